This design comes from an exercise in tuning for small area, a short achievable clock period and few clock cycles per item on the open sky130 flow, not from production work. In this exercise RTL edits were held to simulation tests only and were not proved equivalent to the original. Order is by start time. A run may have started before the one above it ended, and the first run may already hold edits. Some runs may be left out. An edit can pass the tests and still lose a function that they never use. Power and IR drop assume default switching activity.

<file path="design.v">
`timescale 1ns / 1 ps
module SRAM (ReadAddress, ReadBus);
input  [3:0] ReadAddress;  
output [31:0] ReadBus;
reg [31:0]   ReadBus;
always@(*)
  begin
    case(ReadAddress)
      4'd0:  ReadBus = 32'h0000616e ;
      4'd1:  ReadBus = 32'h66726564 ;
      4'd2:  ReadBus = 32'h00616e64 ;
      4'd3:  ReadBus = 32'h66726f64 ;
      4'd4:  ReadBus = 32'h00626174 ;
      4'd5:  ReadBus = 32'h62617474 ;
      4'd6:  ReadBus = 32'h616e6469 ;
      4'd7:  ReadBus = 32'h616e6465 ;
      4'd8:  ReadBus = 32'h66726565 ;
      4'd9:  ReadBus = 32'h00626168 ;
      4'd10: ReadBus = 32'h00000061 ;
      4'd11: ReadBus = 32'h66726f67 ;
      4'd12: ReadBus = 32'h66656564 ;
      4'd13: ReadBus = 32'h00666565 ;
      4'd14: ReadBus = 32'h00666564 ;
      default: ReadBus = 32'h00616e74 ;
    endcase
  end
endmodule
`timescale 1ns / 1 ps
module Match (clock, reset, DataIn, Go_flag, Data, Address, Found, Ready) ;
input clock ;
input reset ;
input [7:0] DataIn ;
input Go_flag ;
output reg [3:0] Address ;
input [31:0] Data ;
output reg [31:0] Found ;
output Ready ;
wire [31:0] Word1, Word2, Word3, Word4 ;
wire [31:0] ex1, ex2, ex3 ;
reg [31:0] theMatch ;  
reg [7:0] Data1, Data2, Data3 ;
reg [31:0] Data_buffer ;
reg [7:0] DataIn_buffer ;
reg [1:0] state ;
reg [3:0] isMatch ;
reg [2:0] isMatchEx ;
reg C_out ;
parameter S0 = 0, S1 = 1, S2 = 2, S3 = 3 ;
assign Ready = (state == S0) ;
assign Word1 = {{24'd0},{DataIn_buffer}} ;
assign Word2 = {{16'd0},{Data1},{DataIn_buffer}} ;
assign Word3 = {{8'd0},{Data2},{Data1},{DataIn_buffer}} ;
assign Word4 = {{Data3},{Data2},{Data1},{DataIn_buffer}} ;
assign ex1 = {{24'd0},{Data1}} ;
assign ex2 = {{16'd0},{Data2},{Data1}} ;
assign ex3 = {{8'd0},{Data3},{Data2},{Data1}} ;
always@(isMatch or isMatchEx or ex1 or ex2 or ex3 or Word4)
	if(isMatch[3]) theMatch = Word4 ;
	else if (~isMatch[3] && isMatchEx[2]) theMatch = ex3 ;
	else if (~isMatch[2] && isMatchEx[1]) theMatch = ex2 ;
	else if (~isMatch[1] && isMatchEx[0]) theMatch = ex1 ;
	else theMatch = 0 ;
always@(posedge clock)
if(reset) begin
	state = S0 ;
	Found = 0 ;
	isMatch = 4'b0000 ;
	isMatchEx = 3'b000 ;
	Address = 0 ;
	C_out = 0 ;
	DataIn_buffer <= 0 ;
	Data1 <= 0 ;
	Data2 <= 0 ;
	Data3 <= 0 ;
end
else
case(state)
S0: begin
	Found = 0 ;
	isMatch = 4'b0000 ;
	Address = 0 ;
	C_out = 0 ;
	if(Go_flag) begin
		state = S3 ;
		DataIn_buffer <= DataIn ;
		Data1 <= DataIn_buffer ;
		Data2 <= Data1 ;
		Data3 <= Data2 ;
	end
	else state = S0 ;
end
S1: begin
	if(Data_buffer == Word1) isMatch[0] = 1 ;
	if(Data_buffer == Word2) isMatch[1] = 1 ;
	if(Data_buffer == Word3) isMatch[2] = 1 ;
	if(Data_buffer == Word4) begin isMatch[3] = 1 ; state = S2 ;  end
	else begin		
		if(~C_out) state = S3 ;
		else if(C_out)begin
			if(|theMatch) state = S2 ;
			else begin
				isMatchEx = isMatch[2:0] ;
				state = S0 ;
			end
		end
	end
end
S2: begin
	Found = theMatch ;
	state = S0 ;
	isMatchEx = isMatch[2:0] ;
end
S3: begin
	Data_buffer = Data ;
	{{C_out},{Address}} = Address + 1 ;
	state = S1 ;
end
default: state = S0 ;
endcase
endmodule
`timescale 1ns / 1 ps
module top(clock, reset, DataIn, Go_flag, Found, Ready) ;
 input clock ;
 input reset ;
 input [7:0] DataIn ;
 input Go_flag ;
 output [31:0] Found ; 
 output Ready ;
 wire [3:0] Address ;
 wire [31:0] Data ;
Match Match_DUT(.clock(clock), .reset(reset), .DataIn(DataIn), .Go_flag(Go_flag), .Data(Data), .Address(Address), .Found(Found), .Ready(Ready));
SRAM MatchMemory(.ReadAddress(Address), .ReadBus(Data)) ;
endmodule
</file>
<file path="run.sh">
#!/bin/bash
# synth_recipe.tcl (not shown) runs the flow's synth.tcl, then flattens the netlist and writes it again
# the make line also repeats each setting of config.mk as NAME=value (left out here)
make -C /OpenROAD-flow-scripts/flow DESIGN_CONFIG=/design/flow/config.mk WORK_HOME=/design/flow/orfs CLKGATE_MAP_FILE= SYNTH_SCRIPT=/design/flow/synth_recipe.tcl finish
</file>
<file path="config.mk">
export PLATFORM = sky130hd
export DESIGN_NAME = top
export DESIGN_NICKNAME = top
export VERILOG_FILES = /design/flow/design.v
export SDC_FILE = /design/flow/constraint.sdc
export NUM_CORES = 4
export LEC_CHECK = 0
export CAP_MARGIN = 20
export CORE_MARGIN = 2
export CORE_UTILIZATION = 30
export SLEW_MARGIN = 20
</file>
<file path="constraint.sdc">
create_clock -name core_clock -period 3.5 [get_ports {clock}]
set_input_delay 0.7000 -clock core_clock [delete_from_list [all_inputs] [get_ports {clock}]]
set_output_delay 0.7000 -clock core_clock [all_outputs]
set_load 0.01 [all_outputs]
</file>
==> results of run 1 <==
## layer usage
| metal | up-vias | share of wire |
|---|---|---|
| met3 | 19 | 0.052 |
| met2 | 119 | 0.47 |
| li1 | 1905 | - |
| met5 | - | 0 |
| met1 | 1855 | 0.46 |
| met4 | 0 | 0.025 |
## final cells by class
class | count | area (sq um) | share of cell area
clock buffers | 12 | 268 | 0.0499
clock inverters | 4 | 30.0 | 0.00559
inverters | 14 | 52.6 | 0.00979
multi-input cells | 375 | 2170 | 0.404
flip-flops and latches | 97 | 2130 | 0.397
well taps | 184 | 230 | 0.0429
repair buffers | 51 | 485 | 0.0904
## worst max-delay path, stage by stage, from the launching register on
cell             delay [ns]
dfxtp_1                0.34
inv_1                  0.08
ha_1                   0.27
clkdlybuf4s50_1        0.59
## registers in the layout (all words and copies together), names as in the netlist
| signal | cells |
|---|---|
| Match_DUT.Found | 32 |
| Match_DUT.Data_buffer | 19 |
| Match_DUT.Data1 | 8 |
| Match_DUT.Data2 | 8 |
| Match_DUT.Data3 | 8 |
| Match_DUT.DataIn_buffer | 8 |
| Match_DUT.Address | 4 |
| Match_DUT.isMatch | 4 |
| Match_DUT.isMatchEx | 3 |
| Match_DUT.state | 2 |
| Match_DUT.C_out | 1 |
## stage by stage
stage	area [sq um]	setup WS, ns	util
final	5370	1.17	0.368
after global routing	5370	1.06	0.368
after CTS	5370	1.14	0.368
after detailed placement	5070	1.32	0.348
after global placement	5070	1.39	0.348
after floorplan	4490	1.16	-
## path summary, 6_finish.rpt
| kind | from | endpoint | slack, ns | cells past startpoint |
|---|---|---|---|---|
| worst max register to register | Match_DUT.isMatch[3] | Match_DUT.isMatchEx[1] | 1.24 | 7 |
| worst min register to register | Match_DUT.DataIn_buffer[5] | Match_DUT.Data1[5] | 0.51 | 2 |
| worst min-delay path | Match_DUT.DataIn_buffer[5] | Match_DUT.Data1[5] | 0.51 | 2 |
| worst max-delay path | Match_DUT.state[1] | Ready | 1.17 | 3 |
## synthesized netlist by cell type, drive strengths merged (2+ instances only)
| library cell | n |
|---|---|
| inv | 13 |
| edfxtp | 19 |
| or3 | 5 |
| nand3 | 9 |
| and4 | 2 |
| o21a | 2 |
| a31oi | 4 |
| nand2b | 6 |
| buf | 2 |
| nand4 | 3 |
| a22oi | 33 |
| o21ai | 10 |
| and3 | 3 |
| ha | 14 |
| o31a | 2 |
| nor2b | 3 |
| clkbuf | 33 |
| dfxtp | 78 |
| and2 | 2 |
| nor2 | 60 |
| a211oi | 3 |
| xnor2 | 5 |
| o211ai | 2 |
| a22o | 22 |
| nor3 | 11 |
| nand2 | 86 |
| xor2 | 11 |
| a311oi | 4 |
| nand3b | 2 |
| a21o | 3 |
| a21oi | 47 |
| o31ai | 2 |
| nor4 | 8 |
| or4 | 3 |
## power breakdown
| part | switching, mW | internal (mW) |
|---|---|---|
| Combinational | 0.203 | 0.0878 |
| Sequential | 0.0347 | 1.16 |
| Clock | 0.437 | 0.549 |
| Total | 0.675 | 1.80 |
## cell families after synthesis
logic type	share of synthesized area
adders and majority gates	0.0390
buffers and inverters	0.0413
AOI/OAI and AO/OA	0.211
and+or+nand+nor	0.202
xor gates and xnor gates	0.0312
DFF	0.475
==> results.tsv, run 1 <==
stage	metric	value	unit
run_status	status	finished clean	
final_layout	fill_cells	1448	
final_layout	layout.cells.most_common	nand2_1	
routing	viasPerCell	5.29	
final_layout	final_cells	737	
global_route	grt_pass1_wl	19.4	mm
clocking	cts_resized	0	
routing	drtPass1Iterations	5	
floorplan	num_rows	44	
timing	finalHoldViolations	0	
critical_path	cp_data_arrival_time	1.63	ns
synthesis	ys_ff_latch	97	
power_and_ir_drop	power_density	461	nW/um^2
synthesis	synth.area.top_cells	dfxtp_1 35%, edfxtp_1 13%, nand2_1 7.2%, a22oi_1 5.5%, a21oi_1 5.2%	
clocking	cts.sinks	97	
clocking	cts_root_buf	clkbuf_16	
clocking	cts_hold_buf	0	
routing	wl_per_cell	16.1	microns
power_and_ir_drop	vdd_drop_max	0.000237	V
timing	slew_headroom	0.412	
floorplan	die_y	126	microns
timing	fin_crit_sh	0.666	
routing	drc	0	
placed_design	dp_hpwl	8.43	mm
floorplan	fp.dieW	126	microns
timing	fin_hold_ws	0.507	ns
routing	drt-initial-drc-count	412	
timing	setup_tns	0	ns
floorplan	core	14600	sq um
final_layout	nets	573	
timing	drv_slew	0	
routing	dr_total_vias	3898	
synthesis	syn_inst	521	
global_route	antenna_found_initial	0	
final_layout	final_cell_mix	86 x nand2_1, 78 x dfxtp_1, 60 x nor2_1	
global_route	grt_pass1_vias	3648	
placed_design	place_inst	721	
timing	clock.fmax	429	MHz
global_route	grt.busiest_layer	met2	
synthesis	async_reset_ff_frac	0	
synthesis	yosysSeqAreaShare	0.475	
critical_path	worstSetupPathType	reg -> out	
clocking	cts_tree	done	
timing	rsz0062_at_grt	no	
global_route	use_met3	0.0405	
synthesis	synthDistinctLibCells	46	
synthesis	ys_warn_count	2	
clocking	worstSkewPairLatency	0.36	ns
synthesis	synth_top_area_frac	0.348	
routing	finalWirelength	11.8	mm
critical_path	crit_path_end_kind	output port	
clocking	cts_buffer_depth	2	
placed_design	place_congestion	0.904	
final_layout	area_delta_synth_final	19.6	%
global_route	met1_usage	0.201	
power_and_ir_drop	p_total	2.48	mW
final_layout	antenna_cells	0	
final_layout	drive_above_1_share	0.0506	
synthesis	ys.flop_type	dfxtp_1	
synthesis	postSynthAreaPerCell	8.61	sq um
worst_hold_path	min-delay-path-class	reg -> reg	
global_route	grt_max_degree	36	
placed_design	io_buffer_count	43	
critical_path	crit_path_max_fanout	6	
routing	postRouteAntennaNets	0	
floorplan	die_area	16000	sq um
global_route	use_met2	0.241	
timing	fin_crit	2.33	ns
timing	setup_viol	0	
synthesis	synth.largest_area_cell	dfxtp_1	
clocking	ctsHtreeMaxLevel	3	
global_route	grt_usage	0.153	
critical_path	worst_setup_path_start_kind	flop	
run	drv_cap	0	
synthesis	netlist_area	4490	sq um
floorplan	ioPinCount	44	
clocking	cts_setup_buffers	0	
timing	tightest_slew	0.878	ns
synthesis	synth_edf_count	19	
power_and_ir_drop	p_leak	1.88	nW
floorplan	initial_core_util	0.308	
global_route	grt_overflow	0	
timing	finClkSkew	0.0124	ns
critical_path	cp.required	2.80	ns
clocking	numCtsBuffers	9	
clocking	path_clk_slew	0.07	ns
Testbench counts, summed over its fixed seeds: cycles 100,608, chars 3,200.
==> run 2, diff against run 1 <==
==> design.v (replaced) <==
`timescale 1ns / 1 ps
module WordRom ( 
    f0, f1, f2, f3, f4,
    w0, w1, w2, w3, w4, w5, w6, w7, w8, w9, w10, w11, w12, w13, w14, w15,
    w16, w17, w18, w19, w20, w21, w22, w23, w24, w25, w26, w27, w28, w29,
    w30, w31  );
  input  f0, f1, f2, f3, f4;
  output w0, w1, w2, w3, w4, w5, w6, w7, w8, w9, w10, w11, w12, w13, w14, w15,
    w16, w17, w18, w19, w20, w21, w22, w23, w24, w25, w26, w27, w28, w29,
    w30, w31;
  wire new_n39, new_n40, new_n41, new_n42, new_n43, new_n44, new_n45,
    new_n46, new_n47, new_n48, new_n50, new_n51, new_n52, new_n53, new_n54,
    new_n56, new_n57, new_n58, new_n59, new_n60, new_n61, new_n62, new_n63,
    new_n64, new_n66, new_n67, new_n68, new_n69, new_n70, new_n72, new_n73,
    new_n74, new_n77, new_n78, new_n79, new_n81, new_n82, new_n83, new_n84,
    new_n86, new_n87, new_n88, new_n89, new_n90, new_n91, new_n92, new_n93,
    new_n94, new_n96, new_n97, new_n98, new_n99, new_n100, new_n101,
    new_n103, new_n104, new_n106, new_n108, new_n109, new_n111, new_n112,
    new_n113, new_n115, new_n117, new_n118, new_n120, new_n122, new_n125;
  assign new_n39 = f0 & f1;
  assign new_n40 = f3 & ~f4;
  assign new_n41 = ~f0 & ~f1;
  assign new_n42 = ~f3 & new_n41;
  assign new_n43 = f4 & new_n42;
  assign new_n44 = ~new_n40 & ~new_n43;
  assign new_n45 = f0 & ~f4;
  assign new_n46 = new_n44 & ~new_n45;
  assign new_n47 = ~f1 & f2;
  assign new_n48 = ~new_n39 & ~new_n47;
  assign w0 = ~new_n46 & new_n48;
  assign new_n50 = f1 & ~f4;
  assign new_n51 = ~f1 & f4;
  assign new_n52 = ~new_n50 & ~new_n51;
  assign new_n53 = ~f2 & ~f3;
  assign new_n54 = ~f0 & new_n53;
  assign w1 = ~new_n52 & new_n54;
  assign new_n56 = ~f1 & ~f3;
  assign new_n57 = f1 & f3;
  assign new_n58 = ~f0 & new_n57;
  assign new_n59 = ~f4 & ~new_n56;
  assign new_n60 = ~new_n58 & new_n59;
  assign new_n61 = ~f0 & f2;
  assign new_n62 = ~f4 & new_n61;
  assign new_n63 = ~f2 & new_n43;
  assign new_n64 = ~new_n60 & ~new_n62;
  assign w2 = new_n63 | ~new_n64;
  assign new_n66 = f2 & ~f3;
  assign new_n67 = f0 & ~new_n66;
  assign new_n68 = ~f4 & ~new_n41;
  assign new_n69 = f1 & f2;
  assign new_n70 = ~new_n67 & ~new_n69;
  assign w3 = new_n68 & new_n70;
  assign new_n72 = ~f3 & new_n62;
  assign new_n73 = ~f2 & f3;
  assign new_n74 = f1 & new_n45;
  assign w12 = new_n73 & new_n74;
  assign w4 = new_n72 | w12;
  assign new_n77 = ~f2 & new_n41;
  assign new_n78 = ~f3 & new_n77;
  assign new_n79 = ~f4 & ~new_n78;
  assign w5 = new_n63 | new_n79;
  assign new_n81 = ~f0 & ~new_n57;
  assign new_n82 = ~f2 & ~new_n81;
  assign new_n83 = ~f4 & ~new_n42;
  assign new_n84 = ~new_n82 & new_n83;
  assign w8 = new_n63 | new_n84;
  assign new_n86 = f0 & f3;
  assign new_n87 = new_n69 & new_n86;
  assign new_n88 = f2 & ~new_n41;
  assign new_n89 = ~f2 & ~new_n39;
  assign new_n90 = ~f3 & ~new_n88;
  assign new_n91 = ~new_n89 & new_n90;
  assign new_n92 = ~new_n87 & ~new_n91;
  assign new_n93 = f4 & ~new_n92;
  assign new_n94 = ~new_n43 & new_n92;
  assign w9 = ~new_n93 & ~new_n94;
  assign new_n96 = ~f3 & ~new_n39;
  assign new_n97 = ~f4 & ~new_n96;
  assign new_n98 = f4 & new_n53;
  assign new_n99 = f2 & ~f4;
  assign new_n100 = ~new_n98 & ~new_n99;
  assign new_n101 = new_n41 & ~new_n100;
  assign w10 = new_n97 | new_n101;
  assign new_n103 = ~f2 & new_n56;
  assign new_n104 = ~f4 & ~new_n103;
  assign w13 = new_n63 | new_n104;
  assign new_n106 = ~f4 & ~new_n89;
  assign w16 = ~new_n88 & new_n106;
  assign new_n108 = ~new_n44 & new_n89;
  assign new_n109 = f2 & new_n68;
  assign w17 = new_n108 | new_n109;
  assign new_n111 = ~new_n39 & new_n88;
  assign new_n112 = new_n39 & ~new_n66;
  assign new_n113 = new_n97 & ~new_n112;
  assign w18 = ~new_n111 & new_n113;
  assign new_n115 = ~new_n39 & new_n73;
  assign w19 = new_n68 & new_n115;
  assign new_n117 = f2 & new_n40;
  assign new_n118 = ~new_n41 & new_n117;
  assign w20 = new_n63 | new_n118;
  assign new_n120 = ~new_n97 & ~new_n99;
  assign w21 = new_n63 | ~new_n120;
  assign new_n122 = f3 & new_n106;
  assign w25 = new_n63 | new_n122;
  assign w26 = new_n63 | new_n117;
  assign new_n125 = new_n40 & ~new_n77;
  assign w29 = new_n63 | new_n125;
  assign w7 = 1'b0;
  assign w15 = 1'b0;
  assign w23 = 1'b0;
  assign w27 = 1'b0;
  assign w28 = 1'b0;
  assign w31 = 1'b0;
  assign w6 = w5;
  assign w11 = w9;
  assign w14 = w13;
  assign w22 = w21;
  assign w24 = w19;
  assign w30 = w29;
endmodule
`timescale 1ns / 1 ps
module Match (clock, reset, DataIn, Go_flag, Found, Ready);
input clock;
input reset;
input [7:0] DataIn;
input Go_flag;
output [31:0] Found;
output Ready;
reg [4:0] state;
reg [4:0] fcode;
wire [4:0] nstate;
wire [4:0] nfcode;
assign Ready = 1'b1;
NextState ns (.s0(state[0]), .s1(state[1]), .s2(state[2]), .s3(state[3]), .s4(state[4]), .d0(DataIn[0]), .d1(DataIn[1]), .d2(DataIn[2]), .d3(DataIn[3]), .d4(DataIn[4]), .d5(DataIn[5]), .d6(DataIn[6]), .d7(DataIn[7]), .ns0(nstate[0]), .ns1(nstate[1]), .ns2(nstate[2]), .ns3(nstate[3]), .ns4(nstate[4]), .nf0(nfcode[0]), .nf1(nfcode[1]), .nf2(nfcode[2]), .nf3(nfcode[3]), .nf4(nfcode[4]));
always @(posedge clock) begin
  if (reset) state <= 5'd0;
  else if (Go_flag) state <= nstate;
  fcode <= nfcode;
end
WordRom rom (.f0(fcode[0]), .f1(fcode[1]), .f2(fcode[2]), .f3(fcode[3]), .f4(fcode[4]), .w0(Found[0]), .w1(Found[1]), .w2(Found[2]), .w3(Found[3]), .w4(Found[4]), .w5(Found[5]), .w6(Found[6]), .w7(Found[7]), .w8(Found[8]), .w9(Found[9]), .w10(Found[10]), .w11(Found[11]), .w12(Found[12]), .w13(Found[13]), .w14(Found[14]), .w15(Found[15]), .w16(Found[16]), .w17(Found[17]), .w18(Found[18]), .w19(Found[19]), .w20(Found[20]), .w21(Found[21]), .w22(Found[22]), .w23(Found[23]), .w24(Found[24]), .w25(Found[25]), .w26(Found[26]), .w27(Found[27]), .w28(Found[28]), .w29(Found[29]), .w30(Found[30]), .w31(Found[31]));
endmodule
`timescale 1ns / 1 ps
module NextState ( 
    s0, s1, s2, s3, s4, d0, d1, d2, d3, d4, d5, d6, d7,
    ns0, ns1, ns2, ns3, ns4, nf0, nf1, nf2, nf3, nf4  );
  input  s0, s1, s2, s3, s4, d0, d1, d2, d3, d4, d5, d6, d7;
  output ns0, ns1, ns2, ns3, ns4, nf0, nf1, nf2, nf3, nf4;
  wire new_n24, new_n25, new_n26, new_n27, new_n28, new_n29, new_n30,
    new_n31, new_n32, new_n33, new_n34, new_n35, new_n36, new_n37, new_n38,
    new_n39, new_n40, new_n41, new_n42, new_n43, new_n44, new_n45, new_n46,
    new_n47, new_n48, new_n49, new_n50, new_n51, new_n52, new_n53, new_n54,
    new_n55, new_n56, new_n57, new_n58, new_n59, new_n60, new_n61, new_n62,
    new_n63, new_n64, new_n65, new_n66, new_n67, new_n68, new_n69, new_n70,
    new_n71, new_n72, new_n73, new_n74, new_n75, new_n76, new_n77, new_n78,
    new_n79, new_n80, new_n81, new_n82, new_n83, new_n84, new_n85, new_n86,
    new_n87, new_n88, new_n89, new_n90, new_n91, new_n92, new_n93, new_n94,
    new_n95, new_n96, new_n97, new_n98, new_n99, new_n100, new_n102,
    new_n103, new_n104, new_n105, new_n106, new_n107, new_n108, new_n109,
    new_n110, new_n111, new_n112, new_n113, new_n114, new_n115, new_n116,
    new_n117, new_n118, new_n119, new_n120, new_n121, new_n122, new_n123,
    new_n124, new_n125, new_n126, new_n127, new_n128, new_n129, new_n130,
    new_n131, new_n132, new_n133, new_n134, new_n136, new_n137, new_n138,
    new_n139, new_n140, new_n141, new_n142, new_n143, new_n144, new_n145,
    new_n146, new_n147, new_n148, new_n149, new_n150, new_n151, new_n152,
    new_n153, new_n154, new_n155, new_n156, new_n157, new_n158, new_n159,
    new_n160, new_n161, new_n162, new_n163, new_n164, new_n165, new_n166,
    new_n167, new_n169, new_n170, new_n171, new_n172, new_n173, new_n174,
    new_n175, new_n176, new_n177, new_n178, new_n179, new_n180, new_n181,
    new_n182, new_n183, new_n184, new_n185, new_n186, new_n187, new_n188,
    new_n189, new_n190, new_n191, new_n192, new_n193, new_n195, new_n196,
    new_n197, new_n198, new_n199, new_n200, new_n202, new_n203, new_n204,
    new_n205, new_n206, new_n207, new_n208, new_n209, new_n210, new_n211,
    new_n212, new_n213, new_n214, new_n215, new_n216, new_n217, new_n218,
    new_n219, new_n220, new_n221, new_n222, new_n224, new_n225, new_n226,
    new_n227, new_n228, new_n229, new_n230, new_n231, new_n232, new_n233,
    new_n234, new_n235, new_n236, new_n237, new_n238, new_n239, new_n240,
    new_n241, new_n242, new_n243, new_n244, new_n245, new_n247, new_n248,
    new_n249, new_n250, new_n251, new_n252, new_n253, new_n254, new_n255,
    new_n256, new_n257, new_n258, new_n259, new_n260, new_n261, new_n262,
    new_n263, new_n264, new_n266, new_n267, new_n268, new_n269, new_n270,
    new_n271, new_n272, new_n273, new_n274, new_n275, new_n277, new_n278;
  assign new_n24 = s1 & s3;
  assign new_n25 = s3 & ~s4;
  assign new_n26 = ~s1 & ~s3;
  assign new_n27 = s4 & new_n26;
  assign new_n28 = ~new_n25 & ~new_n27;
  assign new_n29 = ~s2 & ~new_n28;
  assign new_n30 = ~new_n24 & ~new_n29;
  assign new_n31 = d5 & d6;
  assign new_n32 = ~d7 & new_n31;
  assign new_n33 = ~d3 & new_n32;
  assign new_n34 = ~d0 & d2;
  assign new_n35 = s0 & new_n34;
  assign new_n36 = new_n33 & new_n35;
  assign new_n37 = ~new_n30 & new_n36;
  assign new_n38 = ~s1 & s2;
  assign new_n39 = s3 & new_n38;
  assign new_n40 = ~s0 & d0;
  assign new_n41 = ~d1 & new_n40;
  assign new_n42 = new_n39 & new_n41;
  assign new_n43 = new_n33 & new_n42;
  assign new_n44 = ~new_n37 & ~new_n43;
  assign new_n45 = ~d4 & ~new_n44;
  assign new_n46 = ~d0 & d1;
  assign new_n47 = ~s2 & ~s3;
  assign new_n48 = s2 & s3;
  assign new_n49 = ~new_n47 & ~new_n48;
  assign new_n50 = ~s0 & ~s1;
  assign new_n51 = ~s4 & new_n50;
  assign new_n52 = ~d2 & new_n46;
  assign new_n53 = new_n49 & new_n52;
  assign new_n54 = new_n51 & new_n53;
  assign new_n55 = new_n33 & new_n54;
  assign new_n56 = ~s1 & ~s2;
  assign new_n57 = s3 & s4;
  assign new_n58 = ~new_n56 & new_n57;
  assign new_n59 = ~d4 & new_n46;
  assign new_n60 = d2 & new_n33;
  assign new_n61 = new_n59 & new_n60;
  assign new_n62 = ~new_n58 & ~new_n61;
  assign new_n63 = ~new_n55 & ~new_n62;
  assign new_n64 = d4 & new_n55;
  assign new_n65 = ~new_n63 & ~new_n64;
  assign new_n66 = new_n33 & new_n59;
  assign new_n67 = ~s2 & s3;
  assign new_n68 = ~s1 & ~s4;
  assign new_n69 = ~s0 & ~s2;
  assign new_n70 = s0 & s2;
  assign new_n71 = ~new_n69 & ~new_n70;
  assign new_n72 = ~new_n67 & new_n68;
  assign new_n73 = ~new_n71 & new_n72;
  assign new_n74 = new_n66 & new_n73;
  assign new_n75 = d3 & new_n32;
  assign new_n76 = ~d1 & ~d4;
  assign new_n77 = ~d0 & ~d2;
  assign new_n78 = new_n76 & new_n77;
  assign new_n79 = new_n75 & new_n78;
  assign new_n80 = ~new_n24 & ~new_n27;
  assign new_n81 = new_n69 & ~new_n80;
  assign new_n82 = new_n79 & new_n81;
  assign new_n83 = d0 & new_n76;
  assign new_n84 = ~d2 & new_n83;
  assign new_n85 = new_n33 & new_n84;
  assign new_n86 = s0 & new_n39;
  assign new_n87 = new_n47 & new_n51;
  assign new_n88 = ~new_n86 & ~new_n87;
  assign new_n89 = ~new_n85 & new_n88;
  assign new_n90 = ~d3 & ~d5;
  assign new_n91 = ~d6 & ~d7;
  assign new_n92 = new_n90 & new_n91;
  assign new_n93 = new_n78 & new_n92;
  assign new_n94 = ~new_n85 & ~new_n93;
  assign new_n95 = new_n85 & ~new_n88;
  assign new_n96 = ~new_n89 & ~new_n94;
  assign new_n97 = ~new_n95 & new_n96;
  assign new_n98 = ~new_n74 & ~new_n82;
  assign new_n99 = ~new_n97 & new_n98;
  assign new_n100 = ~new_n45 & new_n99;
  assign ns0 = new_n65 & new_n100;
  assign new_n102 = s1 & s2;
  assign new_n103 = s0 & ~s4;
  assign new_n104 = ~s3 & new_n103;
  assign new_n105 = new_n102 & new_n104;
  assign new_n106 = new_n85 & new_n105;
  assign new_n107 = new_n60 & new_n83;
  assign new_n108 = s3 & new_n51;
  assign new_n109 = new_n107 & new_n108;
  assign new_n110 = ~new_n106 & ~new_n109;
  assign new_n111 = d1 & ~d4;
  assign new_n112 = d0 & d2;
  assign new_n113 = new_n111 & new_n112;
  assign new_n114 = new_n39 & new_n113;
  assign new_n115 = new_n75 & new_n114;
  assign new_n116 = new_n34 & new_n111;
  assign new_n117 = new_n32 & new_n116;
  assign new_n118 = s3 & new_n102;
  assign new_n119 = new_n117 & new_n118;
  assign new_n120 = ~new_n115 & ~new_n119;
  assign new_n121 = ~s0 & ~new_n120;
  assign new_n122 = new_n56 & new_n104;
  assign new_n123 = new_n117 & new_n122;
  assign new_n124 = ~d1 & new_n34;
  assign new_n125 = new_n33 & new_n124;
  assign new_n126 = d4 & new_n125;
  assign new_n127 = ~new_n79 & ~new_n126;
  assign new_n128 = new_n69 & ~new_n127;
  assign new_n129 = ~new_n80 & new_n128;
  assign new_n130 = ~new_n93 & ~new_n123;
  assign new_n131 = ~new_n95 & new_n130;
  assign new_n132 = ~new_n121 & new_n131;
  assign new_n133 = new_n110 & new_n132;
  assign new_n134 = new_n65 & new_n133;
  assign ns1 = ~new_n129 & new_n134;
  assign new_n136 = ~s0 & ~s4;
  assign new_n137 = s1 & new_n136;
  assign new_n138 = new_n49 & new_n137;
  assign new_n139 = new_n75 & new_n138;
  assign new_n140 = ~new_n74 & ~new_n139;
  assign new_n141 = new_n116 & ~new_n140;
  assign new_n142 = ~new_n87 & new_n93;
  assign new_n143 = new_n47 & new_n136;
  assign new_n144 = ~new_n105 & ~new_n143;
  assign new_n145 = new_n85 & new_n144;
  assign new_n146 = ~new_n142 & ~new_n145;
  assign new_n147 = ~new_n58 & ~new_n86;
  assign new_n148 = ~new_n146 & new_n147;
  assign new_n149 = new_n56 & new_n117;
  assign new_n150 = ~s0 & ~s3;
  assign new_n151 = s4 & new_n150;
  assign new_n152 = d3 & new_n151;
  assign new_n153 = new_n149 & new_n152;
  assign new_n154 = ~new_n58 & ~new_n73;
  assign new_n155 = ~d2 & new_n66;
  assign new_n156 = new_n154 & new_n155;
  assign new_n157 = s0 & ~s2;
  assign new_n158 = new_n60 & new_n76;
  assign new_n159 = new_n157 & new_n158;
  assign new_n160 = ~new_n128 & ~new_n159;
  assign new_n161 = s1 & new_n25;
  assign new_n162 = ~new_n27 & ~new_n161;
  assign new_n163 = ~new_n160 & ~new_n162;
  assign new_n164 = ~new_n55 & ~new_n153;
  assign new_n165 = ~new_n156 & new_n164;
  assign new_n166 = ~new_n141 & new_n165;
  assign new_n167 = ~new_n148 & new_n166;
  assign ns2 = new_n163 | ~new_n167;
  assign new_n169 = s4 & ~new_n56;
  assign new_n170 = new_n75 & new_n116;
  assign new_n171 = ~new_n38 & ~new_n170;
  assign new_n172 = ~new_n169 & ~new_n171;
  assign new_n173 = s0 & ~s3;
  assign new_n174 = ~new_n94 & new_n173;
  assign new_n175 = ~s0 & new_n107;
  assign new_n176 = ~new_n174 & ~new_n175;
  assign new_n177 = new_n172 & ~new_n176;
  assign new_n178 = ~d3 & new_n154;
  assign new_n179 = s4 & ~new_n47;
  assign new_n180 = s1 & new_n47;
  assign new_n181 = ~s0 & ~new_n68;
  assign new_n182 = ~new_n179 & new_n181;
  assign new_n183 = ~new_n180 & new_n182;
  assign new_n184 = ~new_n122 & ~new_n183;
  assign new_n185 = ~new_n178 & new_n184;
  assign new_n186 = new_n117 & ~new_n185;
  assign new_n187 = new_n115 & new_n136;
  assign new_n188 = ~d4 & new_n47;
  assign new_n189 = new_n137 & new_n188;
  assign new_n190 = new_n85 & new_n189;
  assign new_n191 = ~new_n187 & ~new_n190;
  assign new_n192 = ~new_n64 & new_n191;
  assign new_n193 = ~new_n186 & new_n192;
  assign ns3 = new_n177 | ~new_n193;
  assign new_n195 = ~new_n56 & ~new_n102;
  assign new_n196 = s3 & new_n103;
  assign new_n197 = ~new_n195 & new_n196;
  assign new_n198 = new_n125 & new_n197;
  assign new_n199 = ~new_n187 & ~new_n198;
  assign new_n200 = new_n110 & new_n199;
  assign ns4 = new_n163 | ~new_n200;
  assign new_n202 = ~d4 & new_n125;
  assign new_n203 = s1 & ~new_n202;
  assign new_n204 = s2 & ~new_n126;
  assign new_n205 = ~new_n203 & ~new_n204;
  assign new_n206 = s0 & ~new_n205;
  assign new_n207 = ~s1 & ~new_n125;
  assign new_n208 = ~s2 & new_n126;
  assign new_n209 = ~new_n207 & ~new_n208;
  assign new_n210 = s3 & ~new_n209;
  assign new_n211 = new_n75 & new_n84;
  assign new_n212 = s4 & ~new_n211;
  assign new_n213 = new_n180 & ~new_n212;
  assign new_n214 = s3 & ~d4;
  assign new_n215 = s4 & new_n157;
  assign new_n216 = ~new_n214 & new_n215;
  assign new_n217 = new_n51 & ~new_n85;
  assign new_n218 = ~new_n58 & ~new_n216;
  assign new_n219 = ~new_n217 & new_n218;
  assign new_n220 = ~new_n172 & new_n219;
  assign new_n221 = ~new_n213 & new_n220;
  assign new_n222 = ~new_n206 & new_n221;
  assign nf0 = ~new_n210 & new_n222;
  assign new_n224 = new_n67 & new_n137;
  assign new_n225 = d4 & new_n224;
  assign new_n226 = s1 & s4;
  assign new_n227 = new_n157 & new_n214;
  assign new_n228 = ~new_n226 & new_n227;
  assign new_n229 = ~new_n225 & ~new_n228;
  assign new_n230 = new_n125 & ~new_n229;
  assign new_n231 = new_n56 & new_n57;
  assign new_n232 = new_n175 & new_n231;
  assign new_n233 = s2 & s4;
  assign new_n234 = new_n173 & new_n233;
  assign new_n235 = ~s1 & new_n234;
  assign new_n236 = ~new_n125 & new_n197;
  assign new_n237 = d3 & new_n103;
  assign new_n238 = new_n149 & new_n237;
  assign new_n239 = ~s2 & new_n107;
  assign new_n240 = s1 & new_n151;
  assign new_n241 = ~new_n239 & new_n240;
  assign new_n242 = ~new_n235 & ~new_n236;
  assign new_n243 = ~new_n238 & new_n242;
  assign new_n244 = ~new_n230 & new_n243;
  assign new_n245 = ~new_n232 & ~new_n241;
  assign nf1 = ~new_n244 | ~new_n245;
  assign new_n247 = ~new_n71 & ~new_n207;
  assign new_n248 = ~s3 & new_n169;
  assign new_n249 = ~new_n247 & new_n248;
  assign new_n250 = ~new_n127 & new_n224;
  assign new_n251 = ~s3 & ~d4;
  assign new_n252 = new_n233 & new_n251;
  assign new_n253 = s1 & ~d4;
  assign new_n254 = ~s1 & d4;
  assign new_n255 = ~new_n253 & ~new_n254;
  assign new_n256 = new_n67 & new_n103;
  assign new_n257 = ~new_n255 & new_n256;
  assign new_n258 = ~new_n252 & ~new_n257;
  assign new_n259 = new_n125 & ~new_n258;
  assign new_n260 = s0 & d0;
  assign new_n261 = new_n231 & ~new_n260;
  assign new_n262 = new_n158 & new_n261;
  assign new_n263 = ~new_n259 & ~new_n262;
  assign new_n264 = ~new_n249 & new_n263;
  assign nf2 = new_n250 | ~new_n264;
  assign new_n266 = new_n151 & new_n211;
  assign new_n267 = ~new_n107 & ~new_n266;
  assign new_n268 = ~new_n25 & ~new_n150;
  assign new_n269 = s1 & ~s2;
  assign new_n270 = ~new_n136 & new_n269;
  assign new_n271 = ~new_n268 & new_n270;
  assign new_n272 = ~new_n267 & new_n271;
  assign new_n273 = ~s1 & ~new_n126;
  assign new_n274 = new_n234 & ~new_n273;
  assign new_n275 = ~new_n262 & ~new_n272;
  assign nf3 = new_n274 | ~new_n275;
  assign new_n277 = new_n111 & new_n260;
  assign new_n278 = new_n231 & new_n277;
  assign nf4 = new_n60 & new_n278;
endmodule
`timescale 1ns / 1 ps
module top(clock, reset, DataIn, Go_flag, Found, Ready);
input clock;
input reset;
input [7:0] DataIn;
input Go_flag;
output [31:0] Found;
output Ready;
Match Match_DUT(.clock(clock), .reset(reset), .DataIn(DataIn), .Go_flag(Go_flag), .Found(Found), .Ready(Ready));
endmodule
==> run 2 against run 1 <==
  * Clock skew down 0.0067 ns
  * First-iteration DRC count down 41%
  * Worst hold slack better by 0.15 ns
  * Sequential share of layout area down 31 points
  * Combinational power down 32%
  * Critical path depth up 1
  * Synthesized area down 55%
  * Sequential power down 88%
  * Clock-buffer cell count down 9
==> results.tsv, run 2 <==
stage	metric	value	unit	change
global_route	met1_usage	0.203		+0.00144
critical_path	r2r_start	Match_DUT.state[2]		
final_layout	drive_above_1_share	0.0478		-0.00285
synthesis	synth_edf_count	0		-19
critical_path	worstPathBufferInverterCount	1		-1
critical_path	cp_data_arrival_time	2.26	ns	+0.63 ns
floorplan	fp.dieW	85.8	microns	-32%
global_route	antenna_found_initial	0		unchanged
synthesis	synthTopCellsByCount	33 x buf_4, 31 x nor2_1, 27 x nand2_1		
clocking	cts_hold_buf	0		unchanged
run	drv_cap	0		unchanged
routing	postRouteAntennaNets	0		unchanged
synthesis	synth.largest_area_cell	buf_4		
final_layout	final_cells	370		-50%
clocking	cts_buffer_depth	2		unchanged
timing	finalHoldViolations	0		unchanged
synthesis	synth_top_area_frac	0.124		-0.224
routing	finalWirelength	5.55	mm	-53%
final_layout	nets	315		-45%
clocking	cts_setup_buffers	0		unchanged
worst_hold_path	hp-start	Match_DUT.state[3]		
placed_design	place_inst	367		-49%
global_route	grt_usage	0.148		-0.00456
critical_path	slowest_stage	clkdlybuf4s50_1		
routing	viasPerCell	5.88		+11%
synthesis	synthMostInstantiatedCell	buf_4		
final_layout	antenna_cells	0		unchanged
routing	drt-initial-drc-count	242		-41%
critical_path	cp.required	2.80	ns	about the same
clocking	cts.sinks	10		-90%
synthesis	ys_warn_count	1		-1
critical_path	r2r_cells	6		-1
placed_design	io_buffer_count	36		-16%
final_layout	layout.cells.most_common	clkdlybuf4s50_1		
clocking	cts_root_buf	clkbuf_8		
timing	tightest_slew	0.660	ns	-0.217 ns
timing	fin_crit	2.96	ns	+0.626 ns
global_route	grt_pass1_vias	1865		-49%
critical_path	worst_setup_path_start_kind	flop		
timing	finClkSkew	0.00571	ns	-0.00670 ns
timing	setup_ws	0.542	ns	-0.626 ns
synthesis	ys_ff_latch	10		-90%
final_layout	final_cell_mix	36 x clkdlybuf4s50_1, 31 x nor2_1, 27 x nand2_1		
critical_path	crit_path_max_fanout	22		+16
global_route	grt.busiest_layer	met2		
timing	setup_tns	0	ns	unchanged
global_route	grt_max_degree	23		-36%
worst_hold_path	min-delay-path-class	reg -> reg		
clocking	numCtsBuffers	3		-6
placed_design	dp_hpwl	4.19	mm	-50%
critical_path	path_cells	nor3b_1 -> nand2_1 -> o21ai_0 -> clkdlybuf4s50_1		
synthesis	syn_inst	298		-43%
critical_path	crit_path_end_kind	output port		
timing	clock.fmax	338	MHz	-21%
global_route	use_met2	0.241		+0.000807
floorplan	core	6420	sq um	-56%
global_route	grt_pass1_wl	9.18	mm	-53%
routing	drc	0		unchanged
routing	wl_per_cell	15.0	microns	-6.7%
timing	fin_crit_sh	0.845		+0.179
global_route	grt_overflow	0		unchanged
synthesis	yosysSeqAreaShare	0.0998		-0.375
timing	drv_slew	0		unchanged
critical_path	r2r_slack	0.99	ns	-0.25 ns
synthesis	synthDistinctLibCells	62		+35%
floorplan	ioPinCount	44		unchanged
floorplan	initial_core_util	0.312		+0.00466
clocking	cts_resized	0		unchanged
clocking	cts_tree	done		
worst_hold_path	hold_end	Match_DUT.state[3]		
run_status	status	finished clean		
floorplan	die_y	85.8	microns	-32%
timing	setup_viol	0		unchanged
clocking	worstSkewPairLatency	0.24	ns	-0.12 ns
power_and_ir_drop	power_density	206	nW/um^2	-55%
timing	rsz0062_at_grt	no		
worst_hold_path	hold_depth	2		unchanged
placed_design	pre_cts_slack	0.655	ns	-0.669 ns
clocking	ctsHtreeMaxLevel	1		-2
power_and_ir_drop	vdd_drop_max	0.000102	V	-57%
global_route	use_met3	0.0298		-0.0107
floorplan	die_area	7360	sq um	-54%
placed_design	place_congestion	1.01		+12%
timing	slew_headroom	0.559		+0.147
synthesis	postSynthAreaPerCell	6.73	sq um	-22%
critical_path	worstSetupPathType	reg -> out		
critical_path	crit_family	simple AND/OR/NAND/NOR gates		
synthesis	netlist_area	2010	sq um	-55%
floorplan	num_rows	29		-34%
routing	dr_total_vias	2176		-44%
synthesis	ys.flop_type	dfxtp_1		
critical_path	r2r_end	Match_DUT.state[2]		
final_layout	area_delta_synth_final	10.5	%	
clocking	path_clk_slew	0.05	ns	-0.02 ns
power_and_ir_drop	p_leak	0.798	nW	-58%
synthesis	synth.area.top_cells	buf_4 12%, dfxtp_1 10%, nor2_1 5.8%, o21ai_0 5.7%, ha_1 5.6%		
routing	drtPass1Iterations	25		+20
synthesis	async_reset_ff_frac	0		unchanged
critical_path	slowest_delay	0.59	ns	about the same
run 2: how the worst max path moves through the flow:
stage	slack, ns	to	cells past startpoint	from
after floorplan	1.35	Match_DUT.state[0]	8	Match_DUT.state[0]
after global placement	0.61	Match_DUT.state[1]	6	DataIn[3]
after detailed placement	0.65	Match_DUT.state[1]	6	DataIn[3]
after CTS	0.53	Found[9]	4	Match_DUT.fcode[2]
after global routing	0.30	Found[21]	4	Match_DUT.fcode[2]
final	0.54	Found[9]	4	Match_DUT.fcode[2]
run 2: cell type report:
cell class	count	area [sq um]
inverter	9	33.8
timing repair buffer	42	405
tap	77	96.3
fill	662	4210
clock buffer	3	41.3
sequential	10	200
multi-input combinational	229	1440
run 2: routing by layer:
metal	share of wire	vias up
met5	0	-
met4	0.025	0
met3	0.096	19
met2	0.45	137
met1	0.43	981
li1	-	1039
run 2: tightest hold or removal path, stage by stage (launching register included):
cell and delay [ns]:
dfxtp_1 0.42, nor2_1 0.13, a311oi_1 0.06
run 2: logic make-up after synthesis:
| group | after synthesis | synth area share |
|---|---|---|
| multiplexers | 2 | 0.00998 |
| buffers and inverters | 64 | 0.192 |
| other | 2 | 0.00374 |
| adder cells (fa/ha/maj) | 9 | 0.0561 |
| XOR/XNOR | 4 | 0.0175 |
| AO/OA/AOI/OAI | 84 | 0.288 |
| AND/OR/NAND/NOR | 123 | 0.333 |
| flip-flops | 10 | 0.0998 |
run 2: metrics by stage:
stage	total power [mW]	hold WS (ns)	instance area (sq um)	util
5_1_grt	0.485	0.674	2220	0.345
3_3_place_gp	0.341	0.635	2180	0.339
3_5_place_dp	0.336	0.636	2180	0.339
4_1_cts	0.455	0.645	2220	0.345
2_1_floorplan	0.288	0.541	2020	-
6_report	0.458	0.658	2220	0.345
run 2: report_power, final:
group          total (mW)  switching [mW]  internal [mW]
logic               0.199           0.111         0.0881
clock network       0.119          0.0440         0.0752
registers           0.139          0.0185          0.121
Testbench counts for the RTL of run 2, summed over its fixed seeds: cycles 3,208, chars 3,200.
==> run 3, diff against run 2 <==
--- a/config.mk
+++ b/config.mk
@@ -5,7 +5,9 @@
 export SDC_FILE = /design/flow/constraint.sdc
 export NUM_CORES = 4
 export LEC_CHECK = 0
+export ABC_CLOCK_PERIOD_IN_PS = 2000
 export CAP_MARGIN = 20
 export CORE_MARGIN = 2
 export CORE_UTILIZATION = 30
+export SETUP_SLACK_MARGIN = 1.2
 export SLEW_MARGIN = 20
==> run 3 against run 2 <==
  * Largest cell class unchanged
  * Still clean on timing, DRC and antenna
  * Combinational power increased by 11%
  * Maximum frequency increased by 29%
  * Total power increased by 3.8%
  * Synthesized cell count unchanged
  * Highest routed layer unchanged
  * Final cell count increased by 5.7%
  * Clock power about the same
  * Global-route usage increased by 0.50 points
==> results.tsv, run 3 <==
stage	metric	value	unit	change
synthesis	synth_edf_count	0		unchanged
floorplan	ioPinCount	44		unchanged
worst_hold_path	min-delay-path-class	reg -> reg		
synthesis	ys_warn_count	1		unchanged
placed_design	io_buffer_count	36		unchanged
critical_path	crit_path_end_kind	flop		
synthesis	yosysSeqAreaShare	0.0998		unchanged
timing	tightest_slew	0.745	ns	+0.0846 ns
placed_design	dp_hpwl	4.19	mm	unchanged
final_layout	fill_cells	656		-0.91%
timing	clock.fmax	435	MHz	+29%
power_and_ir_drop	power_density	193	nW/um^2	-6.3%
run	drv_cap	0		unchanged
routing	drc	0		unchanged
timing	setup_viol	0		unchanged
clocking	worstSkewPairLatency	0.24	ns	about the same
critical_path	cp.required	3.64	ns	+0.84 ns
timing	rsz0062_at_grt	yes		
floorplan	initial_core_util	0.312		unchanged
global_route	grt_pass1_wl	9.47	mm	+3.1%
clocking	ctsHtreeMaxLevel	1		unchanged
clocking	cts_tree	done		
critical_path	worst_setup_path_start_kind	input pin		
critical_path	crit_path_max_fanout	10		-55%
final_layout	register_area	220	sq um	+10%
clocking	cts_root_buf	clkbuf_8		
placed_design	pre_cts_slack	0.655	ns	unchanged
routing	drt-initial-drc-count	242		unchanged
timing	setup_tns	0	ns	unchanged
floorplan	core	6420	sq um	unchanged
synthesis	postSynthAreaPerCell	6.73	sq um	unchanged
synthesis	netlist_area	2010	sq um	unchanged
placed_design	place_congestion	1.01		unchanged
critical_path	path_cells	dlygate4sd2_1 -> nor4b_4 -> nand2_1 -> o31ai_2 -> a311oi_1 -> a311oi_1		
routing	drtPass1Iterations	20		-20%
global_route	grt_usage	0.153		+0.00502
synthesis	synth_top_area_frac	0.124		unchanged
global_route	grt_overflow	0		unchanged
synthesis	synthDistinctLibCells	62		unchanged
timing	finClkSkew	0.00376	ns	-0.00194 ns
timing	slew_headroom	0.503		-0.0565
synthesis	ys_ff_latch	10		unchanged
global_route	antenna_found_initial	0		unchanged
power_and_ir_drop	vdd_drop_max	0.000104	V	+2.4%
synthesis	synth.area.top_cells	buf_4 12%, dfxtp_1 10%, nor2_1 5.8%, o21ai_0 5.7%, ha_1 5.6%		
clocking	numCtsBuffers	3		unchanged
run_status	status	finished clean		
synthesis	syn_inst	298		unchanged
timing	setup_ws	1.20	ns	+0.659 ns
final_layout	area_delta_synth_final	22.5	%	
floorplan	fp.dieW	85.8	microns	unchanged
final_layout	nets	336		+6.7%
timing	drv_slew	0		unchanged
critical_path	slowest_stage	dlygate4sd2_1		
timing	finalHoldViolations	0		unchanged
global_route	grt_pass1_vias	1955		+4.8%
routing	viasPerCell	5.97		+1.6%
synthesis	synth.largest_area_cell	buf_4		
power_and_ir_drop	p_leak	1.06	nW	+32%
synthesis	synthMostInstantiatedCell	buf_4		
global_route	grt_max_degree	22		-4.3%
clocking	cts.sinks	10		unchanged
floorplan	die_area	7360	sq um	unchanged
routing	wl_per_cell	15.9	microns	+5.8%
critical_path	slowest_delay	0.48	ns	-0.11 ns
final_layout	multi_input_area	1540	sq um	+7.2%
routing	postRouteAntennaNets	0		unchanged
clocking	cts_buffer_depth	2		unchanged
final_layout	drive_above_1_share	0.201		+0.153
critical_path	worstSetupPathType	in -> reg		
critical_path	cp_data_arrival_time	2.44	ns	+0.18 ns
floorplan	num_rows	29		unchanged
clocking	cts_hold_buf	0		unchanged
routing	finalWirelength	6.20	mm	+12%
floorplan	die_y	85.8	microns	unchanged
clocking	path_clk_slew	0.05	ns	about the same
synthesis	synthTopCellsByCount	33 x buf_4, 31 x nor2_1, 27 x nand2_1		
final_layout	antenna_cells	0		unchanged
synthesis	ys.flop_type	dfxtp_1		
routing	dr_total_vias	2336		+7.4%
synthesis	async_reset_ff_frac	0		unchanged
critical_path	cp_common_cell	a311oi_1		
timing	fin_crit_sh	0.657		-0.188
timing	fin_crit	2.30	ns	-0.659 ns
final_layout	final_cell_mix	27 x nand2_1, 27 x nor2_1, 25 x buf_4		
==> run 3: cell count changes in the layout (fill, tap and decap cells not counted), sizes merged <==
cell,delta
clkdlybuf4s50,-31
nand2,+1
dlymetal6s2s,+2
clkinvlp,+1
clkbuf,+3
dlygate4sd2,+24
buf,+19
clkdlybuf4s15,+3
inv,-1
==> run 3: final cells by class <==
| class | instances | share of cell area |
|---|---|---|
| multi-input combinational | 230 | 0.628 |
| timing repair buffer | 62 | 0.211 |
| sequential | 10 | 0.0896 |
| tap | 77 | 0.0392 |
| clock buffer | 3 | 0.0168 |
| inverter | 9 | 0.0153 |
==> run 3: worst paths after layout <==
path / start / end / slack [ns] / cells after the start
worst min-delay path: Match_DUT.state[3] / Match_DUT.state[3] / 0.58 / 2
worst max register to register: Match_DUT.state[2] / Match_DUT.state[0] / 1.27 / 7
worst min register to register: Match_DUT.state[3] / Match_DUT.state[3] / 0.58 / 2
worst max-delay path: DataIn[0] / Match_DUT.state[2] / 1.20 / 6
==> run 3: report_power, final <==
group	total, mW	switching, mW	internal (mW)
Sequential	0.136	0.0161	0.120
Combinational	0.220	0.127	0.0928
Clock	0.119	0.0441	0.0752
Total	0.475	0.188	0.288
==> run 3: critical path: cells and delay by family <==
| kind | cells | cell delay, ns |
|---|---|---|
| AOI/OAI and AO/OA | 3 | 0.67 |
| buffers and inverters | 1 | 0.48 |
| and+or+nand+nor | 2 | 0.59 |
==> run 3: cell families after synthesis <==
group	after synthesis	synth area share
AOI/OAI and AO/OA	84	0.288
buffers and inverters	64	0.192
adders and majority gates	9	0.0561
and+or+nand+nor	123	0.333
DFF	10	0.0998
muxes	2	0.00998
xor gates and xnor gates	4	0.0175
other	2	0.00374
==> run 3: per-layer routing <==
layer	up-vias	GRT usage	share of wire	wire length, microns
li1	1090	-	-	-
met1	1046	0.203	0.40	2450
met2	174	0.255	0.47	2910
met3	26	0.0289	0.11	666
met4	0	0.0418	0.027	170
met5	-	0	0	0
==> run 3: per-stage QoR <==
stage	util	area, sq um	power, mW	std cells	hold WS [ns]
floorplan	-	2020	0.288	303	0.541
global placement	0.339	2180	0.341	367	0.635
detailed placement	0.339	2180	0.336	367	0.636
CTS	0.358	2300	0.449	378	0.573
global route	0.383	2460	0.503	391	0.603
finish	0.383	2460	0.475	391	0.577
==> run 3: timing repair <==
action / in CTS / in global routing
resized for setup: 52 / 26
gates cloned: 1 / 0
buffers inserted: 7 / 13
pin swaps: 2 / 2
endpoints found under the setup margin: 35 / 23
==> run 4, diff against run 3 <==
--- a/config.mk
+++ b/config.mk
@@ -5,7 +5,6 @@
 export SDC_FILE = /design/flow/constraint.sdc
 export NUM_CORES = 4
 export LEC_CHECK = 0
-export ABC_CLOCK_PERIOD_IN_PS = 2000
 export CAP_MARGIN = 20
 export CORE_MARGIN = 2
 export CORE_UTILIZATION = 30
==> run 4 against run 3 <==
  * Critical path depth stayed put
  * Combinational power hardly changed
  * Maximum frequency stayed put
  * Highest routed layer unchanged
  * First-iteration DRC count stayed put
  * Register-to-register slack hardly changed
  * Non-clock buffer count stayed put
==> results.tsv, run 4 <==
stage	metric	value	unit	change
run_status	status	finished clean		
floorplan	core	6420	sq um	unchanged
clocking	numCtsBuffers	3		unchanged
global_route	grt_max_degree	22		unchanged
critical_path	path_cells	dlygate4sd2_1 -> nor4b_4 -> nand2_1 -> o31ai_2 -> a311oi_1 -> a311oi_1		
critical_path	crit_family	compound AO/OA/AOI/OAI gates		
routing	wl_per_cell	15.9	microns	unchanged
placed_design	place_area	2180	sq um	unchanged
placed_design	io_buffer_count	36		unchanged
placed_design	dp_hpwl	4.19	mm	unchanged
placed_design	place_congestion	1.01		unchanged
clocking	cts.sinks	10		unchanged
clocking	cts_root_buf	clkbuf_8		
floorplan	fp.dieW	85.8	microns	unchanged
timing	finClkSkew	0.00376	ns	unchanged
synthesis	synth.area.top_cells	buf_4 12%, dfxtp_1 10%, nor2_1 5.8%, o21ai_0 5.7%, ha_1 5.6%		
floorplan	ioPinCount	44		unchanged
power_and_ir_drop	p_leak	1.06	nW	unchanged
timing	clock.fmax	435	MHz	unchanged
critical_path	cp_common_cell	a311oi_1		
global_route	grt_overflow	0		unchanged
final_layout	drive_above_1_share	0.201		unchanged
final_layout	antenna_cells	0		unchanged
final_layout	area_delta_synth_final	22.5	%	unchanged
timing	finalHoldViolations	0		unchanged
routing	drt-initial-drc-count	242		unchanged
power_and_ir_drop	power_density	193	nW/um^2	unchanged
final_layout	stdcell_area	2460	sq um	unchanged
timing	drv_slew	0		unchanged
synthesis	synth_edf_count	0		unchanged
clocking	path_clk_slew	0.05	ns	about the same
routing	postRouteAntennaNets	0		unchanged
timing	fin_crit_sh	0.657		unchanged
critical_path	worstPathBufferInverterCount	1		unchanged
timing	fin_hold_ws	0.577	ns	unchanged
critical_path	cp_data_arrival_time	2.44	ns	about the same
timing	fin_crit	2.30	ns	unchanged
routing	dr_total_vias	2336		unchanged
synthesis	syn_inst	298		unchanged
routing	viasPerCell	5.97		unchanged
routing	drc	0		unchanged
global_route	grt_usage	0.153		unchanged
clocking	cts_tree	done		
synthesis	synthTopCellsByCount	33 x buf_4, 31 x nor2_1, 27 x nand2_1		
final_layout	final_cells	391		unchanged
synthesis	synthMostInstantiatedCell	buf_4		
power_and_ir_drop	vdd_drop_max	0.000104	V	unchanged
final_layout	final_cell_mix	27 x nand2_1, 27 x nor2_1, 25 x buf_4		
critical_path	worst_setup_path_start_kind	input pin		
clocking	cts_buffer_depth	2		unchanged
critical_path	cp.depth	6		unchanged
critical_path	r2r_cells	7		unchanged
synthesis	yosysSeqAreaShare	0.0998		unchanged
global_route	grt_pass1_wl	9.47	mm	unchanged
worst_hold_path	min-delay-path-class	reg -> reg		
synthesis	ys_ff_latch	10		unchanged
synthesis	async_reset_ff_frac	0		unchanged
synthesis	ys_warn_count	1		unchanged
floorplan	num_rows	29		unchanged
clocking	worstSkewPairLatency	0.24	ns	about the same
worst_hold_path	hold_depth	2		unchanged
timing	rsz0062_at_grt	yes		
synthesis	postSynthAreaPerCell	6.73	sq um	unchanged
final_layout	nets	336		unchanged
critical_path	crit_path_max_fanout	10		unchanged
critical_path	crit_path_end_kind	flop		
routing	finalWirelength	6.20	mm	unchanged
critical_path	cp.required	3.64	ns	about the same
global_route	grt_pass1_vias	1955		unchanged
synthesis	synthDistinctLibCells	62		unchanged
synthesis	synth.largest_area_cell	buf_4		
clocking	ctsHtreeMaxLevel	1		unchanged
timing	setup_viol	0		unchanged
global_route	antenna_found_initial	0		unchanged
critical_path	worstSetupPathType	in -> reg		
timing	slew_headroom	0.503		unchanged
critical_path	slowest_stage	dlygate4sd2_1		
synthesis	synth_top_area_frac	0.124		unchanged
placed_design	place_inst	367		unchanged
floorplan	initial_core_util	0.312		unchanged
floorplan	die_y	85.8	microns	unchanged
synthesis	ys.flop_type	dfxtp_1		
run	drv_cap	0		unchanged
critical_path	slowest_delay	0.48	ns	about the same
routing	drtPass1Iterations	20		unchanged
timing	tightest_slew	0.745	ns	unchanged
timing	setup_tns	0	ns	unchanged
floorplan	die_area	7360	sq um	unchanged
synthesis	netlist_area	2010	sq um	unchanged
run 4: cell counts after synthesis:
Identical to the previous run, type by type.
run 4: cells by family (layout without fill, tap and decap cells):
| family | after synthesis | count (layout) | synth area share |
|---|---|---|---|
| compound gates | 84 | 84 | 0.288 |
| xor+xnor | 4 | 4 | 0.0175 |
| fa+ha+maj | 9 | 9 | 0.0561 |
| buf+inv | 64 | 74 | 0.192 |
| flops | 10 | 10 | 0.0998 |
| mux | 2 | 2 | 0.00998 |
| other cells | 2 | 7 | 0.00374 |
| simple gates | 123 | 124 | 0.333 |
run 4: timing repair:
| action | 4_1_cts | 5_1_grt |
|---|---|---|
| pin swaps | 2 | 2 |
| endpoints found under the hold margin | 0 | 0 |
| cloned | 1 | 0 |
| hold buffers | 0 | 0 |
| setup endpoints to repair | 35 | 23 |
| buffers inserted | 7 | 13 |
| gates resized for setup | 52 | 26 |
run 4: layout make-up:
class                           count  area (sq um)
Fill cell                         656          3970
Timing Repair Buffer               62           518
Tap cell                           77          96.3
Inverter                            9          37.5
Sequential cell                    10           220
Multi-Input combinational cell    230          1540
Clock buffer                        3          41.3
run 4: worst reg2reg max path: cells and delay by family (launching register included):
family | cells | cell delay [ns]
simple gates | 2 | 0.62
fa+ha+maj | 1 | 0.29
buf+inv | 1 | 0.18
flops | 1 | 0.42
compound gates | 3 | 0.60
run 4: worst paths after layout:
check                startpoint            endpoint  slack (ns)
min reg2reg  Match_DUT.state[3]  Match_DUT.state[3]        0.58
min          Match_DUT.state[3]  Match_DUT.state[3]        0.58
max reg2reg  Match_DUT.state[2]  Match_DUT.state[0]        1.27
max                   DataIn[0]  Match_DUT.state[2]        1.20
run 4: per-layer routing:
layer | share of wire | wire length [microns] | track usage
met2 | 0.47 | 2910 | 0.255
met1 | 0.40 | 2450 | 0.203
met4 | 0.027 | 170 | 0.0418
met5 | 0 | 0 | 0
met3 | 0.11 | 666 | 0.0289
run 4: where the power goes:
group | switching, mW | internal (mW) | leakage [nW] | total [mW]
Sequential | 0.0161 | 0.120 | 0.0861 | 0.136
Clock | 0.0441 | 0.0752 | 0.0216 | 0.119
Combinational | 0.127 | 0.0928 | 0.949 | 0.220
run 4: stage by stage:
stage	worst slack (ns)	util	total power [mW]
after floorplan	1.35	-	0.288
final	1.20	0.383	0.475
after global placement	0.612	0.339	0.341
after detailed placement	0.655	0.339	0.336
after CTS	1.16	0.358	0.449
after global routing	1.17	0.383	0.503
==> run 5, diff against run 4 <==
==> flow/run.sh (new file) <==
#!/bin/bash
# Standard ORFS layout, but with port buffers of a plain buffer cell and
# resizing free to change a cell's footprint.
set -euo pipefail
cd "$(dirname "$0")/.."
bash standard.sh MATCH_CELL_FOOTPRINT=0 "BUFFER_PORTS_ARGS=-buffer_cell sky130_fd_sc_hd__buf_2" finish > standard_flow.log 2>&1
==> standard.sh (new file) <==
#!/bin/bash
# synth_recipe.tcl (not shown) runs the flow's synth.tcl, then flattens the netlist and writes it again
# the make line also repeats each setting of config.mk as NAME=value (left out here)
make -C /OpenROAD-flow-scripts/flow DESIGN_CONFIG=/design/flow/config.mk WORK_HOME=/design/flow/orfs CLKGATE_MAP_FILE= SYNTH_SCRIPT=/design/flow/synth_recipe.tcl "${@:-finish}"
--- a/config.mk
+++ b/config.mk
@@ -8,5 +8,5 @@
 export CAP_MARGIN = 20
 export CORE_MARGIN = 2
 export CORE_UTILIZATION = 30
-export SETUP_SLACK_MARGIN = 1.2
+export SETUP_SLACK_MARGIN = 1.8
 export SLEW_MARGIN = 20
removed: run.sh
==> run 5 against run 4 <==
  * Still clean on timing, DRC and antenna
  * Maximum frequency up 13%
  * Clock-buffer cell count did not move
  * Total power is 19% higher
  * Final cell count is 8.2% higher
  * Critical path depth decreased by 1
  * Routed wire length is 23% higher
  * Sequential power is essentially flat
  * Utilization grew 9.7 points
  * Via count rose by 8.9%
  * First-iteration DRC count is 6.6% lower
  * Highest routed layer unchanged
==> results.tsv, run 5 <==
stage	metric	value	unit	change
run_status	status	finished clean		
timing	setup_viol	0		unchanged
clocking	cts_buffer_depth	2		unchanged
power_and_ir_drop	power_density	184	nW/um^2	-4.9%
critical_path	cp.required	2.80	ns	-0.84 ns
routing	drtPass1Iterations	20		unchanged
clocking	ctsHtreeMaxLevel	1		unchanged
timing	setup_tns	0	ns	unchanged
routing	drc	0		unchanged
routing	wl_per_cell	18.0	microns	+14%
synthesis	ys_ff_latch	10		unchanged
final_layout	final_util	0.480		+0.0972
clocking	path_clk_slew	0.05	ns	about the same
global_route	grt_overflow	0		unchanged
synthesis	postSynthAreaPerCell	6.73	sq um	unchanged
final_layout	nets	368		+9.5%
synthesis	synthTopCellsByCount	33 x buf_4, 31 x nor2_1, 27 x nand2_1		
synthesis	synth.area.top_cells	buf_4 12%, dfxtp_1 10%, nor2_1 5.8%, o21ai_0 5.7%, ha_1 5.6%		
power_and_ir_drop	p_leak	1.24	nW	+17%
synthesis	ys.flop_type	dfxtp_1		
critical_path	cp_data_arrival_time	1.34	ns	-1.10 ns
critical_path	path_cells	buf_6 -> nor2b_4 -> mux2i_1 -> o22ai_1 -> buf_2		
final_layout	layout.cells.most_common	buf_4		
synthesis	ys_warn_count	1		unchanged
timing	drv_slew	0		unchanged
global_route	grt_usage	0.187		+0.0339
final_layout	antenna_cells	0		unchanged
critical_path	r2r_cells	6		-1
placed_design	place_area	2060	sq um	-5.5%
floorplan	num_rows	29		unchanged
floorplan	die_y	85.8	microns	unchanged
synthesis	synth.largest_area_cell	buf_4		
routing	drt-initial-drc-count	226		-6.6%
final_layout	final_cell_mix	43 x buf_4, 31 x buf_2, 24 x nor2_1		
synthesis	yosysSeqAreaShare	0.0998		unchanged
floorplan	fp.dieW	85.8	microns	unchanged
floorplan	initial_core_util	0.312		unchanged
final_layout	area_delta_synth_final	53.6	%	
floorplan	core	6420	sq um	unchanged
clocking	worstSkewPairLatency	0.25	ns	about the same
synthesis	synth_edf_count	0		unchanged
synthesis	synthDistinctLibCells	62		unchanged
placed_design	dp_hpwl	4.12	mm	-1.6%
critical_path	crit_path_max_fanout	6		-4
timing	clock.fmax	490	MHz	+13%
global_route	grt_max_degree	22		unchanged
floorplan	die_area	7360	sq um	unchanged
synthesis	synth_top_area_frac	0.124		unchanged
routing	viasPerCell	6.01		+0.67%
worst_hold_path	hold_depth	2		unchanged
timing	finalHoldViolations	0		unchanged
synthesis	netlist_area	2010	sq um	unchanged
run	drv_cap	0		unchanged
global_route	grt_pass1_vias	2227		+14%
routing	dr_total_vias	2544		+8.9%
placed_design	place_congestion	0.925		-8.6%
placed_design	io_buffer_count	36		unchanged
worst_hold_path	min-delay-path-class	in -> reg		
timing	fin_crit	2.04	ns	-0.260 ns
routing	finalWirelength	7.63	mm	+23%
power_and_ir_drop	vdd_drop_max	0.000133	V	+27%
clocking	cts.sinks	10		unchanged
clocking	cts_tree	done		
global_route	antenna_found_initial	0		unchanged
critical_path	worstSetupPathType	reg -> out		
clocking	numCtsBuffers	3		unchanged
critical_path	worst_setup_path_start_kind	flop		
critical_path	slowest_delay	0.40	ns	-0.08 ns
synthesis	async_reset_ff_frac	0		unchanged
clocking	cts_root_buf	clkbuf_8		
critical_path	crit_path_end_kind	output port		
synthesis	synthMostInstantiatedCell	buf_4		
critical_path	slowest_stage	dfxtp_4		
global_route	grt_pass1_wl	11.1	mm	+17%
timing	finClkSkew	0.00762	ns	+0.00386 ns
final_layout	stdcell_area	3080	sq um	+25%
floorplan	ioPinCount	44		unchanged
synthesis	syn_inst	298		unchanged
timing	rsz0062_at_grt	yes		
timing	fin_crit_sh	0.583		-0.0742
routing	postRouteAntennaNets	0		unchanged
final_layout	drive_above_1_share	0.526		+0.325
[run 5: worst paths after layout]
path,endpoint,start,slack [ns]
setup reg to reg,Match_DUT.state[2],Match_DUT.state[2],1.57
hold reg to reg,Match_DUT.fcode[2],Match_DUT.state[3],0.69
setup / recovery,Found[0],Match_DUT.fcode[3],1.46
hold / removal,Match_DUT.state[4],reset,0.67
[run 5: final cells by class]
class | count | area (sq um)
clock buffers | 3 | 41.3
repair buffers | 94 | 773
inverters | 9 | 42.5
well taps | 77 | 96.3
multi-input cells | 230 | 1890
fillers | 604 | 3340
flip-flops and latches | 10 | 235
[run 5: critical path, delay by kind of cell (launching register included)]
family,cells,cell delay [ns]
buffers and inverters,2,0.30
AO/OA/AOI/OAI,1,0.17
AND/OR/NAND/NOR,1,0.15
multiplexers,1,0.08
flip-flops,1,0.40
[run 5: layer usage]
metal,share of wire,global-route usage,vias up
li1,-,-,1153
met1,0.37,0.231,1164
met2,0.49,0.324,188
met3,0.10,0.0366,39
met4,0.041,0.0664,0
met5,0,0,-
[run 5: per-stage QoR]
step / worst slack [ns] / hold slack (ns) / total power [mW] / cells
after CTS: 1.47 / 0.662 / 0.517 / 410
after floorplan: 1.54 / 0.509 / 0.303 / 303
final: 1.46 / 0.666 / 0.567 / 423
after global placement: 1.21 / 0.567 / 0.324 / 363
after detailed placement: 1.17 / 0.574 / 0.324 / 363
after global routing: 1.40 / 0.680 / 0.592 / 423
[run 5: cell families after synthesis]
group | after synthesis | synth area share
other | 2 | 0.00374
xor gates and xnor gates | 4 | 0.0175
buffers and inverters | 64 | 0.192
and+or+nand+nor | 123 | 0.333
adders and majority gates | 9 | 0.0561
AOI/OAI and AO/OA | 84 | 0.288
DFF | 10 | 0.0998
muxes | 2 | 0.00998
[run 5: timing repair]
| action | CTS | global route |
|---|---|---|
| endpoints found under the hold margin | 0 | 0 |
| pin swaps | 36 | 27 |
| setup endpoints to repair | 35 | 35 |
| resized for setup | 98 | 40 |
| setup buffers | 41 | 13 |
| hold buffers | 0 | 0 |
| gates cloned | 3 | 0 |
[run 5: where the power goes]
| group | switching (mW) | internal [mW] |
|---|---|---|
| registers | 0.0158 | 0.118 |
| clock network | 0.0475 | 0.0755 |
| logic | 0.170 | 0.140 |
==> run 6, diff against run 5 <==
--- a/config.mk
+++ b/config.mk
@@ -5,8 +5,9 @@
 export SDC_FILE = /design/flow/constraint.sdc
 export NUM_CORES = 4
 export LEC_CHECK = 0
+export ABC_AREA = 1
 export CAP_MARGIN = 20
 export CORE_MARGIN = 2
 export CORE_UTILIZATION = 30
-export SETUP_SLACK_MARGIN = 1.8
+export SETUP_SLACK_MARGIN = 1.2
 export SLEW_MARGIN = 20
==> run 6 against run 5 <==
  * Combinational power shrank about 40%
  * First-iteration DRC count is 33% higher
  * Largest power group unchanged
  * Total power is 24% lower
  * Register-to-register slack worse by 0.11 ns
  * Clock-buffer cell count stayed put
  * Sequential share of layout area grew 2.6 points
  * Final area is 32% lower
  * Highest routed layer unchanged
  * Worst hold slack lost 0.0073 ns
==> results.tsv, run 6 <==
stage	metric	value	unit	change
placed_design	place_congestion	0.950		+2.7%
power_and_ir_drop	power_density	207	nW/um^2	+13%
synthesis	synth_edf_count	0		unchanged
final_layout	final_cell_mix	80 x nand2_1, 42 x nor2_1, 36 x buf_2		
global_route	grt_usage	0.153		-0.0347
synthesis	synth_simple_gate_area_share	0.443		+0.110
timing	fin_crit_sh	0.645		+0.0620
synthesis	synthAdderAreaFrac	0.0572		+0.00103
routing	wl_per_cell	13.3	microns	-26%
final_layout	final_cells	431		+1.9%
synthesis	ys.flop_type	dfxtp_1		
critical_path	slowest_delay	0.36	ns	-0.04 ns
floorplan	ioPinCount	44		unchanged
worst_hold_path	min-delay-path-class	in -> reg		
clocking	cts_root_buf	clkbuf_8		
power_and_ir_drop	vdd_drop_max	0.000111	V	-17%
critical_path	crit_path_end_kind	output port		
timing	clock.fmax	443	MHz	-9.6%
synthesis	synth.area.top_cells	nand2_1 15%, buf_4 14%, dfxtp_1 10%, nor2_1 8.6%, inv_1 6.5%		
placed_design	io_buffer_count	36		unchanged
routing	viasPerCell	5.15		-14%
floorplan	initial_core_util	0.310		-0.00215
power_and_ir_drop	p_leak	1.08	nW	-13%
timing	rsz0062_at_grt	yes		
final_layout	antenna_cells	0		unchanged
synthesis	synth_compound_area_frac	0.157		-0.131
critical_path	cp_data_arrival_time	1.56	ns	+0.22 ns
synthesis	synth.largest_area_cell	nand2_1		
timing	setup_tns	0	ns	unchanged
critical_path	crit_family	simple AND/OR/NAND/NOR gates		
synthesis	synth_top_area_frac	0.154		+0.0309
clocking	cts_tree	done		
synthesis	synth_top_family_by_area	simple AND/OR/NAND/NOR gates		
global_route	grt_pass1_vias	1936		-13%
run	drv_cap	0		unchanged
synthesis	async_reset_ff_frac	0		unchanged
floorplan	core	6350	sq um	-1.1%
critical_path	worstPathBufferInverterCount	3		+1
placed_design	place_inst	423		+17%
global_route	antenna_found_initial	0		unchanged
timing	fin_crit	2.26	ns	+0.217 ns
routing	finalWirelength	5.72	mm	-25%
clocking	numCtsBuffers	3		unchanged
final_layout	drive_above_1_share	0.234		-0.292
floorplan	die_y	85.0	microns	-0.87%
critical_path	worst_setup_path_start_kind	flop		
synthesis	netlist_area	1970	sq um	-1.8%
synthesis	postSynthAreaPerCell	5.69	sq um	-15%
final_layout	stdcell_area	2090	sq um	-32%
synthesis	syn_inst	346		+16%
clocking	path_clk_slew	0.04	ns	about the same
critical_path	cp_common_cell	nor2_4		
clocking	cts.sinks	10		unchanged
synthesis	yosysSeqAreaShare	0.102		+0.00184
critical_path	cp.required	2.80	ns	about the same
routing	drtPass1Iterations	6		-70%
final_layout	nets	376		+2.2%
placed_design	place_area	1970	sq um	-4.3%
synthesis	synth_xor_area_frac	0		-0.0175
timing	drv_slew	0		unchanged
critical_path	slowest_stage	dfxtp_4		
synthesis	ys_warn_count	1		unchanged
synthesis	synthMuxAreaShare	0		-0.00998
routing	drc	0		unchanged
routing	drt-initial-drc-count	301		+33%
synthesis	ys_ff_latch	10		unchanged
final_layout	layout.cells.most_common	nand2_1		
critical_path	worstSetupPathType	reg -> out		
timing	fin_hold_ws	0.659	ns	-0.00729 ns
final_layout	area_delta_synth_final	6.10	%	
routing	dr_total_vias	2218		-13%
global_route	grt_pass1_wl	9.12	mm	-18%
floorplan	die_area	7230	sq um	-1.7%
clocking	ctsHtreeMaxLevel	1		unchanged
clocking	worstSkewPairLatency	0.23	ns	-0.02 ns
run_status	status	finished clean		
critical_path	crit_path_max_fanout	6		unchanged
global_route	grt_overflow	0		unchanged
timing	finClkSkew	0.000888	ns	-0.00674 ns
clocking	cts_hold_buf	0		unchanged
clocking	cts_buffer_depth	2		unchanged
floorplan	num_rows	29		unchanged
placed_design	dp_hpwl	4.52	mm	+9.6%
critical_path	path_cells	nor2_4 -> inv_2 -> nor2_4 -> nand2_2 -> nor2_4 -> inv_1 -> o311ai_0 -> buf_2		
routing	postRouteAntennaNets	0		unchanged
timing	setup_viol	0		unchanged
synthesis	synthTopCellsByCount	81 x nand2_1, 45 x nor2_1, 36 x buf_4		
synthesis	synthMostInstantiatedCell	nand2_1		
synthesis	synthDistinctLibCells	39		-37%
timing	finalHoldViolations	0		unchanged
floorplan	fp.dieW	85.0	microns	-0.87%
global_route	grt_max_degree	14		-36%
final_layout	fill_cells	699		+16%
run 6: cell count changes in the layout (fill, tap and decap cells not counted), moves of 6 or more:
cell,change
buf_4,-37
nand3_1,+19
nor3_2,-6
o21ai_2,-9
inv_1,+27
dfxtp_4,-6
nor2_1,+18
nand2_1,+58
buf_6,-12
nor2_4,+7
o21ai_0,+6
run 6: timing repair:
action,4_1_cts,5_1_grt
endpoints found under the setup margin,14,21
pin swaps,1,5
setup buffers,1,4
resized for setup,5,13
run 6: area by class of cell:
cell class	count	area [sq um]	share of cell area
Timing Repair Buffer	42	225	0.108
Tap cell	77	96.3	0.0461
Clock buffer	3	41.3	0.0198
Multi-Input combinational cell	257	1350	0.646
Sequential cell	10	214	0.102
Inverter	42	163	0.0778
run 6: layer usage:
layer	vias up	part of all wire	track usage	routed length [microns]
met5	-	0	0	0
met2	125	0.46	0.251	2640
met3	10	0.088	0.0321	501
li1	1105	-	-	-
met1	978	0.43	0.207	2480
met4	0	0.017	0.0317	97
run 6: cells by family after synthesis:
kind of cell / count (synthesis)
simple gates: 191
flops: 10
fa+ha+maj: 9
compound gates: 50
other cells: 2
buf+inv: 84
run 6: per-stage QoR:
step / power (mW) / utilization / worst slack [ns]
global placement: 0.303 / 0.310 / 1.34
detailed placement: 0.303 / 0.310 / 1.30
floorplan: 0.279 / - / 1.48
finish: 0.433 / 0.329 / 1.24
global route: 0.468 / 0.329 / 1.14
CTS: 0.421 / 0.319 / 1.17
run 6: worst reg2reg max path: stages, from the launching register on:
cell and delay, ns:
dfxtp_1 0.47, inv_1 0.25, ha_1 0.36, nor2_1 0.11
nand3_1 0.13, nand3b_1 0.25, o21ai_0 0.11, nand2_1 0.08
nand3_1 0.11, nor2_1 0.06, nor2_2 0.06
run 6: final timing paths:
| check | from | endpoint | slack [ns] | cells past startpoint |
|---|---|---|---|---|
| worst max-delay path | Match_DUT.fcode[0] | Found[2] | 1.24 | 8 |
| worst max register to register | Match_DUT.state[2] | Match_DUT.state[2] | 1.46 | 10 |
| worst min-delay path | reset | Match_DUT.state[1] | 0.66 | 2 |
| worst min register to register | Match_DUT.state[1] | Match_DUT.state[1] | 0.67 | 3 |
run 6: power breakdown:
| group | leakage [nW] | internal (mW) | switching (mW) |
|---|---|---|---|
| Sequential | 0.0853 | 0.120 | 0.0147 |
| Clock | 0.0216 | 0.0746 | 0.0373 |
| Combinational | 0.972 | 0.0673 | 0.119 |
| Total | 1.08 | 0.262 | 0.171 |
==> run 7, diff against run 6 <==
--- a/config.mk
+++ b/config.mk
@@ -5,7 +5,6 @@
 export SDC_FILE = /design/flow/constraint.sdc
 export NUM_CORES = 4
 export LEC_CHECK = 0
-export ABC_AREA = 1
 export CAP_MARGIN = 20
 export CORE_MARGIN = 2
 export CORE_UTILIZATION = 30
==> run 7 against run 6 <==
  * Synthesized cell count fell by 14%
  * Clock-buffer cell count did not move
  * Total power rose by 1.5%
  * Sequential share of layout area rose by 0.26 points
  * Flip-flop and latch count did not move
  * Non-clock buffer count rose by 2
  * Critical path depth fell by 2
  * Synthesized area rose by 1.8%
  * Final area rose by 0.42%
  * Critical endpoint is now Match_DUT.fcode[0]
==> results.tsv, run 7 <==
stage	metric	value	unit	change
run_status	status	finished clean		
synthesis	netlist_area	2010	sq um	+1.8%
synthesis	synthMostInstantiatedCell	buf_4		
global_route	grt_usage	0.145		-0.00779
synthesis	synth.area.top_cells	buf_4 12%, dfxtp_1 10%, nor2_1 5.8%, o21ai_0 5.7%, ha_1 5.6%		
placed_design	io_buffer_count	36		unchanged
critical_path	crit_path_max_fanout	20		+14
power_and_ir_drop	vdd_drop_max	0.000126	V	+14%
routing	postRouteAntennaNets	0		unchanged
synthesis	synthTopCellsByCount	33 x buf_4, 31 x nor2_1, 27 x nand2_1		
clocking	cts.sinks	10		unchanged
placed_design	dp_hpwl	3.98	mm	-12%
final_layout	antenna_cells	0		unchanged
global_route	grt_pass1_wl	8.68	mm	-4.8%
clocking	cts_tree	done		
global_route	grt_pass1_vias	1756		-9.3%
timing	tightest_slew	0.687	ns	
synthesis	synth.largest_area_cell	buf_4		
timing	finClkSkew	0.00459	ns	+0.00370 ns
routing	viasPerCell	5.79		+12%
critical_path	slowest_stage	a2111oi_1		
critical_path	crit_path_end_kind	flop		
synthesis	yosysSeqAreaShare	0.0998		-0.00184
floorplan	ioPinCount	44		unchanged
worst_hold_path	min-delay-path-class	reg -> reg		
global_route	grt_overflow	0		unchanged
floorplan	fp.dieW	85.8	microns	+0.88%
floorplan	num_rows	29		unchanged
final_layout	layout.cells.most_common	buf_2		
synthesis	syn_inst	298		-14%
synthesis	ys.flop_type	dfxtp_1		
synthesis	ys_warn_count	1		unchanged
global_route	antenna_found_initial	0		unchanged
synthesis	synthDistinctLibCells	62		+59%
power_and_ir_drop	p_leak	0.861	nW	-20%
clocking	path_clk_slew	0.05	ns	about the same
routing	dr_total_vias	2153		-2.9%
final_layout	final_cell_mix	36 x buf_2, 30 x nor2_1, 26 x nand2_1		
floorplan	initial_core_util	0.312		+0.00215
timing	rsz0062_at_grt	no		
synthesis	postSynthAreaPerCell	6.73	sq um	+18%
synthesis	synth_edf_count	0		unchanged
timing	setup_tns	0	ns	unchanged
routing	finalWirelength	5.39	mm	-5.7%
run	drv_cap	0		unchanged
floorplan	die_area	7360	sq um	+1.8%
global_route	grt_max_degree	23		+9
clocking	worstSkewPairLatency	0.24	ns	about the same
floorplan	core	6420	sq um	+1.1%
final_layout	area_delta_synth_final	4.62	%	
critical_path	slowest_delay	0.42	ns	+0.06 ns
placed_design	place_congestion	0.932		-1.9%
power_and_ir_drop	power_density	209	nW/um^2	+1.0%
timing	setup_viol	0		unchanged
final_layout	drive_above_1_share	0.217		-0.0175
timing	slew_headroom	0.541		
routing	wl_per_cell	14.5	microns	+9.2%
synthesis	synth_top_area_frac	0.124		-0.0309
clocking	cts_hold_buf	0		unchanged
critical_path	cp.required	3.59	ns	+0.79 ns
floorplan	die_y	85.8	microns	+0.88%
timing	fin_crit_sh	0.630		-0.0152
final_layout	nets	317		-16%
routing	drc	0		unchanged
synthesis	async_reset_ff_frac	0		unchanged
critical_path	worst_setup_path_start_kind	input pin		
clocking	cts_buffer_depth	2		unchanged
clocking	numCtsBuffers	3		unchanged
placed_design	pre_cts_slack	1.13	ns	-0.168 ns
critical_path	cp_data_arrival_time	2.30	ns	+0.74 ns
clocking	cts_root_buf	clkbuf_8		
timing	setup_ws	1.30	ns	+0.0531 ns
timing	drv_slew	0		unchanged
timing	clock.fmax	454	MHz	+2.4%
routing	drtPass1Iterations	20		+14
timing	finalHoldViolations	0		unchanged
critical_path	path_cells	buf_2 -> and4bb_1 -> and3_1 -> o21ai_0 -> nand2_1 -> a2111oi_1		
timing	fin_crit	2.20	ns	-0.0531 ns
routing	drt-initial-drc-count	127		-58%
synthesis	ys_ff_latch	10		unchanged
clocking	ctsHtreeMaxLevel	1		unchanged
critical_path	worstSetupPathType	in -> reg		
==> run 7: cell count changes after synthesis, moves of 6 or more <==
cell / delta
nand2b_1: +6
nor2b_1: +8
clkbuf_1: +9
nand2_1: -54
o21ai_0: +9
nor2_2: -8
nand3_1: -17
buf_2: +6
inv_1: -26
nor2_1: -14
==> run 7: layout make-up <==
type | count | area [sq um]
inverters | 9 | 41.3
well taps | 77 | 96.3
clock buffers | 3 | 41.3
fillers | 664 | 4320
repair buffers | 44 | 240
multi-input cells | 229 | 1460
flip-flops and latches | 10 | 220
==> run 7: repair_timing <==
action                                  4_1_cts  5_1_grt
resized for setup                             9        9
buffers inserted                              0        4
endpoints found under the setup margin       19       14
pin swaps                                     0        1
==> run 7: stage by stage <==
stage / hold slack [ns] / cell area, sq um / cells / util / total power, mW
global route: 0.611 / 2100 / 372 / 0.327 / 0.469
floorplan: 0.541 / 2020 / 303 / - / 0.288
detailed placement: 0.630 / 1980 / 365 / 0.308 / 0.311
finish: 0.577 / 2100 / 372 / 0.327 / 0.440
CTS: 0.570 / 2040 / 368 / 0.318 / 0.436
global placement: 0.621 / 1980 / 365 / 0.308 / 0.314
==> run 7: layer usage <==
layer | share of wire | track usage
met5 | 0 | 0
met4 | 0.031 | 0.0736
met3 | 0.12 | 0.0385
met2 | 0.43 | 0.212
met1 | 0.42 | 0.195
==> run 7: power breakdown <==
group / total (mW) / internal [mW] / switching (mW)
registers: 0.142 / 0.120 / 0.0221
clock network: 0.120 / 0.0753 / 0.0447
logic: 0.178 / 0.0708 / 0.107
==> run 7: worst paths after layout <==
check                          start                  to  slack [ns]  cells after the start
setup / recovery           DataIn[4]  Match_DUT.fcode[0]        1.30                      6
hold / removal    Match_DUT.state[2]  Match_DUT.state[2]        0.58                      2
setup reg to reg  Match_DUT.state[1]  Match_DUT.state[3]        1.32                      7
hold reg to reg   Match_DUT.state[2]  Match_DUT.state[2]        0.58                      2
==> run 7: logic make-up (layout without fill, tap and decap cells) <==
| family | Yosys count | count (layout) | share of synthesized area |
|---|---|---|---|
| simple gates | 123 | 123 | 0.333 |
| compound gates | 84 | 84 | 0.288 |
| buf+inv | 64 | 56 | 0.192 |
| flops | 10 | 10 | 0.0998 |
| fa+ha+maj | 9 | 9 | 0.0561 |
| xor+xnor | 4 | 4 | 0.0175 |
| other cells | 2 | 7 | 0.00374 |
| mux | 2 | 2 | 0.00998 |
==> run 7: worst max-delay path, delay by kind of cell <==
family | cells | cell delay [ns]
compound gates | 2 | 0.64
buf+inv | 1 | 0.33
simple gates | 3 | 0.62
==> run 8, diff against run 7 <==
--- a/config.mk
+++ b/config.mk
@@ -8,5 +8,5 @@
 export CAP_MARGIN = 20
 export CORE_MARGIN = 2
 export CORE_UTILIZATION = 30
-export SETUP_SLACK_MARGIN = 1.2
+export SETUP_SLACK_MARGIN = 1.4
 export SLEW_MARGIN = 20
==> run 8 against run 7 <==
  * Routed wire length increased by 18%
  * Worst hold slack got worse by 0.0090 ns
  * Via count increased by 8.9%
  * First-iteration DRC count increased by 69%
  * Utilization increased by 4.9 points
  * Sequential power increased by 5%
  * Register-to-register slack improved by 0.10 ns
  * Synthesized area unchanged
  * Maximum frequency increased by 5.2%
  * Final area increased by 15%
  * Critical endpoint unchanged
  * Largest cell class unchanged
==> results.tsv, run 8 <==
stage	metric	value	unit	change
run_status	status	finished clean		
run	drv_cap	0		unchanged
floorplan	die_y	85.8	microns	unchanged
critical_path	cp_data_arrival_time	2.20	ns	-0.10 ns
floorplan	core	6420	sq um	unchanged
clocking	cts_root_buf	clkbuf_8		
power_and_ir_drop	combPwrFrac	0.434		+0.029
placed_design	io_buffer_count	36		unchanged
timing	setup_tns	0	ns	unchanged
final_layout	layout.cells.most_common	buf_2		
final_layout	area_delta_synth_final	20.5	%	
clocking	path_clk_slew	0.05	ns	about the same
power_and_ir_drop	switchingPower	0.192	mW	+11%
synthesis	ys_ff_latch	10		unchanged
synthesis	ys.flop_type	dfxtp_1		
critical_path	worstPathBufferInverterCount	1		unchanged
routing	wl_met1	2.68	mm	+18%
power_and_ir_drop	switching_share	0.406		+0.0107
placed_design	place_congestion	0.975		+4.5%
timing	fin_crit_sh	0.598		-0.0312
synthesis	netlist_area	2010	sq um	unchanged
critical_path	path_cells	buf_2 -> and4bb_4 -> and3_1 -> o22ai_1 -> a2111oi_1		
clocking	cts_hold_buf	0		unchanged
timing	drv_slew	0		unchanged
routing	dr_total_vias	2344		+8.9%
floorplan	initial_core_util	0.312		unchanged
global_route	grt_pass1_wl	9.63	mm	+11%
synthesis	async_reset_ff_frac	0		unchanged
placed_design	dp_hpwl	4.15	mm	+4.1%
critical_path	cp.depth	5		-1
floorplan	num_rows	29		unchanged
global_route	grt_pass1_vias	1974		+12%
critical_path	r2r_cells	7		unchanged
routing	finalWirelength	6.38	mm	+18%
floorplan	fp.dieW	85.8	microns	unchanged
power_and_ir_drop	p_leak	0.981	nW	+14%
clocking	cts_tree	done		
synthesis	postSynthAreaPerCell	6.73	sq um	unchanged
final_layout	nets	335		+5.7%
timing	finalHoldViolations	0		unchanged
power_and_ir_drop	clkPwrFrac	0.251		-0.022
critical_path	worstSetupPathType	in -> reg		
timing	clock.fmax	477	MHz	+5.2%
clocking	worstSkewPairLatency	0.24	ns	about the same
synthesis	synth_edf_count	0		unchanged
synthesis	syn_inst	298		unchanged
critical_path	slowest_stage	and3_1		
routing	top_layer	met4		
routing	wl_met3	517	microns	-19%
clocking	numCtsBuffers	3		unchanged
critical_path	slowest_delay	0.40	ns	-0.02 ns
final_layout	drive_above_1_share	0.351		+0.134
synthesis	ys_warn_count	1		unchanged
routing	drt-initial-drc-count	215		+69%
clocking	cts_buffer_depth	2		unchanged
timing	finClkSkew	0.00176	ns	-0.00283 ns
floorplan	ioPinCount	44		unchanged
synthesis	synthTopCellsByCount	33 x buf_4, 31 x nor2_1, 27 x nand2_1		
timing	setup_viol	0		unchanged
critical_path	cp.required	3.61	ns	+0.02 ns
routing	drtPass1Iterations	16		-20%
routing	wl_met2	2.97	mm	+28%
power_and_ir_drop	seqPwrFrac	0.315		-0.008
timing	rsz0062_at_grt	yes		
power_and_ir_drop	vdd_drop_max	0.000188	V	+49%
critical_path	crit_path_end_kind	flop		
global_route	antenna_found_initial	0		unchanged
critical_path	worst_setup_path_start_kind	input pin		
global_route	grt_overflow	0		unchanged
synthesis	synthMostInstantiatedCell	buf_4		
worst_hold_path	hold_depth	2		unchanged
routing	postRouteAntennaNets	0		unchanged
synthesis	yosysSeqAreaShare	0.0998		unchanged
global_route	grt_usage	0.158		+0.0127
final_layout	antenna_cells	0		unchanged
synthesis	synthDistinctLibCells	62		unchanged
routing	viasPerCell	6.01		+3.8%
routing	wl_per_cell	16.4	microns	+13%
critical_path	crit_path_max_fanout	14		-30%
final_layout	final_cell_mix	35 x buf_2, 28 x nor2_1, 25 x nand2_1		
power_and_ir_drop	power_density	196	nW/um^2	-6.3%
critical_path	crit_family	simple AND/OR/NAND/NOR gates		
floorplan	die_area	7360	sq um	unchanged
power_and_ir_drop	power.internal	0.282	mW	+5.9%
power_and_ir_drop	p_total	0.474	mW	+7.8%
clocking	cts.sinks	10		unchanged
synthesis	synth.largest_area_cell	buf_4		
synthesis	synth.area.top_cells	buf_4 12%, dfxtp_1 10%, nor2_1 5.8%, o21ai_0 5.7%, ha_1 5.6%		
global_route	grt_max_degree	24		+4.3%
timing	fin_crit	2.09	ns	-0.109 ns
worst_hold_path	min-delay-path-class	reg -> reg		
clocking	ctsHtreeMaxLevel	1		unchanged
routing	drc	0		unchanged
synthesis	synth_top_area_frac	0.124		unchanged
run 8: final timing paths:
path	from	slack (ns)	end
worst max-delay path	DataIn[3]	1.41	Match_DUT.fcode[0]
worst min-delay path	Match_DUT.state[2]	0.57	Match_DUT.state[2]
worst max register to register	Match_DUT.state[2]	1.42	Match_DUT.state[0]
worst min register to register	Match_DUT.state[2]	0.57	Match_DUT.state[2]
run 8: area by class of cell:
cell class | count | area, sq um
flip-flops and latches | 10 | 231
fillers | 667 | 4010
inverters | 9 | 45.0
multi-input cells | 230 | 1630
clock buffers | 3 | 41.3
well taps | 77 | 96.3
repair buffers | 61 | 374
run 8: per-stage QoR:
stage / hold slack, ns / instance area [sq um] / cells / setup slack (ns) / utilization
6_report: 0.568 / 2420 / 390 / 1.41 / 0.376
5_1_grt: 0.589 / 2420 / 390 / 1.34 / 0.376
4_1_cts: 0.578 / 2170 / 379 / 1.38 / 0.338
3_5_place_dp: 0.639 / 1970 / 363 / 0.801 / 0.307
3_3_place_gp: 0.630 / 1970 / 363 / 0.852 / 0.307
2_1_floorplan: 0.541 / 2030 / 303 / 1.42 / -
run 8: what timing repair did:
action                     CTS  global route
setup endpoints to repair   30            29
setup buffers               12            11
cloned                       1             0
pin swaps                    0            11
resized for setup           29            39
run 8: power by group through the flow:
stage                     sequential [mW]  combinational (mW)  clock (mW)
after global placement              0.151               0.160           0
after global routing                0.152               0.223       0.128
after floorplan                     0.128               0.161           0
after detailed placement            0.151               0.160           0
after CTS                           0.149               0.167       0.123
final                               0.149               0.206       0.119
run 8: cell families after synthesis:
family / Yosys count / share of synthesized area
XOR/XNOR: 4 / 0.0175
other: 2 / 0.00374
AND/OR/NAND/NOR: 123 / 0.333
buffers and inverters: 64 / 0.192
AO/OA/AOI/OAI: 84 / 0.288
flip-flops: 10 / 0.0998
multiplexers: 2 / 0.00998
adder cells (fa/ha/maj): 9 / 0.0561
run 8: per-layer routing:
metal	GRT usage	vias to the layer above
met3	0.0318	22
met4	0.0447	0
met2	0.251	122
met1	0.215	1109
met5	0	-
li1	-	1091
run 8: worst reg2reg max path: cells and delay by family, from the launching register on:
| family | cells | cell delay, ns |
|---|---|---|
| buffers and inverters | 1 | 0.20 |
| AND/OR/NAND/NOR | 2 | 0.57 |
| adder cells (fa/ha/maj) | 1 | 0.23 |
| AO/OA/AOI/OAI | 3 | 0.58 |
| flip-flops | 1 | 0.40 |
==> run 9, diff against run 8 <==
--- a/config.mk
+++ b/config.mk
@@ -8,5 +8,5 @@
 export CAP_MARGIN = 20
 export CORE_MARGIN = 2
 export CORE_UTILIZATION = 30
-export SETUP_SLACK_MARGIN = 1.4
+export SETUP_SLACK_MARGIN = 1.0
 export SLEW_MARGIN = 20
==> run 9 against run 8 <==
  * Critical path depth unchanged
  * Clock-buffer cell count is the same
  * Highest routed layer unchanged
  * Register-to-register slack got worse by 0.19 ns
  * Total power fell by 8.4%
  * Clock power about the same
  * Sequential share of layout area up 0.63 points
  * Largest cell class unchanged
  * Die area unchanged
  * Still clean on timing, DRC and antenna
  * Flip-flop and latch count did not move
  * Final cell count down 5.6%
==> results.tsv, run 9 <==
stage	metric	value	unit	change
clocking	cts_tree	done		
floorplan	num_rows	29		unchanged
synthesis	synth_top_area_frac	0.124		unchanged
critical_path	cp.required	2.80	ns	-0.81 ns
timing	setup_tns	0	ns	unchanged
clocking	ctsHtreeMaxLevel	1		unchanged
placed_design	io_buffer_count	36		unchanged
synthesis	synthDistinctLibCells	62		unchanged
routing	finalWirelength	5.33	mm	-16%
synthesis	postSynthAreaPerCell	6.73	sq um	unchanged
timing	setup_viol	0		unchanged
power_and_ir_drop	power_density	213	nW/um^2	+8.8%
timing	slew_headroom	0.543		
placed_design	dp_hpwl	3.98	mm	-4.0%
critical_path	cp_data_arrival_time	1.59	ns	-0.61 ns
run_status	status	finished clean		
synthesis	synth.largest_area_cell	buf_4		
synthesis	netlist_area	2010	sq um	unchanged
clocking	cts_root_buf	clkbuf_8		
final_layout	final_cells	368		-5.6%
power_and_ir_drop	p_total	0.434	mW	-8.4%
timing	fin_crit_sh	0.656		+0.0572
final_layout	layout.cells.most_common	buf_2		
floorplan	die_y	85.8	microns	unchanged
run	drv_cap	0		unchanged
critical_path	slowest_delay	0.55	ns	+0.15 ns
timing	finalHoldViolations	0		unchanged
clocking	numCtsBuffers	3		unchanged
routing	viasPerCell	5.79		-3.7%
floorplan	initial_core_util	0.312		unchanged
global_route	grt_usage	0.145		-0.0129
clocking	path_clk_slew	0.05	ns	about the same
floorplan	fp.dieW	85.8	microns	unchanged
critical_path	crit_family	flip-flops		
synthesis	syn_inst	298		unchanged
placed_design	pre_cts_slack	1.13	ns	+0.329 ns
timing	tightest_slew	0.684	ns	
routing	wl_per_cell	14.5	microns	-11%
global_route	grt_max_degree	23		-4.2%
final_layout	area_delta_synth_final	1.43	%	
synthesis	yosysSeqAreaShare	0.0998		unchanged
final_layout	drive_above_1_share	0.189		-0.162
critical_path	worst_setup_path_start_kind	flop		
global_route	grt_pass1_wl	8.67	mm	-9.9%
synthesis	ys_warn_count	1		unchanged
synthesis	async_reset_ff_frac	0		unchanged
synthesis	synth.area.top_cells	buf_4 12%, dfxtp_1 10%, nor2_1 5.8%, o21ai_0 5.7%, ha_1 5.6%		
clocking	cts.sinks	10		unchanged
routing	postRouteAntennaNets	0		unchanged
critical_path	worstSetupPathType	reg -> out		
critical_path	crit_path_max_fanout	22		+8
placed_design	place_congestion	0.932		-4.3%
global_route	grt_pass1_vias	1755		-11%
timing	clock.fmax	436	MHz	-8.7%
critical_path	worstPathBufferInverterCount	1		unchanged
clocking	cts_setup_buffers	0		-12
final_layout	fill_cells	675		+1.2%
routing	drtPass1Iterations	21		+5
timing	fin_crit	2.29	ns	+0.200 ns
critical_path	path_cells	nor2b_1 -> nor3_1 -> a21oi_1 -> o21ai_0 -> buf_2		
floorplan	die_area	7360	sq um	unchanged
timing	finClkSkew	0.00423	ns	+0.00247 ns
final_layout	antenna_cells	0		unchanged
synthesis	synthTopCellsByCount	33 x buf_4, 31 x nor2_1, 27 x nand2_1		
synthesis	ys.flop_type	dfxtp_1		
routing	drt-initial-drc-count	153		-29%
timing	rsz0062_at_grt	no		
final_layout	nets	313		-6.6%
timing	setup_ws	1.21	ns	-0.200 ns
routing	drc	0		unchanged
worst_hold_path	min-delay-path-class	reg -> reg		
floorplan	core	6420	sq um	unchanged
clocking	worstSkewPairLatency	0.24	ns	about the same
power_and_ir_drop	vdd_drop_max	0.000125	V	-34%
synthesis	synth_edf_count	0		unchanged
floorplan	ioPinCount	44		unchanged
clocking	cts_buffer_depth	2		unchanged
routing	dr_total_vias	2129		-9.2%
clocking	cts_hold_buf	0		unchanged
synthesis	synthMostInstantiatedCell	buf_4		
critical_path	crit_path_end_kind	output port		
synthesis	ys_ff_latch	10		unchanged
placed_design	place_inst	365		+0.55%
global_route	grt_overflow	0		unchanged
global_route	antenna_found_initial	0		unchanged
final_layout	final_cell_mix	36 x buf_2, 31 x nor2_1, 27 x nand2_1		
power_and_ir_drop	p_leak	0.845	nW	-14%
timing	drv_slew	0		unchanged
critical_path	slowest_stage	dfxtp_2		
==> run 9: final cells by class <==
type                            instances  area [sq um]  area share
Timing Repair Buffer                   40           210       0.103
Multi-Input combinational cell        229          1450       0.710
Sequential cell                        10           208       0.102
Tap cell                               77          96.3      0.0474
Clock buffer                            3          41.3      0.0203
Inverter                                9          33.8      0.0166
==> run 9: where the power goes <==
group | leakage (nW) | total, mW | internal (mW) | switching [mW]
clock network | 0.0216 | 0.120 | 0.0753 | 0.0447
logic | 0.739 | 0.172 | 0.0661 | 0.106
registers | 0.0844 | 0.143 | 0.122 | 0.0209
total | 0.845 | 0.434 | 0.263 | 0.171
==> run 9: final timing paths <==
path,from,end,slack (ns),cells after the start
worst max-delay path,Match_DUT.fcode[2],Found[11],1.21,5
worst min-delay path,Match_DUT.state[2],Match_DUT.state[2],0.57,2
worst max register to register,Match_DUT.state[0],Match_DUT.state[3],1.23,7
worst min register to register,Match_DUT.state[2],Match_DUT.state[2],0.57,2
==> run 9: metrics by stage <==
stage          instance area, sq um   util  hold WS [ns]
6_report                       2030  0.317         0.573
5_1_grt                        2030  0.317         0.612
4_1_cts                        2020  0.315         0.637
3_5_place_dp                   1980  0.308         0.630
3_3_place_gp                   1980  0.308         0.621
2_1_floorplan                  2020      -         0.541
==> run 9: layer usage <==
| metal | GRT usage | wire [microns] | vias up |
|---|---|---|---|
| li1 | - | - | 1035 |
| met1 | 0.195 | 2250 | 936 |
| met2 | 0.211 | 2270 | 139 |
| met3 | 0.0395 | 607 | 19 |
| met4 | 0.0736 | 201 | 0 |
| met5 | 0 | 0 | - |
==> run 9: cell families after synthesis <==
family | Yosys count | share of synthesized area
compound gates | 84 | 0.288
xor+xnor | 4 | 0.0175
fa+ha+maj | 9 | 0.0561
buf+inv | 64 | 0.192
flops | 10 | 0.0998
mux | 2 | 0.00998
other cells | 2 | 0.00374
simple gates | 123 | 0.333
==> run 9: what timing repair did <==
item | 4_1_cts | 5_1_grt
pin swaps | 0 | 0
endpoints found under the setup margin | 2 | 16
resized for setup | 1 | 6
==> run 9: tightest hold or removal path, cell delays in order, from the launching register on <==
cell,delay [ns]
dfxtp_2,0.37
nor2_1,0.10
a311oi_1,0.05
==> run 10, diff against run 9 <==
==> flow/run.sh (replaced) <==
#!/bin/bash
# Standard ORFS layout, but with port buffers of a plain buffer cell and
# resizing free to change a cell's footprint.
set -euo pipefail
cd "$(dirname "$0")/.."
bash standard.sh MATCH_CELL_FOOTPRINT=0 "BUFFER_PORTS_ARGS=-buffer_cell sky130_fd_sc_hd__buf_1" finish > standard_flow.log 2>&1
--- a/config.mk
+++ b/config.mk
@@ -7,6 +7,6 @@
 export LEC_CHECK = 0
 export CAP_MARGIN = 20
 export CORE_MARGIN = 2
-export CORE_UTILIZATION = 30
+export CORE_UTILIZATION = 60
 export SETUP_SLACK_MARGIN = 1.0
 export SLEW_MARGIN = 20
==> run 10 against run 9 <==
  * Still clean
  * Clock-buffer cell count rose by 1
  * Flip-flop and latch count is the same
  * Total power down 3.6%
  * Clock power decreased by 9%
  * Clock skew up 0.012 ns
  * Final area down 4.7%
  * Final cell count fell by 9.2%
  * First-iteration DRC count up 18%
  * Synthesized area stayed put
  * Critical path type is now reg -> reg
  * Highest routed layer unchanged
==> results.tsv, run 10 <==
stage	metric	value	unit	change
run_status	status	finished clean		
final_layout	drive_above_1_share	0.0724		-0.117
clocking	ctsHtreeMaxLevel	1		unchanged
synthesis	synthDistinctLibCells	62		unchanged
timing	rsz0062_at_grt	no		
power_and_ir_drop	p_leak	0.702	nW	-17%
global_route	grt_overflow	0		unchanged
clocking	cts_buffer_depth	2		unchanged
clocking	cts_setup_buffers	0		unchanged
global_route	grt_pass1_wl	8.66	mm	-0.16%
global_route	antenna_found_initial	0		unchanged
worst_hold_path	min-delay-path-class	reg -> reg		
synthesis	synth_top_family_by_area	simple AND/OR/NAND/NOR gates		
synthesis	ys.flop_type	dfxtp_1		
synthesis	synthTopCellsByCount	33 x buf_4, 31 x nor2_1, 27 x nand2_1		
critical_path	worst_setup_path_start_kind	flop		
routing	dr_total_vias	2141		+0.56%
global_route	grt_usage	0.303		+0.158
critical_path	crit_path_max_fanout	21		-4.5%
synthesis	synthMuxAreaShare	0.00998		unchanged
timing	drv_slew	0		unchanged
synthesis	ys_warn_count	1		unchanged
critical_path	slowest_stage	dfxtp_2		
final_layout	fill_cells	328		-51%
clocking	cts_tree	done		
final_layout	layout.cells.most_common	buf_1		
floorplan	die_y	61.8	microns	-28%
routing	wl_per_cell	16.7	microns	+16%
clocking	worstSkewPairLatency	0.28	ns	+0.04 ns
clocking	cts_root_buf	clkbuf_4		
placed_design	dp_hpwl	3.96	mm	-0.62%
clocking	cts.sinks	10		unchanged
clocking	numCtsBuffers	3		unchanged
timing	finClkSkew	0.0164	ns	+0.0121 ns
routing	drc	0		unchanged
critical_path	worstSetupPathType	reg -> reg		
final_layout	nets	311		-0.64%
run	drv_cap	0		unchanged
timing	setup_viol	0		unchanged
floorplan	fp.dieW	61.8	microns	-28%
power_and_ir_drop	p_total	0.418	mW	-3.6%
clocking	cts_hold_buf	0		unchanged
synthesis	synth_simple_gate_area_share	0.333		unchanged
synthesis	yosysSeqAreaShare	0.0998		unchanged
synthesis	async_reset_ff_frac	0		unchanged
critical_path	path_cells	inv_1 -> ha_1 -> nand3b_1 -> nand2_1 -> nor2_1 -> o311ai_1 -> a311oi_1		
placed_design	place_congestion	1.01		+7.8%
synthesis	postSynthAreaPerCell	6.73	sq um	unchanged
synthesis	netlist_area	2010	sq um	unchanged
timing	fin_crit_sh	0.664		+0.00858
timing	tightest_slew	0.690	ns	+0.00552 ns
floorplan	ioPinCount	44		unchanged
synthesis	ys_ff_latch	10		unchanged
synthesis	syn_inst	298		unchanged
final_layout	area_delta_synth_final	-3.37	%	
global_route	grt_max_degree	23		unchanged
timing	slew_headroom	0.528		-0.0149
timing	finalHoldViolations	0		unchanged
power_and_ir_drop	power_density	216	nW/um^2	+1.1%
synthesis	synth_top_area_frac	0.124		unchanged
routing	drtPass1Iterations	5		-76%
floorplan	num_rows	20		-31%
global_route	grt_pass1_vias	1739		-0.91%
final_layout	final_cell_mix	35 x buf_1, 30 x nor2_1, 27 x nand2_1		
timing	clock.fmax	430	MHz	-1.3%
synthesis	synth_xor_area_frac	0.0175		unchanged
synthesis	synthAdderAreaFrac	0.0561		unchanged
synthesis	synth.largest_area_cell	buf_4		
synthesis	synth.area.top_cells	buf_4 12%, dfxtp_1 10%, nor2_1 5.8%, o21ai_0 5.7%, ha_1 5.6%		
critical_path	crit_path_end_kind	flop		
floorplan	core	3130	sq um	-51%
routing	finalWirelength	5.59	mm	+4.9%
synthesis	synth_edf_count	0		unchanged
critical_path	crit_family	flip-flops		
critical_path	worstPathBufferInverterCount	1		unchanged
critical_path	slowest_delay	0.59	ns	+0.04 ns
critical_path	cp.required	3.65	ns	+0.85 ns
routing	drt-initial-drc-count	180		+18%
placed_design	io_buffer_count	36		unchanged
floorplan	die_area	3820	sq um	-48%
power_and_ir_drop	vdd_drop_max	0.000211	V	+69%
routing	viasPerCell	6.41		+11%
synthesis	synthMostInstantiatedCell	buf_4		
critical_path	cp_data_arrival_time	2.48	ns	+0.89 ns
floorplan	initial_core_util	0.641		+0.329
routing	postRouteAntennaNets	0		unchanged
synthesis	synth_compound_area_frac	0.288		unchanged
timing	setup_tns	0	ns	unchanged
timing	fin_crit	2.32	ns	+0.0300 ns
clocking	path_clk_slew	0.08	ns	+0.03 ns
final_layout	antenna_cells	0		unchanged
==> run 10: metal layers <==
metal / GRT usage / part of all wire / wire length, microns / vias up
li1: - / - / - / 1033
met4: 0.0669 / 0.016 / 89 / 0
met2: 0.420 / 0.42 / 2340 / 160
met1: 0.467 / 0.44 / 2470 / 931
met5: 0 / 0 / 0 / -
met3: 0.0745 / 0.12 / 689 / 17
==> run 10: path summary, 6_finish.rpt <==
kind,start,end,slack [ns],cells after the start
setup / recovery,Match_DUT.state[1],Match_DUT.state[3],1.18,7
setup reg to reg,Match_DUT.state[1],Match_DUT.state[3],1.18,7
hold reg to reg,Match_DUT.state[2],Match_DUT.state[2],0.58,2
hold / removal,Match_DUT.state[2],Match_DUT.state[2],0.58,2
==> run 10: tightest hold or removal path, delay by kind of cell (launching register included) <==
family,cells,cell delay [ns]
and+or+nand+nor,1,0.10
AOI/OAI and AO/OA,1,0.05
DFF,1,0.39
==> run 10: cell type report <==
cell class | instances | area, sq um | area share
well taps | 44 | 55.1 | 0.0284
inverters | 9 | 33.8 | 0.0174
multi-input cells | 229 | 1450 | 0.747
repair buffers | 38 | 151 | 0.0781
clock buffers | 4 | 36.3 | 0.0187
flip-flops and latches | 10 | 214 | 0.110
==> run 10: cells by family (layout without fill, tap and decap cells) <==
family | Yosys count | in the layout
multiplexers | 2 | 2
other | 2 | 7
AND/OR/NAND/NOR | 123 | 123
buffers and inverters | 64 | 51
XOR/XNOR | 4 | 4
adder cells (fa/ha/maj) | 9 | 9
flip-flops | 10 | 10
AO/OA/AOI/OAI | 84 | 84
==> run 10: per-stage QoR <==
stage	cells	util	instance area [sq um]	worst slack [ns]	hold WS, ns
after global routing	334	0.620	1940	1.01	0.600
after CTS	334	0.614	1920	1.00	0.613
after detailed placement	330	0.601	1880	0.809	0.609
after floorplan	303	-	2020	1.35	0.541
final	334	0.620	1940	1.18	0.579
after global placement	330	0.601	1880	0.869	0.625
==> run 10: what timing repair did <==
action / 4_1_cts / 5_1_grt
setup endpoints to repair: 16 / 20
gates resized for setup: 3 / 10
gates cloned: 0 / 0
==> run 10: power breakdown <==
| group | total [mW] | internal [mW] | switching, mW |
|---|---|---|---|
| clock network | 0.109 | 0.0633 | 0.0458 |
| logic | 0.165 | 0.0597 | 0.105 |
| registers | 0.145 | 0.120 | 0.0248 |
==> run 11, diff against run 10 <==
==> design.v (replaced) <==
`timescale 1ns / 1 ps
module WordRom ( 
    f0, f1, f2, f3, f4,
    w0, w1, w2, w3, w4, w5, w6, w7, w8, w9, w10, w11, w12, w13, w14, w15,
    w16, w17, w18, w19, w20, w21, w22, w23, w24, w25, w26, w27, w28, w29,
    w30, w31  );
  input  f0, f1, f2, f3, f4;
  output w0, w1, w2, w3, w4, w5, w6, w7, w8, w9, w10, w11, w12, w13, w14, w15,
    w16, w17, w18, w19, w20, w21, w22, w23, w24, w25, w26, w27, w28, w29,
    w30, w31;
  wire new_n39, new_n40, new_n41, new_n42, new_n43, new_n44, new_n45,
    new_n46, new_n47, new_n48, new_n50, new_n51, new_n52, new_n53, new_n54,
    new_n56, new_n57, new_n58, new_n59, new_n60, new_n61, new_n62, new_n63,
    new_n64, new_n66, new_n67, new_n68, new_n69, new_n70, new_n72, new_n73,
    new_n74, new_n77, new_n78, new_n79, new_n81, new_n82, new_n83, new_n84,
    new_n86, new_n87, new_n88, new_n89, new_n90, new_n91, new_n92, new_n93,
    new_n94, new_n96, new_n97, new_n98, new_n99, new_n100, new_n101,
    new_n103, new_n104, new_n106, new_n108, new_n109, new_n111, new_n112,
    new_n113, new_n115, new_n117, new_n118, new_n120, new_n122, new_n125;
  assign new_n39 = f0 & f1;
  assign new_n40 = f3 & ~f4;
  assign new_n41 = ~f0 & ~f1;
  assign new_n42 = ~f3 & new_n41;
  assign new_n43 = f4 & new_n42;
  assign new_n44 = ~new_n40 & ~new_n43;
  assign new_n45 = f0 & ~f4;
  assign new_n46 = new_n44 & ~new_n45;
  assign new_n47 = ~f1 & f2;
  assign new_n48 = ~new_n39 & ~new_n47;
  assign w0 = ~new_n46 & new_n48;
  assign new_n50 = f1 & ~f4;
  assign new_n51 = ~f1 & f4;
  assign new_n52 = ~new_n50 & ~new_n51;
  assign new_n53 = ~f2 & ~f3;
  assign new_n54 = ~f0 & new_n53;
  assign w1 = ~new_n52 & new_n54;
  assign new_n56 = ~f1 & ~f3;
  assign new_n57 = f1 & f3;
  assign new_n58 = ~f0 & new_n57;
  assign new_n59 = ~f4 & ~new_n56;
  assign new_n60 = ~new_n58 & new_n59;
  assign new_n61 = ~f0 & f2;
  assign new_n62 = ~f4 & new_n61;
  assign new_n63 = ~f2 & new_n43;
  assign new_n64 = ~new_n60 & ~new_n62;
  assign w2 = new_n63 | ~new_n64;
  assign new_n66 = f2 & ~f3;
  assign new_n67 = f0 & ~new_n66;
  assign new_n68 = ~f4 & ~new_n41;
  assign new_n69 = f1 & f2;
  assign new_n70 = ~new_n67 & ~new_n69;
  assign w3 = new_n68 & new_n70;
  assign new_n72 = ~f3 & new_n62;
  assign new_n73 = ~f2 & f3;
  assign new_n74 = f1 & new_n45;
  assign w12 = new_n73 & new_n74;
  assign w4 = new_n72 | w12;
  assign new_n77 = ~f2 & new_n41;
  assign new_n78 = ~f3 & new_n77;
  assign new_n79 = ~f4 & ~new_n78;
  assign w5 = new_n63 | new_n79;
  assign new_n81 = ~f0 & ~new_n57;
  assign new_n82 = ~f2 & ~new_n81;
  assign new_n83 = ~f4 & ~new_n42;
  assign new_n84 = ~new_n82 & new_n83;
  assign w8 = new_n63 | new_n84;
  assign new_n86 = f0 & f3;
  assign new_n87 = new_n69 & new_n86;
  assign new_n88 = f2 & ~new_n41;
  assign new_n89 = ~f2 & ~new_n39;
  assign new_n90 = ~f3 & ~new_n88;
  assign new_n91 = ~new_n89 & new_n90;
  assign new_n92 = ~new_n87 & ~new_n91;
  assign new_n93 = f4 & ~new_n92;
  assign new_n94 = ~new_n43 & new_n92;
  assign w9 = ~new_n93 & ~new_n94;
  assign new_n96 = ~f3 & ~new_n39;
  assign new_n97 = ~f4 & ~new_n96;
  assign new_n98 = f4 & new_n53;
  assign new_n99 = f2 & ~f4;
  assign new_n100 = ~new_n98 & ~new_n99;
  assign new_n101 = new_n41 & ~new_n100;
  assign w10 = new_n97 | new_n101;
  assign new_n103 = ~f2 & new_n56;
  assign new_n104 = ~f4 & ~new_n103;
  assign w13 = new_n63 | new_n104;
  assign new_n106 = ~f4 & ~new_n89;
  assign w16 = ~new_n88 & new_n106;
  assign new_n108 = ~new_n44 & new_n89;
  assign new_n109 = f2 & new_n68;
  assign w17 = new_n108 | new_n109;
  assign new_n111 = ~new_n39 & new_n88;
  assign new_n112 = new_n39 & ~new_n66;
  assign new_n113 = new_n97 & ~new_n112;
  assign w18 = ~new_n111 & new_n113;
  assign new_n115 = ~new_n39 & new_n73;
  assign w19 = new_n68 & new_n115;
  assign new_n117 = f2 & new_n40;
  assign new_n118 = ~new_n41 & new_n117;
  assign w20 = new_n63 | new_n118;
  assign new_n120 = ~new_n97 & ~new_n99;
  assign w21 = new_n63 | ~new_n120;
  assign new_n122 = f3 & new_n106;
  assign w25 = new_n63 | new_n122;
  assign w26 = new_n63 | new_n117;
  assign new_n125 = new_n40 & ~new_n77;
  assign w29 = new_n63 | new_n125;
  assign w7 = 1'b0;
  assign w15 = 1'b0;
  assign w23 = 1'b0;
  assign w27 = 1'b0;
  assign w28 = 1'b0;
  assign w31 = 1'b0;
  assign w6 = w5;
  assign w11 = w9;
  assign w14 = w13;
  assign w22 = w21;
  assign w24 = w19;
  assign w30 = w29;
endmodule
`timescale 1ns / 1 ps
module Match (clock, reset, DataIn, Go_flag, Found, Ready);
input clock;
input reset;
input [7:0] DataIn;
input Go_flag;
output [31:0] Found;
output Ready;
reg [4:0] state;
reg [4:0] fcode;
wire [4:0] nstate;
wire [4:0] nfcode;
assign Ready = 1'b1;
NextState ns (.s0(state[0]), .s1(state[1]), .s2(state[2]), .s3(state[3]), .s4(state[4]), .d0(DataIn[0]), .d1(DataIn[1]), .d2(DataIn[2]), .d3(DataIn[3]), .d4(DataIn[4]), .d5(DataIn[5]), .d6(DataIn[6]), .d7(DataIn[7]), .ns0(nstate[0]), .ns1(nstate[1]), .ns2(nstate[2]), .ns3(nstate[3]), .ns4(nstate[4]), .nf0(nfcode[0]), .nf1(nfcode[1]), .nf2(nfcode[2]), .nf3(nfcode[3]), .nf4(nfcode[4]));
always @(posedge clock) begin
  if (reset) state <= 5'd0;
  else if (Go_flag) state <= nstate;
  fcode <= nfcode;
end
WordRom rom (.f0(fcode[0]), .f1(fcode[1]), .f2(fcode[2]), .f3(fcode[3]), .f4(fcode[4]), .w0(Found[0]), .w1(Found[1]), .w2(Found[2]), .w3(Found[3]), .w4(Found[4]), .w5(Found[5]), .w6(Found[6]), .w7(Found[7]), .w8(Found[8]), .w9(Found[9]), .w10(Found[10]), .w11(Found[11]), .w12(Found[12]), .w13(Found[13]), .w14(Found[14]), .w15(Found[15]), .w16(Found[16]), .w17(Found[17]), .w18(Found[18]), .w19(Found[19]), .w20(Found[20]), .w21(Found[21]), .w22(Found[22]), .w23(Found[23]), .w24(Found[24]), .w25(Found[25]), .w26(Found[26]), .w27(Found[27]), .w28(Found[28]), .w29(Found[29]), .w30(Found[30]), .w31(Found[31]));
endmodule
`timescale 1ns / 1 ps
module NextState ( 
    s0, s1, s2, s3, s4, d0, d1, d2, d3, d4, d5, d6, d7,
    ns0, ns1, ns2, ns3, ns4, nf0, nf1, nf2, nf3, nf4  );
  input  s0, s1, s2, s3, s4, d0, d1, d2, d3, d4, d5, d6, d7;
  output ns0, ns1, ns2, ns3, ns4, nf0, nf1, nf2, nf3, nf4;
  wire new_n24, new_n25, new_n26, new_n27, new_n28, new_n29, new_n30,
    new_n31, new_n32, new_n33, new_n34, new_n35, new_n36, new_n37, new_n38,
    new_n39, new_n40, new_n41, new_n42, new_n43, new_n44, new_n45, new_n46,
    new_n47, new_n48, new_n49, new_n50, new_n51, new_n52, new_n53, new_n54,
    new_n55, new_n56, new_n57, new_n58, new_n59, new_n60, new_n61, new_n62,
    new_n63, new_n64, new_n65, new_n66, new_n67, new_n68, new_n69, new_n70,
    new_n71, new_n72, new_n73, new_n74, new_n75, new_n76, new_n77, new_n78,
    new_n79, new_n80, new_n81, new_n82, new_n83, new_n84, new_n85, new_n86,
    new_n87, new_n88, new_n89, new_n90, new_n91, new_n92, new_n93, new_n94,
    new_n96, new_n97, new_n98, new_n99, new_n100, new_n101, new_n102,
    new_n103, new_n104, new_n105, new_n106, new_n107, new_n108, new_n109,
    new_n110, new_n111, new_n112, new_n113, new_n115, new_n116, new_n117,
    new_n118, new_n119, new_n120, new_n121, new_n123, new_n124, new_n125,
    new_n126, new_n127, new_n128, new_n129, new_n130, new_n131, new_n132,
    new_n133, new_n134, new_n135, new_n136, new_n138, new_n139, new_n140,
    new_n141, new_n142, new_n143, new_n144, new_n145, new_n146, new_n147,
    new_n148, new_n149, new_n151, new_n152, new_n153, new_n154, new_n155,
    new_n156, new_n157, new_n158, new_n159, new_n160, new_n161, new_n162,
    new_n163, new_n164, new_n165, new_n166, new_n167, new_n168, new_n169,
    new_n170, new_n171, new_n172, new_n173, new_n174, new_n175, new_n176,
    new_n177, new_n178, new_n179, new_n180, new_n181, new_n183, new_n184,
    new_n185, new_n186, new_n187, new_n188, new_n189, new_n190, new_n191,
    new_n192, new_n193, new_n194, new_n195, new_n196, new_n197, new_n198,
    new_n199, new_n201, new_n202, new_n203, new_n204, new_n205, new_n206,
    new_n207, new_n208, new_n209, new_n210, new_n211, new_n212, new_n214,
    new_n215, new_n216, new_n217, new_n218, new_n219, new_n220, new_n221,
    new_n222, new_n223, new_n224, new_n225, new_n226, new_n228, new_n229;
  assign new_n24 = ~s1 & ~s2;
  assign new_n25 = s3 & ~s4;
  assign new_n26 = ~new_n24 & new_n25;
  assign new_n27 = ~d1 & ~d3;
  assign new_n28 = ~d4 & new_n27;
  assign new_n29 = d5 & d6;
  assign new_n30 = ~d7 & new_n29;
  assign new_n31 = d0 & new_n28;
  assign new_n32 = new_n30 & new_n31;
  assign new_n33 = ~d2 & new_n32;
  assign new_n34 = s0 & ~s4;
  assign new_n35 = s3 & ~new_n34;
  assign new_n36 = s0 & ~s2;
  assign new_n37 = ~s0 & s2;
  assign new_n38 = ~new_n36 & ~new_n37;
  assign new_n39 = ~s1 & ~new_n35;
  assign new_n40 = ~new_n38 & new_n39;
  assign new_n41 = d3 & ~new_n40;
  assign new_n42 = d2 & ~d7;
  assign new_n43 = new_n29 & new_n42;
  assign new_n44 = d1 & ~d4;
  assign new_n45 = ~d0 & new_n44;
  assign new_n46 = new_n43 & new_n45;
  assign new_n47 = ~new_n41 & new_n46;
  assign new_n48 = ~new_n33 & ~new_n47;
  assign new_n49 = ~s0 & ~s3;
  assign new_n50 = s1 & new_n49;
  assign new_n51 = new_n33 & new_n50;
  assign new_n52 = ~new_n26 & ~new_n51;
  assign new_n53 = ~new_n48 & new_n52;
  assign new_n54 = s1 & new_n36;
  assign new_n55 = d1 & ~d3;
  assign new_n56 = new_n30 & new_n55;
  assign new_n57 = ~s3 & ~d0;
  assign new_n58 = ~d2 & d4;
  assign new_n59 = new_n57 & new_n58;
  assign new_n60 = new_n54 & new_n59;
  assign new_n61 = new_n56 & new_n60;
  assign new_n62 = s0 & ~s3;
  assign new_n63 = s1 & s2;
  assign new_n64 = new_n44 & new_n63;
  assign new_n65 = new_n43 & new_n64;
  assign new_n66 = s4 & d0;
  assign new_n67 = d3 & new_n66;
  assign new_n68 = new_n62 & new_n67;
  assign new_n69 = new_n65 & new_n68;
  assign new_n70 = ~d1 & ~d2;
  assign new_n71 = ~d4 & new_n70;
  assign new_n72 = ~d0 & ~d3;
  assign new_n73 = ~d5 & ~d6;
  assign new_n74 = ~d7 & new_n73;
  assign new_n75 = new_n72 & new_n74;
  assign new_n76 = new_n71 & new_n75;
  assign new_n77 = s0 & new_n63;
  assign new_n78 = ~s0 & new_n24;
  assign new_n79 = ~new_n77 & ~new_n78;
  assign new_n80 = ~s4 & ~new_n79;
  assign new_n81 = ~new_n26 & new_n76;
  assign new_n82 = ~new_n80 & new_n81;
  assign new_n83 = ~new_n69 & ~new_n82;
  assign new_n84 = new_n49 & new_n63;
  assign new_n85 = new_n32 & new_n84;
  assign new_n86 = ~d0 & new_n27;
  assign new_n87 = new_n43 & new_n86;
  assign new_n88 = d4 & new_n87;
  assign new_n89 = ~s1 & s2;
  assign new_n90 = ~s3 & new_n89;
  assign new_n91 = new_n88 & new_n90;
  assign new_n92 = ~new_n61 & ~new_n85;
  assign new_n93 = ~new_n91 & new_n92;
  assign new_n94 = new_n83 & new_n93;
  assign ns0 = new_n53 | ~new_n94;
  assign new_n96 = d2 & new_n32;
  assign new_n97 = s2 & ~s4;
  assign new_n98 = s1 & new_n62;
  assign new_n99 = ~new_n97 & new_n98;
  assign new_n100 = new_n96 & new_n99;
  assign new_n101 = ~new_n61 & ~new_n100;
  assign new_n102 = new_n83 & new_n101;
  assign new_n103 = d3 & new_n30;
  assign new_n104 = new_n71 & new_n103;
  assign new_n105 = ~s1 & new_n104;
  assign new_n106 = new_n37 & new_n57;
  assign new_n107 = new_n105 & new_n106;
  assign new_n108 = ~s0 & new_n91;
  assign new_n109 = ~d0 & ~d4;
  assign new_n110 = ~new_n26 & new_n109;
  assign new_n111 = new_n56 & new_n110;
  assign new_n112 = ~new_n107 & ~new_n111;
  assign new_n113 = ~new_n108 & new_n112;
  assign ns1 = ~new_n102 | ~new_n113;
  assign new_n115 = ~s2 & new_n51;
  assign new_n116 = d3 & new_n46;
  assign new_n117 = new_n40 & new_n116;
  assign new_n118 = new_n28 & new_n43;
  assign new_n119 = new_n84 & new_n118;
  assign new_n120 = ~new_n117 & ~new_n119;
  assign new_n121 = ~new_n115 & new_n120;
  assign ns2 = ~new_n102 | ~new_n121;
  assign new_n123 = ~new_n91 & ~new_n107;
  assign new_n124 = new_n62 & new_n89;
  assign new_n125 = new_n87 & new_n124;
  assign new_n126 = ~s4 & new_n78;
  assign new_n127 = new_n33 & new_n126;
  assign new_n128 = ~new_n34 & ~new_n96;
  assign new_n129 = new_n34 & ~new_n76;
  assign new_n130 = ~s3 & new_n63;
  assign new_n131 = ~new_n129 & new_n130;
  assign new_n132 = ~new_n128 & new_n131;
  assign new_n133 = ~new_n69 & ~new_n119;
  assign new_n134 = ~new_n125 & new_n133;
  assign new_n135 = ~new_n127 & new_n134;
  assign new_n136 = new_n123 & new_n135;
  assign ns3 = new_n132 | ~new_n136;
  assign new_n138 = new_n54 & new_n96;
  assign new_n139 = ~s1 & new_n36;
  assign new_n140 = new_n116 & new_n139;
  assign new_n141 = new_n38 & ~new_n89;
  assign new_n142 = new_n33 & new_n141;
  assign new_n143 = new_n56 & new_n109;
  assign new_n144 = ~new_n79 & new_n143;
  assign new_n145 = ~new_n140 & ~new_n144;
  assign new_n146 = ~new_n138 & new_n145;
  assign new_n147 = ~new_n142 & new_n146;
  assign new_n148 = ~s4 & ~new_n147;
  assign new_n149 = ~new_n26 & ~new_n76;
  assign ns4 = ~new_n148 & new_n149;
  assign new_n151 = ~s4 & new_n49;
  assign new_n152 = new_n33 & new_n151;
  assign new_n153 = ~d4 & new_n87;
  assign new_n154 = ~s4 & new_n153;
  assign new_n155 = new_n62 & new_n154;
  assign new_n156 = ~new_n152 & ~new_n155;
  assign new_n157 = ~s1 & ~new_n156;
  assign new_n158 = d0 & new_n105;
  assign new_n159 = s3 & s4;
  assign new_n160 = ~s0 & new_n159;
  assign new_n161 = ~new_n63 & new_n160;
  assign new_n162 = ~new_n158 & new_n161;
  assign new_n163 = new_n139 & ~new_n159;
  assign new_n164 = ~new_n116 & new_n163;
  assign new_n165 = s1 & ~s2;
  assign new_n166 = new_n159 & new_n165;
  assign new_n167 = new_n88 & new_n166;
  assign new_n168 = s1 & new_n159;
  assign new_n169 = ~new_n151 & ~new_n168;
  assign new_n170 = s2 & ~new_n169;
  assign new_n171 = new_n153 & new_n170;
  assign new_n172 = s4 & ~new_n109;
  assign new_n173 = ~s3 & ~new_n88;
  assign new_n174 = ~new_n116 & new_n173;
  assign new_n175 = ~new_n172 & ~new_n174;
  assign new_n176 = ~s0 & new_n89;
  assign new_n177 = ~new_n175 & new_n176;
  assign new_n178 = ~new_n164 & ~new_n167;
  assign new_n179 = ~new_n171 & new_n178;
  assign new_n180 = ~new_n162 & new_n179;
  assign new_n181 = ~new_n157 & new_n180;
  assign nf0 = new_n177 | ~new_n181;
  assign new_n183 = s3 & new_n140;
  assign new_n184 = ~new_n108 & ~new_n183;
  assign new_n185 = ~s4 & ~new_n184;
  assign new_n186 = ~s4 & ~d4;
  assign new_n187 = new_n87 & ~new_n186;
  assign new_n188 = new_n124 & ~new_n187;
  assign new_n189 = new_n84 & new_n154;
  assign new_n190 = s2 & ~new_n153;
  assign new_n191 = s0 & new_n168;
  assign new_n192 = ~new_n190 & new_n191;
  assign new_n193 = ~s2 & new_n96;
  assign new_n194 = s1 & ~new_n96;
  assign new_n195 = new_n160 & ~new_n193;
  assign new_n196 = ~new_n194 & new_n195;
  assign new_n197 = ~new_n188 & ~new_n189;
  assign new_n198 = ~new_n192 & new_n197;
  assign new_n199 = ~new_n185 & new_n198;
  assign nf1 = new_n196 | ~new_n199;
  assign new_n201 = ~s4 & ~new_n123;
  assign new_n202 = new_n63 & ~new_n118;
  assign new_n203 = ~new_n24 & new_n160;
  assign new_n204 = ~new_n202 & new_n203;
  assign new_n205 = s0 & new_n159;
  assign new_n206 = new_n153 & new_n205;
  assign new_n207 = s1 & new_n87;
  assign new_n208 = new_n36 & new_n159;
  assign new_n209 = ~new_n207 & new_n208;
  assign new_n210 = ~new_n204 & ~new_n206;
  assign new_n211 = ~new_n209 & new_n210;
  assign new_n212 = ~new_n189 & new_n211;
  assign nf2 = new_n201 | ~new_n212;
  assign new_n214 = new_n63 & new_n118;
  assign new_n215 = ~new_n104 & ~new_n118;
  assign new_n216 = d0 & new_n24;
  assign new_n217 = ~new_n215 & new_n216;
  assign new_n218 = ~new_n214 & ~new_n217;
  assign new_n219 = new_n160 & ~new_n218;
  assign new_n220 = new_n96 & new_n151;
  assign new_n221 = ~new_n206 & ~new_n220;
  assign new_n222 = new_n63 & ~new_n221;
  assign new_n223 = new_n88 & new_n165;
  assign new_n224 = ~new_n89 & ~new_n223;
  assign new_n225 = new_n205 & ~new_n224;
  assign new_n226 = ~new_n219 & ~new_n225;
  assign nf3 = new_n222 | ~new_n226;
  assign new_n228 = d0 & ~d3;
  assign new_n229 = new_n205 & new_n228;
  assign nf4 = new_n65 & new_n229;
endmodule
`timescale 1ns / 1 ps
module top(clock, reset, DataIn, Go_flag, Found, Ready);
input clock;
input reset;
input [7:0] DataIn;
input Go_flag;
output [31:0] Found;
output Ready;
Match Match_DUT(.clock(clock), .reset(reset), .DataIn(DataIn), .Go_flag(Go_flag), .Found(Found), .Ready(Ready));
endmodule
==> flow/run.sh (replaced) <==
#!/bin/bash
# Standard ORFS layout, but with port buffers of a plain buffer cell and
# resizing free to change a cell's footprint.
set -euo pipefail
cd "$(dirname "$0")/.."
bash standard.sh MATCH_CELL_FOOTPRINT=0 "BUFFER_PORTS_ARGS=-buffer_cell sky130_fd_sc_hd__buf_2" finish > standard_flow.log 2>&1
--- a/config.mk
+++ b/config.mk
@@ -7,6 +7,6 @@
 export LEC_CHECK = 0
 export CAP_MARGIN = 20
 export CORE_MARGIN = 2
-export CORE_UTILIZATION = 60
+export CORE_UTILIZATION = 30
 export SETUP_SLACK_MARGIN = 1.0
 export SLEW_MARGIN = 20
==> run 11 against run 10 <==
  * Maximum frequency is 2.7% lower
  * Utilization is 31 points lower
  * Still clean on timing, DRC and antenna
  * Die area is 76% higher
  * Synthesized area is 8.9% lower
  * Largest cell class unchanged
  * Combinational power is 33% lower
  * Total power is 11% lower
  * Critical path depth is 1 lower
  * Via count is 7.8% lower
  * Synthesized cell count is 8.1% lower
  * Global-route usage is 16 points lower
  * Final cell count is 2.1% higher
  * Non-clock buffer count is 1 lower
==> results.tsv, run 11 <==
stage	metric	value	unit	change
floorplan	core	5920	sq um	+89%
critical_path	slowest_stage	dfxtp_2		
global_route	grt_max_degree	23		unchanged
synthesis	ys_ff_latch	10		unchanged
routing	viasPerCell	5.79		-9.7%
synthesis	netlist_area	1830	sq um	-8.9%
clocking	numCtsBuffers	3		unchanged
synthesis	synthMostInstantiatedCell	buf_4		
clocking	worstSkewPairLatency	0.24	ns	-0.04 ns
power_and_ir_drop	p_total	0.371	mW	-11%
timing	finClkSkew	0.00530	ns	-0.0111 ns
final_layout	nets	281		-9.6%
critical_path	worst_setup_path_start_kind	flop		
critical_path	r2r_cells	6		-1
synthesis	synth_edf_count	0		unchanged
timing	drv_slew	0		unchanged
final_layout	stdcell_area	1840	sq um	-5.1%
clocking	cts.sinks	10		unchanged
final_layout	layout.cells.most_common	buf_2		
global_route	grt_pass1_wl	7.67	mm	-11%
timing	setup_tns	0	ns	unchanged
floorplan	initial_core_util	0.309		-0.332
placed_design	place_inst	338		+2.4%
routing	drtPass1Iterations	5		unchanged
clocking	cts_tree	done		
placed_design	place_area	1790	sq um	-4.7%
placed_design	io_buffer_count	36		unchanged
critical_path	cp.required	3.65	ns	about the same
timing	fin_crit_sh	0.683		+0.0187
critical_path	path_cells	clkinv_1 -> ha_1 -> a211o_1 -> a2111oi_0 -> nor3_1 -> a211oi_1		
global_route	antenna_found_initial	0		unchanged
final_layout	drive_above_1_share	0.188		+0.116
synthesis	synth.area.top_cells	buf_4 14%, dfxtp_1 11%, nor2_1 6.6%, o21ai_0 5.2%, nor3_1 4.4%		
timing	setup_ws	1.11	ns	-0.0654 ns
floorplan	fp.dieW	82.1	microns	+33%
final_layout	antenna_cells	0		unchanged
routing	drc	0		unchanged
synthesis	yosysSeqAreaShare	0.110		+0.00970
clocking	ctsHtreeMaxLevel	1		unchanged
floorplan	num_rows	28		+40%
critical_path	crit_path_max_fanout	17		-19%
synthesis	synth_top_area_frac	0.136		+0.0120
global_route	grt_usage	0.142		-0.161
floorplan	die_y	82.1	microns	+33%
final_layout	area_delta_synth_final	0.616	%	
synthesis	async_reset_ff_frac	0		unchanged
synthesis	synthTopCellsByCount	33 x buf_4, 32 x nor2_1, 19 x o21ai_0		
run_status	status	finished clean		
timing	fin_crit	2.39	ns	+0.0654 ns
synthesis	syn_inst	274		-8.1%
routing	dr_total_vias	1973		-7.8%
synthesis	postSynthAreaPerCell	6.67	sq um	-0.88%
global_route	grt_overflow	0		unchanged
routing	postRouteAntennaNets	0		unchanged
routing	finalWirelength	4.89	mm	-13%
critical_path	worstPathBufferInverterCount	1		unchanged
routing	drt-initial-drc-count	106		-41%
timing	rsz0062_at_grt	no		
floorplan	ioPinCount	44		unchanged
synthesis	ys_warn_count	1		unchanged
routing	wl_per_cell	14.3	microns	-14%
run	drv_cap	0		unchanged
critical_path	cp.depth	6		-1
timing	tightest_slew	0.734	ns	+0.0447 ns
synthesis	synth.largest_area_cell	buf_4		
critical_path	slowest_delay	0.51	ns	-0.08 ns
worst_hold_path	min-delay-path-class	reg -> reg		
timing	finalHoldViolations	0		unchanged
floorplan	die_area	6730	sq um	+76%
placed_design	pre_cts_slack	0.938	ns	+0.129 ns
power_and_ir_drop	p_leak	0.732	nW	+4.2%
timing	setup_viol	0		unchanged
timing	slew_headroom	0.510		-0.0186
final_layout	fill_cells	640		+95%
critical_path	worstSetupPathType	reg -> reg		
clocking	cts_buffer_depth	2		unchanged
placed_design	place_congestion	0.929		-7.6%
synthesis	synthDistinctLibCells	57		-8.1%
global_route	grt_pass1_vias	1603		-7.8%
clocking	cts_root_buf	clkbuf_8		
timing	clock.fmax	418	MHz	-2.7%
critical_path	crit_family	compound AO/OA/AOI/OAI gates		
final_layout	final_cells	341		+2.1%
worst_hold_path	hold_depth	2		unchanged
clocking	path_clk_slew	0.05	ns	-0.03 ns
final_layout	final_cell_mix	36 x buf_2, 32 x nor2_1, 19 x o21ai_0		
power_and_ir_drop	power_density	202	nW/um^2	-6.6%
synthesis	ys.flop_type	dfxtp_1		
power_and_ir_drop	vdd_drop_max	0.000139	V	-34%
placed_design	dp_hpwl	3.57	mm	-9.7%
critical_path	crit_path_end_kind	flop		
critical_path	cp_data_arrival_time	2.54	ns	+0.06 ns
[run 11: cell count changes after synthesis, sizes merged, moves of 4 or more]
cell | previous run | this run
nor2b | 8 | 12
nor3 | 9 | 17
ha | 9 | 2
nand2 | 27 | 18
o21ai | 24 | 20
[run 11: cell families (layout without fill, tap and decap cells)]
family,Yosys count,in the layout,share of synthesized area
adder cells (fa/ha/maj),2,2,0.0137
AND/OR/NAND/NOR,132,132,0.417
XOR/XNOR,4,4,0.0192
AO/OA/AOI/OAI,61,61,0.218
buffers and inverters,59,46,0.197
multiplexers,4,4,0.0219
other,2,7,0.00411
flip-flops,10,10,0.110
[run 11: final cells by class]
| type | instances | area, sq um | area share |
|---|---|---|---|
| multi-input cells | 210 | 1290 | 0.701 |
| flip-flops and latches | 10 | 205 | 0.112 |
| repair buffers | 37 | 188 | 0.102 |
| well taps | 75 | 93.8 | 0.0510 |
| clock buffers | 3 | 41.3 | 0.0224 |
| inverters | 6 | 22.5 | 0.0122 |
[run 11: worst paths after layout]
path | from | end | slack (ns)
max | Match_DUT.state[0] | Match_DUT.state[0] | 1.11
min | Match_DUT.state[0] | Match_DUT.state[0] | 0.64
max reg2reg | Match_DUT.state[0] | Match_DUT.state[0] | 1.11
min reg2reg | Match_DUT.state[0] | Match_DUT.state[0] | 0.64
[run 11: where the power goes]
group / total [mW] / internal, mW / switching (mW)
clock: 0.116 / 0.0750 / 0.0414
sequential: 0.143 / 0.120 / 0.0230
combinational: 0.111 / 0.0431 / 0.0683
total: 0.371 / 0.238 / 0.133
[run 11: routing by layer]
layer / vias to the layer above / share of wire / global-route usage
li1: 943 / - / -
met1: 896 / 0.43 / 0.188
met2: 115 / 0.45 / 0.227
met3: 19 / 0.093 / 0.0264
met4: 0 / 0.032 / 0.0500
met5: - / 0 / 0
[run 11: per-stage QoR]
step,util,hold WS (ns)
3_3_place_gp,0.302,0.693
3_5_place_dp,0.302,0.704
5_1_grt,0.311,0.699
6_report,0.311,0.636
2_1_floorplan,-,0.605
4_1_cts,0.310,0.629
[run 11: what timing repair did]
item / in CTS / in global routing
hold buffers: 0 / 0
pin swaps: 0 / 0
gates resized for setup: 1 / 4
buffers inserted: 0 / 0
endpoints found under the setup margin: 1 / 15
[run 11: worst register-to-register path: stages, from the launching register on]
cell and delay [ns]:
dfxtp_2 0.51, clkinv_1 0.33, ha_1 0.43, a211o_1 0.30, a2111oi_0 0.44, nor3_1 0.09
a211oi_1 0.20
Testbench counts for the RTL of run 11, summed over its fixed seeds: cycles 3,208, chars 3,200.
==> run 12, diff against run 11 <==
--- a/config.mk
+++ b/config.mk
@@ -8,5 +8,5 @@
 export CAP_MARGIN = 20
 export CORE_MARGIN = 2
 export CORE_UTILIZATION = 30
-export SETUP_SLACK_MARGIN = 1.0
+export SETUP_SLACK_MARGIN = 1.4
 export SLEW_MARGIN = 20
==> run 12 against run 11 <==
  * Maximum frequency grew 16%
  * Final area is 12% higher
  * Still clean
  * Largest power group unchanged
  * Critical path depth is 1 lower
  * Flip-flop and latch count unchanged
  * Via count rose by 3.6%
  * Clock-buffer cell count stayed put
  * Routed wire length grew 6.4%
  * Largest cell class unchanged
  * Die area unchanged
==> results.tsv, run 12 <==
stage	metric	value	unit	change
run_status	status	finished clean		
timing	fin_crit_sh	0.591		-0.0922
critical_path	worstSetupPathType	reg -> out		
synthesis	synthAdderAreaFrac	0.0137		unchanged
global_route	grt_usage	0.145		+0.00384
run	drv_cap	0		unchanged
synthesis	synth_simple_gate_area_share	0.417		unchanged
synthesis	synth_compound_area_frac	0.218		unchanged
synthesis	synth.area.top_cells	buf_4 14%, dfxtp_1 11%, nor2_1 6.6%, o21ai_0 5.2%, nor3_1 4.4%		
floorplan	initial_core_util	0.309		unchanged
synthesis	netlist_area	1830	sq um	unchanged
synthesis	synthTopCellsByCount	33 x buf_4, 32 x nor2_1, 19 x o21ai_0		
final_layout	nets	301		+7.1%
power_and_ir_drop	vdd_drop_max	0.000155	V	+11%
floorplan	ioPinCount	44		unchanged
final_layout	stdcell_area	2060	sq um	+12%
final_layout	area_delta_synth_final	12.7	%	
critical_path	worst_setup_path_start_kind	flop		
critical_path	cp.depth	5		-1
critical_path	crit_family	flip-flops		
synthesis	ys_ff_latch	10		unchanged
synthesis	synth_xor_area_frac	0.0192		unchanged
final_layout	drive_above_1_share	0.294		+0.106
critical_path	crit_path_max_fanout	12		-5
routing	wl_per_cell	14.4	microns	+0.49%
floorplan	core	5920	sq um	unchanged
clocking	ctsHtreeMaxLevel	1		unchanged
final_layout	final_cells	361		+5.9%
floorplan	num_rows	28		unchanged
routing	dr_total_vias	2044		+3.6%
synthesis	synth_top_area_frac	0.136		unchanged
floorplan	fp.dieW	82.1	microns	unchanged
final_layout	antenna_cells	0		unchanged
final_layout	multi_input_area	1340	sq um	+3.7%
power_and_ir_drop	power_density	186	nW/um^2	-7.6%
critical_path	cp.required	2.80	ns	-0.85 ns
placed_design	dp_hpwl	3.57	mm	unchanged
synthesis	syn_inst	274		unchanged
synthesis	yosysSeqAreaShare	0.110		unchanged
global_route	grt_overflow	0		unchanged
routing	postRouteAntennaNets	0		unchanged
timing	clock.fmax	484	MHz	+16%
clocking	cts_tree	done		
power_and_ir_drop	p_leak	0.844	nW	+15%
clocking	numCtsBuffers	3		unchanged
synthesis	async_reset_ff_frac	0		unchanged
critical_path	slowest_delay	0.38	ns	-0.13 ns
final_layout	fill_cells	617		-3.6%
synthesis	postSynthAreaPerCell	6.67	sq um	unchanged
routing	viasPerCell	5.66		-2.1%
clocking	cts_root_buf	clkbuf_8		
timing	drv_slew	0		unchanged
global_route	grt_max_degree	23		unchanged
synthesis	synth_top_family_by_area	simple AND/OR/NAND/NOR gates		
final_layout	register_area	225	sq um	+9.8%
critical_path	slowest_stage	dfxtp_4		
final_layout	final_cell_mix	35 x buf_2, 30 x nor2_1, 19 x buf_4		
critical_path	r2r_cells	5		-1
synthesis	synthMostInstantiatedCell	buf_4		
timing	fin_crit	2.07	ns	-0.323 ns
global_route	grt_pass1_wl	7.87	mm	+2.7%
floorplan	die_area	6730	sq um	unchanged
synthesis	synth_edf_count	0		unchanged
placed_design	io_buffer_count	36		unchanged
timing	rsz0062_at_grt	yes		
timing	finClkSkew	0.00626	ns	+0.000963 ns
synthesis	synthMuxAreaShare	0.0219		unchanged
synthesis	synth.largest_area_cell	buf_4		
critical_path	crit_path_end_kind	output port		
clocking	path_clk_slew	0.05	ns	about the same
critical_path	path_cells	nor2b_2 -> nor3_2 -> a21oi_1 -> o21ai_1 -> buf_2		
synthesis	synthDistinctLibCells	57		unchanged
synthesis	ys.flop_type	dfxtp_1		
global_route	antenna_found_initial	0		unchanged
placed_design	place_area	1790	sq um	unchanged
synthesis	ys_warn_count	1		unchanged
critical_path	cp_data_arrival_time	1.37	ns	-1.17 ns
routing	drtPass1Iterations	4		-1
global_route	grt_pass1_vias	1660		+3.6%
final_layout	layout.cells.most_common	buf_2		
clocking	cts_buffer_depth	2		unchanged
timing	finalHoldViolations	0		unchanged
floorplan	die_y	82.1	microns	unchanged
clocking	worstSkewPairLatency	0.24	ns	about the same
timing	setup_tns	0	ns	unchanged
critical_path	worstPathBufferInverterCount	1		unchanged
timing	fin_hold_ws	0.613	ns	-0.0225 ns
clocking	cts.sinks	10		unchanged
routing	drc	0		unchanged
placed_design	place_congestion	0.929		unchanged
worst_hold_path	min-delay-path-class	reg -> reg		
routing	finalWirelength	5.20	mm	+6.4%
worst_hold_path	hold_depth	2		unchanged
timing	setup_viol	0		unchanged
placed_design	place_inst	338		unchanged
routing	drt-initial-drc-count	93		-12%
==> run 12: worst paths after layout <==
kind	start	to	slack, ns
setup / recovery	Match_DUT.fcode[2]	Found[9]	1.43
hold / removal	Match_DUT.state[2]	Match_DUT.state[2]	0.61
setup reg to reg	Match_DUT.state[2]	Match_DUT.state[0]	1.57
hold reg to reg	Match_DUT.state[2]	Match_DUT.state[2]	0.61
==> run 12: power by group <==
part           internal, mW  total [mW]  switching [mW]  leakage [nW]
Combinational        0.0533       0.131          0.0772         0.735
Clock                0.0749       0.115          0.0405        0.0216
Sequential            0.118       0.138          0.0196        0.0874
Total                 0.246       0.384           0.137         0.844
==> run 12: stage by stage <==
step	total power, mW	utilization	worst slack (ns)
finish	0.384	0.348	1.43
global route	0.407	0.348	1.33
CTS	0.372	0.327	1.40
detailed placement	0.253	0.302	0.938
global placement	0.252	0.302	0.958
floorplan	0.237	-	1.50
==> run 12: layout make-up <==
| type | instances | area share |
|---|---|---|
| clock buffer | 3 | 0.0200 |
| inverter | 6 | 0.0128 |
| multi-input combinational | 211 | 0.649 |
| sequential | 10 | 0.109 |
| tap | 75 | 0.0456 |
| timing repair buffer | 56 | 0.163 |
==> run 12: what timing repair did <==
item,4_1_cts,5_1_grt
setup endpoints to repair,30,24
pin swaps,0,2
gates cloned,1,0
resized for setup,19,14
setup buffers,7,12
hold buffers,0,0
==> run 12: cells by family after synthesis <==
family | count (synthesis)
simple gates | 132
compound gates | 61
buf+inv | 59
flops | 10
xor+xnor | 4
mux | 4
fa+ha+maj | 2
other cells | 2
==> run 12: layer usage <==
layer  up-vias  track usage  part of all wire
met4         0       0.0500             0.026
met3        17       0.0264             0.071
met5         -            0                 0
met1       939        0.190              0.44
met2        99        0.239              0.46
li1        989            -                 -
==> run 12: worst reg2reg max path: stages (launching register included) <==
cell,delay (ns)
dfxtp_2,0.48
ha_1,0.33
a211o_1,0.30
a2111oi_0,0.44
nor3_1,0.10
a211oi_1,0.20
==> run 13, diff against run 12 <==
--- a/config.mk
+++ b/config.mk
@@ -8,5 +8,5 @@
 export CAP_MARGIN = 20
 export CORE_MARGIN = 2
 export CORE_UTILIZATION = 30
-export SETUP_SLACK_MARGIN = 1.4
+export SETUP_SLACK_MARGIN = 1.2
 export SLEW_MARGIN = 20
==> run 13 against run 12 <==
  * Worst setup slack worse by 0.16 ns
  * First-iteration DRC count up 14%
  * Global-route usage down 0.36 points
  * Non-clock buffer count down 19
  * Flip-flop and latch count unchanged
  * Critical path depth up 1
  * Utilization down 3.1 points
  * Critical endpoint is now Match_DUT.state[0]
  * Largest cell class unchanged
==> results.tsv, run 13 <==
stage	metric	value	unit	change
routing	wl_per_cell	14.4	microns	-0.34%
global_route	antenna_found_initial	0		unchanged
routing	top_layer	met4		
final_layout	drive_above_1_share	0.207		-0.0869
critical_path	crit_path_max_fanout	17		+5
clocking	cts_setup_buffers	0		-7
clocking	cts.sinks	10		unchanged
routing	drc	0		unchanged
floorplan	num_rows	28		unchanged
power_and_ir_drop	power.internal	0.236	mW	-4.1%
final_layout	layout.cells.most_common	buf_2		
clocking	worstSkewPairLatency	0.24	ns	about the same
global_route	grt_pass1_wl	7.67	mm	-2.5%
run_status	status	finished clean		
timing	finalHoldViolations	0		unchanged
timing	tightest_slew	0.740	ns	
power_and_ir_drop	seqPwrFrac	0.382		+0.023
final_layout	stdcell_area	1870	sq um	-9.1%
critical_path	worst_setup_path_start_kind	flop		
synthesis	synthDistinctLibCells	57		unchanged
synthesis	ys_ff_latch	10		unchanged
floorplan	die_area	6730	sq um	unchanged
routing	drtPass1Iterations	4		unchanged
power_and_ir_drop	switching_share	0.361		+0.00325
final_layout	antenna_cells	0		unchanged
floorplan	fp.dieW	82.1	microns	unchanged
final_layout	final_cells	341		-5.5%
run	drv_cap	0		unchanged
routing	drt-initial-drc-count	106		+14%
final_layout	fill_cells	637		+3.2%
routing	wl_met1	2.16	mm	-6.1%
synthesis	syn_inst	274		unchanged
synthesis	synthTopCellsByCount	33 x buf_4, 32 x nor2_1, 19 x o21ai_0		
routing	finalWirelength	4.90	mm	-5.9%
final_layout	final_util	0.316		-0.0315
power_and_ir_drop	power_density	197	nW/um^2	+5.9%
synthesis	netlist_area	1830	sq um	unchanged
timing	fin_crit	2.22	ns	+0.158 ns
worst_hold_path	min-delay-path-class	reg -> reg		
synthesis	synthMostInstantiatedCell	buf_4		
floorplan	ioPinCount	44		unchanged
power_and_ir_drop	vdd_drop_max	0.000137	V	-12%
routing	viasPerCell	5.76		+1.7%
global_route	grt_max_degree	23		unchanged
clocking	ctsHtreeMaxLevel	1		unchanged
synthesis	ys.flop_type	dfxtp_1		
timing	rsz0062_at_grt	no		
routing	wl_met3	409	microns	+11%
synthesis	ys_warn_count	1		unchanged
critical_path	crit_path_end_kind	flop		
critical_path	worstSetupPathType	reg -> reg		
timing	setup_tns	0	ns	unchanged
timing	slew_headroom	0.506		
clocking	cts_buffer_depth	2		unchanged
timing	clock.fmax	449	MHz	-7.1%
timing	fin_crit_sh	0.636		+0.0451
clocking	cts_tree	done		
floorplan	die_y	82.1	microns	unchanged
synthesis	synth.area.top_cells	buf_4 14%, dfxtp_1 11%, nor2_1 6.6%, o21ai_0 5.2%, nor3_1 4.4%		
global_route	grt_usage	0.142		-0.00361
routing	wl_met2	2.19	mm	-8.5%
timing	finClkSkew	0.00542	ns	-0.000838 ns
placed_design	place_congestion	0.929		unchanged
power_and_ir_drop	switchingPower	0.133	mW	-2.8%
power_and_ir_drop	combPwrFrac	0.303		-0.037
placed_design	dp_hpwl	3.57	mm	unchanged
placed_design	io_buffer_count	36		unchanged
final_layout	nets	281		-6.6%
synthesis	synth_edf_count	0		unchanged
placed_design	place_inst	338		unchanged
placed_design	place_area	1790	sq um	unchanged
clocking	numCtsBuffers	3		unchanged
timing	drv_slew	0		unchanged
power_and_ir_drop	p_leak	0.736	nW	-13%
critical_path	cp.required	3.65	ns	+0.85 ns
clocking	path_clk_slew	0.05	ns	about the same
synthesis	yosysSeqAreaShare	0.110		unchanged
power_and_ir_drop	clkPwrFrac	0.315		+0.014
clocking	cts_root_buf	clkbuf_8		
floorplan	initial_core_util	0.309		unchanged
routing	postRouteAntennaNets	0		unchanged
final_layout	final_cell_mix	36 x buf_2, 31 x nor2_1, 19 x o21ai_0		
timing	setup_viol	0		unchanged
synthesis	synth_top_area_frac	0.136		unchanged
final_layout	area_delta_synth_final	2.46	%	
power_and_ir_drop	p_total	0.370	mW	-3.6%
floorplan	core	5920	sq um	unchanged
routing	dr_total_vias	1963		-4.0%
synthesis	synth.largest_area_cell	buf_4		
synthesis	async_reset_ff_frac	0		unchanged
synthesis	postSynthAreaPerCell	6.67	sq um	unchanged
global_route	grt_overflow	0		unchanged
global_route	grt_pass1_vias	1609		-3.1%
critical_path	cp_data_arrival_time	2.37	ns	+1.00 ns
-- run 13: logic make-up after synthesis --
kind of cell	after synthesis	share of synthesized area
adder cells (fa/ha/maj)	2	0.0137
AND/OR/NAND/NOR	132	0.417
AO/OA/AOI/OAI	61	0.218
buffers and inverters	59	0.197
other	2	0.00411
multiplexers	4	0.0219
XOR/XNOR	4	0.0192
flip-flops	10	0.110
-- run 13: critical path: stages, from the launching register on --
cell	delay [ns]
dfxtp_4	0.46
clkinvlp_4	0.23
ha_1	0.39
a211o_1	0.30
a2111oi_0	0.45
nor3_1	0.10
a211oi_1	0.20
-- run 13: metrics by stage --
step	worst slack, ns	hold WS [ns]
after CTS	1.16	0.629
after global routing	1.21	0.670
final	1.28	0.607
after detailed placement	0.938	0.704
after global placement	0.958	0.693
after floorplan	1.50	0.605
-- run 13: final timing paths --
check,start,to,slack [ns],cells past startpoint
worst max-delay path,Match_DUT.state[0],Match_DUT.state[0],1.28,6
worst min-delay path,Match_DUT.state[0],Match_DUT.state[0],0.61,2
worst max register to register,Match_DUT.state[0],Match_DUT.state[0],1.28,6
worst min register to register,Match_DUT.state[0],Match_DUT.state[0],0.61,2
-- run 13: power groups by stage --
stage	logic [mW]	clock network (mW)	registers (mW)
floorplan	0.111	0	0.126
global placement	0.108	0	0.144
detailed placement	0.109	0	0.144
CTS	0.110	0.120	0.142
global route	0.125	0.124	0.143
finish	0.112	0.116	0.141
-- run 13: routing by layer --
| metal | GRT usage | vias to the layer above |
|---|---|---|
| met3 | 0.0264 | 17 |
| li1 | - | 953 |
| met5 | 0 | - |
| met2 | 0.228 | 105 |
| met4 | 0.0500 | 0 |
| met1 | 0.188 | 888 |
-- run 13: final cells by class --
class,count,area [sq um],share of cell area
clock buffer,3,41.3,0.0220
sequential,10,219,0.117
inverter,6,26.3,0.0140
multi-input combinational,210,1310,0.697
timing repair buffer,37,188,0.100
tap,75,93.8,0.0501
-- run 13: what timing repair did --
| action | 4_1_cts | 5_1_grt |
|---|---|---|
| resized for setup | 7 | 9 |
| setup endpoints to repair | 22 | 8 |
| hold buffers | 0 | 0 |
| pin swaps | 0 | 0 |
==> run 14, diff against run 13 <==
==> flow/run.sh (replaced) <==
#!/bin/bash
# Standard ORFS layout, except: port buffers of a plain buffer cell, resizing
# free to change a cell's footprint, and no half/full-adder cell extraction in
# synthesis (the design has no arithmetic; the extracted cells are slow).
set -euo pipefail
cd "$(dirname "$0")/.."
bash standard.sh MATCH_CELL_FOOTPRINT=0 "BUFFER_PORTS_ARGS=-buffer_cell sky130_fd_sc_hd__buf_2" ADDER_MAP_FILE= finish > standard_flow.log 2>&1
--- a/config.mk
+++ b/config.mk
@@ -8,5 +8,5 @@
 export CAP_MARGIN = 20
 export CORE_MARGIN = 2
 export CORE_UTILIZATION = 30
-export SETUP_SLACK_MARGIN = 1.2
+export SETUP_SLACK_MARGIN = 1.4
 export SLEW_MARGIN = 20
==> run 14 against run 13 <==
  * Still clean on timing, DRC and antenna
  * Combinational power grew 19%
  * Worst hold slack worse by 0.0086 ns
  * Synthesized area up 3.7%
  * Critical path depth is the same
  * Final area increased by 14%
  * Critical endpoint is now Match_DUT.state[4]
  * Largest cell class unchanged
  * Largest power group is now clock
  * Highest routed layer unchanged
==> results.tsv, run 14 <==
stage	metric	value	unit	change
power_and_ir_drop	p_leak	0.833	nW	+13%
clocking	cts_root_buf	clkbuf_8		
final_layout	drive_above_1_share	0.324		+0.117
placed_design	place_congestion	0.913		-1.6%
timing	rsz0062_at_grt	yes		
final_layout	fill_cells	644		+1.1%
floorplan	num_rows	28		unchanged
synthesis	synth_top_area_frac	0.131		-0.00483
timing	finClkSkew	0.00505	ns	-0.000374 ns
synthesis	synthAdderAreaFrac	0		-0.0137
clocking	ctsHtreeMaxLevel	1		unchanged
routing	drtPass1Iterations	5		+1
synthesis	synthDistinctLibCells	59		+3.5%
final_layout	final_cell_mix	35 x buf_2, 34 x nor2_1, 17 x nand2_1		
timing	finalHoldViolations	0		unchanged
routing	finalWirelength	5.48	mm	+12%
timing	fin_crit	2.12	ns	-0.105 ns
critical_path	worst_setup_path_start_kind	input pin		
routing	dr_total_vias	2094		+6.7%
floorplan	die_y	83.5	microns	+1.7%
synthesis	synthTopCellsByCount	37 x nor2_1, 33 x buf_4, 19 x clkbuf_1, 19 x nand2_1, 19 x o21ai_0		
clocking	cts_tree	done		
placed_design	dp_hpwl	3.61	mm	+0.91%
final_layout	layout.cells.most_common	buf_2		
synthesis	ys_warn_count	1		unchanged
critical_path	crit_path_max_fanout	10		-7
synthesis	postSynthAreaPerCell	6.65	sq um	-0.31%
floorplan	die_area	6970	sq um	+3.5%
synthesis	async_reset_ff_frac	0		unchanged
final_layout	area_delta_synth_final	13.1	%	
synthesis	synth_top_family_by_area	simple AND/OR/NAND/NOR gates		
synthesis	synth_compound_area_frac	0.258		+0.0404
synthesis	synth.largest_area_cell	buf_4		
synthesis	ys.flop_type	dfxtp_1		
synthesis	synth.area.top_cells	buf_4 13%, dfxtp_1 11%, nor2_1 7.3%, o21ai_0 5.0%, clkbuf_1 3.8%		
routing	viasPerCell	5.83		+1.3%
global_route	grt_usage	0.140		-0.00127
routing	drc	0		unchanged
synthesis	synthMuxAreaShare	0.0211		-0.000781
critical_path	slowest_stage	or3_1		
synthesis	synth_simple_gate_area_share	0.391		-0.0261
routing	drt-initial-drc-count	144		+36%
timing	slew_headroom	0.661		+0.155
synthesis	syn_inst	285		+4.0%
power_and_ir_drop	power_density	196	nW/um^2	-0.45%
power_and_ir_drop	vdd_drop_max	0.000109	V	-21%
clocking	numCtsBuffers	3		unchanged
run_status	status	finished clean		
critical_path	cp.required	3.63	ns	-0.02 ns
synthesis	netlist_area	1900	sq um	+3.7%
synthesis	synthMostInstantiatedCell	nor2_1		
routing	postRouteAntennaNets	0		unchanged
clocking	cts_buffer_depth	2		unchanged
clocking	cts.sinks	10		unchanged
synthesis	synth_edf_count	0		unchanged
final_layout	nets	296		+5.3%
final_layout	antenna_cells	0		unchanged
global_route	grt_overflow	0		unchanged
timing	clock.fmax	472	MHz	+5.0%
final_layout	stdcell_area	2140	sq um	+14%
placed_design	place_area	1830	sq um	+2.0%
critical_path	cp_data_arrival_time	2.25	ns	-0.12 ns
timing	tightest_slew	0.508	ns	-0.232 ns
timing	drv_slew	0		unchanged
worst_hold_path	min-delay-path-class	reg -> reg		
critical_path	crit_path_end_kind	flop		
timing	fin_crit_sh	0.606		-0.0301
synthesis	ys_ff_latch	10		unchanged
critical_path	worstSetupPathType	in -> reg		
global_route	antenna_found_initial	0		unchanged
placed_design	io_buffer_count	36		unchanged
timing	setup_tns	0	ns	unchanged
global_route	grt_pass1_wl	8.39	mm	+9.4%
floorplan	ioPinCount	44		unchanged
floorplan	core	6030	sq um	+1.8%
critical_path	path_cells	buf_2 -> nand4bb_4 -> or3_1 -> o31ai_1 -> a221oi_1 -> o21a_1		
synthesis	yosysSeqAreaShare	0.106		-0.00390
global_route	grt_max_degree	29		+26%
critical_path	slowest_delay	0.52	ns	+0.06 ns
clocking	worstSkewPairLatency	0.24	ns	about the same
clocking	path_clk_slew	0.05	ns	about the same
synthesis	synth_xor_area_frac	0.0185		-0.000683
floorplan	initial_core_util	0.315		+0.00583
timing	setup_viol	0		unchanged
routing	wl_per_cell	15.3	microns	+6.3%
run	drv_cap	0		unchanged
global_route	grt_pass1_vias	1726		+7.3%
floorplan	fp.dieW	83.5	microns	+1.7%
-- run 14: worst paths after layout --
path	startpoint	to	slack (ns)	cells past startpoint
setup reg to reg	Match_DUT.state[2]	Match_DUT.state[0]	1.49	5
setup / recovery	DataIn[1]	Match_DUT.state[4]	1.38	6
hold reg to reg	Match_DUT.state[1]	Match_DUT.state[1]	0.60	2
hold / removal	Match_DUT.state[1]	Match_DUT.state[1]	0.60	2
-- run 14: per-layer routing --
metal	GRT usage	share of wire	vias up
met5	0	0	-
met4	0.0264	0.021	0
met3	0.0346	0.087	15
met2	0.228	0.47	117
met1	0.190	0.43	956
li1	-	-	1006
-- run 14: metrics by stage --
stage,hold slack (ns),std cells,total power [mW],worst slack [ns],utilization
after global placement,0.731,341,0.255,1.11,0.303
after global routing,0.629,359,0.447,1.33,0.356
final,0.598,359,0.421,1.38,0.356
after floorplan,0.571,290,0.242,1.38,-
after CTS,0.622,352,0.405,1.39,0.329
after detailed placement,0.740,341,0.253,1.15,0.303
-- run 14: layout make-up --
class	instances	area, sq um	area share
timing repair buffer	50	299	0.139
sequential	10	228	0.106
inverter	4	18.8	0.00875
tap	75	93.8	0.0438
multi-input combinational	216	1450	0.676
clock buffer	4	55.1	0.0257
-- run 14: cells by family (layout without fill, tap and decap cells) --
kind of cell,after synthesis,after routing
other,2,7
muxes,4,4
buffers and inverters,64,58
DFF,10,10
and+or+nand+nor,130,130
xor gates and xnor gates,4,4
AOI/OAI and AO/OA,71,71
-- run 14: report_power, final --
group	total, mW	switching [mW]	internal, mW
Clock	0.146	0.0473	0.0990
Combinational	0.133	0.0757	0.0574
Sequential	0.142	0.0247	0.117
Total	0.421	0.148	0.274
-- run 14: timing repair --
| action | CTS | global route |
|---|---|---|
| setup buffers | 7 | 7 |
| cloned | 0 | 0 |
| resized for setup | 20 | 38 |
| pin swaps | 2 | 6 |
| hold buffers | 0 | 0 |
| setup endpoints to repair | 30 | 25 |
-- run 14: critical path: cells and delay by family --
kind / cells / cell delay, ns
simple gates: 2 / 0.74
compound gates: 3 / 0.64
buf+inv: 1 / 0.16
==> run 15, diff against run 14 <==
--- a/config.mk
+++ b/config.mk
@@ -7,6 +7,6 @@
 export LEC_CHECK = 0
 export CAP_MARGIN = 20
 export CORE_MARGIN = 2
-export CORE_UTILIZATION = 30
-export SETUP_SLACK_MARGIN = 1.4
+export CORE_UTILIZATION = 55
+export SETUP_SLACK_MARGIN = 1.2
 export SLEW_MARGIN = 20
==> run 15 against run 14 <==
  * Largest power group is now registers
  * Via count down 2.1%
  * Final cell count down 11%
  * Clock power down 24%
  * Global-route usage up 11 points
  * Total power down 13%
  * Worst setup slack worse by 0.062 ns
  * Critical endpoint is now Found[9]
  * Synthesized cell count unchanged
  * Sequential share of layout area up 0.89 points
==> results.tsv, run 15 <==
stage	metric	value	unit	change
power_and_ir_drop	seqPwrFrac	0.392		+0.055
global_route	grt_max_degree	29		unchanged
run	drv_cap	0		unchanged
floorplan	ioPinCount	44		unchanged
timing	fin_crit	2.18	ns	+0.0620 ns
timing	finClkSkew	0.00227	ns	-0.00278 ns
clocking	worstSkewPairLatency	0.28	ns	+0.04 ns
synthesis	synth_edf_count	0		unchanged
timing	setup_viol	0		unchanged
power_and_ir_drop	switchingPower	0.140	mW	-5.4%
clocking	cts_buffer_depth	2		unchanged
power_and_ir_drop	power.internal	0.229	mW	-16%
final_layout	final_cells	321		-11%
synthesis	ys.flop_type	dfxtp_1		
timing	setup_tns	0	ns	unchanged
global_route	grt_pass1_vias	1751		+1.4%
synthesis	ys_warn_count	1		unchanged
global_route	grt_usage	0.250		+0.109
routing	drtPass1Iterations	7		+2
routing	finalWirelength	5.00	mm	-8.7%
synthesis	synth_top_area_frac	0.131		unchanged
final_layout	antenna_cells	0		unchanged
floorplan	num_rows	21		-25%
clocking	ctsHtreeMaxLevel	1		unchanged
placed_design	dp_hpwl	3.54	mm	-1.9%
final_layout	fill_cells	355		-45%
timing	drv_slew	0		unchanged
power_and_ir_drop	power_density	194	nW/um^2	-1.5%
routing	drt-initial-drc-count	163		+13%
final_layout	layout.cells.most_common	buf_2		
final_layout	area_delta_synth_final	0.330	%	
floorplan	die_area	3930	sq um	-44%
power_and_ir_drop	combPwrFrac	0.308		-0.008
floorplan	initial_core_util	0.573		+0.258
critical_path	worstSetupPathType	reg -> out		
timing	rsz0062_at_grt	no		
clocking	numCtsBuffers	3		unchanged
synthesis	synthTopCellsByCount	37 x nor2_1, 33 x buf_4, 19 x clkbuf_1, 19 x nand2_1, 19 x o21ai_0		
final_layout	drive_above_1_share	0.229		-0.0949
critical_path	cp_data_arrival_time	1.48	ns	-0.77 ns
clocking	cts.sinks	10		unchanged
synthesis	netlist_area	1900	sq um	unchanged
placed_design	io_buffer_count	36		unchanged
timing	slew_headroom	0.435		-0.226
clocking	cts_root_buf	clkbuf_4		
placed_design	place_congestion	0.917		+0.39%
timing	setup_ws	1.32	ns	-0.0620 ns
placed_design	place_area	1780	sq um	-2.3%
final_layout	nets	287		-3.0%
synthesis	synth.largest_area_cell	buf_4		
global_route	grt_pass1_wl	8.26	mm	-1.6%
critical_path	worst_setup_path_start_kind	flop		
placed_design	place_inst	312		-8.5%
synthesis	synth.area.top_cells	buf_4 13%, dfxtp_1 11%, nor2_1 7.3%, o21ai_0 5.0%, clkbuf_1 3.8%		
synthesis	postSynthAreaPerCell	6.65	sq um	unchanged
final_layout	final_cell_mix	36 x buf_2, 35 x nor2_1, 19 x nand2_1, 19 x o21ai_0, 14 x a21oi_1		
floorplan	fp.dieW	62.7	microns	-25%
critical_path	crit_path_max_fanout	22		+12
global_route	antenna_found_initial	0		unchanged
power_and_ir_drop	clkPwrFrac	0.301		-0.046
final_layout	final_util	0.574		+0.219
routing	viasPerCell	6.39		+9.5%
power_and_ir_drop	vdd_drop_max	0.0000817	V	-25%
routing	postRouteAntennaNets	0		unchanged
critical_path	crit_path_end_kind	output port		
synthesis	synthMostInstantiatedCell	nor2_1		
worst_hold_path	hold_depth	2		unchanged
run_status	status	finished clean		
timing	fin_crit_sh	0.623		+0.0177
final_layout	stdcell_area	1900	sq um	-11%
power_and_ir_drop	switching_share	0.379		+0.0288
worst_hold_path	min-delay-path-class	reg -> reg		
routing	dr_total_vias	2050		-2.1%
placed_design	pre_cts_slack	1.08	ns	-0.0746 ns
clocking	cts_tree	done		
clocking	path_clk_slew	0.07	ns	+0.02 ns
synthesis	syn_inst	285		unchanged
critical_path	cp.required	2.80	ns	-0.83 ns
critical_path	r2r_cells	5		unchanged
floorplan	die_y	62.7	microns	-25%
synthesis	synthDistinctLibCells	59		unchanged
synthesis	async_reset_ff_frac	0		unchanged
timing	tightest_slew	0.847	ns	+0.339 ns
timing	clock.fmax	458	MHz	-2.8%
floorplan	core	3310	sq um	-45%
routing	drc	0		unchanged
global_route	grt_overflow	0		unchanged
synthesis	yosysSeqAreaShare	0.106		unchanged
synthesis	ys_ff_latch	10		unchanged
power_and_ir_drop	p_leak	0.747	nW	-10%
routing	wl_per_cell	15.6	microns	+2.1%
timing	finalHoldViolations	0		unchanged
==> run 15: path summary, 6_finish.rpt <==
check                                         from                  to  slack (ns)
worst max-delay path            Match_DUT.fcode[2]            Found[9]        1.32
worst min-delay path            Match_DUT.state[1]  Match_DUT.state[1]        0.65
worst max register to register  Match_DUT.state[3]  Match_DUT.state[0]        1.43
worst min register to register  Match_DUT.state[1]  Match_DUT.state[1]        0.65
==> run 15: power groups by stage <==
stage / Clock [mW] / Sequential, mW / Combinational (mW)
2_1_floorplan: 0 / 0.124 / 0.117
3_3_place_gp: 0 / 0.148 / 0.106
3_5_place_dp: 0 / 0.148 / 0.106
4_1_cts: 0.108 / 0.145 / 0.106
5_1_grt: 0.115 / 0.147 / 0.125
6_report: 0.111 / 0.144 / 0.113
==> run 15: timing repair <==
action | in CTS | in global routing
buffers inserted | 0 | 5
resized for setup | 6 | 11
hold buffers | 0 | 0
endpoints found under the hold margin | 0 | 0
setup endpoints to repair | 20 | 19
==> run 15: final cells by class <==
type | instances | area (sq um) | share of cell area
inverters | 4 | 15.0 | 0.00789
repair buffers | 41 | 218 | 0.114
flip-flops and latches | 10 | 219 | 0.115
multi-input cells | 216 | 1360 | 0.713
well taps | 46 | 57.6 | 0.0303
clock buffers | 4 | 36.3 | 0.0191
==> run 15: cells by family (layout without fill, tap and decap cells) <==
| group | Yosys count | after routing | synth area share |
|---|---|---|---|
| XOR/XNOR | 4 | 4 | 0.0185 |
| AO/OA/AOI/OAI | 71 | 71 | 0.258 |
| AND/OR/NAND/NOR | 130 | 130 | 0.391 |
| other | 2 | 7 | 0.00396 |
| flip-flops | 10 | 10 | 0.106 |
| buffers and inverters | 64 | 49 | 0.202 |
| multiplexers | 4 | 4 | 0.0211 |
==> run 15: layer usage <==
metal	routed length (microns)	track usage	vias up
met5	0	0	-
met4	185	0.114	0
met3	297	0.0126	25
met2	2470	0.441	111
met1	2040	0.311	926
li1	-	-	988
==> run 15: per-stage QoR <==
step	hold slack, ns	power (mW)
3_3_place_gp	0.748	0.254
4_1_cts	0.669	0.359
6_report	0.654	0.368
5_1_grt	0.689	0.387
3_5_place_dp	0.757	0.253
2_1_floorplan	0.571	0.241
==> run 15: critical path, stage by stage, from the launching register on <==
cell and delay, ns:
dfxtp_4 0.42, nor2b_2 0.19, nor3_1 0.18, a21oi_1 0.05, o21ai_0 0.18, buf_2 0.17
==> run 16, diff against run 15 <==
--- a/config.mk
+++ b/config.mk
@@ -7,6 +7,7 @@
 export LEC_CHECK = 0
 export CAP_MARGIN = 20
 export CORE_MARGIN = 2
-export CORE_UTILIZATION = 55
+export CORE_UTILIZATION = 30
+export GPL_TIMING_DRIVEN = 1
 export SETUP_SLACK_MARGIN = 1.2
 export SLEW_MARGIN = 20
==> run 16 against run 15 <==
  * Utilization down 26 points
  * Flip-flop and latch count stayed put
  * Clock-buffer cell count is the same
  * First-iteration DRC count is 28% lower
  * Global-route usage down 11 points
  * Critical endpoint is now Found[11]
  * Via count down 4.9%
  * Register-to-register slack got worse by 0.05 ns
  * Clock power up 31%
  * Worst hold slack worse by 0.013 ns
  * Synthesized cell count did not move
  * Clock skew up 0.0024 ns
==> results.tsv, run 16 <==
stage	metric	value	unit	change
clocking	cts_hold_buf	0		unchanged
power_and_ir_drop	combPwrFrac	0.272		-0.036
worst_hold_path	min-delay-path-class	reg -> reg		
critical_path	crit_path_max_fanout	22		unchanged
synthesis	synthDistinctLibCells	59		unchanged
critical_path	r2r_slack	1.38	ns	-0.05 ns
global_route	grt_pass1_wl	8.23	mm	-0.34%
timing	fin_crit_sh	0.617		-0.00649
synthesis	synth.area.top_cells	buf_4 13%, dfxtp_1 11%, nor2_1 7.3%, o21ai_0 5.0%, clkbuf_1 3.8%		
routing	viasPerCell	5.65		-11%
floorplan	die_area	6970	sq um	+77%
power_and_ir_drop	p_total	0.398	mW	+8.1%
synthesis	synth.largest_area_cell	buf_4		
clocking	cts.sinks	10		unchanged
timing	fin_hold_ws	0.641	ns	-0.0131 ns
synthesis	ys.flop_type	dfxtp_1		
power_and_ir_drop	p_leak	0.727	nW	-2.6%
routing	wl_per_cell	14.1	microns	-9.2%
synthesis	netlist_area	1900	sq um	unchanged
power_and_ir_drop	seqPwrFrac	0.364		-0.028
clocking	numCtsBuffers	3		unchanged
final_layout	nets	282		-1.7%
timing	setup_ws	1.34	ns	+0.0227 ns
run_status	status	finished clean		
timing	tightest_slew	0.860	ns	+0.0132 ns
synthesis	yosysSeqAreaShare	0.106		unchanged
critical_path	r2r_cells	5		unchanged
routing	postRouteAntennaNets	0		unchanged
placed_design	place_area	1820	sq um	+2.0%
final_layout	final_cell_mix	36 x nor2_1, 36 x buf_2, 19 x nand2_1		
synthesis	postSynthAreaPerCell	6.65	sq um	unchanged
synthesis	async_reset_ff_frac	0		unchanged
critical_path	cp_data_arrival_time	1.46	ns	-0.02 ns
placed_design	dp_hpwl	3.51	mm	-0.85%
synthesis	ys_warn_count	1		unchanged
final_layout	stdcell_area	1910	sq um	+0.59%
synthesis	synthTopCellsByCount	37 x nor2_1, 33 x buf_4, 19 x clkbuf_1, 19 x nand2_1, 19 x o21ai_0		
global_route	grt_max_degree	29		unchanged
clocking	cts_root_buf	clkbuf_8		
clocking	cts_buffer_depth	2		unchanged
final_layout	final_util	0.317		-0.257
critical_path	worst_setup_path_start_kind	flop		
clocking	cts_setup_buffers	0		unchanged
run	drv_cap	0		unchanged
timing	setup_viol	0		unchanged
timing	setup_tns	0	ns	unchanged
synthesis	ys_ff_latch	10		unchanged
final_layout	antenna_cells	0		unchanged
power_and_ir_drop	switchingPower	0.136	mW	-2.6%
routing	drc	0		unchanged
timing	finClkSkew	0.00472	ns	+0.00244 ns
critical_path	r2r_start	Match_DUT.state[1]		
routing	finalWirelength	4.88	mm	-2.5%
placed_design	place_congestion	0.915		-0.22%
routing	dr_total_vias	1950		-4.9%
timing	rsz0062_at_grt	no		
floorplan	num_rows	28		+33%
power_and_ir_drop	clkPwrFrac	0.364		+0.063
final_layout	final_cells	345		+7.5%
power_and_ir_drop	vdd_drop_max	0.000150	V	+84%
final_layout	drive_above_1_share	0.211		-0.0180
clocking	ctsHtreeMaxLevel	1		unchanged
placed_design	place_inst	341		+9.3%
final_layout	area_delta_synth_final	0.924	%	
synthesis	synth_edf_count	0		unchanged
routing	drt-initial-drc-count	117		-28%
placed_design	io_buffer_count	36		unchanged
global_route	grt_pass1_vias	1732		-1.1%
worst_hold_path	hp-start	Match_DUT.state[1]		
critical_path	startpoint	Match_DUT.fcode[2]		
timing	clock.fmax	463	MHz	+1.1%
placed_design	pre_cts_slack	1.12	ns	+0.0463 ns
critical_path	r2r_end	Match_DUT.state[0]		
timing	slew_headroom	0.426		-0.00879
floorplan	die_y	83.5	microns	+33%
power_and_ir_drop	power.internal	0.262	mW	+15%
global_route	antenna_found_initial	0		unchanged
global_route	grt_usage	0.136		-0.114
critical_path	cp-endpoint	Found[11]		
routing	drtPass1Iterations	4		-3
floorplan	ioPinCount	44		unchanged
synthesis	synthMostInstantiatedCell	nor2_1		
power_and_ir_drop	power_density	208	nW/um^2	+7.5%
floorplan	core	6030	sq um	+82%
critical_path	worstSetupPathType	reg -> out		
clocking	cts_tree	done		
synthesis	synth_top_area_frac	0.131		unchanged
floorplan	initial_core_util	0.315		-0.258
critical_path	crit_path_end_kind	output port		
critical_path	cp.required	2.80	ns	about the same
global_route	grt_overflow	0		unchanged
timing	finalHoldViolations	0		unchanged
floorplan	fp.dieW	83.5	microns	+33%
timing	drv_slew	0		unchanged
clocking	worstSkewPairLatency	0.24	ns	-0.04 ns
synthesis	syn_inst	285		unchanged
power_and_ir_drop	switching_share	0.342		-0.0377
clocking	path_clk_slew	0.05	ns	-0.02 ns
timing	fin_crit	2.16	ns	-0.0227 ns
## run 16: how the worst min path moves through the flow
stage	to	slack, ns	cells past startpoint
CTS	Match_DUT.state[1]	0.63	2
detailed placement	Match_DUT.state[1]	0.76	2
global placement	Match_DUT.state[1]	0.74	2
finish	Match_DUT.state[1]	0.64	2
global route	Match_DUT.state[1]	0.71	2
floorplan	Match_DUT.fcode[4]	0.57	2
## run 16: cell type report
cell class,count,area (sq um)
Fill cell,675,4110
Multi-Input combinational cell,216,1350
Sequential cell,10,219
Timing Repair Buffer,36,180
Tap cell,75,93.8
Clock buffer,4,55.1
Inverter,4,15.0
## run 16: timing repair
| item | in CTS | in global routing |
|---|---|---|
| gates cloned | 0 | 0 |
| endpoints found under the setup margin | 22 | 19 |
| pin swaps | 0 | 0 |
| resized for setup | 8 | 8 |
## run 16: metal layers
metal / up-vias / part of all wire / routed length (microns) / track usage
met5: - / 0 / 0 / 0
met4: 0 / 0.029 / 142 / 0.0469
met1: 880 / 0.46 / 2240 / 0.188
met2: 82 / 0.45 / 2190 / 0.212
li1: 970 / - / - / -
met3: 18 / 0.062 / 301 / 0.0237
## run 16: critical path, stage by stage, from the launching register on
cell and delay [ns]:
dfxtp_4 0.47, nor2b_1 0.29, nor3_1 0.10, a21oi_1 0.12
o21ai_1 0.09, buf_2 0.16
## run 16: kinds of logic (layout without fill, tap and decap cells)
family | count (synthesis) | in the layout | synth area share
flops | 10 | 10 | 0.106
xor+xnor | 4 | 4 | 0.0185
mux | 4 | 4 | 0.0211
other cells | 2 | 7 | 0.00396
buf+inv | 64 | 44 | 0.202
compound gates | 71 | 71 | 0.258
simple gates | 130 | 130 | 0.391
## run 16: power groups by stage
stage / Clock (mW) / Combinational [mW] / Sequential, mW
after detailed placement: 0 / 0.105 / 0.148
final: 0.145 / 0.108 / 0.145
after CTS: 0.148 / 0.106 / 0.146
after global routing: 0.157 / 0.121 / 0.148
after global placement: 0 / 0.105 / 0.148
after floorplan: 0 / 0.117 / 0.124
==> run 17, diff against run 16 <==
--- a/config.mk
+++ b/config.mk
@@ -8,6 +8,5 @@
 export CAP_MARGIN = 20
 export CORE_MARGIN = 2
 export CORE_UTILIZATION = 30
-export GPL_TIMING_DRIVEN = 1
 export SETUP_SLACK_MARGIN = 1.2
 export SLEW_MARGIN = 20
==> run 17 against run 16 <==
  * Utilization stayed put
  * Flip-flop and latch count stayed put
  * Highest routed layer unchanged
  * Sequential power hardly changed
  * Final area stayed put
  * Clock skew stayed put
  * Via count stayed put
  * First-iteration DRC count stayed put
==> results.tsv, run 17 <==
stage	metric	value	unit	change
placed_design	dp_hpwl	3.51	mm	unchanged
clocking	cts_root_buf	clkbuf_8		
floorplan	ioPinCount	44		unchanged
clocking	numCtsBuffers	3		unchanged
synthesis	syn_inst	285		unchanged
run	drv_cap	0		unchanged
critical_path	worst_setup_path_start_kind	flop		
global_route	grt_max_degree	29		unchanged
clocking	cts.sinks	10		unchanged
timing	fin_crit	2.16	ns	unchanged
floorplan	num_rows	28		unchanged
worst_hold_path	min-delay-path-class	reg -> reg		
timing	fin_crit_sh	0.617		unchanged
synthesis	synthTopCellsByCount	37 x nor2_1, 33 x buf_4, 19 x clkbuf_1, 19 x nand2_1, 19 x o21ai_0		
synthesis	yosysSeqAreaShare	0.106		unchanged
synthesis	ys.flop_type	dfxtp_1		
critical_path	path_cells	nor2b_1 -> nor3_1 -> a21oi_1 -> o21ai_1 -> buf_2		
routing	postRouteAntennaNets	0		unchanged
critical_path	cp_data_arrival_time	1.46	ns	about the same
critical_path	cp.depth	5		unchanged
global_route	grt_usage	0.136		unchanged
clocking	ctsHtreeMaxLevel	1		unchanged
synthesis	synth_top_area_frac	0.131		unchanged
floorplan	fp.dieW	83.5	microns	unchanged
synthesis	netlist_area	1900	sq um	unchanged
placed_design	place_congestion	0.915		unchanged
synthesis	synthDistinctLibCells	59		unchanged
clocking	worstSkewPairLatency	0.24	ns	about the same
synthesis	synth_edf_count	0		unchanged
synthesis	synth_xor_area_frac	0.0185		unchanged
critical_path	cp.required	2.80	ns	about the same
synthesis	ys_ff_latch	10		unchanged
clocking	cts_tree	done		
synthesis	synth_simple_gate_area_share	0.391		unchanged
synthesis	synthMostInstantiatedCell	nor2_1		
synthesis	async_reset_ff_frac	0		unchanged
routing	drt-initial-drc-count	117		unchanged
clocking	path_clk_slew	0.05	ns	about the same
timing	tightest_slew	0.860	ns	unchanged
floorplan	die_area	6970	sq um	unchanged
synthesis	synth_top_family_by_area	simple AND/OR/NAND/NOR gates		
critical_path	r2r_slack	1.38	ns	about the same
power_and_ir_drop	vdd_drop_max	0.000150	V	unchanged
critical_path	crit_path_end_kind	output port		
routing	drc	0		unchanged
critical_path	slowest_stage	dfxtp_4		
final_layout	antenna_cells	0		unchanged
final_layout	nets	282		unchanged
global_route	grt_pass1_vias	1732		unchanged
power_and_ir_drop	power_density	208	nW/um^2	unchanged
placed_design	io_buffer_count	36		unchanged
routing	drtPass1Iterations	4		unchanged
timing	drv_slew	0		unchanged
global_route	grt_overflow	0		unchanged
synthesis	synthMuxAreaShare	0.0211		unchanged
synthesis	postSynthAreaPerCell	6.65	sq um	unchanged
critical_path	crit_family	flip-flops		
global_route	antenna_found_initial	0		unchanged
final_layout	final_cell_mix	36 x nor2_1, 36 x buf_2, 19 x nand2_1		
global_route	grt_pass1_wl	8.23	mm	unchanged
run_status	status	finished clean		
synthesis	synth.largest_area_cell	buf_4		
timing	setup_viol	0		unchanged
synthesis	synth.area.top_cells	buf_4 13%, dfxtp_1 11%, nor2_1 7.3%, o21ai_0 5.0%, clkbuf_1 3.8%		
synthesis	synthAdderAreaFrac	0		unchanged
timing	finalHoldViolations	0		unchanged
floorplan	core	6030	sq um	unchanged
routing	viasPerCell	5.65		unchanged
critical_path	worstPathBufferInverterCount	1		unchanged
timing	rsz0062_at_grt	no		
floorplan	die_y	83.5	microns	unchanged
floorplan	initial_core_util	0.315		unchanged
critical_path	worstSetupPathType	reg -> out		
routing	wl_per_cell	14.1	microns	unchanged
critical_path	r2r_cells	5		unchanged
final_layout	area_delta_synth_final	0.924	%	unchanged
final_layout	drive_above_1_share	0.211		unchanged
timing	fin_hold_ws	0.641	ns	unchanged
clocking	cts_buffer_depth	2		unchanged
power_and_ir_drop	p_leak	0.727	nW	unchanged
critical_path	crit_path_max_fanout	22		unchanged
timing	setup_tns	0	ns	unchanged
synthesis	ys_warn_count	1		unchanged
routing	finalWirelength	4.88	mm	unchanged
worst_hold_path	hold_depth	2		unchanged
timing	finClkSkew	0.00472	ns	unchanged
routing	dr_total_vias	1950		unchanged
timing	slew_headroom	0.426		unchanged
clocking	cts_hold_buf	0		unchanged
synthesis	synth_compound_area_frac	0.258		unchanged
critical_path	slowest_delay	0.47	ns	about the same
timing	clock.fmax	463	MHz	unchanged
## run 17: cell counts in the layout (fill, tap and decap cells not counted)
No cell type changed its count.
## run 17: final cells by class
| type | instances | area (sq um) |
|---|---|---|
| fillers | 675 | 4110 |
| multi-input cells | 216 | 1350 |
| flip-flops and latches | 10 | 219 |
| repair buffers | 36 | 180 |
| well taps | 75 | 93.8 |
| clock buffers | 4 | 55.1 |
| inverters | 4 | 15.0 |
## run 17: per-layer routing
layer  share of wire  vias up  GRT usage
li1                -      970          -
met1            0.46      880      0.188
met2            0.45       82      0.212
met3           0.062       18     0.0237
met4           0.029        0     0.0469
met5               0        -          0
## run 17: power by group
group          internal (mW)  switching, mW  leakage, nW
combinational         0.0452         0.0629        0.613
clock                 0.0989         0.0462       0.0288
sequential             0.118         0.0270       0.0862
## run 17: worst paths after layout
| path | endpoint | startpoint |
|---|---|---|
| worst max register to register | Match_DUT.state[0] | Match_DUT.state[1] |
| worst max-delay path | Found[11] | Match_DUT.fcode[2] |
| worst min-delay path | Match_DUT.state[1] | Match_DUT.state[1] |
| worst min register to register | Match_DUT.state[1] | Match_DUT.state[1] |
## run 17: timing repair
item,4_1_cts,5_1_grt
setup endpoints to repair,22,19
buffers inserted,0,0
resized for setup,8,8
pin swaps,0,0
## run 17: through the flow
stage               cells  total power, mW  setup WS (ns)   util  instance area, sq um
finish                345            0.398           1.34  0.317                  1910
CTS                   345            0.400           1.22  0.313                  1890
floorplan             290            0.241           1.34      -                  1910
global route          345            0.426           1.20  0.317                  1910
detailed placement    341            0.253           1.12  0.302                  1820
global placement      341            0.253           1.12  0.302                  1820
## run 17: worst register-to-register path, stage by stage, from the launching register on
cell	delay (ns)
dfxtp_2	0.52
clkinv_1	0.33
or3_1	0.48
nor4_1	0.36
nor4b_1	0.11
a211oi_1	0.24
## run 17: cells by family after synthesis
family	count (synthesis)
compound gates	71
xor+xnor	4
buf+inv	64
flops	10
mux	4
other cells	2
simple gates	130
==> run 18, diff against run 17 <==
==> flow/run.sh (replaced) <==
#!/bin/bash
# Standard ORFS layout, except: port buffers of a plain buffer cell, resizing
# free to change a cell's footprint, and no half/full-adder cell extraction in
# synthesis (the design has no arithmetic; the extracted cells are slow).
set -euo pipefail
cd "$(dirname "$0")/.."
bash standard.sh MATCH_CELL_FOOTPRINT=0 "BUFFER_PORTS_ARGS=-buffer_cell sky130_fd_sc_hd__buf_1" ADDER_MAP_FILE= finish > standard_flow.log 2>&1
==> run 18 against run 17 <==
  * Critical path depth is 1 higher
  * Flip-flop and latch count stayed put
  * Worst setup slack worse by 0.011 ns
  * Via count is 3.1% higher
  * Register-to-register slack better by 0.04 ns
  * Final area is 1.4% lower
  * Global-route usage is 0.26 points higher
  * Clock skew is 0.0019 ns higher
  * Utilization is 0.46 points lower
  * Sequential power hardly changed
  * Total power is 0.52% lower
  * Clock-buffer cell count stayed put
  * Largest cell class unchanged
  * Largest power group unchanged
==> results.tsv, run 18 <==
stage	metric	value	unit	change
run_status	status	finished clean		
synthesis	netlist_area	1900	sq um	unchanged
global_route	grt_usage	0.138		+0.00256
clocking	path_clk_slew	0.05	ns	about the same
critical_path	slowest_delay	0.43	ns	-0.04 ns
global_route	grt_pass1_wl	8.29	mm	+0.75%
routing	viasPerCell	5.83		+3.1%
clocking	cts_setup_buffers	0		unchanged
routing	postRouteAntennaNets	0		unchanged
floorplan	fp.dieW	83.5	microns	unchanged
routing	wl_per_cell	14.6	microns	+3.3%
synthesis	synthDistinctLibCells	59		unchanged
timing	fin_crit	2.17	ns	+0.0114 ns
routing	dr_total_vias	2011		+3.1%
final_layout	area_delta_synth_final	-0.528	%	
placed_design	place_congestion	0.974		+6.4%
placed_design	io_buffer_count	36		unchanged
power_and_ir_drop	vdd_drop_max	0.000138	V	-8.0%
critical_path	crit_path_max_fanout	15		-32%
clocking	cts_resized	9		+1
floorplan	core	6030	sq um	unchanged
floorplan	die_area	6970	sq um	unchanged
power_and_ir_drop	p_leak	0.605	nW	-17%
synthesis	synthTopCellsByCount	37 x nor2_1, 33 x buf_4, 19 x clkbuf_1, 19 x nand2_1, 19 x o21ai_0		
timing	finalHoldViolations	0		unchanged
synthesis	synthMostInstantiatedCell	nor2_1		
final_layout	nets	282		unchanged
placed_design	dp_hpwl	3.61	mm	+2.9%
synthesis	syn_inst	285		unchanged
critical_path	cp_data_arrival_time	1.47	ns	about the same
run	drv_cap	0		unchanged
timing	tightest_slew	0.894	ns	+0.0343 ns
synthesis	ys_ff_latch	10		unchanged
worst_hold_path	min-delay-path-class	reg -> reg		
global_route	grt_overflow	0		unchanged
critical_path	cp.required	2.80	ns	about the same
final_layout	stdcell_area	1890	sq um	-1.4%
critical_path	crit_family	flip-flops		
clocking	cts_hold_buf	0		unchanged
final_layout	fill_cells	667		-1.2%
clocking	ctsHtreeMaxLevel	1		unchanged
final_layout	final_cell_mix	35 x nor2_1, 31 x buf_1, 19 x nand2_1		
timing	fin_crit_sh	0.620		+0.00325
critical_path	slowest_stage	dfxtp_4		
timing	slew_headroom	0.403		-0.0229
timing	setup_tns	0	ns	unchanged
timing	setup_viol	0		unchanged
critical_path	crit_path_end_kind	output port		
synthesis	yosysSeqAreaShare	0.106		unchanged
synthesis	synth_edf_count	0		unchanged
global_route	antenna_found_initial	0		unchanged
timing	clock.fmax	461	MHz	-0.52%
floorplan	initial_core_util	0.315		unchanged
routing	drt-initial-drc-count	104		-11%
synthesis	synth.area.top_cells	buf_4 13%, dfxtp_1 11%, nor2_1 7.3%, o21ai_0 5.0%, clkbuf_1 3.8%		
synthesis	ys_warn_count	1		unchanged
global_route	grt_max_degree	29		unchanged
power_and_ir_drop	power_density	210	nW/um^2	+0.93%
synthesis	async_reset_ff_frac	0		unchanged
final_layout	drive_above_1_share	0.107		-0.104
critical_path	path_cells	nor2b_1 -> nor2_1 -> a21oi_1 -> a21oi_1 -> o21ai_0 -> buf_1		
synthesis	postSynthAreaPerCell	6.65	sq um	unchanged
routing	drtPass1Iterations	5		+1
timing	rsz0062_at_grt	yes		
routing	finalWirelength	5.04	mm	+3.3%
critical_path	worst_setup_path_start_kind	flop		
clocking	numCtsBuffers	3		unchanged
clocking	cts_tree	done		
critical_path	cp_common_cell	a21oi_1		
floorplan	num_rows	28		unchanged
clocking	cts_buffer_depth	2		unchanged
clocking	cts_root_buf	clkbuf_8		
synthesis	synth_top_area_frac	0.131		unchanged
power_and_ir_drop	p_total	0.396	mW	-0.52%
global_route	grt_pass1_vias	1719		-0.75%
final_layout	layout.cells.most_common	nor2_1		
clocking	cts.sinks	10		unchanged
critical_path	worstSetupPathType	reg -> out		
timing	drv_slew	0		unchanged
timing	finClkSkew	0.00664	ns	+0.00193 ns
final_layout	final_util	0.313		-0.00457
critical_path	worstPathBufferInverterCount	1		unchanged
floorplan	ioPinCount	44		unchanged
floorplan	die_y	83.5	microns	unchanged
clocking	worstSkewPairLatency	0.24	ns	about the same
placed_design	place_area	1780	sq um	-2.5%
routing	drc	0		unchanged
synthesis	synth.largest_area_cell	buf_4		
synthesis	ys.flop_type	dfxtp_1		
final_layout	antenna_cells	0		unchanged
-- run 18: cell counts after synthesis --
No cell type changed its count.
-- run 18: metrics by stage --
| stage | instances | setup slack [ns] | hold slack, ns |
|---|---|---|---|
| 3_3_place_gp | 341 | 0.989 | 0.754 |
| 3_5_place_dp | 341 | 0.940 | 0.752 |
| 4_1_cts | 345 | 1.20 | 0.756 |
| 5_1_grt | 345 | 1.20 | 0.693 |
| 2_1_floorplan | 290 | 1.34 | 0.571 |
| 6_report | 345 | 1.33 | 0.629 |
-- run 18: cells by family (layout without fill, tap and decap cells) --
family                    after synthesis  in the layout  share of synthesized area
other                                   2              7                    0.00396
buffers and inverters                  64             44                      0.202
and+or+nand+nor                       130            130                      0.391
AOI/OAI and AO/OA                      71             71                      0.258
muxes                                   4              4                     0.0211
xor gates and xnor gates                4              4                     0.0185
DFF                                    10             10                      0.106
-- run 18: worst paths after layout --
kind	start	endpoint	depth (start not counted)	slack [ns]
max	Match_DUT.fcode[3]	Found[8]	6	1.33
min	Match_DUT.state[1]	Match_DUT.state[1]	2	0.63
max reg2reg	Match_DUT.state[0]	Match_DUT.state[0]	5	1.42
min reg2reg	Match_DUT.state[1]	Match_DUT.state[1]	2	0.63
-- run 18: layout make-up --
type,instances,area [sq um],share of cell area
repair buffers,36,141,0.0750
well taps,75,93.8,0.0498
flip-flops and latches,10,219,0.116
inverters,4,15.0,0.00796
multi-input cells,216,1360,0.722
clock buffers,4,55.1,0.0292
-- run 18: where the power goes --
part | switching (mW) | internal [mW]
registers | 0.0269 | 0.118
clock network | 0.0460 | 0.0989
logic | 0.0644 | 0.0419
total | 0.137 | 0.259
-- run 18: per-layer routing --
| metal | vias to the layer above | track usage | wire length [microns] |
|---|---|---|---|
| li1 | 980 | - | - |
| met1 | 925 | 0.191 | 2240 |
| met2 | 98 | 0.227 | 2310 |
| met3 | 8 | 0.0218 | 411 |
| met4 | 0 | 0.0308 | 74 |
| met5 | - | 0 | 0 |
-- run 18: worst register-to-register path: stages, from the launching register on --
cell      delay, ns
dfxtp_1        0.90
or3_1          0.22
a21oi_1        0.07
o311ai_1       0.44
nor4b_1        0.11
a211oi_1       0.25
==> run 19, diff against run 18 <==
==> flow/run.sh (replaced) <==
#!/bin/bash
# Standard ORFS layout, except: port buffers of a plain buffer cell, resizing
# free to change a cell's footprint, and no half/full-adder cell extraction in
# synthesis (the design has no arithmetic; the extracted cells are slow).
set -euo pipefail
cd "$(dirname "$0")/.."
bash standard.sh MATCH_CELL_FOOTPRINT=0 "BUFFER_PORTS_ARGS=-buffer_cell sky130_fd_sc_hd__buf_2" ADDER_MAP_FILE= finish > standard_flow.log 2>&1
--- a/config.mk
+++ b/config.mk
@@ -8,5 +8,6 @@
 export CAP_MARGIN = 20
 export CORE_MARGIN = 2
 export CORE_UTILIZATION = 30
+export CTS_BUF_LIST = sky130_fd_sc_hd__clkbuf_4
 export SETUP_SLACK_MARGIN = 1.2
 export SLEW_MARGIN = 20
==> run 19 against run 18 <==
  * Global-route usage is 0.34 points lower
  * Total power is 16% lower
  * Worst hold slack better by 0.0062 ns
  * Sequential power hardly changed
  * Critical path depth is 1 lower
  * Clock power is 44% lower
  * Synthesized area stayed put
  * Final cell count stayed put
  * First-iteration DRC count is 14% lower
  * Critical path type unchanged
  * Largest power group unchanged
==> results.tsv, run 19 <==
stage	metric	value	unit	change
critical_path	r2r_slack	1.35	ns	-0.07 ns
timing	clock.fmax	457	MHz	-0.89%
final_layout	nets	282		unchanged
timing	slew_headroom	0.411		+0.00750
routing	drtPass1Iterations	4		-1
synthesis	synth_edf_count	0		unchanged
final_layout	final_cell_mix	36 x nor2_1, 36 x buf_2, 19 x nand2_1		
global_route	antenna_found_initial	0		unchanged
synthesis	async_reset_ff_frac	0		unchanged
critical_path	startpoint	Match_DUT.fcode[2]		
final_layout	area_delta_synth_final	-1.06	%	
synthesis	synthDistinctLibCells	59		unchanged
critical_path	cp_data_arrival_time	1.49	ns	+0.02 ns
floorplan	fp.dieW	83.5	microns	unchanged
final_layout	antenna_cells	0		unchanged
routing	dr_total_vias	1968		-2.1%
synthesis	synth.area.top_cells	buf_4 13%, dfxtp_1 11%, nor2_1 7.3%, o21ai_0 5.0%, clkbuf_1 3.8%		
floorplan	num_rows	28		unchanged
synthesis	postSynthAreaPerCell	6.65	sq um	unchanged
routing	finalWirelength	4.91	mm	-2.5%
clocking	cts_hold_buf	0		unchanged
clocking	ctsHtreeMaxLevel	1		unchanged
critical_path	slowest_delay	0.47	ns	+0.04 ns
critical_path	crit_path_end_kind	output port		
timing	fin_crit_sh	0.626		+0.00554
power_and_ir_drop	combPwrFrac	0.322		+0.054
synthesis	synth.largest_area_cell	buf_4		
clocking	worstSkewPairLatency	0.26	ns	+0.02 ns
power_and_ir_drop	p_leak	0.712	nW	+18%
floorplan	initial_core_util	0.315		unchanged
timing	setup_viol	0		unchanged
clocking	numCtsBuffers	3		unchanged
critical_path	r2r_cells	5		unchanged
synthesis	synth_top_area_frac	0.131		unchanged
timing	rsz0062_at_grt	yes		
power_and_ir_drop	switchingPower	0.130	mW	-5.5%
critical_path	cp-endpoint	Found[11]		
critical_path	worstSetupPathType	reg -> out		
power_and_ir_drop	power.internal	0.204	mW	-21%
run_status	status	finished clean		
final_layout	drive_above_1_share	0.204		+0.0963
clocking	cts_setup_buffers	0		unchanged
global_route	grt_max_degree	29		unchanged
floorplan	ioPinCount	44		unchanged
critical_path	worstPathBufferInverterCount	1		unchanged
floorplan	die_y	83.5	microns	unchanged
critical_path	cp.depth	5		-1
synthesis	ys_warn_count	1		unchanged
synthesis	ys_ff_latch	10		unchanged
clocking	cts_buffer_depth	2		unchanged
placed_design	place_congestion	0.915		-6.1%
timing	finalHoldViolations	0		unchanged
routing	drc	0		unchanged
placed_design	io_buffer_count	36		unchanged
timing	finClkSkew	0.00288	ns	-0.00376 ns
critical_path	r2r_start	Match_DUT.state[1]		
synthesis	netlist_area	1900	sq um	unchanged
critical_path	crit_family	flip-flops		
timing	drv_slew	0		unchanged
power_and_ir_drop	vdd_drop_max	0.000218	V	+57%
synthesis	synthMostInstantiatedCell	nor2_1		
final_layout	final_util	0.311		-0.00166
timing	fin_crit	2.19	ns	+0.0194 ns
run	drv_cap	0		unchanged
global_route	grt_usage	0.135		-0.00338
floorplan	core	6030	sq um	unchanged
synthesis	synthTopCellsByCount	37 x nor2_1, 33 x buf_4, 19 x clkbuf_1, 19 x nand2_1, 19 x o21ai_0		
routing	drt-initial-drc-count	89		-14%
power_and_ir_drop	switching_share	0.389		+0.0426
critical_path	crit_path_max_fanout	22		+7
global_route	grt_pass1_wl	8.22	mm	-0.83%
critical_path	slowest_stage	dfxtp_4		
clocking	cts_tree	done		
global_route	grt_pass1_vias	1719		unchanged
clocking	path_clk_slew	0.07	ns	+0.02 ns
timing	tightest_slew	0.883	ns	-0.0112 ns
power_and_ir_drop	clkPwrFrac	0.243		-0.123
critical_path	worst_setup_path_start_kind	flop		
worst_hold_path	min-delay-path-class	reg -> reg		
power_and_ir_drop	seqPwrFrac	0.435		+0.069
synthesis	yosysSeqAreaShare	0.106		unchanged
timing	setup_tns	0	ns	unchanged
synthesis	syn_inst	285		unchanged
placed_design	dp_hpwl	3.51	mm	-2.8%
synthesis	ys.flop_type	dfxtp_1		
global_route	grt_overflow	0		unchanged
critical_path	path_cells	nor2b_1 -> nor3_1 -> a21oi_1 -> o21ai_1 -> buf_2		
clocking	cts_root_buf	clkbuf_4		
routing	viasPerCell	5.70		-2.1%
critical_path	cp.required	2.80	ns	about the same
routing	wl_per_cell	14.2	microns	-2.5%
floorplan	die_area	6970	sq um	unchanged
clocking	cts.sinks	10		unchanged
critical_path	r2r_end	Match_DUT.state[0]		
power_and_ir_drop	power_density	178	nW/um^2	-15%
routing	postRouteAntennaNets	0		unchanged
## run 19: cell counts after synthesis
Identical to the previous run, type by type.
## run 19: worst min path at each step
stage                       start                 end  cells past startpoint
3_3_place_gp   Match_DUT.state[1]  Match_DUT.state[1]                      2
5_1_grt                     reset  Match_DUT.state[0]                      2
3_5_place_dp   Match_DUT.state[1]  Match_DUT.state[1]                      2
2_1_floorplan  Match_DUT.state[2]  Match_DUT.fcode[4]                      2
6_report       Match_DUT.state[1]  Match_DUT.state[1]                      2
4_1_cts        Match_DUT.state[1]  Match_DUT.state[1]                      2
## run 19: kinds of logic after synthesis
group | count (synthesis) | share of synthesized area
AO/OA/AOI/OAI | 71 | 0.258
other | 2 | 0.00396
AND/OR/NAND/NOR | 130 | 0.391
XOR/XNOR | 4 | 0.0185
buffers and inverters | 64 | 0.202
multiplexers | 4 | 0.0211
flip-flops | 10 | 0.106
## run 19: timing repair
| action | 4_1_cts | 5_1_grt |
|---|---|---|
| endpoints found under the setup margin | 23 | 13 |
| gates resized for setup | 9 | 6 |
| hold endpoints to repair | 0 | 0 |
## run 19: worst min-delay path, stage by stage (launching register included)
cell	delay (ns)
dfxtp_2	0.42
nor2_1	0.12
a311oi_1	0.05
## run 19: metal layers
layer,track usage,up-vias,part of all wire
met3,0.0237,18,0.075
li1,-,974,-
met1,0.188,881,0.45
met4,0.0425,0,0.030
met2,0.211,95,0.44
met5,0,-,0
## run 19: layout make-up
class                           count  area, sq um
Fill cell                         676         4150
Sequential cell                    10          219
Multi-Input combinational cell    216         1340
Tap cell                           75         93.8
Timing Repair Buffer               36          180
Clock buffer                        3         22.5
Inverter                            4         15.0
Clock inverter                      1         3.75
## run 19: power by group through the flow
stage	registers (mW)	clock network, mW	logic, mW
after floorplan	0.124	0	0.117
after global routing	0.148	0.0928	0.120
after CTS	0.145	0.0821	0.106
after global placement	0.148	0	0.105
final	0.145	0.0811	0.107
after detailed placement	0.148	0	0.105
## run 19: metrics by stage
stage | power (mW) | worst slack (ns) | std cells | hold WS, ns | cell area (sq um)
detailed placement | 0.253 | 1.12 | 341 | 0.764 | 1820
global route | 0.361 | 1.16 | 345 | 0.687 | 1880
global placement | 0.253 | 1.12 | 341 | 0.743 | 1820
CTS | 0.333 | 1.20 | 345 | 0.635 | 1860
floorplan | 0.241 | 1.34 | 290 | 0.571 | 1910
finish | 0.333 | 1.31 | 345 | 0.635 | 1880
==> run 20, diff against run 19 <==
==> design.v (replaced) <==
`timescale 1ns / 1 ps
module WordRom ( 
    f0, f1, f2, f3, f4,
    w0, w1, w2, w3, w4, w5, w6, w7, w8, w9, w10, w11, w12, w13, w14, w15,
    w16, w17, w18, w19, w20, w21, w22, w23, w24, w25, w26, w27, w28, w29,
    w30, w31  );
  input  f0, f1, f2, f3, f4;
  output w0, w1, w2, w3, w4, w5, w6, w7, w8, w9, w10, w11, w12, w13, w14, w15,
    w16, w17, w18, w19, w20, w21, w22, w23, w24, w25, w26, w27, w28, w29,
    w30, w31;
  wire new_n39, new_n40, new_n41, new_n42, new_n43, new_n44, new_n45,
    new_n46, new_n47, new_n48, new_n49, new_n50, new_n53, new_n54, new_n55,
    new_n56, new_n57, new_n59, new_n60, new_n61, new_n62, new_n63, new_n64,
    new_n65, new_n66, new_n68, new_n69, new_n70, new_n71, new_n72, new_n73,
    new_n74, new_n77, new_n78, new_n79, new_n83, new_n84, new_n85, new_n86,
    new_n87, new_n88, new_n89, new_n90, new_n93, new_n95, new_n96, new_n98,
    new_n99, new_n100, new_n101, new_n104, new_n105, new_n106, new_n107,
    new_n108, new_n110, new_n112, new_n113;
  assign new_n39 = f1 & ~f4;
  assign new_n40 = ~f0 & f2;
  assign new_n41 = f0 & ~f2;
  assign new_n42 = ~new_n40 & ~new_n41;
  assign new_n43 = ~new_n39 & new_n42;
  assign new_n44 = ~f0 & ~f2;
  assign new_n45 = ~f4 & ~new_n44;
  assign new_n46 = ~new_n43 & ~new_n45;
  assign new_n47 = f3 & ~new_n46;
  assign new_n48 = ~f1 & ~f4;
  assign new_n49 = new_n40 & new_n48;
  assign new_n50 = ~f3 & ~new_n49;
  assign w0 = ~new_n47 & ~new_n50;
  assign w29 = f3 & f4;
  assign new_n53 = new_n40 & w29;
  assign new_n54 = ~f2 & ~f3;
  assign new_n55 = ~f4 & new_n54;
  assign new_n56 = f0 & new_n55;
  assign new_n57 = ~new_n53 & ~new_n56;
  assign w1 = f1 & ~new_n57;
  assign new_n59 = f0 & f1;
  assign new_n60 = ~f3 & ~new_n59;
  assign new_n61 = f0 & ~f1;
  assign new_n62 = f2 & ~new_n61;
  assign new_n63 = ~f4 & ~new_n60;
  assign new_n64 = ~new_n62 & new_n63;
  assign new_n65 = ~f1 & new_n41;
  assign new_n66 = w29 & ~new_n65;
  assign w2 = new_n64 | new_n66;
  assign new_n68 = ~f2 & f4;
  assign new_n69 = ~new_n40 & ~new_n68;
  assign new_n70 = ~f0 & f4;
  assign new_n71 = ~f1 & f3;
  assign new_n72 = ~new_n70 & new_n71;
  assign new_n73 = ~new_n69 & new_n72;
  assign new_n74 = new_n55 & new_n59;
  assign w3 = new_n73 | new_n74;
  assign w4 = new_n42 & new_n72;
  assign new_n77 = new_n39 & new_n41;
  assign new_n78 = f2 & ~f4;
  assign new_n79 = f1 & new_n78;
  assign w21 = f3 & ~new_n79;
  assign w13 = new_n77 | w21;
  assign w5 = new_n49 | w13;
  assign new_n83 = ~f1 & ~f2;
  assign new_n84 = f1 & f2;
  assign new_n85 = ~new_n83 & ~new_n84;
  assign new_n86 = ~f4 & ~new_n85;
  assign new_n87 = f3 & ~new_n86;
  assign new_n88 = ~f1 & f4;
  assign new_n89 = ~new_n44 & new_n88;
  assign new_n90 = new_n87 & ~new_n89;
  assign w8 = new_n77 | new_n90;
  assign w10 = f3 & ~new_n78;
  assign new_n93 = ~new_n48 & ~new_n84;
  assign w9 = w10 & ~new_n93;
  assign new_n95 = f0 & new_n88;
  assign new_n96 = f2 & new_n95;
  assign w12 = f3 & new_n96;
  assign new_n98 = ~f2 & ~new_n39;
  assign new_n99 = ~new_n59 & ~new_n88;
  assign new_n100 = new_n98 & new_n99;
  assign new_n101 = ~new_n96 & ~new_n100;
  assign w16 = f3 & ~new_n101;
  assign w17 = new_n87 & new_n101;
  assign new_n104 = ~new_n39 & ~new_n95;
  assign new_n105 = ~f2 & ~new_n104;
  assign new_n106 = ~f0 & ~new_n48;
  assign new_n107 = new_n85 & new_n106;
  assign new_n108 = ~new_n105 & ~new_n107;
  assign w18 = f3 & ~new_n108;
  assign new_n110 = ~f1 & ~new_n42;
  assign w19 = w29 & new_n110;
  assign new_n112 = f1 & new_n44;
  assign new_n113 = ~f1 & ~new_n44;
  assign w26 = w29 & ~new_n113;
  assign w20 = ~new_n112 & w26;
  assign w25 = w29 & ~new_n110;
  assign w7 = 1'b0;
  assign w15 = 1'b0;
  assign w23 = 1'b0;
  assign w27 = 1'b0;
  assign w28 = 1'b0;
  assign w31 = 1'b0;
  assign w6 = w5;
  assign w11 = w9;
  assign w14 = w13;
  assign w22 = w21;
  assign w24 = w19;
  assign w30 = w29;
endmodule
`timescale 1ns / 1 ps
module Match (clock, reset, DataIn, Go_flag, Found, Ready);
input clock;
input reset;
input [7:0] DataIn;
input Go_flag;
output [31:0] Found;
output Ready;
reg [4:0] state;
reg [4:0] fcode;
wire [4:0] nstate;
wire [4:0] nfcode;
assign Ready = 1'b1;
NextState ns (.s0(state[0]), .s1(state[1]), .s2(state[2]), .s3(state[3]), .s4(state[4]), .d0(DataIn[0]), .d1(DataIn[1]), .d2(DataIn[2]), .d3(DataIn[3]), .d4(DataIn[4]), .d5(DataIn[5]), .d6(DataIn[6]), .d7(DataIn[7]), .ns0(nstate[0]), .ns1(nstate[1]), .ns2(nstate[2]), .ns3(nstate[3]), .ns4(nstate[4]), .nf0(nfcode[0]), .nf1(nfcode[1]), .nf2(nfcode[2]), .nf3(nfcode[3]), .nf4(nfcode[4]));
always @(posedge clock) begin
  if (reset) state <= 5'd0;
  else if (Go_flag) state <= nstate;
  fcode <= nfcode;
end
WordRom rom (.f0(fcode[0]), .f1(fcode[1]), .f2(fcode[2]), .f3(fcode[3]), .f4(fcode[4]), .w0(Found[0]), .w1(Found[1]), .w2(Found[2]), .w3(Found[3]), .w4(Found[4]), .w5(Found[5]), .w6(Found[6]), .w7(Found[7]), .w8(Found[8]), .w9(Found[9]), .w10(Found[10]), .w11(Found[11]), .w12(Found[12]), .w13(Found[13]), .w14(Found[14]), .w15(Found[15]), .w16(Found[16]), .w17(Found[17]), .w18(Found[18]), .w19(Found[19]), .w20(Found[20]), .w21(Found[21]), .w22(Found[22]), .w23(Found[23]), .w24(Found[24]), .w25(Found[25]), .w26(Found[26]), .w27(Found[27]), .w28(Found[28]), .w29(Found[29]), .w30(Found[30]), .w31(Found[31]));
endmodule
`timescale 1ns / 1 ps
module NextState ( 
    s0, s1, s2, s3, s4, d0, d1, d2, d3, d4, d5, d6, d7,
    ns0, ns1, ns2, ns3, ns4, nf0, nf1, nf2, nf3, nf4  );
  input  s0, s1, s2, s3, s4, d0, d1, d2, d3, d4, d5, d6, d7;
  output ns0, ns1, ns2, ns3, ns4, nf0, nf1, nf2, nf3, nf4;
  wire new_n24, new_n25, new_n26, new_n27, new_n28, new_n29, new_n30,
    new_n31, new_n32, new_n33, new_n34, new_n35, new_n36, new_n37, new_n38,
    new_n39, new_n40, new_n41, new_n42, new_n43, new_n44, new_n45, new_n46,
    new_n47, new_n48, new_n49, new_n50, new_n51, new_n52, new_n53, new_n54,
    new_n55, new_n56, new_n57, new_n58, new_n59, new_n60, new_n61, new_n62,
    new_n63, new_n64, new_n65, new_n66, new_n67, new_n68, new_n69, new_n70,
    new_n71, new_n72, new_n73, new_n74, new_n75, new_n76, new_n77, new_n78,
    new_n79, new_n80, new_n81, new_n82, new_n83, new_n84, new_n85, new_n86,
    new_n87, new_n88, new_n89, new_n90, new_n91, new_n92, new_n93, new_n94,
    new_n95, new_n96, new_n97, new_n99, new_n100, new_n101, new_n102,
    new_n103, new_n104, new_n105, new_n106, new_n107, new_n108, new_n109,
    new_n110, new_n111, new_n112, new_n113, new_n115, new_n116, new_n117,
    new_n118, new_n119, new_n120, new_n121, new_n122, new_n123, new_n124,
    new_n125, new_n126, new_n127, new_n128, new_n129, new_n130, new_n132,
    new_n133, new_n134, new_n135, new_n136, new_n137, new_n138, new_n139,
    new_n140, new_n141, new_n142, new_n143, new_n144, new_n145, new_n146,
    new_n147, new_n148, new_n150, new_n151, new_n152, new_n153, new_n154,
    new_n155, new_n156, new_n157, new_n158, new_n159, new_n160, new_n162,
    new_n163, new_n164, new_n165, new_n166, new_n167, new_n168, new_n169,
    new_n170, new_n171, new_n172, new_n173, new_n174, new_n175, new_n176,
    new_n177, new_n178, new_n179, new_n180, new_n181, new_n182, new_n184,
    new_n185, new_n186, new_n187, new_n188, new_n189, new_n190, new_n191,
    new_n192, new_n193, new_n194, new_n195, new_n196, new_n198, new_n199,
    new_n200, new_n201, new_n202, new_n203, new_n204, new_n206, new_n207,
    new_n208, new_n209, new_n210, new_n211, new_n212, new_n213, new_n214,
    new_n215, new_n217, new_n218, new_n219, new_n220, new_n221, new_n222,
    new_n223, new_n224, new_n225;
  assign new_n24 = s0 & s2;
  assign new_n25 = ~s0 & ~s2;
  assign new_n26 = ~new_n24 & ~new_n25;
  assign new_n27 = s3 & s4;
  assign new_n28 = new_n26 & ~new_n27;
  assign new_n29 = d3 & ~new_n28;
  assign new_n30 = ~d0 & d1;
  assign new_n31 = ~s1 & ~s2;
  assign new_n32 = s3 & ~s4;
  assign new_n33 = ~new_n31 & new_n32;
  assign new_n34 = new_n30 & ~new_n33;
  assign new_n35 = ~new_n29 & new_n34;
  assign new_n36 = d2 & ~new_n35;
  assign new_n37 = ~d4 & ~d7;
  assign new_n38 = d5 & d6;
  assign new_n39 = new_n37 & new_n38;
  assign new_n40 = d0 & ~d1;
  assign new_n41 = ~d3 & new_n40;
  assign new_n42 = ~d2 & ~new_n41;
  assign new_n43 = s2 & s3;
  assign new_n44 = ~s1 & ~new_n43;
  assign new_n45 = d2 & ~d3;
  assign new_n46 = ~new_n43 & new_n45;
  assign new_n47 = ~new_n27 & ~new_n44;
  assign new_n48 = ~new_n46 & new_n47;
  assign new_n49 = new_n39 & ~new_n42;
  assign new_n50 = ~new_n48 & new_n49;
  assign new_n51 = ~new_n36 & new_n50;
  assign new_n52 = ~d7 & new_n38;
  assign new_n53 = ~d0 & ~d1;
  assign new_n54 = new_n45 & new_n53;
  assign new_n55 = new_n52 & new_n54;
  assign new_n56 = s2 & ~s3;
  assign new_n57 = ~s1 & d4;
  assign new_n58 = new_n56 & new_n57;
  assign new_n59 = new_n55 & new_n58;
  assign new_n60 = ~d3 & new_n39;
  assign new_n61 = new_n40 & new_n60;
  assign new_n62 = s0 & ~d2;
  assign new_n63 = ~s0 & s1;
  assign new_n64 = s2 & new_n63;
  assign new_n65 = ~new_n62 & ~new_n64;
  assign new_n66 = ~s3 & ~new_n65;
  assign new_n67 = new_n61 & new_n66;
  assign new_n68 = s0 & s1;
  assign new_n69 = ~s3 & new_n68;
  assign new_n70 = ~s2 & ~d2;
  assign new_n71 = ~d3 & d4;
  assign new_n72 = new_n70 & new_n71;
  assign new_n73 = new_n30 & new_n72;
  assign new_n74 = new_n52 & new_n69;
  assign new_n75 = new_n73 & new_n74;
  assign new_n76 = ~d2 & new_n53;
  assign new_n77 = ~d3 & ~d5;
  assign new_n78 = ~d6 & new_n77;
  assign new_n79 = new_n37 & new_n78;
  assign new_n80 = new_n76 & new_n79;
  assign new_n81 = s1 & s2;
  assign new_n82 = ~new_n31 & ~new_n81;
  assign new_n83 = ~s4 & ~new_n26;
  assign new_n84 = ~new_n82 & new_n83;
  assign new_n85 = ~new_n33 & new_n80;
  assign new_n86 = ~new_n84 & new_n85;
  assign new_n87 = d0 & d1;
  assign new_n88 = d3 & new_n56;
  assign new_n89 = s4 & d2;
  assign new_n90 = new_n68 & new_n89;
  assign new_n91 = new_n39 & new_n90;
  assign new_n92 = new_n87 & new_n88;
  assign new_n93 = new_n91 & new_n92;
  assign new_n94 = ~new_n75 & ~new_n93;
  assign new_n95 = ~new_n86 & new_n94;
  assign new_n96 = ~new_n59 & ~new_n67;
  assign new_n97 = ~new_n51 & new_n96;
  assign ns0 = ~new_n95 | ~new_n97;
  assign new_n99 = ~s0 & ~s1;
  assign new_n100 = d4 & new_n99;
  assign new_n101 = new_n55 & new_n100;
  assign new_n102 = new_n56 & new_n101;
  assign new_n103 = s2 & ~s4;
  assign new_n104 = d2 & new_n61;
  assign new_n105 = new_n69 & ~new_n103;
  assign new_n106 = new_n104 & new_n105;
  assign new_n107 = new_n34 & new_n60;
  assign new_n108 = new_n39 & new_n99;
  assign new_n109 = new_n76 & new_n88;
  assign new_n110 = new_n108 & new_n109;
  assign new_n111 = ~new_n107 & ~new_n110;
  assign new_n112 = ~new_n102 & new_n111;
  assign new_n113 = ~new_n106 & new_n112;
  assign ns1 = ~new_n95 | ~new_n113;
  assign new_n115 = ~d2 & new_n61;
  assign new_n116 = ~s2 & ~s3;
  assign new_n117 = new_n63 & new_n116;
  assign new_n118 = new_n115 & new_n117;
  assign new_n119 = new_n28 & new_n44;
  assign new_n120 = d2 & new_n39;
  assign new_n121 = d3 & new_n30;
  assign new_n122 = new_n120 & new_n121;
  assign new_n123 = new_n119 & new_n122;
  assign new_n124 = ~d1 & ~d3;
  assign new_n125 = new_n63 & new_n124;
  assign new_n126 = new_n120 & new_n125;
  assign new_n127 = new_n56 & new_n126;
  assign new_n128 = ~new_n123 & ~new_n127;
  assign new_n129 = ~new_n106 & new_n128;
  assign new_n130 = ~new_n118 & new_n129;
  assign ns2 = ~new_n95 | ~new_n130;
  assign new_n132 = s1 & new_n56;
  assign new_n133 = new_n89 & new_n132;
  assign new_n134 = new_n61 & new_n133;
  assign new_n135 = ~s2 & ~s4;
  assign new_n136 = new_n99 & new_n135;
  assign new_n137 = new_n115 & new_n136;
  assign new_n138 = new_n69 & new_n103;
  assign new_n139 = new_n80 & new_n138;
  assign new_n140 = s0 & ~s1;
  assign new_n141 = new_n56 & new_n140;
  assign new_n142 = new_n55 & new_n141;
  assign new_n143 = ~new_n59 & ~new_n110;
  assign new_n144 = ~new_n142 & new_n143;
  assign new_n145 = ~new_n127 & new_n144;
  assign new_n146 = ~new_n93 & ~new_n134;
  assign new_n147 = ~new_n139 & new_n146;
  assign new_n148 = ~new_n137 & new_n147;
  assign ns3 = ~new_n145 | ~new_n148;
  assign new_n150 = new_n135 & new_n140;
  assign new_n151 = new_n122 & new_n150;
  assign new_n152 = d2 & ~new_n68;
  assign new_n153 = ~new_n62 & new_n135;
  assign new_n154 = ~new_n152 & new_n153;
  assign new_n155 = new_n61 & new_n154;
  assign new_n156 = ~new_n107 & ~new_n115;
  assign new_n157 = new_n84 & ~new_n156;
  assign new_n158 = ~new_n33 & ~new_n80;
  assign new_n159 = ~new_n151 & new_n158;
  assign new_n160 = ~new_n155 & new_n159;
  assign ns4 = ~new_n157 & new_n160;
  assign new_n162 = new_n99 & ~new_n104;
  assign new_n163 = new_n39 & new_n54;
  assign new_n164 = s2 & ~new_n163;
  assign new_n165 = new_n68 & ~new_n164;
  assign new_n166 = ~new_n162 & ~new_n165;
  assign new_n167 = new_n27 & ~new_n166;
  assign new_n168 = s3 & new_n151;
  assign new_n169 = ~new_n55 & new_n141;
  assign new_n170 = ~s0 & new_n41;
  assign new_n171 = new_n43 & new_n89;
  assign new_n172 = new_n39 & new_n171;
  assign new_n173 = new_n170 & new_n172;
  assign new_n174 = ~new_n169 & ~new_n173;
  assign new_n175 = ~new_n168 & new_n174;
  assign new_n176 = ~d0 & new_n126;
  assign new_n177 = ~d4 & new_n140;
  assign new_n178 = ~new_n101 & ~new_n177;
  assign new_n179 = ~new_n176 & new_n178;
  assign new_n180 = ~s4 & new_n56;
  assign new_n181 = ~new_n179 & new_n180;
  assign new_n182 = new_n175 & ~new_n181;
  assign nf0 = new_n167 | ~new_n182;
  assign new_n184 = new_n119 & ~new_n122;
  assign new_n185 = ~new_n53 & ~new_n87;
  assign new_n186 = s3 & ~d3;
  assign new_n187 = ~new_n185 & new_n186;
  assign new_n188 = new_n91 & new_n187;
  assign new_n189 = ~new_n184 & ~new_n188;
  assign new_n190 = new_n172 & ~new_n189;
  assign new_n191 = ~s1 & new_n27;
  assign new_n192 = ~s3 & ~s4;
  assign new_n193 = new_n126 & new_n192;
  assign new_n194 = ~new_n191 & ~new_n193;
  assign new_n195 = s2 & ~new_n194;
  assign new_n196 = new_n175 & ~new_n190;
  assign nf1 = new_n195 | ~new_n196;
  assign new_n198 = new_n99 & new_n192;
  assign new_n199 = new_n115 & new_n198;
  assign new_n200 = ~s2 & new_n27;
  assign new_n201 = new_n120 & new_n170;
  assign new_n202 = ~s1 & ~new_n201;
  assign new_n203 = new_n200 & ~new_n202;
  assign new_n204 = new_n189 & ~new_n199;
  assign nf2 = new_n203 | ~new_n204;
  assign new_n206 = new_n68 & new_n87;
  assign new_n207 = s0 & d0;
  assign new_n208 = ~d1 & ~new_n99;
  assign new_n209 = ~new_n207 & new_n208;
  assign new_n210 = ~new_n206 & ~new_n209;
  assign new_n211 = ~d3 & ~new_n210;
  assign new_n212 = new_n120 & new_n211;
  assign new_n213 = new_n81 & ~new_n212;
  assign new_n214 = new_n27 & ~new_n213;
  assign new_n215 = ~s4 & ~new_n145;
  assign nf3 = new_n214 | new_n215;
  assign new_n217 = ~d2 & d3;
  assign new_n218 = ~new_n45 & ~new_n217;
  assign new_n219 = new_n40 & ~new_n218;
  assign new_n220 = new_n108 & new_n219;
  assign new_n221 = d4 & new_n68;
  assign new_n222 = new_n55 & new_n221;
  assign new_n223 = ~new_n220 & ~new_n222;
  assign new_n224 = new_n200 & ~new_n223;
  assign new_n225 = new_n172 & new_n211;
  assign nf4 = new_n224 | new_n225;
endmodule
`timescale 1ns / 1 ps
module top(clock, reset, DataIn, Go_flag, Found, Ready);
input clock;
input reset;
input [7:0] DataIn;
input Go_flag;
output [31:0] Found;
output Ready;
Match Match_DUT(.clock(clock), .reset(reset), .DataIn(DataIn), .Go_flag(Go_flag), .Found(Found), .Ready(Ready));
endmodule
==> flow/run.sh (replaced) <==
#!/bin/bash
# Standard ORFS layout, except: port buffers of a plain buffer cell, resizing
# free to change a cell's footprint, and no half/full-adder cell extraction in
# synthesis (the design has no arithmetic; the extracted cells are slow).
set -euo pipefail
cd "$(dirname "$0")/.."
bash standard.sh MATCH_CELL_FOOTPRINT=0 "BUFFER_PORTS_ARGS=-buffer_cell sky130_fd_sc_hd__buf_1" ADDER_MAP_FILE= finish > standard_flow.log 2>&1
==> run 20 against run 19 <==
  * Maximum frequency rose by 0.90%
  * Largest cell class unchanged
  * Clock power rose by 1%
  * Critical endpoint is now Found[0]
  * Still clean
  * Flip-flop and latch count did not move
==> results.tsv, run 20 <==
stage	metric	value	unit	change
run_status	status	finished clean		
run	drv_cap	0		unchanged
synthesis	synthDistinctLibCells	60		+1.7%
critical_path	slowest_delay	0.42	ns	-0.05 ns
final_layout	final_cell_mix	34 x buf_1, 25 x nor2_1, 17 x a21oi_1		
synthesis	synthMostInstantiatedCell	buf_4		
routing	finalWirelength	4.31	mm	-12%
routing	drc	0		unchanged
synthesis	synth_top_area_frac	0.150		+0.0196
final_layout	fill_cells	585		-13%
floorplan	initial_core_util	0.317		+0.00201
critical_path	worst_setup_path_start_kind	flop		
timing	setup_ws	1.33	ns	+0.0196 ns
power_and_ir_drop	p_leak	0.535	nW	-25%
synthesis	async_reset_ff_frac	0		unchanged
final_layout	nets	256		-9.2%
power_and_ir_drop	seqPwrFrac	0.430		-0.005
routing	viasPerCell	5.44		-4.6%
clocking	path_clk_slew	0.07	ns	about the same
timing	finalHoldViolations	0		unchanged
timing	clock.fmax	461	MHz	+0.90%
synthesis	synth_edf_count	0		unchanged
final_layout	final_util	0.317		+0.00557
power_and_ir_drop	combPwrFrac	0.317		-0.005
power_and_ir_drop	p_total	0.326	mW	-2.3%
clocking	numCtsBuffers	3		unchanged
placed_design	dp_hpwl	3.14	mm	-10%
global_route	grt_usage	0.143		+0.00773
synthesis	ys_ff_latch	10		unchanged
global_route	grt_pass1_wl	7.29	mm	-11%
timing	setup_tns	0	ns	unchanged
clocking	cts.sinks	10		unchanged
critical_path	cp_common_cell	a22o_1		
worst_hold_path	min-delay-path-class	reg -> reg		
critical_path	cp.depth	5		unchanged
placed_design	io_buffer_count	36		unchanged
routing	drtPass1Iterations	4		unchanged
floorplan	die_area	6100	sq um	-12%
clocking	cts_setup_buffers	0		unchanged
critical_path	r2r_end	Match_DUT.fcode[1]		
floorplan	ioPinCount	44		unchanged
clocking	cts_buffer_depth	2		unchanged
critical_path	cp.required	2.80	ns	about the same
final_layout	final_cells	314		-9.0%
critical_path	slowest_stage	dfxtp_4		
synthesis	syn_inst	252		-12%
routing	postRouteAntennaNets	0		unchanged
power_and_ir_drop	power_density	198	nW/um^2	+11%
critical_path	cp-endpoint	Found[0]		
critical_path	worstSetupPathType	reg -> out		
power_and_ir_drop	clkPwrFrac	0.253		+0.010
timing	fin_crit_sh	0.620		-0.00559
floorplan	core	5200	sq um	-14%
timing	tightest_slew	0.585	ns	-0.298 ns
critical_path	startpoint	Match_DUT.fcode[0]		
clocking	worstSkewPairLatency	0.27	ns	about the same
power_and_ir_drop	switching_share	0.387		-0.00274
final_layout	multi_input_area	1150	sq um	-14%
critical_path	cp_data_arrival_time	1.47	ns	-0.02 ns
global_route	grt_overflow	0		unchanged
power_and_ir_drop	power.internal	0.200	mW	-1.8%
global_route	grt_pass1_vias	1519		-12%
synthesis	synth.area.top_cells	buf_4 15%, dfxtp_1 12%, nor2_1 5.9%, a21oi_1 5.2%, clkbuf_1 4.1%		
timing	fin_crit	2.17	ns	-0.0196 ns
floorplan	fp.dieW	78.1	microns	-6.4%
final_layout	layout.cells.most_common	buf_1		
placed_design	pre_cts_slack	1.08	ns	-0.0459 ns
synthesis	yosysSeqAreaShare	0.121		+0.0159
timing	rsz0062_at_grt	yes		
synthesis	ys.flop_type	dfxtp_1		
floorplan	num_rows	26		-7.1%
clocking	cts_root_buf	clkbuf_4		
power_and_ir_drop	vdd_drop_max	0.000137	V	-37%
final_layout	drive_above_1_share	0.111		-0.0930
timing	setup_viol	0		unchanged
synthesis	netlist_area	1650	sq um	-13%
timing	fin_hold_ws	0.677	ns	+0.0422 ns
critical_path	crit_family	flip-flops		
routing	dr_total_vias	1709		-13%
floorplan	die_y	78.1	microns	-6.4%
clocking	ctsHtreeMaxLevel	1		unchanged
final_layout	register_area	218	sq um	-0.57%
critical_path	worstPathBufferInverterCount	1		unchanged
placed_design	place_area	1570	sq um	-14%
clocking	cts_tree	done		
synthesis	postSynthAreaPerCell	6.54	sq um	-1.7%
critical_path	crit_path_max_fanout	14		-36%
global_route	grt_max_degree	21		-28%
timing	slew_headroom	0.609		+0.199
critical_path	crit_path_end_kind	output port		
global_route	antenna_found_initial	0		unchanged
synthesis	synth.largest_area_cell	buf_4		
timing	drv_slew	0		unchanged
critical_path	r2r_slack	1.43	ns	+0.08 ns
timing	finClkSkew	0.00455	ns	+0.00166 ns
routing	wl_per_cell	13.7	microns	-3.6%
placed_design	place_inst	310		-9.1%
critical_path	r2r_start	Match_DUT.state[0]		
final_layout	stdcell_area	1650	sq um	-12%
final_layout	antenna_cells	0		unchanged
routing	drt-initial-drc-count	108		+21%
critical_path	path_cells	nand2b_2 -> nand2_1 -> a22o_1 -> a22o_1 -> buf_1		
critical_path	r2r_cells	5		unchanged
synthesis	synthTopCellsByCount	33 x buf_4, 26 x nor2_1, 18 x clkbuf_1		
synthesis	ys_warn_count	1		unchanged
placed_design	place_congestion	0.857		-6.4%
power_and_ir_drop	switchingPower	0.126	mW	-3.0%
clocking	cts_hold_buf	0		unchanged
final_layout	area_delta_synth_final	0.0759	%	
[run 20: cell types whose count changed after synthesis, moves of 4 or more]
cell      before  now
nand2b_1       5   10
nor3_1         8   12
or2_2          0    4
nor2_1        37   26
o21ai_0       19    9
[run 20: how the worst min path moves through the flow]
stage                             startpoint  cells past startpoint            endpoint
after floorplan           Match_DUT.state[2]                      2  Match_DUT.fcode[4]
after CTS                              reset                      2  Match_DUT.state[4]
after global placement    Match_DUT.state[4]                      1  Match_DUT.fcode[3]
after detailed placement  Match_DUT.state[4]                      1  Match_DUT.fcode[3]
final                     Match_DUT.state[1]                      2  Match_DUT.state[1]
after global routing      Match_DUT.state[1]                      2  Match_DUT.state[1]
[run 20: metal layers]
layer  GRT usage  up-vias  wire [microns]
li1            -      860               -
met5           0        -               0
met4      0.0316        0              69
met2       0.228       95            1970
met3      0.0310        8             363
met1       0.197      746            1900
[run 20: layout make-up]
type,count,area share
Clock buffer,3,0.0137
Sequential cell,10,0.132
Multi-Input combinational cell,187,0.697
Inverter,6,0.0137
Tap cell,70,0.0531
Timing Repair Buffer,37,0.0880
Clock inverter,1,0.00228
[run 20: power by group through the flow]
stage	sequential [mW]	clock, mW	combinational [mW]
floorplan	0.125	0	0.105
global placement	0.144	0	0.0979
detailed placement	0.143	0	0.0978
CTS	0.140	0.0853	0.0986
global route	0.143	0.0936	0.115
finish	0.140	0.0823	0.103
[run 20: what timing repair did]
item | in CTS | in global routing
endpoints found under the setup margin | 17 | 23
resized for setup | 7 | 14
gates cloned | 0 | 0
[run 20: kinds of logic (layout without fill, tap and decap cells)]
logic type                count (synthesis)  count (layout)  share of synthesized area
buffers and inverters                    60              47                      0.213
DFF                                      10              10                      0.121
muxes                                     1               1                    0.00607
other                                     2               7                    0.00456
AOI/OAI and AO/OA                        67              67                      0.278
xor gates and xnor gates                  4               4                     0.0213
and+or+nand+nor                         108             108                      0.355
[run 20: worst register-to-register path, stage by stage, from the launching register on]
cell and delay, ns:
dfxtp_1 0.68, nand2_1 0.35, or4_1 0.61, a21oi_1 0.16
o21ai_0 0.11, nand2_1 0.10
Testbench counts for the RTL of run 20, summed over its fixed seeds: cycles 3,208, chars 3,200.
==> run 21, diff against run 20 <==
--- a/config.mk
+++ b/config.mk
@@ -9,5 +9,5 @@
 export CORE_MARGIN = 2
 export CORE_UTILIZATION = 30
 export CTS_BUF_LIST = sky130_fd_sc_hd__clkbuf_4
-export SETUP_SLACK_MARGIN = 1.2
+export SETUP_SLACK_MARGIN = 1.0
 export SLEW_MARGIN = 20
==> run 21 against run 20 <==
  * Synthesized area is the same
  * First-iteration DRC count grew 2.8%
  * Worst setup slack lost 0.12 ns
  * Utilization fell by 0.82 points
  * Register-to-register slack worse by 0.11 ns
  * Sequential share of layout area shrank 0.27 points
  * Flip-flop and latch count is the same
  * Largest power group unchanged
  * Critical endpoint is now Found[8]
  * Die area stayed put
  * Clock skew is essentially flat
  * Clock power shrank 0.6%
  * Worst hold slack better by 0.036 ns
  * Maximum frequency fell by 5.0%
==> results.tsv, run 21 <==
stage	metric	value	unit	change
run_status	status	finished clean		
routing	postRouteAntennaNets	0		unchanged
synthesis	yosysSeqAreaShare	0.121		unchanged
routing	finalWirelength	4.33	mm	+0.56%
timing	fin_crit_sh	0.653		+0.0329
power_and_ir_drop	vdd_drop_max	0.000137	V	-0.19%
critical_path	crit_path_max_fanout	15		+1
worst_hold_path	min-delay-path-class	in -> reg		
routing	wl_per_cell	13.8	microns	+0.56%
clocking	ctsHtreeMaxLevel	1		unchanged
critical_path	cp.required	2.80	ns	about the same
floorplan	fp.dieW	78.1	microns	unchanged
timing	setup_tns	0	ns	unchanged
synthesis	ys_ff_latch	10		unchanged
routing	dr_total_vias	1748		+2.3%
critical_path	cp_data_arrival_time	1.59	ns	+0.12 ns
timing	slew_headroom	0.545		-0.0648
synthesis	synth_compound_area_frac	0.278		unchanged
final_layout	area_delta_synth_final	-2.51	%	
synthesis	postSynthAreaPerCell	6.54	sq um	unchanged
timing	drv_slew	0		unchanged
routing	wl_met2	1.96	mm	-0.51%
final_layout	fill_cells	588		+0.51%
synthesis	async_reset_ff_frac	0		unchanged
synthesis	synth_edf_count	0		unchanged
critical_path	crit_family	simple AND/OR/NAND/NOR gates		
clocking	worstSkewPairLatency	0.27	ns	about the same
synthesis	synthMuxAreaShare	0.00607		unchanged
critical_path	worstPathBufferInverterCount	1		unchanged
floorplan	core	5200	sq um	unchanged
critical_path	r2r_end	Match_DUT.fcode[1]		
routing	wl_met3	345	microns	-5.0%
floorplan	num_rows	26		unchanged
synthesis	synth_top_area_frac	0.150		unchanged
routing	drt-initial-drc-count	111		+2.8%
critical_path	r2r_slack	1.32	ns	-0.11 ns
critical_path	slowest_delay	0.47	ns	+0.05 ns
worst_hold_path	hold_end	Match_DUT.state[4]		
synthesis	synthTopCellsByCount	33 x buf_4, 26 x nor2_1, 18 x clkbuf_1		
power_and_ir_drop	power_density	201	nW/um^2	+1.9%
synthesis	synth_xor_area_frac	0.0213		unchanged
synthesis	ys.flop_type	dfxtp_1		
timing	setup_viol	0		unchanged
timing	fin_hold_ws	0.713	ns	+0.0363 ns
routing	wl_met1	1.97	mm	+3.5%
synthesis	syn_inst	252		unchanged
clocking	cts.sinks	10		unchanged
timing	clock.fmax	438	MHz	-5.0%
final_layout	nets	256		unchanged
global_route	grt_pass1_wl	7.28	mm	about the same
synthesis	synthAdderAreaFrac	0		unchanged
floorplan	die_area	6100	sq um	unchanged
critical_path	crit_path_end_kind	output port		
floorplan	die_y	78.1	microns	unchanged
placed_design	place_congestion	0.857		unchanged
synthesis	synth_simple_gate_area_share	0.355		unchanged
floorplan	ioPinCount	44		unchanged
timing	finClkSkew	0.00479	ns	+0.000244 ns
critical_path	r2r_cells	5		unchanged
power_and_ir_drop	p_leak	0.523	nW	-2.3%
critical_path	path_cells	nor2b_2 -> nor2_1 -> a21oi_1 -> o21ai_0 -> nand2_1 -> buf_1		
synthesis	synthDistinctLibCells	60		unchanged
timing	rsz0062_at_grt	yes		
placed_design	dp_hpwl	3.14	mm	unchanged
critical_path	r2r_start	Match_DUT.state[1]		
timing	fin_crit	2.29	ns	+0.115 ns
critical_path	worst_setup_path_start_kind	flop		
synthesis	synth_top_family_by_area	simple AND/OR/NAND/NOR gates		
timing	finalHoldViolations	0		unchanged
final_layout	final_cell_mix	36 x buf_1, 26 x nor2_1, 17 x a21oi_1		
global_route	grt_max_degree	21		unchanged
clocking	numCtsBuffers	3		unchanged
worst_hold_path	hp-start	reset		
placed_design	io_buffer_count	36		unchanged
floorplan	initial_core_util	0.317		unchanged
final_layout	drive_above_1_share	0.0738		-0.0369
final_layout	antenna_cells	0		unchanged
clocking	cts_buffer_depth	2		unchanged
routing	drc	0		unchanged
clocking	path_clk_slew	0.07	ns	about the same
routing	top_layer	met4		
synthesis	synth.largest_area_cell	buf_4		
synthesis	netlist_area	1650	sq um	unchanged
synthesis	synth.area.top_cells	buf_4 15%, dfxtp_1 12%, nor2_1 5.9%, a21oi_1 5.2%, clkbuf_1 4.1%		
clocking	cts_setup_buffers	0		unchanged
critical_path	worstSetupPathType	reg -> out		
routing	viasPerCell	5.57		+2.3%
timing	tightest_slew	0.682	ns	+0.0971 ns
final_layout	layout.cells.most_common	buf_1		
global_route	antenna_found_initial	0		unchanged
critical_path	slowest_stage	dfxtp_2		
clocking	cts_root_buf	clkbuf_4		
routing	drtPass1Iterations	5		+1
clocking	cts_tree	done		
synthesis	synthMostInstantiatedCell	buf_4		
run	drv_cap	0		unchanged
synthesis	ys_warn_count	1		unchanged
global_route	grt_usage	0.143		unchanged
global_route	grt_overflow	0		unchanged
global_route	grt_pass1_vias	1518		-0.066%
worst_hold_path	hold_depth	2		unchanged
critical_path	cp.depth	6		+1
==> run 21: cell counts after synthesis <==
No cell type changed its count.
==> run 21: where the power goes <==
group	internal (mW)	switching [mW]
Combinational	0.0391	0.0613
Clock	0.0412	0.0406
Sequential	0.119	0.0225
Total	0.199	0.124
==> run 21: cell families after synthesis <==
logic type | count (synthesis)
buf+inv | 60
xor+xnor | 4
mux | 1
other cells | 2
compound gates | 67
simple gates | 108
flops | 10
==> run 21: final cells by class <==
cell class | count | area (sq um) | area share
inverter | 6 | 22.5 | 0.0140
tap | 70 | 87.6 | 0.0545
sequential | 10 | 208 | 0.129
clock inverter | 1 | 3.75 | 0.00234
multi-input combinational | 187 | 1120 | 0.697
clock buffer | 3 | 22.5 | 0.0140
timing repair buffer | 37 | 143 | 0.0888
==> run 21: worst max-delay path by stage <==
stage / from / endpoint / slack (ns)
floorplan: DataIn[3] / Match_DUT.state[2] / 1.35
global placement: DataIn[4] / Match_DUT.state[1] / 1.09
detailed placement: DataIn[4] / Match_DUT.state[2] / 1.08
CTS: Match_DUT.fcode[1] / Found[5] / 1.06
global route: Match_DUT.fcode[2] / Found[8] / 0.98
finish: Match_DUT.fcode[2] / Found[8] / 1.21
==> run 21: stage by stage <==
step	area, sq um	utilization	instances	setup WS, ns	power (mW)
2_1_floorplan	1670	-	257	1.35	0.230
3_3_place_gp	1570	0.301	310	1.09	0.241
3_5_place_dp	1570	0.301	310	1.08	0.241
4_1_cts	1600	0.307	314	1.06	0.324
5_1_grt	1610	0.309	314	0.982	0.350
6_report	1610	0.309	314	1.21	0.323
==> run 21: per-layer routing <==
layer | vias to the layer above | track usage
li1 | 863 | -
met1 | 794 | 0.197
met2 | 87 | 0.228
met3 | 4 | 0.0310
met4 | 0 | 0.0316
met5 | - | 0
==> run 21: repair_timing <==
item	in CTS	in global routing
hold buffers	0	0
endpoints found under the setup margin	7	12
gates resized for setup	2	5
==> run 22, diff against run 21 <==
--- a/config.mk
+++ b/config.mk
@@ -9,5 +9,5 @@
 export CORE_MARGIN = 2
 export CORE_UTILIZATION = 30
 export CTS_BUF_LIST = sky130_fd_sc_hd__clkbuf_4
-export SETUP_SLACK_MARGIN = 1.0
+export SETUP_SLACK_MARGIN = 1.1
 export SLEW_MARGIN = 20
==> run 22 against run 21 <==
  * Global-route usage unchanged
  * Non-clock buffer count unchanged
  * Sequential share of layout area up 0.26 points
  * Sequential power about the same
  * Utilization up 0.31 points
  * Clock-buffer cell count unchanged
  * Clock skew down 0.00069 ns
  * Routed wire length up 0.18%
  * Largest cell class unchanged
==> results.tsv, run 22 <==
stage	metric	value	unit	change
clocking	cts.sinks	10		unchanged
placed_design	io_buffer_count	36		unchanged
clocking	worstSkewPairLatency	0.27	ns	about the same
timing	tightest_slew	0.679	ns	-0.00316 ns
critical_path	worstSetupPathType	reg -> out		
final_layout	final_cell_mix	36 x buf_1, 26 x nor2_1, 17 x a21oi_1		
clocking	cts_tree	done		
synthesis	synthTopCellsByCount	33 x buf_4, 26 x nor2_1, 18 x clkbuf_1		
final_layout	multi_input_area	1130	sq um	+0.89%
routing	postRouteAntennaNets	0		unchanged
run_status	status	finished clean		
floorplan	core	5200	sq um	unchanged
critical_path	crit_path_end_kind	output port		
final_layout	layout.cells.most_common	buf_1		
critical_path	crit_path_max_fanout	14		-1
floorplan	initial_core_util	0.317		unchanged
synthesis	async_reset_ff_frac	0		unchanged
final_layout	area_delta_synth_final	-1.52	%	
global_route	grt_overflow	0		unchanged
synthesis	synth_top_area_frac	0.150		unchanged
global_route	grt_pass1_vias	1519		+0.066%
final_layout	drive_above_1_share	0.0820		+0.00820
timing	finClkSkew	0.00410	ns	-0.000688 ns
synthesis	syn_inst	252		unchanged
routing	dr_total_vias	1748		unchanged
routing	viasPerCell	5.57		unchanged
floorplan	num_rows	26		unchanged
placed_design	place_congestion	0.857		unchanged
placed_design	dp_hpwl	3.14	mm	unchanged
timing	fin_crit	2.25	ns	-0.0332 ns
timing	clock.fmax	444	MHz	+1.5%
power_and_ir_drop	vdd_drop_max	0.000137	V	+0.58%
critical_path	worst_setup_path_start_kind	flop		
synthesis	postSynthAreaPerCell	6.54	sq um	unchanged
timing	fin_hold_ws	0.726	ns	+0.0123 ns
synthesis	synthDistinctLibCells	60		unchanged
synthesis	netlist_area	1650	sq um	unchanged
routing	wl_met3	357	microns	+3.5%
synthesis	synth.area.top_cells	buf_4 15%, dfxtp_1 12%, nor2_1 5.9%, a21oi_1 5.2%, clkbuf_1 4.1%		
power_and_ir_drop	p_leak	0.526	nW	+0.62%
routing	wl_met2	2.00	mm	+1.8%
clocking	path_clk_slew	0.07	ns	about the same
timing	drv_slew	0		unchanged
critical_path	cp.required	2.80	ns	about the same
routing	finalWirelength	4.34	mm	+0.18%
timing	setup_viol	0		unchanged
routing	top_layer	met4		
floorplan	die_y	78.1	microns	unchanged
clocking	ctsHtreeMaxLevel	1		unchanged
synthesis	synth.largest_area_cell	buf_4		
final_layout	antenna_cells	0		unchanged
clocking	numCtsBuffers	3		unchanged
routing	drc	0		unchanged
critical_path	cp_data_arrival_time	1.55	ns	-0.04 ns
floorplan	ioPinCount	44		unchanged
synthesis	ys_ff_latch	10		unchanged
synthesis	yosysSeqAreaShare	0.121		unchanged
floorplan	fp.dieW	78.1	microns	unchanged
global_route	grt_max_degree	21		unchanged
global_route	grt_usage	0.143		unchanged
run	drv_cap	0		unchanged
floorplan	die_area	6100	sq um	unchanged
synthesis	synth_edf_count	0		unchanged
final_layout	final_util	0.312		+0.00312
timing	rsz0062_at_grt	no		
routing	wl_per_cell	13.8	microns	+0.18%
routing	drt-initial-drc-count	103		-7.2%
synthesis	synthMostInstantiatedCell	buf_4		
timing	fin_crit_sh	0.643		-0.00949
final_layout	nets	256		unchanged
final_layout	fill_cells	589		+0.17%
timing	slew_headroom	0.547		+0.00211
routing	drtPass1Iterations	5		unchanged
timing	setup_tns	0	ns	unchanged
global_route	grt_pass1_wl	7.29	mm	about the same
clocking	cts_root_buf	clkbuf_4		
global_route	antenna_found_initial	0		unchanged
synthesis	ys.flop_type	dfxtp_1		
timing	finalHoldViolations	0		unchanged
final_layout	register_area	214	sq um	+3.0%
worst_hold_path	min-delay-path-class	in -> reg		
routing	wl_met1	1.92	mm	-2.4%
clocking	cts_buffer_depth	2		unchanged
power_and_ir_drop	power_density	200	nW/um^2	-0.83%
synthesis	ys_warn_count	1		unchanged
[run 22: cell count changes in the layout (fill, tap and decap cells not counted)]
cell     previous run  this run
nor3_2              0         1
nor3_1             12        11
dfxtp_1             6         5
nor2b_2             2         1
dfxtp_2             3         2
nor2b_4             0         1
dfxtp_4             1         3
[run 22: worst paths after layout]
| kind | start | end | slack (ns) | cells after the start |
|---|---|---|---|---|
| setup / recovery | Match_DUT.fcode[0] | Found[0] | 1.25 | 5 |
| setup reg to reg | Match_DUT.state[1] | Match_DUT.fcode[1] | 1.32 | 5 |
| hold / removal | reset | Match_DUT.state[4] | 0.73 | 2 |
| hold reg to reg | Match_DUT.state[4] | Match_DUT.fcode[3] | 0.74 | 1 |
[run 22: area by class of cell]
cell class              count  area share
clock buffers               3      0.0139
clock inverters             1     0.00231
inverters                   6      0.0139
multi-input cells         187       0.696
flip-flops and latches     10       0.132
well taps                  70      0.0540
repair buffers             37      0.0879
[run 22: routing by layer]
| metal | vias to the layer above | GRT usage |
|---|---|---|
| li1 | 855 | - |
| met3 | 6 | 0.0310 |
| met2 | 96 | 0.228 |
| met5 | - | 0 |
| met1 | 791 | 0.197 |
| met4 | 0 | 0.0316 |
[run 22: critical path, cell delays in order, from the launching register on]
cell and delay [ns]:
dfxtp_2 0.46, nand2b_1 0.24, nand2_1 0.07, a22o_1 0.17, a22o_1 0.22, buf_1 0.12
[run 22: where the power goes]
part / internal, mW / switching, mW / leakage, nW
Clock: 0.0412 / 0.0409 / 0.0154
Combinational: 0.0399 / 0.0616 / 0.426
Sequential: 0.118 / 0.0226 / 0.0851
Total: 0.199 / 0.125 / 0.526
[run 22: cell families (layout without fill, tap and decap cells)]
family | Yosys count | after routing | synth area share
AOI/OAI and AO/OA | 67 | 67 | 0.278
xor gates and xnor gates | 4 | 4 | 0.0213
buffers and inverters | 60 | 47 | 0.213
DFF | 10 | 10 | 0.121
muxes | 1 | 1 | 0.00607
other | 2 | 7 | 0.00456
and+or+nand+nor | 108 | 108 | 0.355
[run 22: through the flow]
stage	power (mW)	area, sq um	std cells	setup WS (ns)
floorplan	0.230	1670	257	1.35
global placement	0.241	1570	310	1.09
detailed placement	0.241	1570	310	1.08
CTS	0.325	1600	314	1.14
global route	0.350	1620	314	1.10
finish	0.324	1620	314	1.25
[run 22: what timing repair did]
action	CTS	global route
setup endpoints to repair	8	12
buffers inserted	0	0
hold buffers	0	0
resized for setup	6	6
==> run 23, diff against run 22 <==
--- a/config.mk
+++ b/config.mk
@@ -9,5 +9,5 @@
 export CORE_MARGIN = 2
 export CORE_UTILIZATION = 30
 export CTS_BUF_LIST = sky130_fd_sc_hd__clkbuf_4
-export SETUP_SLACK_MARGIN = 1.1
+export SETUP_SLACK_MARGIN = 1.3
 export SLEW_MARGIN = 20
==> run 23 against run 22 <==
  * First-iteration DRC count increased by 3.9%
  * Critical endpoint is now Found[9]
  * Flip-flop and latch count unchanged
  * Utilization increased by 3.2 points
  * Worst setup slack improved by 0.087 ns
==> results.tsv, run 23 <==
stage	metric	value	unit	change
run_status	status	finished clean		
timing	fin_hold_ws	0.689	ns	-0.0373 ns
floorplan	die_area	6100	sq um	unchanged
floorplan	num_rows	26		unchanged
floorplan	initial_core_util	0.317		unchanged
critical_path	cp_data_arrival_time	1.47	ns	-0.08 ns
synthesis	ys_ff_latch	10		unchanged
global_route	antenna_found_initial	0		unchanged
routing	postRouteAntennaNets	0		unchanged
power_and_ir_drop	p_total	0.344	mW	+6.2%
routing	finalWirelength	4.62	mm	+6.5%
routing	wl_per_cell	14.1	microns	+2.3%
worst_hold_path	hold_end	Match_DUT.state[1]		
critical_path	r2r_start	Match_DUT.state[0]		
global_route	grt_overflow	0		unchanged
placed_design	io_buffer_count	36		unchanged
clocking	cts_hold_buf	0		unchanged
timing	finalHoldViolations	0		unchanged
routing	dr_total_vias	1806		+3.3%
final_layout	fill_cells	565		-4.1%
synthesis	ys_warn_count	1		unchanged
critical_path	crit_path_max_fanout	20		+6
synthesis	postSynthAreaPerCell	6.54	sq um	unchanged
synthesis	synth.largest_area_cell	buf_4		
final_layout	final_util	0.344		+0.0317
routing	drc	0		unchanged
critical_path	r2r_cells	5		unchanged
final_layout	final_cell_mix	31 x buf_1, 25 x nor2_1, 16 x a21oi_1		
synthesis	synth_top_area_frac	0.150		unchanged
synthesis	async_reset_ff_frac	0		unchanged
timing	finClkSkew	0.00314	ns	-0.000959 ns
synthesis	synthTopCellsByCount	33 x buf_4, 26 x nor2_1, 18 x clkbuf_1		
routing	drtPass1Iterations	5		unchanged
synthesis	netlist_area	1650	sq um	unchanged
synthesis	syn_inst	252		unchanged
synthesis	synth_edf_count	0		unchanged
timing	fin_crit_sh	0.619		-0.0249
timing	rsz0062_at_grt	yes		
final_layout	antenna_cells	0		unchanged
timing	tightest_slew	0.579	ns	-0.100 ns
clocking	cts_tree	done		
final_layout	register_area	220	sq um	+2.9%
global_route	grt_pass1_wl	7.28	mm	about the same
clocking	path_clk_slew	0.07	ns	about the same
timing	slew_headroom	0.614		+0.0670
critical_path	worstSetupPathType	reg -> out		
clocking	worstSkewPairLatency	0.27	ns	about the same
synthesis	synthMostInstantiatedCell	buf_4		
clocking	cts.sinks	10		unchanged
synthesis	synth.area.top_cells	buf_4 15%, dfxtp_1 12%, nor2_1 5.9%, a21oi_1 5.2%, clkbuf_1 4.1%		
clocking	cts_buffer_depth	2		unchanged
floorplan	core	5200	sq um	unchanged
final_layout	area_delta_synth_final	8.50	%	
global_route	grt_pass1_vias	1516		-0.20%
clocking	cts_root_buf	clkbuf_4		
critical_path	r2r_end	Match_DUT.fcode[1]		
floorplan	fp.dieW	78.1	microns	unchanged
routing	drt-initial-drc-count	107		+3.9%
final_layout	nets	269		+5.1%
final_layout	layout.cells.most_common	buf_1		
synthesis	synthDistinctLibCells	60		unchanged
critical_path	r2r_slack	1.43	ns	+0.11 ns
final_layout	multi_input_area	1180	sq um	+4.5%
final_layout	drive_above_1_share	0.179		+0.0970
power_and_ir_drop	p_leak	0.621	nW	+18%
worst_hold_path	min-delay-path-class	reg -> reg		
power_and_ir_drop	vdd_drop_max	0.000138	V	+0.61%
timing	setup_viol	0		unchanged
floorplan	ioPinCount	44		unchanged
synthesis	yosysSeqAreaShare	0.121		unchanged
routing	viasPerCell	5.52		-0.79%
critical_path	crit_path_end_kind	output port		
clocking	ctsHtreeMaxLevel	1		unchanged
synthesis	ys.flop_type	dfxtp_1		
placed_design	place_congestion	0.857		unchanged
timing	fin_crit	2.17	ns	-0.0871 ns
critical_path	cp.required	2.80	ns	about the same
global_route	grt_max_degree	21		unchanged
power_and_ir_drop	power_density	192	nW/um^2	-3.6%
timing	setup_tns	0	ns	unchanged
clocking	numCtsBuffers	3		unchanged
timing	clock.fmax	462	MHz	+4.0%
floorplan	die_y	78.1	microns	unchanged
critical_path	worst_setup_path_start_kind	flop		
placed_design	dp_hpwl	3.14	mm	unchanged
run	drv_cap	0		unchanged
timing	drv_slew	0		unchanged
worst_hold_path	hp-start	Match_DUT.state[1]		
global_route	grt_usage	0.143		about the same
worst_hold_path	hold_depth	2		unchanged
-- run 23: where the power goes --
part	switching, mW	internal [mW]
logic	0.0703	0.0544
clock network	0.0409	0.0413
registers	0.0204	0.117
-- run 23: layout make-up --
class                   count  area share
clock inverters             1     0.00210
multi-input cells         187       0.661
repair buffers             50       0.140
inverters                   6      0.0126
flip-flops and latches     10       0.123
clock buffers               3      0.0126
well taps                  70      0.0490
-- run 23: how the worst max path moves through the flow --
stage	cells after the start	slack, ns	end	start
final	3	1.33	Found[9]	Match_DUT.fcode[1]
after detailed placement	5	1.08	Match_DUT.state[2]	DataIn[4]
after floorplan	5	1.35	Match_DUT.state[2]	DataIn[3]
after global placement	5	1.09	Match_DUT.state[1]	DataIn[4]
after global routing	4	1.20	Found[6]	Match_DUT.fcode[1]
after CTS	4	1.27	Found[5]	Match_DUT.fcode[1]
-- run 23: critical path, stage by stage, from the launching register on --
cell      delay [ns]
dfxtp_4         0.41
or3_1           0.38
a21boi_0        0.23
buf_1           0.18
-- run 23: through the flow --
| stage | setup slack [ns] | cells | cell area (sq um) |
|---|---|---|---|
| after floorplan | 1.35 | 257 | 1670 |
| after global placement | 1.09 | 310 | 1570 |
| after detailed placement | 1.08 | 310 | 1570 |
| after CTS | 1.27 | 314 | 1630 |
| after global routing | 1.20 | 327 | 1790 |
| final | 1.33 | 327 | 1790 |
-- run 23: cells by family (layout without fill, tap and decap cells) --
family / after synthesis / after routing / synth area share
other cells: 2 / 7 / 0.00456
flops: 10 / 10 / 0.121
xor+xnor: 4 / 4 / 0.0213
simple gates: 108 / 108 / 0.355
mux: 1 / 1 / 0.00607
buf+inv: 60 / 60 / 0.213
compound gates: 67 / 67 / 0.278
-- run 23: repair_timing --
| action | 4_1_cts | 5_1_grt |
|---|---|---|
| setup buffers | 0 | 13 |
| endpoints found under the setup margin | 20 | 21 |
| pin swaps | 0 | 1 |
| gates resized for setup | 13 | 24 |
-- run 23: per-layer routing --
metal / GRT usage / vias to the layer above / part of all wire / wire length, microns
met5: 0 / - / 0 / 0
met4: 0.0316 / 0 / 0.016 / 76
met3: 0.0310 / 10 / 0.092 / 424
met2: 0.228 / 101 / 0.47 / 2180
met1: 0.196 / 808 / 0.42 / 1930
li1: - / 887 / - / -
==> run 24, diff against run 23 <==
--- a/config.mk
+++ b/config.mk
@@ -9,5 +9,5 @@
 export CORE_MARGIN = 2
 export CORE_UTILIZATION = 30
 export CTS_BUF_LIST = sky130_fd_sc_hd__clkbuf_4
-export SETUP_SLACK_MARGIN = 1.3
+export SETUP_SLACK_MARGIN = 1.4
 export SLEW_MARGIN = 20
==> run 24 against run 23 <==
  * Non-clock buffer count is 5 higher
  * Combinational power is 9.6% higher
  * Critical endpoint is now Found[0]
  * Worst setup slack better by 0.057 ns
  * Still clean on timing, DRC and antenna
  * Utilization is 2.8 points higher
  * Die area stayed put
  * Worst hold slack worse by 0.076 ns
==> results.tsv, run 24 <==
stage	metric	value	unit	change
routing	drt-initial-drc-count	93		-13%
floorplan	core	5200	sq um	unchanged
placed_design	place_area	1580	sq um	+0.48%
global_route	grt_pass1_wl	7.55	mm	+3.7%
floorplan	fp.dieW	78.1	microns	unchanged
placed_design	io_buffer_count	36		unchanged
critical_path	cp_data_arrival_time	1.41	ns	-0.06 ns
final_layout	nets	274		+1.9%
placed_design	dp_hpwl	3.06	mm	-2.6%
timing	setup_ws	1.39	ns	+0.0566 ns
floorplan	die_y	78.1	microns	unchanged
timing	fin_crit	2.11	ns	-0.0566 ns
routing	finalWirelength	4.73	mm	+2.5%
critical_path	r2r_start	Match_DUT.state[2]		
synthesis	syn_inst	252		unchanged
timing	tightest_slew	0.612	ns	+0.0336 ns
timing	finClkSkew	0.0116	ns	+0.00847 ns
critical_path	worstPathBufferInverterCount	2		+1
final_layout	register_area	223	sq um	+1.1%
timing	clock.fmax	474	MHz	+2.7%
run	drv_cap	0		unchanged
final_layout	fill_cells	570		+0.88%
synthesis	synth.area.top_cells	buf_4 15%, dfxtp_1 12%, nor2_1 5.9%, a21oi_1 5.2%, clkbuf_1 4.1%		
routing	wl_per_cell	14.3	microns	+1.3%
floorplan	num_rows	26		unchanged
synthesis	synth_edf_count	0		unchanged
clocking	cts_tree	done		
critical_path	crit_path_max_fanout	6		-70%
final_layout	drive_above_1_share	0.307		+0.128
final_layout	antenna_cells	0		unchanged
global_route	antenna_found_initial	0		unchanged
synthesis	async_reset_ff_frac	0		unchanged
final_layout	multi_input_area	1250	sq um	+5.9%
worst_hold_path	min-delay-path-class	reg -> reg		
critical_path	r2r_slack	1.55	ns	+0.12 ns
placed_design	pre_cts_slack	1.07	ns	-0.0105 ns
synthesis	synthDistinctLibCells	60		unchanged
clocking	cts_root_buf	clkbuf_4		
final_layout	area_delta_synth_final	17.2	%	
global_route	met1_usage	0.204		+0.00737
global_route	use_met2	0.241		+0.0121
timing	rsz0062_at_grt	yes		
synthesis	postSynthAreaPerCell	6.54	sq um	unchanged
synthesis	synth_top_area_frac	0.150		unchanged
synthesis	netlist_area	1650	sq um	unchanged
critical_path	cp.depth	6		+3
routing	dr_total_vias	1863		+3.2%
routing	postRouteAntennaNets	0		unchanged
global_route	use_met3	0.0253		-0.00575
run_status	status	finished clean		
critical_path	cp-endpoint	Found[0]		
timing	setup_tns	0	ns	unchanged
critical_path	path_cells	buf_4 -> nand2b_4 -> nand2_1 -> a22o_1 -> a22o_1 -> clkbuf_2		
critical_path	r2r_end	Match_DUT.state[0]		
clocking	cts_buffer_depth	2		unchanged
critical_path	worst_setup_path_start_kind	flop		
critical_path	cp.required	2.80	ns	about the same
floorplan	die_area	6100	sq um	unchanged
critical_path	crit_family	compound AO/OA/AOI/OAI gates		
clocking	path_clk_slew	0.07	ns	about the same
clocking	worstSkewPairLatency	0.26	ns	about the same
timing	fin_crit_sh	0.602		-0.0162
timing	setup_viol	0		unchanged
synthesis	ys_ff_latch	10		unchanged
timing	finalHoldViolations	0		unchanged
worst_hold_path	hold_depth	1		-1
critical_path	slowest_delay	0.36	ns	-0.05 ns
synthesis	synthMostInstantiatedCell	buf_4		
critical_path	cp_common_cell	a22o_1		
synthesis	synth.largest_area_cell	buf_4		
critical_path	startpoint	Match_DUT.fcode[0]		
critical_path	r2r_cells	5		unchanged
final_layout	stdcell_area	1930	sq um	+8.0%
critical_path	worstSetupPathType	reg -> out		
synthesis	ys_warn_count	1		unchanged
power_and_ir_drop	p_total	0.350	mW	+1.7%
final_layout	layout.cells.most_common	nor2_1		
clocking	ctsHtreeMaxLevel	1		unchanged
routing	drtPass1Iterations	4		-1
global_route	grt.busiest_layer	met2		
final_layout	final_cells	331		+1.2%
power_and_ir_drop	vdd_drop_max	0.000159	V	+15%
routing	drc	0		unchanged
synthesis	ys.flop_type	dfxtp_1		
floorplan	ioPinCount	44		unchanged
final_layout	final_cell_mix	24 x nor2_1, 17 x buf_1, 15 x nand2_1		
synthesis	synthTopCellsByCount	33 x buf_4, 26 x nor2_1, 18 x clkbuf_1		
global_route	grt_usage	0.147		+0.00379
placed_design	place_congestion	0.901		+5.2%
global_route	grt_max_degree	21		unchanged
clocking	numCtsBuffers	3		unchanged
clocking	cts.sinks	10		unchanged
critical_path	crit_path_end_kind	output port		
placed_design	place_inst	310		unchanged
global_route	grt_pass1_vias	1579		+4.2%
power_and_ir_drop	power_density	181	nW/um^2	-5.9%
timing	drv_slew	0		unchanged
timing	slew_headroom	0.591		-0.0224
global_route	grt_overflow	0		unchanged
synthesis	yosysSeqAreaShare	0.121		unchanged
critical_path	slowest_stage	dfxtp_4		
routing	viasPerCell	5.63		+1.9%
floorplan	initial_core_util	0.317		unchanged
power_and_ir_drop	p_leak	0.719	nW	+16%
run 24: changes by cell type in the layout (fill, tap and decap cells not counted), sizes merged:
cell,change
clkinv,-1
clkbuf,+7
buf,-2
run 24: worst min-delay path by stage:
stage	from	endpoint	slack (ns)
finish	Match_DUT.state[4]	Match_DUT.fcode[3]	0.61
global route	Match_DUT.state[4]	Match_DUT.fcode[3]	0.66
CTS	Match_DUT.state[1]	Match_DUT.state[1]	0.67
detailed placement	Match_DUT.state[4]	Match_DUT.fcode[3]	0.70
global placement	Match_DUT.state[4]	Match_DUT.fcode[3]	0.71
floorplan	Match_DUT.state[2]	Match_DUT.fcode[4]	0.59
run 24: layout make-up:
class | count | share of cell area
tap | 70 | 0.0453
inverter | 6 | 0.0117
timing repair buffer | 55 | 0.168
sequential | 10 | 0.115
clock buffer | 3 | 0.0117
multi-input combinational | 187 | 0.648
run 24: timing repair:
item | 4_1_cts | 5_1_grt
hold buffers | 0 | 0
hold endpoints to repair | 0 | 0
setup buffers | 10 | 8
resized for setup | 32 | 49
pin swaps | 1 | 9
endpoints found under the setup margin | 31 | 29
run 24: per-stage QoR:
| step | hold WS (ns) | util |
|---|---|---|
| after floorplan | 0.591 | - |
| after global placement | 0.713 | 0.303 |
| after detailed placement | 0.704 | 0.303 |
| after CTS | 0.666 | 0.338 |
| after global routing | 0.656 | 0.371 |
| final | 0.613 | 0.371 |
run 24: cell families after synthesis:
logic type / share of synthesized area
other cells: 0.00456
compound gates: 0.278
simple gates: 0.355
mux: 0.00607
flops: 0.121
xor+xnor: 0.0213
buf+inv: 0.213
run 24: where the power goes:
| part | internal (mW) | switching (mW) |
|---|---|---|
| Sequential | 0.117 | 0.0188 |
| Clock | 0.0396 | 0.0373 |
| Combinational | 0.0604 | 0.0768 |
| Total | 0.217 | 0.133 |
run 24: routing by layer:
| metal | part of all wire | up-vias |
|---|---|---|
| met3 | 0.057 | 8 |
| met2 | 0.50 | 81 |
| met4 | 0.0093 | 0 |
| li1 | - | 893 |
| met1 | 0.43 | 881 |
| met5 | 0 | - |
==> run 25, diff against run 24 <==
--- a/config.mk
+++ b/config.mk
@@ -7,7 +7,7 @@
 export LEC_CHECK = 0
 export CAP_MARGIN = 20
 export CORE_MARGIN = 2
-export CORE_UTILIZATION = 30
+export CORE_UTILIZATION = 40
 export CTS_BUF_LIST = sky130_fd_sc_hd__clkbuf_4
-export SETUP_SLACK_MARGIN = 1.4
+export SETUP_SLACK_MARGIN = 1.2
 export SLEW_MARGIN = 20
==> run 25 against run 24 <==
  * Final area fell by 15%
  * Largest power group is now registers
  * Final cell count down 10%
  * Routed wire length shrank 11%
  * Synthesized area did not move
  * Clock power increased by 9.8%
  * Register-to-register slack lost 0.15 ns
  * Sequential power about the same
  * Clock skew shrank 0.011 ns
  * First-iteration DRC count grew 6.5%
  * Worst hold slack better by 0.12 ns
  * Die area decreased by 24%
  * Flip-flop and latch count unchanged
==> results.tsv, run 25 <==
stage	metric	value	unit	change
critical_path	cp.required	2.80	ns	about the same
critical_path	r2r_end	Match_DUT.fcode[1]		
synthesis	synth.largest_area_cell	buf_4		
routing	drc	0		unchanged
critical_path	cp_common_cell	nor2_1		
global_route	grt_pass1_vias	1491		-5.6%
placed_design	place_inst	290		-6.5%
worst_hold_path	min-delay-path-class	reg -> reg		
placed_design	dp_hpwl	3.01	mm	-1.7%
power_and_ir_drop	vdd_drop_max	0.000166	V	+4.4%
routing	postRouteAntennaNets	0		unchanged
clocking	cts_buffer_depth	2		unchanged
clocking	numCtsBuffers	3		unchanged
power_and_ir_drop	p_leak	0.560	nW	-22%
critical_path	cp_data_arrival_time	1.48	ns	+0.07 ns
timing	tightest_slew	0.630	ns	+0.0179 ns
power_and_ir_drop	switching_share	0.386		+0.00641
synthesis	ys_ff_latch	10		unchanged
critical_path	slowest_stage	dfxtp_4		
clocking	cts_hold_buf	0		unchanged
critical_path	crit_path_max_fanout	14		+8
global_route	antenna_found_initial	0		unchanged
worst_hold_path	hold_end	Match_DUT.fcode[1]		
routing	wl_per_cell	14.1	microns	-1.4%
worst_hold_path	hold_depth	2		+1
floorplan	fp.dieW	68.2	microns	-13%
global_route	grt_pass1_wl	6.85	mm	-9.2%
floorplan	ioPinCount	44		unchanged
clocking	cts.sinks	10		unchanged
timing	setup_viol	0		unchanged
floorplan	num_rows	23		-12%
timing	fin_crit_sh	0.623		+0.0208
global_route	grt_usage	0.188		+0.0416
synthesis	ys_warn_count	1		unchanged
timing	rsz0062_at_grt	no		
timing	drv_slew	0		unchanged
timing	fin_hold_ws	0.733	ns	+0.120 ns
final_layout	drive_above_1_share	0.121		-0.186
timing	finalHoldViolations	0		unchanged
placed_design	place_congestion	0.884		-1.9%
synthesis	postSynthAreaPerCell	6.54	sq um	unchanged
global_route	grt_max_degree	21		unchanged
final_layout	final_cell_mix	33 x buf_1, 26 x nor2_1, 17 x a21oi_1		
routing	drt-initial-drc-count	99		+6.5%
worst_hold_path	hp-start	Match_DUT.state[2]		
critical_path	slowest_delay	0.39	ns	+0.03 ns
final_layout	stdcell_area	1650	sq um	-15%
synthesis	synthDistinctLibCells	60		unchanged
final_layout	area_delta_synth_final	0.228	%	
floorplan	initial_core_util	0.415		+0.0983
timing	clock.fmax	458	MHz	-3.3%
floorplan	die_y	68.2	microns	-13%
critical_path	r2r_slack	1.40	ns	-0.15 ns
clocking	cts_tree	done		
clocking	path_clk_slew	0.07	ns	about the same
power_and_ir_drop	seqPwrFrac	0.417		+0.029
floorplan	core	3970	sq um	-24%
critical_path	path_cells	nand2b_2 -> nor2_1 -> nor2_1 -> o221ai_1 -> clkbuf_2		
floorplan	die_area	4650	sq um	-24%
clocking	worstSkewPairLatency	0.27	ns	about the same
critical_path	worstSetupPathType	reg -> out		
final_layout	nets	260		-5.1%
global_route	grt_overflow	0		unchanged
critical_path	crit_path_end_kind	output port		
critical_path	r2r_start	Match_DUT.state[1]		
timing	slew_headroom	0.579		-0.0120
power_and_ir_drop	power.internal	0.205	mW	-5.7%
power_and_ir_drop	combPwrFrac	0.330		-0.062
synthesis	synth_top_area_frac	0.150		unchanged
clocking	cts_root_buf	clkbuf_4		
routing	drtPass1Iterations	5		+1
final_layout	antenna_cells	0		unchanged
routing	viasPerCell	5.93		+5.3%
synthesis	syn_inst	252		unchanged
final_layout	layout.cells.most_common	buf_1		
routing	finalWirelength	4.20	mm	-11%
timing	fin_crit	2.18	ns	+0.0729 ns
synthesis	ys.flop_type	dfxtp_1		
power_and_ir_drop	clkPwrFrac	0.253		+0.033
synthesis	synth.area.top_cells	buf_4 15%, dfxtp_1 12%, nor2_1 5.9%, a21oi_1 5.2%, clkbuf_1 4.1%		
final_layout	final_cells	298		-10%
clocking	ctsHtreeMaxLevel	1		unchanged
synthesis	async_reset_ff_frac	0		unchanged
run	drv_cap	0		unchanged
synthesis	synthTopCellsByCount	33 x buf_4, 26 x nor2_1, 18 x clkbuf_1		
placed_design	place_area	1540	sq um	-2.1%
power_and_ir_drop	switchingPower	0.129	mW	-3.1%
synthesis	netlist_area	1650	sq um	unchanged
timing	finClkSkew	0.000537	ns	-0.0111 ns
synthesis	synthMostInstantiatedCell	buf_4		
routing	dr_total_vias	1766		-5.2%
synthesis	yosysSeqAreaShare	0.121		unchanged
synthesis	synth_edf_count	0		unchanged
critical_path	r2r_cells	5		unchanged
critical_path	worst_setup_path_start_kind	flop		
power_and_ir_drop	power_density	202	nW/um^2	+11%
run_status	status	finished clean		
timing	setup_tns	0	ns	unchanged
placed_design	io_buffer_count	36		unchanged
-- run 25: cell counts after synthesis --
No cell type changed its count.
-- run 25: layout make-up --
| class | count | area [sq um] |
|---|---|---|
| clock buffer | 3 | 22.5 |
| clock inverter | 1 | 3.75 |
| fill | 430 | 2320 |
| inverter | 6 | 22.5 |
| multi-input combinational | 187 | 1150 |
| sequential | 10 | 216 |
| tap | 50 | 62.6 |
| timing repair buffer | 41 | 176 |
-- run 25: cell families after synthesis --
group                     count (synthesis)  share of synthesized area
buffers and inverters                    60                      0.213
DFF                                      10                      0.121
muxes                                     1                    0.00607
xor gates and xnor gates                  4                     0.0213
other                                     2                    0.00456
and+or+nand+nor                         108                      0.355
AOI/OAI and AO/OA                        67                      0.278
-- run 25: repair_timing --
| item | in CTS | in global routing |
|---|---|---|
| setup endpoints to repair | 17 | 22 |
| setup buffers | 0 | 4 |
| cloned | 0 | 0 |
| resized for setup | 8 | 13 |
-- run 25: power by group through the flow --
stage / Sequential, mW / Combinational [mW] / Clock (mW)
after CTS: 0.140 / 0.0990 / 0.0845
final: 0.139 / 0.110 / 0.0843
after floorplan: 0.125 / 0.105 / 0
after global placement: 0.143 / 0.0981 / 0
after detailed placement: 0.143 / 0.0974 / 0
after global routing: 0.142 / 0.123 / 0.0944
-- run 25: metal layers --
| layer | vias to the layer above | global-route usage | part of all wire |
|---|---|---|---|
| li1 | 867 | - | - |
| met1 | 808 | 0.248 | 0.45 |
| met2 | 79 | 0.308 | 0.45 |
| met3 | 12 | 0.0395 | 0.073 |
| met4 | 0 | 0.0525 | 0.022 |
| met5 | - | 0 | 0 |
-- run 25: worst max-delay path by stage --
| stage | start | to | slack (ns) |
|---|---|---|---|
| after floorplan | DataIn[3] | Match_DUT.state[2] | 1.35 |
| after global placement | DataIn[4] | Match_DUT.state[2] | 1.09 |
| after detailed placement | DataIn[4] | Match_DUT.state[1] | 1.05 |
| after CTS | Match_DUT.fcode[4] | Found[16] | 1.22 |
| after global routing | Match_DUT.fcode[4] | Found[16] | 1.21 |
| final | Match_DUT.fcode[0] | Found[6] | 1.32 |
-- run 25: worst max-delay path: cells and delay by family (launching register included) --
| kind | cells | cell delay [ns] |
|---|---|---|
| simple gates | 3 | 0.43 |
| flops | 1 | 0.39 |
| compound gates | 1 | 0.21 |
| buf+inv | 1 | 0.17 |
-- run 25: metrics by stage --
stage          setup slack (ns)   util  total power [mW]
2_1_floorplan              1.35      -             0.230
3_3_place_gp               1.09  0.388             0.241
3_5_place_dp               1.05  0.388             0.240
4_1_cts                    1.22  0.399             0.324
5_1_grt                    1.21  0.416             0.359
6_report                   1.32  0.416             0.333
==> run 26, diff against run 25 <==
--- a/config.mk
+++ b/config.mk
@@ -7,7 +7,7 @@
 export LEC_CHECK = 0
 export CAP_MARGIN = 20
 export CORE_MARGIN = 2
-export CORE_UTILIZATION = 40
-export CTS_BUF_LIST = sky130_fd_sc_hd__clkbuf_4
+export CORE_UTILIZATION = 30
+export CTS_BUF_LIST = sky130_fd_sc_hd__clkbuf_2
 export SETUP_SLACK_MARGIN = 1.2
 export SLEW_MARGIN = 20
==> run 26 against run 25 <==
  * Still clean on timing, DRC and antenna
  * Maximum frequency increased by 0.62%
  * Synthesized cell count unchanged
  * Utilization decreased by 10 points
  * Final area decreased by 0.45%
==> results.tsv, run 26 <==
stage	metric	value	unit	change
floorplan	initial_core_util	0.317		-0.0983
timing	clock.fmax	461	MHz	+0.62%
placed_design	place_congestion	0.857		-3.1%
timing	finalHoldViolations	0		unchanged
timing	finClkSkew	0.00795	ns	+0.00742 ns
placed_design	pre_cts_slack	1.08	ns	+0.0246 ns
timing	drv_slew	0		unchanged
routing	finalWirelength	4.37	mm	+4.1%
floorplan	die_y	78.1	microns	+15%
final_layout	drive_above_1_share	0.111		-0.0103
global_route	grt_pass1_vias	1519		+1.9%
synthesis	synth.area.top_cells	buf_4 15%, dfxtp_1 12%, nor2_1 5.9%, a21oi_1 5.2%, clkbuf_1 4.1%		
clocking	cts_tree	done		
clocking	cts_root_buf	clkbuf_2		
timing	slew_headroom	0.609		+0.0297
power_and_ir_drop	power_density	188	nW/um^2	-6.7%
routing	wl_per_cell	13.9	microns	-1.2%
power_and_ir_drop	p_leak	0.532	nW	-5.1%
synthesis	synthTopCellsByCount	33 x buf_4, 26 x nor2_1, 18 x clkbuf_1		
timing	setup_ws	1.33	ns	+0.0134 ns
critical_path	cp.required	2.80	ns	about the same
routing	dr_total_vias	1737		-1.6%
critical_path	worstSetupPathType	reg -> out		
power_and_ir_drop	switching_share	0.408		+0.0222
clocking	cts_buffer_depth	2		unchanged
final_layout	final_cell_mix	35 x buf_1, 25 x nor2_1, 16 x a21oi_1, 16 x nand2_1, 10 x nor3_1		
synthesis	synthMostInstantiatedCell	buf_4		
critical_path	slowest_delay	0.48	ns	+0.09 ns
routing	viasPerCell	5.53		-6.7%
routing	drtPass1Iterations	5		unchanged
floorplan	core	5200	sq um	+31%
synthesis	ys_ff_latch	10		unchanged
timing	fin_crit_sh	0.619		-0.00383
final_layout	fill_cells	587		+37%
clocking	cts.sinks	10		unchanged
global_route	grt_pass1_wl	7.29	mm	+6.3%
power_and_ir_drop	combPwrFrac	0.334		+0.004
routing	postRouteAntennaNets	0		unchanged
clocking	worstSkewPairLatency	0.26	ns	about the same
floorplan	num_rows	26		+13%
timing	tightest_slew	0.586	ns	-0.0445 ns
critical_path	worst_setup_path_start_kind	flop		
synthesis	async_reset_ff_frac	0		unchanged
clocking	cts_hold_buf	0		unchanged
global_route	grt_usage	0.143		-0.0455
final_layout	area_delta_synth_final	-0.228	%	
critical_path	crit_path_end_kind	output port		
synthesis	synth_top_area_frac	0.150		unchanged
clocking	path_clk_slew	0.11	ns	+0.04 ns
final_layout	stdcell_area	1640	sq um	-0.45%
clocking	ctsHtreeMaxLevel	1		unchanged
power_and_ir_drop	switchingPower	0.127	mW	-1.7%
power_and_ir_drop	power.internal	0.183	mW	-10%
synthesis	synth_edf_count	0		unchanged
routing	drc	0		unchanged
power_and_ir_drop	clkPwrFrac	0.213		-0.040
final_layout	layout.cells.most_common	buf_1		
critical_path	crit_path_max_fanout	20		+6
placed_design	dp_hpwl	3.14	mm	+4.4%
global_route	grt_max_degree	21		unchanged
run_status	status	finished clean		
placed_design	place_area	1570	sq um	+1.6%
timing	setup_tns	0	ns	unchanged
power_and_ir_drop	vdd_drop_max	0.000129	V	-23%
critical_path	path_cells	nor2b_4 -> nand2_1 -> o32ai_1 -> buf_1		
critical_path	slowest_stage	dfxtp_4		
timing	fin_crit	2.17	ns	-0.0134 ns
synthesis	postSynthAreaPerCell	6.54	sq um	unchanged
worst_hold_path	min-delay-path-class	reg -> reg		
floorplan	fp.dieW	78.1	microns	+15%
critical_path	cp_data_arrival_time	1.47	ns	about the same
timing	setup_viol	0		unchanged
final_layout	antenna_cells	0		unchanged
floorplan	die_area	6100	sq um	+31%
placed_design	io_buffer_count	36		unchanged
floorplan	ioPinCount	44		unchanged
final_layout	nets	256		-1.5%
synthesis	syn_inst	252		unchanged
synthesis	ys_warn_count	1		unchanged
timing	rsz0062_at_grt	yes		
synthesis	netlist_area	1650	sq um	unchanged
clocking	cts_setup_buffers	0		unchanged
synthesis	synth.largest_area_cell	buf_4		
synthesis	ys.flop_type	dfxtp_1		
timing	fin_hold_ws	0.682	ns	-0.0506 ns
synthesis	synthDistinctLibCells	60		unchanged
global_route	grt_overflow	0		unchanged
synthesis	yosysSeqAreaShare	0.121		unchanged
routing	drt-initial-drc-count	88		-11%
power_and_ir_drop	p_total	0.310	mW	-7.1%
global_route	antenna_found_initial	0		unchanged
power_and_ir_drop	seqPwrFrac	0.453		+0.036
run	drv_cap	0		unchanged
clocking	numCtsBuffers	3		unchanged
## run 26: cell type report
cell class,count,area [sq um],share of cell area
Tap cell,70,87.6,0.0533
Clock inverter,1,3.75,0.00228
Multi-Input combinational cell,187,1150,0.702
Timing Repair Buffer,37,144,0.0875
Sequential cell,10,218,0.132
Inverter,6,22.5,0.0137
Clock buffer,3,15.0,0.00913
## run 26: what timing repair did
action / in CTS / in global routing
endpoints found under the setup margin: 17 / 23
pin swaps: 0 / 0
gates resized for setup: 7 / 14
## run 26: final timing paths
kind / start / endpoint / slack [ns] / depth (start not counted)
max: Match_DUT.fcode[1] / Found[3] / 1.33 / 4
max reg2reg: Match_DUT.state[0] / Match_DUT.fcode[1] / 1.42 / 5
min: Match_DUT.state[1] / Match_DUT.state[1] / 0.68 / 2
min reg2reg: Match_DUT.state[1] / Match_DUT.state[1] / 0.68 / 2
## run 26: critical path, delay by kind of cell (launching register included)
kind            cells  cell delay, ns
simple gates        2            0.30
compound gates      1            0.24
flops               1            0.48
buf+inv             1            0.19
## run 26: kinds of logic (layout without fill, tap and decap cells)
family	after synthesis	count (layout)	synth area share
flip-flops	10	10	0.121
AND/OR/NAND/NOR	108	108	0.355
AO/OA/AOI/OAI	67	67	0.278
buffers and inverters	60	47	0.213
XOR/XNOR	4	4	0.0213
other	2	7	0.00456
multiplexers	1	1	0.00607
## run 26: metrics by stage
stage,utilization,cells
final,0.316,314
after detailed placement,0.301,310
after global placement,0.301,310
after CTS,0.307,314
after global routing,0.316,314
after floorplan,-,257
## run 26: power by group through the flow
stage / combinational [mW] / clock (mW) / sequential [mW]
after floorplan: 0.105 / 0 / 0.125
after global placement: 0.0979 / 0 / 0.144
after detailed placement: 0.0978 / 0 / 0.143
after CTS: 0.0986 / 0.0688 / 0.140
after global routing: 0.115 / 0.0763 / 0.143
final: 0.104 / 0.0659 / 0.140
## run 26: routing by layer
layer / GRT usage / routed length [microns] / share of wire
met1: 0.197 / 1950 / 0.44
met2: 0.228 / 2010 / 0.46
met3: 0.0310 / 367 / 0.084
met4: 0.0316 / 54 / 0.012
met5: 0 / 0 / 0

## re-timing with driven ports
In the flow no input, the clock included, has a driving cell. The finished layouts below were timed again as built, in two steps. Step 1, drivers: a clkbuf_16 drives clock and a buf_2 each remaining input, both assumed. Step 2 also shifts input and output timing later by t, the mid clock arrival at the registers, as if the neighbouring blocks saw the same clock. Three values: ideal ports, drivers, drivers and shift; two values: the first two.
run | t (ns) | setup slack, ns | worst setup path at the end
run 1 | 0.392 | 1.168 / 1.129 / 1.237 | register to register
run 2 | 0.255 | 0.542 / 0.521 / 0.632 | input to register
run 3 | 0.256 | 1.201 / 1.198 / 0.943 | input to register
run 4 | 0.256 | 1.201 / 1.198 / 0.943 | input to register
run 5 | 0.270 | 1.460 / 1.433 / 1.330 | input to register
run 6 | 0.249 | 1.243 / 1.221 / 1.437 | input to register
run 7 | 0.265 | 1.296 / 1.285 / 1.038 | input to register
run 8 | 0.260 | 1.406 / 1.402 / 1.153 | input to register
run 9 | 0.265 | 1.205 / 1.179 / 1.052 | input to register
run 10 | 0.297 | 1.175 / 1.175 / 0.979 | input to register
run 11 | 0.259 | 1.110 / 1.110 / 1.110 | register to register
run 12 | 0.256 | 1.433 / 1.409 / 1.227 | input to register
run 13 | 0.258 | 1.275 / 1.275 / 1.219 | input to register
run 14 | 0.261 | 1.380 / 1.388 / 1.128 | input to register
run 15 | 0.300 | 1.318 / 1.297 / 1.125 | input to register
run 16 | 0.257 | 1.341 / 1.319 / 1.153 | input to register
run 17 | 0.257 | 1.341 / 1.319 / 1.153 | input to register
run 18 | 0.256 | 1.330 / 1.308 / 1.138 | input to register
run 19 | 0.284 | 1.310 / 1.287 / 1.061 | input to register
run 20 | 0.284 | 1.330 / 1.311 / 1.069 | input to register
run 21 | 0.285 | 1.215 / 1.195 / 1.045 | input to register
run 22 | 0.284 | 1.248 / 1.229 / 1.024 | input to register
run 23 | 0.286 | 1.335 / 1.316 / 1.161 | input to register
run 24 | 0.277 | 1.392 / 1.373 / 1.188 | input to register
run 25 | 0.291 | 1.319 / 1.298 / 1.051 | input to register
run 26 | 0.274 | 1.332 / 1.312 / 1.080 | input to register
After both steps setup and hold are still met in every run listed. For run 25, which loses most, drivers alone change the setup slack by -0.021 ns; drivers and shift together by -0.268 ns.
